From an optimization exercise on the open Yosys and OpenROAD flow, aimed at small area; shortcuts taken in it are not production practice.
Where RTL was checked, it was by simulation tests only, not by an equivalence proof against the original.
Order is by start time. A run may have started before the one above it ended, and the first run may already hold edits.
Some runs may be left out. An edit can pass the tests and still lose a function that they never use.
Only the layout flow was run in run 1; the RTL was not checked for function there.
Power and IR drop assume default switching activity.

## config.mk

```make
export PLATFORM = sky130hd
export DESIGN_NAME = System
export DESIGN_NICKNAME = System
export VERILOG_FILES = /design/flow/design.v
export SDC_FILE = /design/flow/constraint.sdc
export NUM_CORES = 4
export LEC_CHECK = 0
export CAP_MARGIN = 20
export CORE_MARGIN = 2
export CORE_UTILIZATION = 40
export SLEW_MARGIN = 20
```

## constraint.sdc

```tcl
create_clock -name core_clock -period 20.0 [get_ports {clk}]
set_input_delay 4.0000 -clock core_clock [delete_from_list [all_inputs] [get_ports {clk}]]
set_output_delay 4.0000 -clock core_clock [all_outputs]
set_load 0.01 [all_outputs]
```

## design.v

```verilog
module Decoder
#(
    parameter nOuts = 12'h200  
)
(
    input logic[$clog2(nOuts) - 1:0] In,
    output logic[nOuts - 1:0] Out
);
always_comb begin
    for(int i = 0; i < nOuts; i++) begin
        Out[i] = In == i; 
    end
end
endmodule
module Cell
#(
    parameter logic[31:0] default_val = 0,
    parameter WORD_SIZE = 8
)
(
    input logic clk, rst,
    input logic Addr, WE,
    input logic[WORD_SIZE - 1:0] DataIn,
    output logic[WORD_SIZE - 1:0] DataOut
);
logic[WORD_SIZE - 1:0] ff;
always_ff @(posedge clk) begin
    if(rst)
        ff <= default_val;
    else if(Addr & WE)
        ff <= DataIn;
end
assign DataOut = Addr ? ff : 0;
endmodule
module MemoryCore
#(
    parameter nCells = 8,
    parameter WORD_SIZE = 8
)
(
    input logic clk, rst,
    input logic WE,
    input logic[nCells - 1:0] PTR,
    input logic[$clog2(nCells) - 1:0] ADDR,
    input logic[WORD_SIZE - 1:0] DataIn,
    output logic[WORD_SIZE - 1:0] DataOut
);
logic[nCells - 1:0][WORD_SIZE - 1:0] cell_out;
Cell #(.WORD_SIZE(WORD_SIZE), .default_val(32'h0_0000_F00)) c0(.clk(clk), .rst(rst), .WE(WE), .Addr(PTR[0]), .DataIn(DataIn), .DataOut(cell_out[0]));        
Cell #(.WORD_SIZE(WORD_SIZE), .default_val(32'h1_0000_000)) c1(.clk(clk), .rst(rst), .WE(WE), .Addr(PTR[1]), .DataIn(DataIn), .DataOut(cell_out[1]));        
Cell #(.WORD_SIZE(WORD_SIZE), .default_val(32'h3_0000_0F0)) c2(.clk(clk), .rst(rst), .WE(WE), .Addr(PTR[2]), .DataIn(DataIn), .DataOut(cell_out[2]));        
Cell #(.WORD_SIZE(WORD_SIZE), .default_val(32'h2_0000_00F)) c3(.clk(clk), .rst(rst), .WE(WE), .Addr(PTR[3]), .DataIn(DataIn), .DataOut(cell_out[3]));        
Cell #(.WORD_SIZE(WORD_SIZE), .default_val(32'h4_0000_F0F)) c4(.clk(clk), .rst(rst), .WE(WE), .Addr(PTR[4]), .DataIn(DataIn), .DataOut(cell_out[4]));        
Cell #(.WORD_SIZE(WORD_SIZE), .default_val(32'h5_0000_F00)) c5(.clk(clk), .rst(rst), .WE(WE), .Addr(PTR[5]), .DataIn(DataIn), .DataOut(cell_out[5]));        
Cell #(.WORD_SIZE(WORD_SIZE), .default_val(32'h6_3030_000)) c6(.clk(clk), .rst(rst), .WE(WE), .Addr(PTR[6]), .DataIn(DataIn), .DataOut(cell_out[6]));        
Cell #(.WORD_SIZE(WORD_SIZE), .default_val(32'h7_0000_000)) c7(.clk(clk), .rst(rst), .WE(WE), .Addr(PTR[7]), .DataIn(DataIn), .DataOut(cell_out[7]));        
assign DataOut = cell_out[ADDR];
endmodule
module MemoryChip
#(
    parameter nCells = 8,
    parameter WORD_SIZE = 8
)
(
    input logic clk, rst,
    input logic WE_bar, CS_bar,
    input logic[$clog2(nCells) - 1:0] Address,
    input logic[WORD_SIZE - 1:0] DataIn, 
    output logic[WORD_SIZE - 1:0] DataOut 
);
logic WE;
assign WE = ~(WE_bar | CS_bar);
logic[nCells - 1:0] PTR;
Decoder #(.nOuts(nCells)) pnt2row(.In(Address), .Out(PTR));
defparam mem_core.nCells = nCells;
defparam mem_core.WORD_SIZE = WORD_SIZE;
MemoryCore mem_core(.clk(clk), .rst(rst), .WE(WE), .PTR(PTR), .ADDR(Address), .DataIn(DataIn), .DataOut(DataOut));
endmodule
module Memory
(
    input logic clk, rst,
    input logic WE_bar, CS_bar,
    input logic[2:0] Address,
    input logic[11:0][7:0] DataIn, 
    output logic[11:0][7:0] DataOut
);
generate;
    genvar i;
    for(i = 0; i < 12; i++) begin : genMemChips
        MemoryChip mem_chp(.clk(clk), .rst(rst), .WE_bar(WE_bar), .CS_bar(CS_bar), .Address(Address), .DataIn(DataIn[i]), .DataOut(DataOut[i]));
    end
endgenerate
endmodule
module PosEdge
(
    input logic clk, rst,
    input logic signal,
    output logic pedge
);
logic[1:0] ff;
always_ff @(posedge clk) begin
    if(rst)
        ff <= 2'd0;
    else begin
        ff[0] <= signal;
        ff[1] <= ff[0];
    end
end
assign pedge = ~ff[1] & ff[0];
endmodule
module Timer
#(
    parameter N = 4
)
(
    input logic clk, rst, start,
    input logic[N-1:0] ceil,
    output logic status
);
enum logic[1:0] {SLEEP, INCR, STOP} state;
logic pStrt;
PosEdge pStart(.clk(clk), .rst(rst), .signal(start), .pedge(pStrt));
logic[N-1:0] ctr;
always_ff @(posedge clk) begin
    if(rst) begin
        ctr <= 0;
        status <= 1'b0;
        state <= SLEEP;
    end else begin
        case(state)
            SLEEP: begin
                status <= 1'b0;
                if(pStrt) state <= INCR;
            end  
            INCR: begin
                if(ctr == ceil - 3) begin 
                    status <= 1'b1;
                    ctr <= 0;
                    state <= SLEEP;
                end else
                    ctr <= ctr + 1;
            end
            default: state <= SLEEP;
        endcase
    end
end
endmodule
module Pedge
(
    input logic clk, rst,
    input logic signal,
    output logic pedge
);
logic start_1s, passed_1s;
Timer #(.N(14)) _2s(.clk(clk), .rst(rst), .start(start_1s), .ceil(14'd9_999), .status(passed_1s));
enum logic[1:0] {S0, S1, S2} state;
always_ff @(posedge clk) begin
    if(rst) begin
        pedge <= 1'b0;
        start_1s <= 1'b0;
        state <= S0;
    end else begin
        case(state)
            S0: begin
                if(signal) begin
                    pedge <= 1'b1;
                    state <= S1; 
                end
            end
            S1: begin
                pedge <= 1'b0;
                start_1s <= 1'b1;
                state <= S2;
            end
            S2: begin 
                start_1s <= 1'b0;
                if(passed_1s) state <= S0;
            end    
            default: state <= S0;
        endcase
    end
end
endmodule
module PWM
(
    input logic clk, rst,
    input logic[15:0] T_LOW, T_HIGH,
    output logic pulse
);
logic[15:0] t_low, t_high;
always_ff @(posedge clk) begin
    if(rst) begin
        pulse <= 1'b1;
        t_low <= 0;
        t_high <= 0;
    end else begin 
        if(t_low == T_LOW - 1) begin
            t_low <= 0;
            pulse <= ~pulse;
        end else if(t_high == T_HIGH - 1) begin
            t_high <= 0;
            pulse <= ~pulse;
        end else begin
            if(pulse)
                t_high <= t_high + 1;
            else
                t_low <= t_low + 1;
        end
    end
end
endmodule
module Usample
(
    input logic[3:0] In,
    output logic[7:0] Out
);
localparam int base4 = 4'hF;
localparam int base8 = 8'hFF;
always_comb begin
    Out = base8 * In / base4;
end
endmodule
module UsampleChip
(
    input logic[2:0][3:0] In,
    output logic[2:0][7:0] Out
);
generate;
    genvar i;
    for(i = 0; i < 3; i++) begin : genUpSampling
        Usample mdl_(.In(In[i]), .Out(Out[i]));
    end
endgenerate
endmodule
module SPI
#(
    parameter T = 80
)
(
    input logic clk, rst,
    input logic start, stop,
    input logic write,
    input logic[7:0] data,
    output logic done,
    output logic sclk, mosi, cs
);
logic pStart, pStop, pWrite;
PosEdge peStart(.clk(clk), .rst(rst), .signal(start), .pedge(pStart));
PosEdge peStop(.clk(clk), .rst(rst), .signal(stop), .pedge(pStop));
PosEdge peWrite(.clk(clk), .rst(rst), .signal(write), .pedge(pWrite));
logic[1:0] sel_sclk;
always_comb begin
    case(sel_sclk)
        2'd0: sclk = 1'b0;
        2'd1: sclk = 1'b1;
        2'd2: sclk = pulse;
        default: sclk = 1'b1;
    endcase
end
localparam T_div_2 = (T / 10) - 1;
logic[$clog2(T_div_2) - 1:0] ctr;
logic pulse;
always_ff @(posedge clk) begin : wav_gen
    if(rst) begin
        ctr <= 3'b0;
        pulse <= 1'b0;
    end
    else if(sel_sclk == 2'd2) begin
        if(ctr == T_div_2) begin
            pulse <= ~pulse;
            ctr <= 3'b0;
        end else
            ctr <= ctr + 1'b1;
    end else begin
        pulse <= 1'b0;
        ctr <= 1'b0;
    end
end
logic[3:0] i;
always_ff @(posedge clk) begin
    if(rst) begin
        i <= 0;
    end else if(sel_sclk == 2'd2) begin
        if(sclk == 1'b1 && ctr == 1'b0) 
            if(i < 8) i <= i + 1;
            else i <= 0;
    end else
        i <= 1'b0;
end
logic _80ns_passed, start_80ns;
Timer #(.N(3)) _80ns(.clk(clk), .rst(rst), .start(start_80ns), .ceil(3'd7), .status(_80ns_passed));
enum {IDLE, S0, S1, S2, S3, S4, DONE} state;
always_ff @(posedge clk) begin
    if(rst) begin
        sel_sclk <= 1'b1;
        cs <= 1'b1;
        mosi <= 1'b0;
        done <= 1'b0;
        start_80ns <= 1'b0;
        state <= IDLE;
    end else begin
        case(state)
            IDLE: begin
                if(pStart) begin
                    start_80ns <= 1'b1;
                    cs <= 1'b0;
                    state <= S0;
                end
            end
            S0: begin
                if(_80ns_passed) begin
                    start_80ns <= 1'b0;
                    sel_sclk <= 2'd0;
                    done <= 1'b1;
                    state <= S1;
                end
            end
            S1: begin
                if(pWrite) begin 
                    sel_sclk <= 2'd2;
                    done <= 1'b0;
                    state <= S2;
                end
                else if(pStop) begin
                    start_80ns <= 1'b1;
                    sel_sclk <= 1'b1;
                    done <= 1'b0;
                    state <= DONE;
                end 
            end
            S2: begin
                if(i < 8 && ctr == 2) begin
                    mosi <= data[7 - i];
                end else if(i == 8 && ctr == 7 && !sclk) begin
                    sel_sclk <= 1'b0;
                    mosi <= 1'b0;
                    done <= 1'b1;
                    state <= S1;
                end
            end
            DONE: begin
                if(_80ns_passed) begin
                    start_80ns <= 1'b0;
                    cs <= 1'b1;
                    state <= IDLE;
                end
            end
            default: state <= IDLE;
        endcase
    end
end
endmodule
module I2C
#(
    parameter T_LOW = 50,  
    parameter T_HIGH = 50,  
    parameter T_SAMPLE = 25  
)
(
    input logic clk, rst, 
    input logic S, P,
    input logic write, read,
    input logic[7:0] wData,
    input logic sda_in,
    output logic sda_out, sda_oe,
    output logic sclk,
    output logic[7:0] rData,
    output logic rdy,
    output logic ack
);
enum logic[2:0] {S_IDLE, S_WAIT, WRITE0, WRITE1, READ0, READ1, P_WAIT, BUS_FREE} state;
logic[2:0] sel_sclk;
always_comb begin
    case(sel_sclk)
        3'b001: sclk = pulse;
        3'b010: sclk = 1'b0;
        3'b100: sclk = 1'b1;
        default: sclk = 1'b0;
    endcase
end
logic[$clog2(T_LOW) - 1:0] t_low;
logic[$clog2(T_HIGH) - 1:0] t_high;
logic pulse;
always_ff @(posedge clk) begin : gen_wav
    if(rst) begin
        pulse <= 1'b0;
        t_low <= 0;
        t_high <= 0;
    end else if(sel_sclk == 1) begin
        if(t_low == T_LOW - 1) begin
            t_low <= 0;
            pulse <= ~pulse;
        end else if(t_high == T_HIGH - 1) begin
            t_high <= 0;
            pulse <= ~pulse;
        end else begin
            if(pulse)
                t_high <= t_high + 1;
            else
                t_low <= t_low + 1;
        end
    end else begin
        t_low <= 0;
        t_high <= 0;
    end
end
logic pWrite;
PosEdge posedge_write(.clk(clk), .rst(rst), .signal(write), .pedge(pWrite));
logic pRead;
PosEdge posedge_read(.clk(clk), .rst(rst), .signal(read), .pedge(pRead));
logic is_out;
logic sda;
assign sda_oe = is_out;
assign sda = is_out ? sda_out : sda_in;
logic hello;
PosEdge pHello(.clk(clk), .rst(rst), .signal(S), .pedge(hello));
logic goodbye;
PosEdge pGoodbye(.clk(clk), .rst(rst), .signal(P), .pedge(goodbye));
logic start_790ns, passed_790ns;
Timer #(.N(7)) _790ns(.clk(clk), .rst(rst), .start(start_790ns), .ceil(7'd79), .status(passed_790ns));
logic start_1p3us, passed_1p3us;
Timer #(.N(8)) _1300ns(.clk(clk), .rst(rst), .start(start_1p3us), .ceil(8'd130), .status(passed_1p3us));
logic rw;
logic[3:0] nPulse;
always_ff @(posedge clk) begin
    if(rst) begin
        sda_out <= 1'b1;
        sel_sclk <= 3'd4;  
        is_out <= 1'b1;
        nPulse <= 1'b0;
        rdy <= 1'b0;
        rw <= 1'b0;
        {ack, start_790ns, start_1p3us} <= 3'b0;
        rData <= 8'h00;
        state <= S_IDLE;
    end else begin
        case(state)
            S_IDLE: begin
                if(hello) begin
                    sda_out <= 1'b0;
                    start_790ns <= 1'b1;
                    rdy <= 1'b0;
                    state <= S_WAIT;
                end
            end
            S_WAIT: begin
                if(passed_790ns) begin
                    start_790ns <= 1'b0;
                    sel_sclk <= 3'd2;
                    rdy <= 1'b1;
                    state <= WRITE0; 
                end
            end
            WRITE0: begin
                if(pWrite) begin
                    sel_sclk <= 3'd1;
                    rdy <= 1'b0;
                    ack <= 1'b0;
                    state <= WRITE1;
                end else if(goodbye) begin
                    rw <= 1'b0;
                    sel_sclk <= 3'd4;
                    start_790ns <= 1'b1;
                    rdy <= 1'b0;
                    state <= P_WAIT;
                end
            end
            WRITE1: begin
                if(nPulse < 10) begin
                    if(t_low == T_SAMPLE) begin
                        if(nPulse < 8)
                            sda_out <= wData[7 - nPulse];
                        if(nPulse == 8)
                            is_out <= 1'b0;
                        nPulse <= nPulse + 1'b1;
                    end
                    if(nPulse == 9 && t_high == 80) begin
                        if(~sda) 
                            ack <= 1'b1;
                        else
                            ack <= 1'b0;
                    end
                end else begin
                    sda_out <= 1'b0;
                    sel_sclk <= 3'd2;
                    is_out <= 1'b1;
                    nPulse <= 0;
                    rdy <= 1'b1;
                    if(!rw) begin
                        rw <= 1'b1;
                        if(wData[0])
                            state <= READ0;
                        else
                            state <= WRITE0;
                    end else 
                        state <= WRITE0;
                end
            end
            READ0: begin
                if(pRead) begin
                    sel_sclk <= 3'd1;
                    is_out <= 1'b0;
                    rdy <= 1'b0;
                    state <= READ1;
                end else if(goodbye) begin
                    rw <= 1'b0;
                    sel_sclk <= 3'd4;
                    start_790ns <= 1'b1;
                    rdy <= 1'b0;
                    state <= P_WAIT;
                end
            end
            READ1: begin
                if(nPulse < 10) begin
                    if(t_low == T_SAMPLE) begin
                        if(nPulse < 8)
                            rData[7 - nPulse] <= sda;
                        if(nPulse == 8) begin
                            sda_out <= 1'b0;
                            is_out <= 1'b1;
                        end
                        nPulse <= nPulse + 1'b1;
                    end
                end else begin
                    sel_sclk <= 3'd2;
                    is_out <= 1'b1;
                    nPulse <= 0;
                    rdy <= 1'b1;
                    state <= READ0;
                end
            end
            P_WAIT: begin
                if(passed_790ns) begin
                    sda_out <= 1'b1;
                    start_790ns <= 1'b0;
                    start_1p3us <= 1'b1;
                    state <= BUS_FREE; 
                end
            end
            BUS_FREE: begin
                if(passed_1p3us) begin
                    start_1p3us <= 1'b0;
                    rdy <= 1'b1;
                    state <= S_IDLE;
                end
            end
            default: state <= S_IDLE;
        endcase
    end   
end
endmodule
module IColor
(
    input logic clk, rst,
    input logic detect,
    input logic led_in,
    input logic sda_in,
    output logic sda_out, sda_oe,
    output logic sclk, led_en,
    output logic R, G, B,
    output logic[7:0] r, g, b
);
enum {IDLE, START0, START1, START2, START3, S0, S1, S2, S3, S4, S5, S6, S7, S8, S9, S10, G0, G1, G2, G3, G4, G5, G6, G7, G8, G9, G10, G11, STOP0, STOP1, STOP2, STOP3} state;
assign led_en = led_in;
logic[7:0] wData, rData;
logic rdy, rcvd_ack;
logic S, P, write, read;
defparam prtcl.T_LOW = 200;
defparam prtcl.T_HIGH = 100;
defparam prtcl.T_SAMPLE = 80;
I2C prtcl(.clk(clk), .rst(rst), .S(S), .write(write), .read(read), .wData(wData), .rData(rData), .P(P), .sclk(sclk), .sda_in(sda_in), .sda_out(sda_out), .sda_oe(sda_oe), .rdy(rdy), .ack(rcvd_ack));
logic start_10ms, passed_10ms;
Timer #(.N(10)) _10ms(.clk(clk), .rst(rst), .start(start_10ms), .ceil(10'd1000), .status(passed_10ms));
logic pDetect;
Pedge peDetect(.clk(clk), .rst(rst), .signal(detect), .pedge(pDetect));
logic[16:0] red, green, blue;
always_comb begin
    red = {buffer[3], buffer[2]};
    green = {buffer[5], buffer[4]};
    blue = {buffer[7], buffer[6]};
end
always_comb begin
    if(red > blue && red > green) begin 
        R = pulse;
        r = 8'hFF;
    end else begin
        R = 1'b0;
        r = 0;
    end 
    if(green > blue && green > red) begin 
        G = pulse;
        g = 8'hFF;
    end else begin
        G = 1'b0;
        g = 0;
    end 
    if(blue > red && blue > green)  begin 
        B = pulse;
        b = 8'hFF;
    end else begin
        B = 1'b0;
        b = 0;
    end 
end
logic pulse;
PWM wav_gen(.clk(clk), .rst(rst), .T_LOW(16'hFFFF), .T_HIGH(16'h0FFF), .pulse(pulse));
logic err;
logic[1:0] flag; 
logic[3:0] j;
logic[2:0] i;
logic[7:0][7:0] buffer;
function automatic logic[7:0] send_data(input logic[2:0] idx);
    case(idx)
        3'd0: send_data = 8'h52;
        3'd1: send_data = 8'hA0;
        3'd2: send_data = 8'h03;
        3'd3: send_data = 8'h52;
        3'd4: send_data = 8'hB4;
        3'd5: send_data = 8'h53;
        default: send_data = 8'h00;
    endcase
endfunction
always_ff @(posedge clk) begin
    if(rst) begin
        i <= 3'd0;
        j <= 3'b0;
        err <= 1'b0;
        flag <= 2'b0;
        {S, P, write, read, start_10ms} <= 5'b0;
        wData <= 8'h00;
        buffer <= 64'h0;
        state <= IDLE;
    end else begin
        case(state)
            IDLE: begin
                if(pDetect) state <= START0; 
            end
            START0: begin
                S <= 1'b1;
                state <= START1;
            end
            START1: begin
                state <= START2;
            end
            START2: begin
                state <= START3;
            end
            START3: begin
                if(rdy) begin
                    S <= 1'b0;
                    case(flag)
                        2'd0:
                            state <= S0;
                        2'd1:
                            state <= S4;
                        2'd2:
                            state <= S8;
                        default:
                            state <= S0;
                    endcase
                end
            end
            S0: begin
                if(i < 3) begin
                    wData <= send_data(i);
                    write <= 1'b1;
                    state <= G0;
                end else begin
                    write <= 1'b0;
                    state <= S2;
                end
            end
            G0: begin
               state <= G1;
            end
            G1: begin
                state <= G2;
            end
            G2: begin
                if(rdy) begin 
                    write <= 1'b0;
                    state <= S1;
                end
            end
            S1: begin
                if(rcvd_ack) begin
                    i <= i + 1;
                    state <= S0;
                end else begin
                    err <= 1'b1;
                    i <= 1'b0;
                    flag <= 2'd0;
                    state <= STOP0;
                end
            end
            S2: begin
                start_10ms <= 1'b1;
                state <= S3;
            end
            S3: begin
                if(passed_10ms) begin
                    start_10ms <= 1'b0;
                    flag <= 2'd1;
                    state <= STOP0;
                end 
            end
            S4: begin
                if(i < 5) begin
                    wData <= send_data(i);
                    write <= 1'b1;
                    state <= G3;
                end else begin
                    write <= 1'b0;
                    state <= S6;
                end
            end
            G3: begin
                state <= G4;
            end
            G4: begin
                state <= G5;
            end
            G5: begin
                if(rdy) begin 
                    write <= 1'b0;
                    state <= S5;
                end
            end
            S5: begin
                if(rcvd_ack) begin
                    i <= i + 1;
                    state <= S4;
                end else begin
                    err <= 1'b1;
                    i <= 3'd0;
                    flag <= 2'd0;
                    state <= STOP0;
                end
            end
            S6: begin
                start_10ms <= 1'b1;
                state <= S7;
            end
            S7: begin
                if(passed_10ms) begin
                    start_10ms <= 1'b0;
                    flag <= 2'd2;
                    state <= STOP0;
                end 
            end
            S8: begin
                flag <= 2'd0;
                wData <= send_data(i);
                write <= 1'b1;
                state <= G6;
            end
            G6: begin
                state <= G7;
            end
            G7: begin
                state <= G8;
            end
            G8: begin
                if(rdy) begin 
                    write <= 1'b0;
                    state <= S9;
                end
            end
            S9: begin
                if(rcvd_ack) begin
                    i <= 3'b0;
                    state <= S10;
                end else begin
                    err <= 1'b1;
                    i <= 3'd0;
                    flag <= 2'd0;
                    state <= STOP0;
                end
            end
            S10: begin
                 if(j < 8) begin
                    read <= 1'b1;
                    state <= G9;
                end else begin
                    j <= 1'b0;
                    state <= STOP0;
                end
            end
            G9: begin
                state <= G10;
            end
            G10: begin
                state <= G11;
            end
            G11: begin
                if(rdy) begin
                    buffer[j] <= rData;
                    read <= 1'b0;
                    j <= j + 1;
                    state <= S10;
                end
            end
            STOP0: begin
                P <= 1'b1;
                state <= STOP1;
            end
            STOP1: begin
                state <= STOP2;
            end
            STOP2: begin
               state <= STOP3;
            end
            STOP3: begin
                if(rdy) begin
                    P <= 1'b0;
                    if(err || |flag) begin
                        err <= 1'b0;
                        state <= START0;
                    end else
                        state <= IDLE;
                end
            end
            default: state <= IDLE;
        endcase
    end
end
endmodule
module IDisplay
(
    input logic clk, rst,
    input logic on_off, exec,
    input logic[3:0] cmd,
    input logic[10:0][7:0] IR,
    output logic rdy,
    output logic sclk, mosi, cs, 
    output logic vcc_en, pmod_en, dc, res
);
enum logic[4:0] {IDLE, ON0, ON1, ON2, ON3, ON4, ON5, ON6, ON7, ON8, ON9, GFX0, GFX1, GFX2, DELAY0, DELAY1, DELAY2, DELAY3, DELAY4, DELAY5, OFF0, OFF1, OFF2} state;
logic[5:0] i;
function automatic logic[7:0] data_to_send(input logic[5:0] idx);
    case(idx)
        6'd0: data_to_send = 8'hFD;
        6'd1: data_to_send = 8'h12;
        6'd2: data_to_send = 8'hAE;
        6'd3: data_to_send = 8'hA0;
        6'd4: data_to_send = 8'h72;
        6'd5: data_to_send = 8'hA1;
        6'd6: data_to_send = 8'h00;
        6'd7: data_to_send = 8'hA2;
        6'd8: data_to_send = 8'h00;
        6'd9: data_to_send = 8'hA4;
        6'd10: data_to_send = 8'hA8;
        6'd11: data_to_send = 8'h3F;
        6'd12: data_to_send = 8'hAD;
        6'd13: data_to_send = 8'h8E;
        6'd14: data_to_send = 8'hB0;
        6'd15: data_to_send = 8'h0B;
        6'd16: data_to_send = 8'hB1;
        6'd17: data_to_send = 8'h31;
        6'd18: data_to_send = 8'hB3;
        6'd19: data_to_send = 8'hF0;
        6'd20: data_to_send = 8'h8A;
        6'd21: data_to_send = 8'h64;
        6'd22: data_to_send = 8'h8B;
        6'd23: data_to_send = 8'h78;
        6'd24: data_to_send = 8'h8C;
        6'd25: data_to_send = 8'h64;
        6'd26: data_to_send = 8'hBB;
        6'd27: data_to_send = 8'h3A;
        6'd28: data_to_send = 8'hBE;
        6'd29: data_to_send = 8'h3E;
        6'd30: data_to_send = 8'h87;
        6'd31: data_to_send = 8'h06;
        6'd32: data_to_send = 8'h81;
        6'd33: data_to_send = 8'h91;
        6'd34: data_to_send = 8'h82;
        6'd35: data_to_send = 8'h50;
        6'd36: data_to_send = 8'h83;
        6'd37: data_to_send = 8'h7D;
        6'd38: data_to_send = 8'h2E;
        6'd39: data_to_send = 8'h25;
        6'd40: data_to_send = 8'h0;
        6'd41: data_to_send = 8'h0;
        6'd42: data_to_send = 8'h3F;
        6'd43: data_to_send = 8'h1F;
        6'd44: data_to_send = 8'hAF;
        default: data_to_send = 8'h00;
    endcase
endfunction
logic start, stop, write, done;
logic[7:0] data;
SPI protocol(.clk(clk), .rst(rst), .sclk(sclk), .mosi(mosi), .cs(cs), .start(start), .stop(stop), .write(write), .data(data), .done(done));
logic passed_25ms, strt_25ms;
Timer #(.N(12)) _25ms(.clk(clk), .rst(rst), .start(strt_25ms), .ceil(12'd2499), .status(passed_25ms));
logic strt_4us, passed_4us;
Timer #(.N(9)) _4us(.clk(clk), .rst(rst), .start(strt_4us), .ceil(9'd399), .status(passed_4us));
logic passed_100ms, strt_100ms;
Timer #(.N(14)) _100ms(.clk(clk), .rst(rst), .start(strt_100ms), .ceil(14'd9999), .status(passed_100ms));
logic strt_400ms, rst_400ms, passed_400ms;
Timer #(.N(16)) _400ms(.clk(clk), .rst(rst), .start(strt_400ms), .ceil(16'd39999), .status(passed_400ms));
logic[3:0] j;  
logic[3:0] nBytes;  
always_ff @(posedge clk) begin
    if(rst) begin
        {i, j} <= 2'b0;
        nBytes <= 2'd2;
        rdy <= 1'b0;
        {dc, res, vcc_en, pmod_en} <= 4'b0;
        {strt_25ms, strt_4us, strt_100ms, strt_400ms} <= 4'b0;
        {start, stop, write} <= 3'b0;
        data <= 8'h00;
        state <= IDLE;
    end else begin
        case(state)
            IDLE: begin
                if(on_off) begin
                    state <= ON0;
                end    
            end
            ON0: begin
                {dc, res, vcc_en, pmod_en} <= 4'b0101;
                strt_25ms <= 1'b1;
                state <= ON1;
            end
            ON1: begin
                if(passed_25ms) begin
                    res <= 1'b0;
                    strt_25ms <= 1'b0; 
                    strt_4us <= 1'b1;
                    state <= ON2;     
                end
            end
            ON2: begin
                if(passed_4us) begin
                    strt_4us <= 1'b0;
                    start <= 1'b1;
                    res <= 1'b1;
                    state <= ON3;     
                end
            end
            ON3: begin
                if(done) begin
                    start <= 1'b0;
                    state <= ON4;
                end    
            end
            ON4: begin
                if(i < 44) begin
                    write <= 1'b1;
                    data <= data_to_send(i);
                    state <= DELAY0;
                end else
                    state <= ON6;
            end
            DELAY0: state <= DELAY1;
            DELAY1: state <= ON5;
            ON5: begin
                write <= 1'b0;
                if(done) begin
                    i <= i + 1;
                    state <= ON4;                    
                end
            end
            ON6: begin
                vcc_en <= 1'b1;
                strt_25ms <= 1'b1;
                write <= 1'b0;
                state <= ON7;
            end
            ON7: begin
                if(passed_25ms) begin
                    strt_25ms <= 1'b0;
                    write <= 1'b1;
                    data <= data_to_send(i);
                    state <= DELAY2;
                end
            end
            DELAY2: state <= DELAY3;
            DELAY3: state <= ON8;    
            ON8: begin
                if(done) begin
                    strt_100ms <= 1'b1;
                    i <= 1'b0;
                    write <= 1'b0;
                    state <= ON9;
                end
            end
            ON9: begin
                if(passed_100ms) begin
                    strt_100ms <= 1'b0;
                    state <= GFX0;                    
                end
            end
            GFX0: begin
                rdy <= 1'b1;
                if(!on_off) begin
                    rdy <= 1'b0;
                    state <= OFF0;
                end
                if(exec) begin
                    rdy <= 1'b0;
                    case(cmd)
                        3'd0: nBytes <= 2'd2;
                        3'd1: nBytes <= 3'd5;
                        3'd2: nBytes <= 3'd7;
                        3'd3: nBytes <= 4'd8;
                        3'd4: nBytes <= 4'd11;
                        default: nBytes <= 2'd2;
                    endcase
                    state <= GFX1;
                end
            end
            GFX1: begin
                if(j < nBytes) begin
                    write <= 1'b1;
                    data <= IR[10 - j];
                    state <= DELAY4;
                end else begin
                    j <= 0;
                    state <= GFX0; 
                end
            end
            DELAY4: state <= DELAY5;
            DELAY5: state <= GFX2;
            GFX2: begin
                write <= 1'b0;
                if(done) begin
                    j <= j + 1;
                    state <= GFX1;
                end
            end
            OFF0: begin
                write <= 1'b1;
                data <= 8'hAE;
                if(done) begin
                    stop <= 1'b1; 
                    state <= OFF1;
                end
            end
            OFF1: begin
                {vcc_en, stop} <= 2'b0;
                strt_400ms <= 1'b1;
                state <= OFF2; 
            end
            OFF2: begin
                if(passed_400ms) begin
                    strt_400ms <= 1'b0;
                    pmod_en <= 1'b0;
                    state <= IDLE;
                end
            end
            default: state <= IDLE;
        endcase
    end
end
endmodule
module IKeyboard
(
    input logic clk, rst,
    input logic[3:0] row,
    output logic[3:0] col, key,
    output logic key_was_pressed
);
logic[15:0] kwp;
logic[1:0][15:0] ff;
assign key_was_pressed = ~(|ff[1]) & |ff[0];
always_ff @(posedge clk) begin
    if(rst)
        ff <= {16'h0, 16'h0};
    else begin
        ff[0] <= kwp;
        ff[1] <= ff[0];
    end
end
logic[$clog2(408) - 1:0] ctr;
always_ff @(posedge clk) begin
    if(rst) begin
        ctr <= 9'd0;
        kwp <= 4'b0;
        col <= 4'b0;
        key <= 4'b0;
    end
    else begin
        if(ctr == 9'd100) begin
            col <= 4'b0111;
            ctr <= ctr + 1'b1;
        end
        else if(ctr == 9'd108) begin
            case(row)
                4'b0111: begin
                    key <= 4'd1;
                    kwp[0] <= 1'b1;
                    kwp[3:1] <= 3'b0;
                end
                4'b1011: begin
                    key <= 4'd4;
                    kwp[1] <= 1'b1;
                    kwp[3:2] <= 2'b0;
                    kwp[0] <= 1'b0;
                end
                4'b1101: begin
                    key <= 4'd7;
                    kwp[2] <= 1'b1;
                    kwp[1:0] <= 2'b0;
                    kwp[3] <= 1'b0;
                end
                4'b1110: begin
                    key <= 4'd0;
                    kwp[3] <= 1'b1;
                    kwp[2:0] <= 3'b0;
                end
                default:
                    kwp[3:0] <= 4'b0;
            endcase
            ctr <= ctr + 1'b1;
        end
        else if(ctr == 9'd200) begin
            col <= 4'b1011;
            ctr <= ctr + 1'b1;
        end
        else if(ctr == 9'd208) begin
            case(row)
                4'b0111: begin
                    key <= 4'd2;
                    kwp[4] <= 1'b1;
                    kwp[7:5] <= 3'b0;
                end
                4'b1011: begin
                    key <= 4'd5;
                    kwp[5] <= 1'b1;
                    kwp[7:6] <= 2'b0;
                    kwp[4] <= 1'b0;
                end
                4'b1101: begin
                    key <= 4'd8;
                    kwp[6] <= 1'b1;
                    kwp[5:4] <= 2'b0;
                    kwp[7] <= 1'b0;
                end
                4'b1110: begin
                    key <= 4'hF;
                    kwp[7] <= 1'b1;
                    kwp[6:4] <= 3'b0;
                end
                default:
                    kwp[7:4] <= 4'b0;
            endcase
            ctr <= ctr + 1'b1;
        end
        else if(ctr == 9'd300) begin
            col <= 4'b1101;
            ctr <= ctr +1'b1;
        end
        else if(ctr == 9'd308) begin
            case(row)
                4'b0111: begin
                    key <= 4'd3;
                    kwp[8] <= 1'b1;
                    kwp[11:9] <= 3'b0;
                end
                4'b1011: begin
                    key <= 4'd6;
                    kwp[9] <= 1'b1;
                    kwp[11:10] <= 2'b0;
                    kwp[8] <= 1'b0;
                end
                4'b1101: begin
                    key <= 4'd9;
                    kwp[10] <= 1'b1;
                    kwp[9:8] <= 2'b0;
                    kwp[11] <= 1'b0;
                end
                4'b1110: begin
                    key <= 4'hE;
                    kwp[11] <= 1'b1;
                    kwp[10:8] <= 3'b0;
                end
                default:
                    kwp[11:8] <= 4'b0;
            endcase
            ctr <= ctr + 1'b1;
        end
        else if(ctr == 9'd400) begin
            col <= 4'b1110;
            ctr <= ctr + 1'b1;
        end
        else if(ctr == 9'd408) begin
            case(row)
               4'b0111: begin
                    key <= 4'hA;
                    kwp[12] <= 1'b1;
                    kwp[15:13] <= 3'b0;
                end
                4'b1011: begin
                    key <= 4'hB;
                    kwp[13] <= 1'b1;
                    kwp[15:14] <= 2'b0;
                    kwp[12] <= 1'b0;
                end
                4'b1101: begin
                    key <= 4'hC;
                    kwp[14] <= 1'b1;
                    kwp[13:12] <= 2'b0;
                    kwp[15] <= 1'b0;
                end
                4'b1110: begin
                    key <= 4'hD;
                    kwp[15] <= 1'b1;
                    kwp[14:12] <= 3'b0;
                end
                default:
                    kwp[15:12] <= 4'b0;
            endcase
            ctr <= 0;
        end
        else begin
            ctr <= ctr + 1'b1;
        end
    end 
end
endmodule
module IEncoder
(
    input logic clk, rst,
    input logic A, B,
    output logic add, sub 
);
enum logic[3:0] {IDLE, A0, A1, A2, B0, B1, B2, SUB, ADD} state;
always_ff @(posedge clk) begin
    if(rst) begin
        add <= 1'b0;
        sub <= 1'b0;
        state <= IDLE;
    end else
        case(state)
            IDLE: begin
                add <= 1'b0;
                sub <= 1'b0;
                if(~A)
                    state <= A0;
                else if(~B)
                    state <= B0;    
            end
            A0: begin
                if(A)
                    state <= IDLE;
                else if(~B)
                    state <= A1;
            end
            A1: begin
                if(B)
                    state <= A0;
                else if(A)
                    state <= A2;
            end
            A2: begin
                if(~A)
                    state <= A1;
                else if(B)
                    state <= SUB;
            end
            SUB: begin
                sub <= 1'b1;
                state <= IDLE;
            end 
            B0: begin
                if(B)
                    state <= IDLE;
                else if(~A)
                    state <= B1;
            end
            B1: begin
                if(A)
                    state <= B0;
                else if(B)
                    state <= B2;
            end
            B2: begin
                if(~B)
                    state <= B1;
                else if(A)
                    state <= ADD;
            end
            ADD: begin
                add <= 1'b1;
                state <= IDLE;
            end
            default:
                state <= IDLE;
        endcase
end
endmodule
module SegmentRefresh
#(
    parameter nSeg = 8
)
(
    input logic clk, rst,
    output logic[7:0] AN
);
logic[7:0] an;
assign AN = an;
logic[6:0] ctr;
always_ff @(posedge clk) begin
    if(rst) begin
        ctr <= 7'd0;
        an <= 8'b11111110;
    end else
        if(ctr == 7'd100) begin
            an <= roll_shift(an);
            ctr <= 7'd0;
        end else
            ctr <= ctr + 1'b1;
end
function automatic logic[7:0] roll_shift(input logic[7:0] bits);
    logic[7:0] ret;
    logic last_bit;
    last_bit = bits[nSeg - 1];
    ret = bits << 1;
    ret[0] = last_bit;
    if(nSeg < 8)
        for (int i = nSeg; i < 8; i++)
            ret[i] = 1'b1;
    roll_shift = ret;
endfunction
endmodule
module ISegmentDisplay
#(
    parameter nSeg = 8
)
(
    input logic[3:0] val,
    output logic[7:0] C
);
always_comb begin
    case(val)
        4'd0:
            C = 8'b00000011;
        4'd1:
            C = 8'b10011111;
        4'd2:
            C = 8'b00100101;
        4'd3:
            C = 8'b00001101;
        4'd4:
            C = 8'b10011001;
        4'd5:
            C = 8'b01001001;
        4'd6:
            C = 8'b01000001;
        4'd7:
            C = 8'b00011111;
        4'd8:
            C = 8'b00000001;
        4'd9:
            C = 8'b00001001;
        4'hA:
            C = 8'b00010001;
        4'hB:
            C = 8'b11000001;
        4'hC:
            C = 8'b01100011;
        4'hD:
            C = 8'b10000101;
        4'hE:
            C = 8'b01100001;
        4'hF:
            C = 8'b01110001;
        default:
            C = 8'b11111111;
    endcase
end
endmodule
module Programmer
(
    input logic clk, rst,
    input logic mode,  
    input logic[1:0] stage,
    input logic[3:0] row,
    output logic[3:0] col,
    input logic A, B,
    input logic btn, swt,
    output logic[7:0] AN, C,
    output logic[2:0] Addr,
    input logic[7:0][3:0] RF_Data,
    output logic WE_bar,
    output logic[31:0] entrdCommand
);
logic kwp;
logic[3:0] key;
IKeyboard PmodKYPD(.clk(clk), .rst(rst), .row(row), .col(col), .key(key), .key_was_pressed(kwp));
logic[2:0] i;
logic[7:0][3:0] kypd_buffer;
assign entrdCommand = kypd_buffer;
always_ff @(posedge clk) begin : writer_kypd_buffer
    if(rst) begin
        kypd_buffer <= 0;
        i <= 0;
    end else if(kwp & !mode & !swt) begin
        kypd_buffer[i] <= key;
        i <= i + 1; 
    end else if(add & !mode & swt) i <= i + 1;
    else if(sub & !mode & swt) i <= i - 1;
end
logic add, sub;
IEncoder PmodENC(.clk(clk), .rst(rst), .A(A), .B(B), .add(add), .sub(sub));
logic[7:0] an;
assign AN = an;
SegmentRefresh arbiter(.clk(clk), .rst(rst), .AN(an));
logic[2:0] k;
always_comb begin : InvEncoder
    k[0] = ~(an[1] & an[3] & an[5] & an[7]);
    k[1] = ~(an[2] & an[3] & an[6] & an[7]);
    k[2] = ~(an[4] & an[5] & an[6] & an[7]);
end
logic pBTN;
Pedge pedge_btn(.clk(clk), .rst(rst), .signal(btn), .pedge(pBTN));
enum logic {IDLE, WRITE_AND_INC} state;
always_ff @(posedge clk) begin
    if(rst) begin
        WE_bar <= 1'b1;
        Addr <= 0;
        state <= IDLE;
    end else begin
        case(state)
            IDLE: begin
                if(add & mode & (stage == 0)) Addr <= Addr + 1;
                else if(sub & mode & (stage == 0)) Addr <= Addr - 1;
                if(pBTN & (stage == 0)) begin
                    WE_bar <= 1'b0;
                    state <= WRITE_AND_INC;
                end
            end
            WRITE_AND_INC: begin
                WE_bar <= 1'b1;
                Addr <= Addr + 1'b1;
                state <= IDLE;
            end
            default: state <= IDLE;
        endcase
    end
end
logic[3:0] val;
assign val = mode ? RF_Data[k] : kypd_buffer[k];
logic[7:0] c;
ISegmentDisplay display(.val(val), .C(c));
always_comb begin : Light_up_dot
    if(!mode) begin
        if(k == i) C = {c[7:1], 1'b0};
        else C = c;
    end else begin
        C = c;
    end
end
endmodule
module Compiler
(
    input logic clk, rst,
    input logic compile,
    input logic[31:0] DataIn,
    input logic[2:0][7:0] color,
    output logic WE_bar, done,
    output logic[2:0] Addr,
    output logic[95:0] DataOut
);
logic pCompile;
Pedge peCompile(.clk(clk), .rst(rst), .signal(compile), .pedge(pCompile));
logic sel_IR;
logic[31:0] IR;
always_ff @(posedge clk) begin : DataInREG
    if(rst) begin
        IR <= 0;
    end else begin
        if(sel_IR)
            IR <= DataIn;
    end
end
logic sel_Addr;
always_ff @(posedge clk) begin : AddrOutREG
    if(rst) begin
        Addr <= 0;
    end else begin
        if(sel_Addr)
            Addr <= Addr + 1;
    end
end
logic sel_cmd, sel_colr, sel_offset, sel_opcode;
logic[1:0][4:0] cmd;
logic[11:0] InColor;
logic[2:0][7:0] OutColor;
logic[1:0][15:0] offset;
logic[1:0][7:0] opcode;
always_ff @(posedge clk) begin : CmdREG
    if(rst) begin
        {cmd, InColor, OutColor, offset} <= 0;
        opcode <= 0;
    end else begin
        if(sel_cmd)
            cmd[0] <= IR[31:28];
        else
            cmd[1] <= cl_cmd;
        if(sel_offset)
            offset[0] <= IR[27:12];
        else
            offset[1] <= offset[0];
        if(sel_colr)
            InColor <= IR[11:0];
        else
            OutColor <= cl_colr;
        if(sel_opcode)
            opcode[0] <= 0;
        else
            opcode[1] <= cl_opcode;
    end
end
logic sel_DataOut;
always_ff @(posedge clk) begin
    if(rst)
        DataOut[95:0] <= 96'h00_00_10_10_40_30_00_00_00_00_00_00;
    else begin
        if(sel_DataOut) begin
            DataOut[92] <= cl_fill;
            DataOut[91:88] <= cmd[1];
            DataOut[87:80] <= opcode[1];
            DataOut[47:0] <= cl_LSBs;
            if(opcode[1] == 8'h25)
                DataOut[79:48] <= 32'h00_00_5F_3F;
            else
                DataOut[79:48] <= 32'h10_10_40_20;
        end
    end
end
logic cl_fill;
logic[3:0] cl_cmd;
logic[7:0] cl_opcode;
always_comb begin : CL_cmd_opcode
    case(cmd[0])
        4'd0: begin
            cl_cmd = 4'd3;
            cl_opcode = 8'h21;
            cl_fill = 1'b0;
        end 
        4'd1: begin
            cl_cmd = 4'd3;
            cl_opcode = 8'h21;
            cl_fill = 1'b0;
        end 
        4'd2: begin
            cl_cmd = 4'd4;
            cl_opcode = 8'h22;
            cl_fill = 1'b0;
        end 
        4'd3: begin
            cl_cmd = 4'd4;
            cl_opcode = 8'h22;
            cl_fill = 1'b1;
        end 
        4'd4: begin
            cl_cmd = 4'd4;
            cl_opcode = 8'h22;
            cl_fill = 1'b0;
        end 
        4'd5: begin
            cl_cmd = 4'd4;
            cl_opcode = 8'h22;
            cl_fill = 1'b1;
        end 
        4'd6: begin
            cl_cmd = 4'd2;
            cl_opcode = 8'h23;
            cl_fill = 1'b0;
        end 
        4'd7: begin
            cl_cmd = 4'd1;
            cl_opcode = 8'h25;
            cl_fill = 1'b0;
        end 
        default: begin
            cl_cmd = 4'd1;
            cl_opcode = 8'h25;
            cl_fill = 1'b0;
        end 
    endcase
end
logic[2:0][7:0] cl_colr;
UsampleChip CL_colr(.In(InColor), .Out(cl_colr));
logic[47:0] cl_LSBs;
always_comb begin
    if(opcode[1] == 8'h23) begin
        cl_LSBs = {offset[1], 32'h0};
    end else begin
        if(cmd[0] == 1 || cmd[0] == 4 || cmd[0] == 5)
            cl_LSBs = {color[2], color[1], color[0], color[2], color[1], color[0]};
        else
            cl_LSBs = {OutColor[2], OutColor[1], OutColor[0], OutColor[2], OutColor[1], OutColor[0]};
    end 
end
enum {S0, S1, S2, S3, S4, S5, S6, S7, S8, S9, IDLE} state;
logic[3:0] i;
always_ff @(posedge clk) begin
    if(rst) begin
        {sel_opcode, sel_cmd, sel_colr, sel_offset} <= 0;
        {sel_IR, sel_DataOut, sel_Addr} <= 0;
        WE_bar <= 1'b1;
        done <= 1'b0;
        i <= 0;
        state <= IDLE;
    end else begin
        case(state)
            IDLE: begin 
                done <= 1'b1;
                if(pCompile) begin
                    done <= 1'b0; 
                    state <= S0;
                end
            end
            S0: begin
                if(i < 8) begin
                    WE_bar <= 1'b1;
                    i <= i + 1;
                    sel_IR <= 1'b1;
                    sel_colr <= 1'b1;
                    state <= S1;
                end else begin
                    {sel_opcode, sel_cmd, sel_colr, sel_offset} <= 0;
                    {sel_IR, sel_DataOut, sel_Addr} <= 0;
                    WE_bar <= 1'b1;
                    i <= 0;
                    state <= IDLE;
                end   
            end
            S1: begin
                {sel_IR, sel_colr} <= 0;
                {sel_opcode, sel_cmd, sel_colr, sel_offset} <= 4'hF;
                sel_Addr <= 1'b1;
                state <= S2;
            end
            S2: begin
                {sel_opcode, sel_cmd, sel_colr, sel_offset} <= 0;
                sel_Addr <= 1'b0;
                state <= S3;
            end
            S3: begin
                sel_DataOut <= 1'b1;
                state <= S4;
            end
            S4: begin
                sel_DataOut <= 1'b0;
                WE_bar <= 1'b0;
                state <= S0;
            end
            default: state <= IDLE;
        endcase
    end   
end
endmodule
module ExecModule
(
    input logic clk, rst,
    input logic rdy_oled, rdy_compiler, run,
    input logic[95:0] DataIn,
    output logic draw,
    output logic[2:0] Addr,
    output logic[3:0] cmd,
    output logic[87:0] oled_IR
);
assign cmd = IR[91:88];
logic pRun;
Pedge peRun(.clk(clk), .rst(rst), .signal(run), .pedge(pRun));
logic sel_IR;
logic[95:0] IR;
always_ff @(posedge clk) begin
    if(rst) begin
        IR <= 0;
    end else if(sel_IR)
        IR <= DataIn;
end
logic sel_Addr;
always_ff @(posedge clk) begin
    if(rst)
        Addr <= 0;
    else if(sel_Addr)
        Addr <= Addr + 1; 
end
logic sel_oIR;
always_ff @(posedge clk) begin
    if(rst)
        oled_IR <= 0;
    else if(sel_oIR)
        oled_IR <= IR[87:0];
    else 
        oled_IR <= cl_command;
end
logic[87:0] cl_command;
always_comb begin : next_oled_instr
    if(IR[92])
        cl_command = 88'h26_01_00_00_00_00_00_00_00_00_00;
    else 
        cl_command = 88'h26_00_00_00_00_00_00_00_00_00_00;
end
enum logic[2:0] {IDLE, S0, S1, S2, S3, S4} state;
always_ff @(posedge clk) begin
    if(rst) begin
        {sel_IR, sel_Addr, sel_oIR} <= 0;
        draw <= 0;
        state <= IDLE;
    end else begin
        case(state)
            IDLE: begin
                if(rdy_compiler & rdy_oled & pRun) state <= S0;    
            end
            S0: begin
                {sel_IR, sel_Addr, sel_oIR} <= 3'b110;
                state <= S1;
            end
            S1: begin
                {sel_IR, sel_Addr, sel_oIR} <= 3'b000;
                draw <= 1'b1;
                state <= S2;
            end
            S2: begin
                {sel_IR, sel_Addr, sel_oIR} <= 3'b000;
                draw <= 1'b0;
                state <= S3;
            end
            S3: begin
                if(rdy_oled) begin
                    {sel_IR, sel_Addr, sel_oIR} <= 3'b001;
                    draw <= 1'b1;
                    state <= S4;
                end
            end
            S4: begin
                {sel_IR, sel_Addr, sel_oIR} <= 3'b001;
                draw <= 1'b0;
                state <= IDLE;
            end
            default: state <= IDLE;
        endcase
    end
end
endmodule
module System
(
    input logic clk, rst,
    input logic mode,  
    input logic[1:0] stage,  
    input logic on_off,  
    input logic detect,  
    input logic compile,  
    input logic run,  
    input logic[3:0] row,
    output logic[3:0] col,
    input logic A_ENC, B_ENC,
    input logic btn, swt,
    input logic led_in,
    input logic sda_in,  
    output logic sda_out, sda_oe,  
    output logic sclk_c, led_en,
    output logic sclk_o, mosi, cs, 
    output logic vcc_en, pmod_en, dc, res,
    output logic R, G, B,
    output logic[7:0] AN, C,
    output logic[2:0] mem_addr
);
logic WE_bar_0;
logic[2:0] RF_Addr;
logic[31:0] entrdCommand;
logic[31:0] DataOut;
logic[2:0] Addr_RF;
logic rdy;
logic[7:0] r, g, b;
logic WE_bar_1, cmpl_done, compl;
logic[2:0] IS_RF_Addr;
logic[95:0] cmpldCommand;
logic[95:0] exeCommand;
logic[2:0] Addr_IS;
logic oled_draw, oled_rdy;
logic[3:0] oled_cmd;
logic[87:0] oled_IR;
logic exe;
logic[2:0] IS_Addr;
assign mem_addr = (stage == 0 || stage == 1) ? Addr_RF : Addr_IS;
assign Addr_RF = (stage == 0) ? RF_Addr : (stage == 1) ? IS_RF_Addr : 0;
assign Addr_IS = (stage == 1) ? IS_RF_Addr : (stage == 2) ? IS_Addr : 0;
assign compl = (stage == 1) ? compile : 1'b0;
assign exe = (stage == 2) ? run : 1'b0;
IColor PmodCOLOR(.clk(clk), .rst(~rst), .detect(detect), .led_in(led_in), .sda_in(sda_in), .sda_out(sda_out), .sda_oe(sda_oe), .sclk(sclk_c), .led_en(led_en), .R(R), .G(G), .B(B), 
                 .r(r), .g(g), .b(b));
Programmer code_writer(.clk(clk), .rst(~rst), .mode(mode), .stage(stage), .row(row), .col(col), .A(A_ENC), .B(B_ENC), .btn(btn), .swt(swt), 
                       .AN(AN), .C(C), .WE_bar(WE_bar_0), .Addr(RF_Addr), .entrdCommand(entrdCommand), .RF_Data(DataOut));
defparam reg_file.WORD_SIZE = 32;  
MemoryChip reg_file(.clk(clk), .rst(~rst), .WE_bar(WE_bar_0), .CS_bar(1'b0), .Address(Addr_RF), .DataIn(entrdCommand), .DataOut(DataOut));
Compiler to_executable(.clk(clk), .rst(~rst), .compile(compl), .DataIn(DataOut), .color({r, g, b}), .WE_bar(WE_bar_1), .done(cmpl_done), 
                       .Addr(IS_RF_Addr), .DataOut(cmpldCommand));
Memory dot_exe(.clk(clk), .rst(~rst), .WE_bar(WE_bar_1), .CS_bar(1'b0), .Address(Addr_IS), .DataIn(cmpldCommand), .DataOut(exeCommand));
ExecModule driver(.clk(clk), .rst(~rst), .rdy_oled(oled_rdy), .rdy_compiler(cmpl_done), .run(exe), .DataIn(exeCommand), .Addr(IS_Addr),
                  .draw(oled_draw), .cmd(oled_cmd), .oled_IR(oled_IR));
IDisplay PmodOLED(.clk(clk), .rst(~rst), .on_off(on_off), .exec(oled_draw), .cmd(oled_cmd), .IR(oled_IR), .rdy(oled_rdy), 
                  .sclk(sclk_o), .mosi(mosi), .vcc_en(vcc_en), .pmod_en(pmod_en), .cs(cs), .dc(dc), .res(res));
endmodule
```

## run.sh

```bash
#!/bin/bash
# synth_recipe.tcl (not shown) runs the flow's synth.tcl, then flattens the netlist and writes it again
# the make line also repeats each setting of config.mk as NAME=value (left out here)
make -C /OpenROAD-flow-scripts/flow DESIGN_CONFIG=/design/flow/config.mk WORK_HOME=/design/flow/orfs CLKGATE_MAP_FILE= SYNTH_SCRIPT=/design/flow/synth_recipe.tcl finish
```

==> results of run 1 <==
-- routing by layer --
metal / vias to the layer above / GRT usage (%) / wire length [um]
li1: 29800 / - / -
met3: 358 / 3.05 / 11800
met2: 1735 / 35.8 / 93100
met4: 4 / 7.80 / 6200
met1: 29000 / 28.9 / 90400
met5: - / 0 / 28
-- path summary, 6_finish.rpt --
path,startpoint,to
max,stage[0],C[4]
min,PmodCOLOR.prtcl.pHello.ff[0],PmodCOLOR.prtcl.pHello.ff[1]
max reg2reg,to_executable.InColor[2],to_executable.OutColor[0]
min reg2reg,PmodCOLOR.prtcl.pHello.ff[0],PmodCOLOR.prtcl.pHello.ff[1]
-- tightest hold or removal path: cells and delay by family (launching register included) --
kind | cells | cell delay, ns
AND/OR/NAND/NOR | 1 | 0.04
buffers and inverters | 1 | 0.06
flip-flops | 1 | 0.29
-- cell type report --
class / instances / area share, %
Antenna cell: 1 / 0.00318
Clock buffer: 241 / 6.19
Clock inverter: 58 / 0.790
Inverter: 222 / 1.07
Multi-Input combinational cell: 6506 / 47.7
Sequential cell: 1529 / 38.9
Tap cell: 2340 / 3.72
Timing Repair Buffer: 147 / 1.62
-- cells in the mapped netlist, types with 30 or more instances --
cell      count  area (um2)
nand4_1      99         619
a31oi_1      94         588
o21a_1       30         225
mux2i_1     176        1760
xor2_1      131        1150
nand2b_1    100         626
clkbuf_1    614        2300
nand2_1    2090        7850
a311oi_1     64         561
o21ai_0     202        1010
and3_1       97         607
a22oi_1      77         578
a211oi_1    137        1030
nor2_1      772        2900
inv_1       219         822
a221oi_1     55         482
ha_1        212        2650
nand3_1     340        1700
buf_1        31         116
nor4_1       51         319
mux2_2       32         360
dfxtp_1    1529       30600
a21oi_1     908        4540
or3_1        32         200
nor3_1      103         515
and2_1       99         619
nor2b_1      68         425
xnor2_1      89         780
mux4_2       83        1870
-- power by group through the flow --
| stage | registers, mW | clock network [mW] | logic (mW) |
|---|---|---|---|
| 3_3_place_gp | 3.20 | 0 | 0.343 |
| 3_5_place_dp | 3.21 | 0 | 0.348 |
| 6_report | 3.14 | 3.09 | 0.354 |
| 5_1_grt | 3.14 | 3.29 | 0.396 |
| 2_1_floorplan | 3.17 | 0 | 0.284 |
| 4_1_cts | 3.14 | 3.16 | 0.350 |
-- sequential cells by signal, indices dropped and copies added (netlist names), 48 cells and up, named ones only --
name	count
dot_exe.genMemChips.mem_chp.mem_core.c3.ff	54
PmodCOLOR.buffer	48
dot_exe.genMemChips.mem_chp.mem_core.c1.ff	52
dot_exe.genMemChips.mem_chp.mem_core.c0.ff	52
driver.oled_IR	52
dot_exe.genMemChips.mem_chp.mem_core.c2.ff	53
to_executable.DataOut	51
driver.IR	55
dot_exe.genMemChips.mem_chp.mem_core.c5.ff	52
dot_exe.genMemChips.mem_chp.mem_core.c7.ff	52
dot_exe.genMemChips.mem_chp.mem_core.c6.ff	52
dot_exe.genMemChips.mem_chp.mem_core.c4.ff	54
-- cell families (layout without fill, tap and decap cells) --
family,count (synthesis),after routing
simple gates,3954,3954
compound gates,1801,1801
flops,1529,1529
buf+inv,877,668
mux,294,294
fa+ha+maj,233,233
xor+xnor,223,223
other cells,1,2
-- stage by stage --
| step | hold slack, ns | setup slack [ns] |
|---|---|---|
| 2_1_floorplan | 0.405 | 7.14 |
| 3_3_place_gp | 0.417 | 6.44 |
| 3_5_place_dp | 0.421 | 6.38 |
| 4_1_cts | 0.429 | 6.36 |
| 5_1_grt | 0.460 | 6.04 |
| 6_report | 0.429 | 6.47 |
==> run summary, run 1 <==
status finished clean; critical path's slowest cell buf_4; 1st-pass router iterations 8; leading cell type in the layout, fill and taps excluded nand2_1; CP most frequent cell mux2i_1; PD cells 83.6 mW/mm2; sequence of cells on the critical path clkdlybuf4s50_1 -> mux2i_1 -> or2_4 -> buf_4 -> mux4_2 -> mux2i_1 -> mux2i_1 -> mux4_2 -> mux2i_1 -> ha_1 -> and2_1 -> o31ai_1 -> clkdlybuf4s50_1; chip height 426 um; Final Power roughly 6.6 mW; CTS tree built; Clock Power Share 47.0%; initial antenna violation count 4; share of power burned in registers 47.7%; initial core utilization just over 40%; crit-path max FO 41; area of the core approximately 0.18 mm2; cell internal pwr 5.01 mW; Cell Count, Final, Fillers Out about 11000; total track usage between 20% and 30%; worst reg-to-reg setup slack roughly 11 ns; CTS Hold Bufs 0; type of the worst setup path in2out; CTS Sinks 1529; fin crit period 13.53 ns; Sw Ratio between 20% and 30%; Async SR Flop Fraction 0%; Finished Cell Area 0.0787 mm2; crit-path leading delay family multiplexers; Clock Latency Late Sink 0.83 ns; Vias 60900; PortBufs 52; H-tree depth 4; # fillers 17400; Routed WL per cell 18.2 um; Placed Instances roughly 11000; Die Footprint 0.182 mm2; sw power 1.57 mW; largest net degree at the start of global routing 202; final hold vios 0; final core occ 44.6%; Register Area between 0.03 and 0.04 mm2; initial DRC count 5332; startpoint class of the critical path input pin; simple-gate portion of the synthesized area 24.1%; Area Overhead vs Synth 10.4%; CTS Buf Count 165; IR drop worst, VDD 0.0000946 V; final worst-path cycle share 67.7%; dpl cell area between 0.07 and 0.08 mm2; worst reg2reg path depth 29; CP bufs+invs 3; Syn Std Cell Area 0.0713 mm2; I/O pin total 56; #FFs+latches synth 1529; Max Freq 73.9 MHz; Top FF cell, synth dfxtp_1; CTS resizes 0; fin. max-slew vios 0; instance count on the critical path 13; worst min path class reg2reg; XOR/XNOR Fraction of Synth Area between 2 and 3%; CTS clock-pin slew for the worst setup and hold paths 0.06 ns; clk_skew between 0.03 and 0.04 ns; syn avg cell area 8.00 um2; drt total wl roughly 200000 um; Seq/Total Area, Yosys 42.9%; # rows 154; Layout Nets 8820; Die Wd 426 um; Mapped Nets approximately 9000; GR Overflow Total 0; DRC viols 0; Vias/cell 5.51; root buffer cell clkbuf_16; post-synth cell types 106; main combinational cell family by area after synthesis simple AND/OR/NAND/NOR gates; Crit path largest cell delay 0.75 ns; RSZ-0062 raised after global routing no; Max clock buf depth 3; Setup Buffers After CTS 0; Worst-Margin Slew 1.30 ns; critical path arrival between 9 and 10 ns; Antenna Nets Post-Route 0; hold depth 2; first-pass GRT wire length 321000 um; slew margin rel. 13.6%; Adder-Cell Fraction of Synth Area around 4.3%; Yosys warning total 40; Multi-input gate area 0.0376 mm2; DP HPWL 123000 um; Post-synth EDFFs 0; Worst Path Required 16.00 ns; final setup vio count 0; Static Leak roughly 29 nW; most frequent cells in the layout 2086 x nand2_1, 1524 x dfxtp_1, 908 x a21oi_1; layout cell share with drive strength beyond 1 under 10%; max-cap viol count 0; CP Capture Type output pin; routability cong. around 0.86; Gate power share 5.4%; post-synthesis compound-gate area fraction 15.5%; vias in the first global route 57800; Final TNS setup 0 ns; post-synthesis mux area share 5.67%; Cells after Synth 8912
==> run 2, diff against run 1 <==
==> design.v (replaced) <==
module MemoryChip
(
    input logic clk, rst,
    input logic WE_bar,
    input logic[2:0] Address,
    input logic[31:0] DataIn,
    output logic[31:0] DataOut
);
function automatic logic[31:0] default_val(input logic[2:0] a);
    case(a)
        3'd0: default_val = 32'h0_0000_F00;
        3'd1: default_val = 32'h1_0000_000;
        3'd2: default_val = 32'h3_0000_0F0;
        3'd3: default_val = 32'h2_0000_00F;
        3'd4: default_val = 32'h4_0000_F0F;
        3'd5: default_val = 32'h5_0000_F00;
        3'd6: default_val = 32'h6_3030_000;
        default: default_val = 32'h7_0000_000;
    endcase
endfunction
logic[7:0][31:0] mem;
always_ff @(posedge clk) begin
    for(int a = 0; a < 8; a++) begin
        if(rst)
            mem[a] <= default_val(a[2:0]);
        else if(!WE_bar && Address == a[2:0])
            mem[a] <= DataIn;
    end
end
assign DataOut = mem[Address];
endmodule
module Memory
(
    input logic clk, rst,
    input logic WE_bar,
    input logic[2:0] Address,
    input logic[18:0] DataIn,
    output logic[18:0] DataOut
);
function automatic logic[7:0] reset_byte(input logic[2:0] a);
    case(a)
        3'd2: reset_byte = 8'hF0;
        3'd3: reset_byte = 8'h0F;
        3'd4: reset_byte = 8'h0F;
        default: reset_byte = 8'h00;
    endcase
endfunction
logic[7:0][18:0] mem;
always_ff @(posedge clk) begin
    for(int a = 0; a < 8; a++) begin
        if(rst)
            mem[a] <= {3'b100, 8'h00, reset_byte(a[2:0])};
        else if(!WE_bar && Address == a[2:0])
            mem[a] <= DataIn;
    end
end
assign DataOut = mem[Address];
endmodule
module PosEdge
(
    input logic clk, rst,
    input logic signal,
    output logic pedge
);
logic[1:0] ff;
always_ff @(posedge clk) begin
    if(rst)
        ff <= 2'd0;
    else begin
        ff[0] <= signal;
        ff[1] <= ff[0];
    end
end
assign pedge = ~ff[1] & ff[0];
endmodule
module Pedge
(
    input logic clk, rst,
    input logic signal,
    output logic pedge
);
logic busy;
logic[13:0] ctr;
always_ff @(posedge clk) begin
    if(rst) begin
        pedge <= 1'b0;
        busy <= 1'b0;
        ctr <= 14'd0;
    end else if(pedge) begin
        pedge <= 1'b0;
        busy <= 1'b1;
    end else if(busy) begin
        if(ctr == 14'd9999) begin
            busy <= 1'b0;
            ctr <= 14'd0;
        end else
            ctr <= ctr + 1'b1;
    end else if(signal)
        pedge <= 1'b1;
end
endmodule
module PWM
(
    input logic clk, rst,
    output logic pulse
);
logic[15:0] ctr;
always_ff @(posedge clk) begin
    if(rst) begin
        pulse <= 1'b1;
        ctr <= 16'd0;
    end else if(pulse ? (ctr == 16'h0FFE) : (ctr == 16'hFFFE)) begin
        pulse <= ~pulse;
        ctr <= 16'd0;
    end else
        ctr <= ctr + 1'b1;
end
endmodule
module SPI
(
    input logic clk, rst,
    input logic start, stop,
    input logic write,
    input logic[7:0] data,
    output logic done,
    output logic sclk, mosi, cs
);
logic pStart, pStop, pWrite;
PosEdge peStart(.clk(clk), .rst(rst), .signal(start), .pedge(pStart));
PosEdge peStop(.clk(clk), .rst(rst), .signal(stop), .pedge(pStop));
PosEdge peWrite(.clk(clk), .rst(rst), .signal(write), .pedge(pWrite));
typedef enum logic[2:0] {IDLE, S0, S1, S2, DONE} state_t;
state_t state;
logic[1:0] sel_sclk;
logic pulse;
always_comb begin
    case(sel_sclk)
        2'd0: sclk = 1'b0;
        2'd2: sclk = pulse;
        default: sclk = 1'b1;
    endcase
end
logic[2:0] ctr;
logic wait_st;
assign wait_st = (state == S0) || (state == DONE);
always_ff @(posedge clk) begin : wav_gen
    if(rst) begin
        ctr <= 3'b0;
        pulse <= 1'b0;
    end else if(sel_sclk == 2'd2) begin
        if(ctr == 3'd7)
            pulse <= ~pulse;
        ctr <= ctr + 1'b1;
    end else begin
        pulse <= 1'b0;
        ctr <= wait_st ? ctr + 1'b1 : 3'd0;
    end
end
logic[3:0] i;
always_ff @(posedge clk) begin
    if(rst) begin
        i <= 0;
    end else if(sel_sclk == 2'd2) begin
        if(sclk == 1'b1 && ctr == 3'd0)
            if(i < 8) i <= i + 1;
            else i <= 0;
    end else
        i <= 1'b0;
end
logic passed;
assign passed = (ctr == 3'd7);
always_ff @(posedge clk) begin
    if(rst) begin
        sel_sclk <= 2'd1;
        cs <= 1'b1;
        mosi <= 1'b0;
        done <= 1'b0;
        state <= IDLE;
    end else begin
        case(state)
            IDLE: begin
                if(pStart) begin
                    cs <= 1'b0;
                    state <= S0;
                end
            end
            S0: begin
                if(passed) begin
                    sel_sclk <= 2'd0;
                    done <= 1'b1;
                    state <= S1;
                end
            end
            S1: begin
                if(pWrite) begin
                    sel_sclk <= 2'd2;
                    done <= 1'b0;
                    state <= S2;
                end
                else if(pStop) begin
                    sel_sclk <= 2'd1;
                    done <= 1'b0;
                    state <= DONE;
                end
            end
            S2: begin
                if(i < 8 && ctr == 3'd2) begin
                    mosi <= data[7 - i];
                end else if(i == 8 && ctr == 3'd7 && !sclk) begin
                    sel_sclk <= 2'd0;
                    mosi <= 1'b0;
                    done <= 1'b1;
                    state <= S1;
                end
            end
            DONE: begin
                if(passed) begin
                    cs <= 1'b1;
                    state <= IDLE;
                end
            end
            default: state <= IDLE;
        endcase
    end
end
endmodule
module I2C
(
    input logic clk, rst,
    input logic S, P,
    input logic write, read,
    input logic[7:0] wData,
    input logic sda_in,
    output logic sda_out, sda_oe,
    output logic sclk,
    output logic[7:0] rData,
    output logic rdy,
    output logic ack
);
localparam T_LOW = 200, T_HIGH = 100, T_SAMPLE = 80;
typedef enum logic[2:0] {S_IDLE, S_WAIT, WRITE0, WRITE1, READ0, READ1, P_WAIT, BUS_FREE} state_t;
state_t state;
logic[1:0] sel_sclk;
logic pulse;
always_comb begin
    case(sel_sclk)
        2'd1: sclk = pulse;
        2'd2: sclk = 1'b0;
        default: sclk = 1'b1;
    endcase
end
logic[7:0] ctr;
logic passed;
always_comb begin
    case(state)
        S_WAIT, P_WAIT: passed = (ctr == 8'd79);
        BUS_FREE: passed = (ctr == 8'd130);
        default: passed = 1'b0;
    endcase
end
logic t_low_sample, t_high_sample;
assign t_low_sample = !pulse && ctr == T_SAMPLE;
assign t_high_sample = pulse && ctr == 8'd80;
always_ff @(posedge clk) begin : gen_wav
    if(rst) begin
        pulse <= 1'b0;
        ctr <= 0;
    end else if(sel_sclk == 2'd1) begin
        if(pulse ? (ctr == T_HIGH - 1) : (ctr == T_LOW - 1)) begin
            ctr <= 0;
            pulse <= ~pulse;
        end else
            ctr <= ctr + 1'b1;
    end else if((state == S_WAIT || state == P_WAIT || state == BUS_FREE) && !passed)
        ctr <= ctr + 1'b1;
    else
        ctr <= 0;
end
logic pWrite;
PosEdge posedge_write(.clk(clk), .rst(rst), .signal(write), .pedge(pWrite));
logic pRead;
PosEdge posedge_read(.clk(clk), .rst(rst), .signal(read), .pedge(pRead));
logic is_out;
logic sda;
assign sda_oe = is_out;
assign sda = is_out ? sda_out : sda_in;
logic hello;
PosEdge pHello(.clk(clk), .rst(rst), .signal(S), .pedge(hello));
logic goodbye;
PosEdge pGoodbye(.clk(clk), .rst(rst), .signal(P), .pedge(goodbye));
logic rw;
logic[3:0] nPulse;
always_ff @(posedge clk) begin
    if(rst) begin
        sda_out <= 1'b1;
        sel_sclk <= 2'd0;
        is_out <= 1'b1;
        nPulse <= 1'b0;
        rdy <= 1'b0;
        rw <= 1'b0;
        ack <= 1'b0;
        rData <= 8'h00;
        state <= S_IDLE;
    end else begin
        case(state)
            S_IDLE: begin
                if(hello) begin
                    sda_out <= 1'b0;
                    rdy <= 1'b0;
                    state <= S_WAIT;
                end
            end
            S_WAIT: begin
                if(passed) begin
                    sel_sclk <= 2'd2;
                    rdy <= 1'b1;
                    state <= WRITE0;
                end
            end
            WRITE0: begin
                if(pWrite) begin
                    sel_sclk <= 2'd1;
                    rdy <= 1'b0;
                    ack <= 1'b0;
                    state <= WRITE1;
                end else if(goodbye) begin
                    rw <= 1'b0;
                    sel_sclk <= 2'd0;
                    rdy <= 1'b0;
                    state <= P_WAIT;
                end
            end
            WRITE1: begin
                if(nPulse < 10) begin
                    if(t_low_sample) begin
                        if(nPulse < 8)
                            sda_out <= wData[7 - nPulse];
                        if(nPulse == 8)
                            is_out <= 1'b0;
                        nPulse <= nPulse + 1'b1;
                    end
                    if(nPulse == 9 && t_high_sample)
                        ack <= ~sda;
                end else begin
                    sda_out <= 1'b0;
                    sel_sclk <= 2'd2;
                    is_out <= 1'b1;
                    nPulse <= 0;
                    rdy <= 1'b1;
                    if(!rw) begin
                        rw <= 1'b1;
                        if(wData[0])
                            state <= READ0;
                        else
                            state <= WRITE0;
                    end else
                        state <= WRITE0;
                end
            end
            READ0: begin
                if(pRead) begin
                    sel_sclk <= 2'd1;
                    is_out <= 1'b0;
                    rdy <= 1'b0;
                    state <= READ1;
                end else if(goodbye) begin
                    rw <= 1'b0;
                    sel_sclk <= 2'd0;
                    rdy <= 1'b0;
                    state <= P_WAIT;
                end
            end
            READ1: begin
                if(nPulse < 10) begin
                    if(t_low_sample) begin
                        if(nPulse < 8)
                            rData[7 - nPulse] <= sda;
                        if(nPulse == 8) begin
                            sda_out <= 1'b0;
                            is_out <= 1'b1;
                        end
                        nPulse <= nPulse + 1'b1;
                    end
                end else begin
                    sel_sclk <= 2'd2;
                    is_out <= 1'b1;
                    nPulse <= 0;
                    rdy <= 1'b1;
                    state <= READ0;
                end
            end
            P_WAIT: begin
                if(passed) begin
                    sda_out <= 1'b1;
                    state <= BUS_FREE;
                end
            end
            BUS_FREE: begin
                if(passed) begin
                    rdy <= 1'b1;
                    state <= S_IDLE;
                end
            end
            default: state <= S_IDLE;
        endcase
    end
end
endmodule
module IColor
(
    input logic clk, rst,
    input logic detect,
    input logic led_in,
    input logic sda_in,
    output logic sda_out, sda_oe,
    output logic sclk, led_en,
    output logic R, G, B,
    output logic[2:0] rgb
);
typedef enum logic[4:0] {IDLE, START0, START1, START2, START3, S0, S1, S2, S3, S4, S5, S6, S7, S8, S9, S10, G0, G1, G2, G3, G4, G5, G6, G7, G8, G9, G10, G11, STOP0, STOP1, STOP2, STOP3} state_t;
state_t state;
assign led_en = led_in;
function automatic logic[7:0] send_data(input logic[2:0] idx);
    case(idx)
        3'd0: send_data = 8'h52;
        3'd1: send_data = 8'hA0;
        3'd2: send_data = 8'h03;
        3'd3: send_data = 8'h52;
        3'd4: send_data = 8'hB4;
        3'd5: send_data = 8'h53;
        default: send_data = 8'h00;
    endcase
endfunction
logic[7:0] rData;
logic rdy, rcvd_ack;
logic S, P, write, read;
logic[2:0] widx;  
I2C prtcl(.clk(clk), .rst(rst), .S(S), .write(write), .read(read), .wData(send_data(widx)), .rData(rData), .P(P), .sclk(sclk), .sda_in(sda_in), .sda_out(sda_out), .sda_oe(sda_oe), .rdy(rdy), .ack(rcvd_ack));
logic[9:0] tctr;
logic passed_10ms;
assign passed_10ms = (tctr == 10'd1000);
always_ff @(posedge clk) begin
    if(rst)
        tctr <= 10'd0;
    else if((state == S3 || state == S7) && !passed_10ms)
        tctr <= tctr + 1'b1;
    else
        tctr <= 10'd0;
end
logic pDetect;
Pedge peDetect(.clk(clk), .rst(rst), .signal(detect), .pedge(pDetect));
logic[7:2][7:0] buffer;
logic[15:0] red, green, blue;
assign red = {buffer[3], buffer[2]};
assign green = {buffer[5], buffer[4]};
assign blue = {buffer[7], buffer[6]};
assign rgb[2] = red > blue && red > green;
assign rgb[1] = green > blue && green > red;
assign rgb[0] = blue > red && blue > green;
logic pulse;
PWM wav_gen(.clk(clk), .rst(rst), .pulse(pulse));
assign R = rgb[2] & pulse;
assign G = rgb[1] & pulse;
assign B = rgb[0] & pulse;
logic err;
logic[1:0] flag;
logic[3:0] j;
logic[2:0] i;
always_ff @(posedge clk) begin
    if(rst) begin
        i <= 3'd0;
        j <= 4'd0;
        err <= 1'b0;
        flag <= 2'b0;
        {S, P, write, read} <= 4'b0;
        widx <= 3'd7;
        buffer <= 48'h0;
        state <= IDLE;
    end else begin
        case(state)
            IDLE: begin
                if(pDetect) state <= START0;
            end
            START0: begin
                S <= 1'b1;
                state <= START1;
            end
            START1: state <= START2;
            START2: state <= START3;
            START3: begin
                if(rdy) begin
                    S <= 1'b0;
                    case(flag)
                        2'd1: state <= S4;
                        2'd2: state <= S8;
                        default: state <= S0;
                    endcase
                end
            end
            S0: begin
                if(i < 3) begin
                    widx <= i;
                    write <= 1'b1;
                    state <= G0;
                end else begin
                    write <= 1'b0;
                    state <= S2;
                end
            end
            G0: state <= G1;
            G1: state <= G2;
            G2: begin
                if(rdy) begin
                    write <= 1'b0;
                    state <= S1;
                end
            end
            S1: begin
                if(rcvd_ack) begin
                    i <= i + 1;
                    state <= S0;
                end else begin
                    err <= 1'b1;
                    i <= 1'b0;
                    flag <= 2'd0;
                    state <= STOP0;
                end
            end
            S2: state <= S3;
            S3: begin
                if(passed_10ms) begin
                    flag <= 2'd1;
                    state <= STOP0;
                end
            end
            S4: begin
                if(i < 5) begin
                    widx <= i;
                    write <= 1'b1;
                    state <= G3;
                end else begin
                    write <= 1'b0;
                    state <= S6;
                end
            end
            G3: state <= G4;
            G4: state <= G5;
            G5: begin
                if(rdy) begin
                    write <= 1'b0;
                    state <= S5;
                end
            end
            S5: begin
                if(rcvd_ack) begin
                    i <= i + 1;
                    state <= S4;
                end else begin
                    err <= 1'b1;
                    i <= 3'd0;
                    flag <= 2'd0;
                    state <= STOP0;
                end
            end
            S6: state <= S7;
            S7: begin
                if(passed_10ms) begin
                    flag <= 2'd2;
                    state <= STOP0;
                end
            end
            S8: begin
                flag <= 2'd0;
                widx <= i;
                write <= 1'b1;
                state <= G6;
            end
            G6: state <= G7;
            G7: state <= G8;
            G8: begin
                if(rdy) begin
                    write <= 1'b0;
                    state <= S9;
                end
            end
            S9: begin
                if(rcvd_ack) begin
                    i <= 3'b0;
                    state <= S10;
                end else begin
                    err <= 1'b1;
                    i <= 3'd0;
                    flag <= 2'd0;
                    state <= STOP0;
                end
            end
            S10: begin
                if(j < 8) begin
                    read <= 1'b1;
                    state <= G9;
                end else begin
                    j <= 1'b0;
                    state <= STOP0;
                end
            end
            G9: state <= G10;
            G10: state <= G11;
            G11: begin
                if(rdy) begin
                    case(j)
                        4'd2: buffer[2] <= rData;
                        4'd3: buffer[3] <= rData;
                        4'd4: buffer[4] <= rData;
                        4'd5: buffer[5] <= rData;
                        4'd6: buffer[6] <= rData;
                        4'd7: buffer[7] <= rData;
                        default: ;
                    endcase
                    read <= 1'b0;
                    j <= j + 1;
                    state <= S10;
                end
            end
            STOP0: begin
                P <= 1'b1;
                state <= STOP1;
            end
            STOP1: state <= STOP2;
            STOP2: state <= STOP3;
            STOP3: begin
                if(rdy) begin
                    P <= 1'b0;
                    if(err || |flag) begin
                        err <= 1'b0;
                        state <= START0;
                    end else
                        state <= IDLE;
                end
            end
            default: state <= IDLE;
        endcase
    end
end
endmodule
module IDisplay
(
    input logic clk, rst,
    input logic on_off, exec,
    input logic[18:0] IR,  
    input logic osel,      
    output logic rdy,
    output logic sclk, mosi, cs,
    output logic vcc_en, pmod_en, dc, res
);
typedef enum logic[4:0] {IDLE, ON0, ON1, ON2, ON3, ON4, ON5, ON6, ON7, ON8, ON9, GFX0, GFX1, GFX2, DELAY0, DELAY1, DELAY2, DELAY3, DELAY4, DELAY5, OFF0, OFF1, OFF2} state_t;
state_t state;
logic[5:0] i;
function automatic logic[7:0] data_to_send(input logic[5:0] idx);
    case(idx)
        6'd0: data_to_send = 8'hFD;
        6'd1: data_to_send = 8'h12;
        6'd2: data_to_send = 8'hAE;
        6'd3: data_to_send = 8'hA0;
        6'd4: data_to_send = 8'h72;
        6'd5: data_to_send = 8'hA1;
        6'd6: data_to_send = 8'h00;
        6'd7: data_to_send = 8'hA2;
        6'd8: data_to_send = 8'h00;
        6'd9: data_to_send = 8'hA4;
        6'd10: data_to_send = 8'hA8;
        6'd11: data_to_send = 8'h3F;
        6'd12: data_to_send = 8'hAD;
        6'd13: data_to_send = 8'h8E;
        6'd14: data_to_send = 8'hB0;
        6'd15: data_to_send = 8'h0B;
        6'd16: data_to_send = 8'hB1;
        6'd17: data_to_send = 8'h31;
        6'd18: data_to_send = 8'hB3;
        6'd19: data_to_send = 8'hF0;
        6'd20: data_to_send = 8'h8A;
        6'd21: data_to_send = 8'h64;
        6'd22: data_to_send = 8'h8B;
        6'd23: data_to_send = 8'h78;
        6'd24: data_to_send = 8'h8C;
        6'd25: data_to_send = 8'h64;
        6'd26: data_to_send = 8'hBB;
        6'd27: data_to_send = 8'h3A;
        6'd28: data_to_send = 8'hBE;
        6'd29: data_to_send = 8'h3E;
        6'd30: data_to_send = 8'h87;
        6'd31: data_to_send = 8'h06;
        6'd32: data_to_send = 8'h81;
        6'd33: data_to_send = 8'h91;
        6'd34: data_to_send = 8'h82;
        6'd35: data_to_send = 8'h50;
        6'd36: data_to_send = 8'h83;
        6'd37: data_to_send = 8'h7D;
        6'd38: data_to_send = 8'h2E;
        6'd39: data_to_send = 8'h25;
        6'd40: data_to_send = 8'h0;
        6'd41: data_to_send = 8'h0;
        6'd42: data_to_send = 8'h3F;
        6'd43: data_to_send = 8'h1F;
        6'd44: data_to_send = 8'hAF;
        default: data_to_send = 8'h00;
    endcase
endfunction
logic[2:0] cls;
logic[15:0] d;
assign cls = IR[18:16];
assign d = IR[15:0];
logic[3:0] nBytes;
always_comb begin
    case(cls)
        3'b000: nBytes = 4'd8;
        3'b001: nBytes = 4'd7;
        3'b101: nBytes = 4'd5;
        3'b100: nBytes = 4'd2;
        default: nBytes = 4'd11;
    endcase
end
logic[3:0] j;  
logic[7:0] cmd_byte;
always_comb begin
    if(!osel) begin
        if(j == 0) cmd_byte = 8'h26;
        else if(j == 1) cmd_byte = {7'b0, cls == 3'b011 || (cls == 3'b100 && d[4])};
        else cmd_byte = 8'h00;
    end else if(cls == 3'b100) begin
        cmd_byte = d[7:0];
    end else begin
        case(j)
            4'd0: case(cls)
                      3'b000: cmd_byte = 8'h21;
                      3'b001: cmd_byte = 8'h23;
                      3'b101: cmd_byte = 8'h25;
                      default: cmd_byte = 8'h22;
                  endcase
            4'd1, 4'd2: cmd_byte = (cls == 3'b101) ? 8'h00 : 8'h10;
            4'd3: cmd_byte = (cls == 3'b101) ? 8'h5F : 8'h40;
            4'd4: cmd_byte = (cls == 3'b101) ? 8'h3F : 8'h20;
            4'd5: cmd_byte = (cls == 3'b001) ? d[15:8] : {2{d[11:8]}};
            4'd6: cmd_byte = (cls == 3'b001) ? d[7:0] : {2{d[7:4]}};
            4'd7, 4'd10: cmd_byte = {2{d[3:0]}};
            4'd8: cmd_byte = {2{d[11:8]}};
            default: cmd_byte = {2{d[7:4]}};
        endcase
    end
end
logic start, stop, write, done;
logic[7:0] data;
SPI protocol(.clk(clk), .rst(rst), .sclk(sclk), .mosi(mosi), .cs(cs), .start(start), .stop(stop), .write(write), .data(data), .done(done));
logic[15:0] tctr;
logic passed;
always_comb begin
    case(state)
        ON1, ON7: passed = (tctr == 16'd2499);
        ON2: passed = (tctr == 16'd399);
        ON9: passed = (tctr == 16'd9999);
        OFF2: passed = (tctr == 16'd39999);
        default: passed = 1'b0;
    endcase
end
always_ff @(posedge clk) begin
    if(rst)
        tctr <= 16'd0;
    else if((state == ON1 || state == ON2 || state == ON7 || state == ON9 || state == OFF2) && !passed)
        tctr <= tctr + 1'b1;
    else
        tctr <= 16'd0;
end
assign dc = 1'b0;
always_ff @(posedge clk) begin
    if(rst) begin
        {i, j} <= 2'b0;
        rdy <= 1'b0;
        {res, vcc_en, pmod_en} <= 3'b0;
        {start, stop, write} <= 3'b0;
        data <= 8'h00;
        state <= IDLE;
    end else begin
        case(state)
            IDLE: begin
                if(on_off) begin
                    state <= ON0;
                end
            end
            ON0: begin
                {res, vcc_en, pmod_en} <= 3'b101;
                state <= ON1;
            end
            ON1: begin
                if(passed) begin
                    res <= 1'b0;
                    state <= ON2;
                end
            end
            ON2: begin
                if(passed) begin
                    start <= 1'b1;
                    res <= 1'b1;
                    state <= ON3;
                end
            end
            ON3: begin
                if(done) begin
                    start <= 1'b0;
                    state <= ON4;
                end
            end
            ON4: begin
                if(i < 44) begin
                    write <= 1'b1;
                    data <= data_to_send(i);
                    state <= DELAY0;
                end else
                    state <= ON6;
            end
            DELAY0: state <= DELAY1;
            DELAY1: state <= ON5;
            ON5: begin
                write <= 1'b0;
                if(done) begin
                    i <= i + 1;
                    state <= ON4;
                end
            end
            ON6: begin
                vcc_en <= 1'b1;
                write <= 1'b0;
                state <= ON7;
            end
            ON7: begin
                if(passed) begin
                    write <= 1'b1;
                    data <= data_to_send(i);
                    state <= DELAY2;
                end
            end
            DELAY2: state <= DELAY3;
            DELAY3: state <= ON8;
            ON8: begin
                if(done) begin
                    i <= 1'b0;
                    write <= 1'b0;
                    state <= ON9;
                end
            end
            ON9: begin
                if(passed) state <= GFX0;
            end
            GFX0: begin
                rdy <= 1'b1;
                if(!on_off) begin
                    rdy <= 1'b0;
                    state <= OFF0;
                end
                if(exec) begin
                    rdy <= 1'b0;
                    state <= GFX1;
                end
            end
            GFX1: begin
                if(j < nBytes) begin
                    write <= 1'b1;
                    data <= cmd_byte;
                    state <= DELAY4;
                end else begin
                    j <= 0;
                    state <= GFX0;
                end
            end
            DELAY4: state <= DELAY5;
            DELAY5: state <= GFX2;
            GFX2: begin
                write <= 1'b0;
                if(done) begin
                    j <= j + 1;
                    state <= GFX1;
                end
            end
            OFF0: begin
                write <= 1'b1;
                data <= 8'hAE;
                if(done) begin
                    stop <= 1'b1;
                    state <= OFF1;
                end
            end
            OFF1: begin
                {vcc_en, stop} <= 2'b0;
                state <= OFF2;
            end
            OFF2: begin
                if(passed) begin
                    pmod_en <= 1'b0;
                    state <= IDLE;
                end
            end
            default: state <= IDLE;
        endcase
    end
end
endmodule
module IKeyboard
(
    input logic clk, rst,
    input logic[3:0] row,
    output logic[3:0] col, key,
    output logic key_was_pressed
);
logic[3:0] grp;
logic[1:0] ff;
assign key_was_pressed = ~ff[1] & ff[0];
logic[8:0] ctr;
logic[1:0] r;
logic hit;
always_comb begin
    hit = 1'b1;
    r = 2'd0;
    case(row)
        4'b0111: r = 2'd0;
        4'b1011: r = 2'd1;
        4'b1101: r = 2'd2;
        4'b1110: r = 2'd3;
        default: hit = 1'b0;
    endcase
end
function automatic logic[3:0] keymap(input logic[1:0] c, input logic[1:0] r);
    case({c, r})
        4'h0: keymap = 4'h1;
        4'h1: keymap = 4'h4;
        4'h2: keymap = 4'h7;
        4'h3: keymap = 4'h0;
        4'h4: keymap = 4'h2;
        4'h5: keymap = 4'h5;
        4'h6: keymap = 4'h8;
        4'h7: keymap = 4'hF;
        4'h8: keymap = 4'h3;
        4'h9: keymap = 4'h6;
        4'hA: keymap = 4'h9;
        4'hB: keymap = 4'hE;
        4'hC: keymap = 4'hA;
        4'hD: keymap = 4'hB;
        4'hE: keymap = 4'hC;
        default: keymap = 4'hD;
    endcase
endfunction
logic scan;
logic[1:0] c;
always_comb begin
    scan = 1'b1;
    c = 2'd0;
    case(ctr)
        9'd108: c = 2'd0;
        9'd208: c = 2'd1;
        9'd308: c = 2'd2;
        9'd408: c = 2'd3;
        default: scan = 1'b0;
    endcase
end
always_ff @(posedge clk) begin
    if(rst) begin
        ctr <= 9'd0;
        grp <= 4'b0;
        col <= 4'b0;
        key <= 4'b0;
        ff <= 2'b0;
    end else begin
        ff[0] <= |grp;
        ff[1] <= ff[0];
        ctr <= (ctr == 9'd408) ? 9'd0 : ctr + 1'b1;
        case(ctr)
            9'd100: col <= 4'b0111;
            9'd200: col <= 4'b1011;
            9'd300: col <= 4'b1101;
            9'd400: col <= 4'b1110;
            default: ;
        endcase
        if(scan) begin
            grp[c] <= hit;
            if(hit) key <= keymap(c, r);
        end
    end
end
endmodule
module IEncoder
(
    input logic clk, rst,
    input logic A, B,
    output logic add, sub
);
typedef enum logic[3:0] {IDLE, A0, A1, A2, B0, B1, B2, SUB, ADD, IDLE_ADD, IDLE_SUB} state_t;
state_t state;
assign add = (state == IDLE_ADD);
assign sub = (state == IDLE_SUB);
always_ff @(posedge clk) begin
    if(rst)
        state <= IDLE;
    else
        case(state)
            IDLE, IDLE_ADD, IDLE_SUB: begin
                if(~A)
                    state <= A0;
                else if(~B)
                    state <= B0;
                else
                    state <= IDLE;
            end
            A0: begin
                if(A)
                    state <= IDLE;
                else if(~B)
                    state <= A1;
            end
            A1: begin
                if(B)
                    state <= A0;
                else if(A)
                    state <= A2;
            end
            A2: begin
                if(~A)
                    state <= A1;
                else if(B)
                    state <= SUB;
            end
            SUB: state <= IDLE_SUB;
            B0: begin
                if(B)
                    state <= IDLE;
                else if(~A)
                    state <= B1;
            end
            B1: begin
                if(A)
                    state <= B0;
                else if(B)
                    state <= B2;
            end
            B2: begin
                if(~B)
                    state <= B1;
                else if(A)
                    state <= ADD;
            end
            ADD: state <= IDLE_ADD;
            default:
                state <= IDLE;
        endcase
end
endmodule
module SegmentRefresh
(
    input logic clk, rst,
    output logic[2:0] idx
);
logic[6:0] ctr;
always_ff @(posedge clk) begin
    if(rst) begin
        ctr <= 7'd0;
        idx <= 3'd0;
    end else if(ctr == 7'd100) begin
        idx <= idx + 1'b1;
        ctr <= 7'd0;
    end else
        ctr <= ctr + 1'b1;
end
endmodule
module ISegmentDisplay
(
    input logic[3:0] val,
    output logic[7:0] C
);
always_comb begin
    case(val)
        4'd0: C = 8'b00000011;
        4'd1: C = 8'b10011111;
        4'd2: C = 8'b00100101;
        4'd3: C = 8'b00001101;
        4'd4: C = 8'b10011001;
        4'd5: C = 8'b01001001;
        4'd6: C = 8'b01000001;
        4'd7: C = 8'b00011111;
        4'd8: C = 8'b00000001;
        4'd9: C = 8'b00001001;
        4'hA: C = 8'b00010001;
        4'hB: C = 8'b11000001;
        4'hC: C = 8'b01100011;
        4'hD: C = 8'b10000101;
        4'hE: C = 8'b01100001;
        default: C = 8'b01110001;
    endcase
end
endmodule
module Programmer
(
    input logic clk, rst,
    input logic mode,  
    input logic[1:0] stage,
    input logic[3:0] row,
    output logic[3:0] col,
    input logic A, B,
    input logic btn, swt,
    output logic[7:0] AN, C,
    output logic[2:0] Addr,
    input logic[7:0][3:0] RF_Data,
    output logic WE_bar,
    output logic[31:0] entrdCommand
);
logic kwp;
logic[3:0] key;
IKeyboard PmodKYPD(.clk(clk), .rst(rst), .row(row), .col(col), .key(key), .key_was_pressed(kwp));
logic add, sub;
IEncoder PmodENC(.clk(clk), .rst(rst), .A(A), .B(B), .add(add), .sub(sub));
logic[2:0] i;
logic[7:0][3:0] kypd_buffer;
assign entrdCommand = kypd_buffer;
always_ff @(posedge clk) begin : writer_kypd_buffer
    if(rst) begin
        kypd_buffer <= 0;
        i <= 0;
    end else if(kwp & !mode & !swt) begin
        kypd_buffer[i] <= key;
        i <= i + 1;
    end else if(add & !mode & swt) i <= i + 1;
    else if(sub & !mode & swt) i <= i - 1;
end
logic[2:0] k;
SegmentRefresh arbiter(.clk(clk), .rst(rst), .idx(k));
assign AN = ~(8'b1 << k);
logic pBTN;
Pedge pedge_btn(.clk(clk), .rst(rst), .signal(btn), .pedge(pBTN));
always_ff @(posedge clk) begin
    if(rst) begin
        WE_bar <= 1'b1;
        Addr <= 0;
    end else if(WE_bar) begin
        if(add & mode & (stage == 0)) Addr <= Addr + 1;
        else if(sub & mode & (stage == 0)) Addr <= Addr - 1;
        if(pBTN & (stage == 0)) WE_bar <= 1'b0;
    end else begin
        WE_bar <= 1'b1;
        Addr <= Addr + 1'b1;
    end
end
logic[3:0] val;
assign val = mode ? RF_Data[k] : kypd_buffer[k];
logic[7:0] c;
ISegmentDisplay display(.val(val), .C(c));
assign C = {c[7:1], c[0] & ~(!mode && k == i)};
endmodule
module Compiler
(
    input logic clk, rst,
    input logic compile,
    input logic[31:0] DataIn,
    input logic[2:0] color,  
    output logic WE_bar, done,
    output logic[2:0] Addr,
    output logic[18:0] DataOut
);
logic pCompile;
Pedge peCompile(.clk(clk), .rst(rst), .signal(compile), .pedge(pCompile));
logic[2:0] cls_in;
always_comb begin
    case(DataIn[31:28])
        4'd0: cls_in = 3'b000;
        4'd1: cls_in = 3'b100;
        4'd2: cls_in = 3'b010;
        4'd3: cls_in = 3'b011;
        4'd4: cls_in = 3'b110;
        4'd5: cls_in = 3'b111;
        4'd6: cls_in = 3'b001;
        default: cls_in = 3'b101;
    endcase
end
typedef enum logic[2:0] {IDLE, S0, S1, S2, S3, S4} state_t;
state_t state;
logic[3:0] i;
always_ff @(posedge clk) begin
    if(rst)
        DataOut <= {3'b100, 16'h0};
    else if(state == S1)
        DataOut <= {cls_in, DataIn[27:24], (cls_in == 3'b001) ? DataIn[23:12] : DataIn[11:0]};
    else if(state == S4 && DataOut[18] && (DataOut[17] || !DataOut[16]))
        DataOut <= {1'b0, DataOut[17:12], {4{color[2]}}, {4{color[1]}}, {4{color[0]}}};
end
always_ff @(posedge clk) begin
    if(rst) begin
        Addr <= 0;
        WE_bar <= 1'b1;
        done <= 1'b0;
        i <= 0;
        state <= IDLE;
    end else begin
        case(state)
            IDLE: begin
                done <= 1'b1;
                if(pCompile) begin
                    done <= 1'b0;
                    state <= S0;
                end
            end
            S0: begin
                WE_bar <= 1'b1;
                if(i < 8) begin
                    i <= i + 1;
                    state <= S1;
                end else begin
                    i <= 0;
                    state <= IDLE;
                end
            end
            S1: state <= S2;
            S2: begin
                Addr <= Addr + 1;
                state <= S3;
            end
            S3: state <= S4;
            S4: begin
                WE_bar <= 1'b0;
                state <= S0;
            end
            default: state <= IDLE;
        endcase
    end
end
endmodule
module ExecModule
(
    input logic clk, rst,
    input logic rdy_oled, rdy_compiler, run,
    input logic[18:0] DataIn,
    output logic draw,
    output logic[2:0] Addr,
    output logic[18:0] IR,
    output logic osel
);
logic pRun;
Pedge peRun(.clk(clk), .rst(rst), .signal(run), .pedge(pRun));
typedef enum logic[2:0] {IDLE, S0, S1, S2, S3, S4} state_t;
state_t state;
logic sel_oIR;
always_ff @(posedge clk) begin
    if(rst) begin
        IR <= {3'b100, 16'h0};
        Addr <= 0;
        sel_oIR <= 1'b0;
        osel <= 1'b0;
        draw <= 1'b0;
        state <= IDLE;
    end else begin
        osel <= sel_oIR;
        if(state == S1) begin
            IR <= DataIn;
            Addr <= Addr + 1;
        end
        case(state)
            IDLE: begin
                if(rdy_compiler & rdy_oled & pRun) state <= S0;
            end
            S0: begin
                sel_oIR <= 1'b0;
                state <= S1;
            end
            S1: begin
                draw <= 1'b1;
                state <= S2;
            end
            S2: begin
                draw <= 1'b0;
                state <= S3;
            end
            S3: begin
                if(rdy_oled) begin
                    sel_oIR <= 1'b1;
                    draw <= 1'b1;
                    state <= S4;
                end
            end
            S4: begin
                sel_oIR <= 1'b1;
                draw <= 1'b0;
                state <= IDLE;
            end
            default: state <= IDLE;
        endcase
    end
end
endmodule
module System
(
    input logic clk, rst,
    input logic mode,  
    input logic[1:0] stage,  
    input logic on_off,  
    input logic detect,  
    input logic compile,  
    input logic run,  
    input logic[3:0] row,
    output logic[3:0] col,
    input logic A_ENC, B_ENC,
    input logic btn, swt,
    input logic led_in,
    input logic sda_in,  
    output logic sda_out, sda_oe,  
    output logic sclk_c, led_en,
    output logic sclk_o, mosi, cs,
    output logic vcc_en, pmod_en, dc, res,
    output logic R, G, B,
    output logic[7:0] AN, C,
    output logic[2:0] mem_addr
);
logic WE_bar_0;
logic[2:0] RF_Addr;
logic[31:0] entrdCommand;
logic[31:0] DataOut;
logic[2:0] Addr_RF;
logic[2:0] rgb;
logic WE_bar_1, cmpl_done, compl;
logic[2:0] IS_RF_Addr;
logic[18:0] cmpldCommand;
logic[18:0] exeCommand;
logic[2:0] Addr_IS;
logic oled_draw, oled_rdy, oled_sel;
logic[18:0] oled_IR;
logic exe;
logic[2:0] IS_Addr;
assign mem_addr = (stage == 0 || stage == 1) ? Addr_RF : Addr_IS;
assign Addr_RF = (stage == 0) ? RF_Addr : (stage == 1) ? IS_RF_Addr : 3'd0;
assign Addr_IS = (stage == 1) ? IS_RF_Addr : (stage == 2) ? IS_Addr : 3'd0;
assign compl = (stage == 1) ? compile : 1'b0;
assign exe = (stage == 2) ? run : 1'b0;
IColor PmodCOLOR(.clk(clk), .rst(~rst), .detect(detect), .led_in(led_in), .sda_in(sda_in), .sda_out(sda_out), .sda_oe(sda_oe), .sclk(sclk_c), .led_en(led_en), .R(R), .G(G), .B(B),
                 .rgb(rgb));
Programmer code_writer(.clk(clk), .rst(~rst), .mode(mode), .stage(stage), .row(row), .col(col), .A(A_ENC), .B(B_ENC), .btn(btn), .swt(swt),
                       .AN(AN), .C(C), .WE_bar(WE_bar_0), .Addr(RF_Addr), .entrdCommand(entrdCommand), .RF_Data(DataOut));
MemoryChip reg_file(.clk(clk), .rst(~rst), .WE_bar(WE_bar_0), .Address(Addr_RF), .DataIn(entrdCommand), .DataOut(DataOut));
Compiler to_executable(.clk(clk), .rst(~rst), .compile(compl), .DataIn(DataOut), .color(rgb), .WE_bar(WE_bar_1), .done(cmpl_done),
                       .Addr(IS_RF_Addr), .DataOut(cmpldCommand));
Memory dot_exe(.clk(clk), .rst(~rst), .WE_bar(WE_bar_1), .Address(Addr_IS), .DataIn(cmpldCommand), .DataOut(exeCommand));
ExecModule driver(.clk(clk), .rst(~rst), .rdy_oled(oled_rdy), .rdy_compiler(cmpl_done), .run(exe), .DataIn(exeCommand), .Addr(IS_Addr),
                  .draw(oled_draw), .IR(oled_IR), .osel(oled_sel));
IDisplay PmodOLED(.clk(clk), .rst(~rst), .on_off(on_off), .exec(oled_draw), .IR(oled_IR), .osel(oled_sel), .rdy(oled_rdy),
                  .sclk(sclk_o), .mosi(mosi), .vcc_en(vcc_en), .pmod_en(pmod_en), .cs(cs), .dc(dc), .res(res));
endmodule
==> run 2 against run 1 <==
Still clean on timing, DRC and antenna. Clock-buffer cell count down 116. Worst hold slack worse by 0.0095 ns. Highest routed layer unchanged. Largest cell class unchanged. Final cell count fell by 41%. Critical path type unchanged.
==> run summary, run 2 <==
total track usage 23.7%; initial antenna violation count 4; post-synth cell types approximately 110; Setup Buffers After CTS 0; startpoint class of the critical path input pin; first-pass GRT wire length 197000 um; max-cap viol count 0; Final TNS setup 0 ns; share of power burned in registers 46.1%; worst setup margin 6.33 ns; DRC viols 0; Biggest register reg_file.mem; Vias 37200; type of the worst setup path in2out; fin. max-slew vios 0; Die Footprint 0.104 mm2; final setup vio count 0; clk_skew 0.0350 ns; Area Overhead vs Synth 10.6%; layout cell share with drive strength beyond 1 5.75%; Syn Std Cell Area 0.0404 mm2; final worst-path cycle share 68.3%; leading cell type in the layout, fill and taps excluded nand2_1; routability cong. 0.962; Max Freq 73.2 MHz; Post-synth top cells 1292 x nand2_1, 819 x dfxtp_1, 585 x a21oi_1; CTS tree built; 1st-pass router iterations 8; IR drop worst, VDD 0.0000670 V; CTS resizes 0; post-synth top area cell dfxtp_1; max FFs per register 256; CTS Buf Count 89; initial DRC count 3465; Cells after Synth 5329; dpl cell area 0.0417 mm2; diodes inserted 0; Seq/Total Area, Yosys 40.6%; Async SR Flop Fraction 0%; root buffer cell clkbuf_16; Final Power 3.72 mW; Max clock buf depth 3; cell with the most instances after synthesis nand2_1; Sw Ratio 26.2%; Post-synth EDFFs 0; Die Wd 322 um; area of the core 0.100 mm2; Yosys warning total 16; CP Capture Type output pin; PD cells 83.3 mW/mm2; Vias/cell 5.69; slew margin rel. 19.6%; Routed WL per cell 19.2 um; PortBufs 52; Clock Power Share 45.0%; Antenna Nets Post-Route 0; # rows 116; drt total wl 125000 um; DP Worst Slack 6.40 ns; Finished Cell Area 0.0447 mm2; Clock Latency Late Sink 0.68 ns; fin crit period 13.67 ns; initial core utilization roughly two fifths; largest net degree at the start of global routing 150; biggest regs reg_file.mem x256, dot_exe.mem x152, PmodCOLOR.buffer x48; Top FF cell, synth dfxtp_1; RSZ-0062 raised after global routing no; sw power 974 uW; chip height around 320 um; worst min path class reg2reg; CTS clock-pin slew for the worst setup and hold paths about 0.06 ns; crit-path max FO 27; CTS Sinks 819; cell internal pwr 2.75 mW; status finished clean; Gate power share 8.8%; vias in the first global route ~34000; DP HPWL 82600 um; top cells by area, synth dfxtp_1 41%, nand2_1 12%, a21oi_1 7.2%; Hold Worst Slack 0.419 ns; final hold vios 0; #FFs+latches synth 819; most frequent cells in the layout 1291 x nand2_1, 819 x dfxtp_1, 585 x a21oi_1; I/O pin total 56; CTS Hold Bufs 0; Static Leak approximately 16 nW; critical path arrival 9.67 ns; H-tree depth 3; post-synth top area share approximately two fifths; Mapped Nets 5480; Layout Nets 5314; syn avg cell area 7.58 um2; Worst-Margin Slew 1.20 ns; Worst Path Required 16.00 ns; GR Overflow Total 0
[run 2: changes by cell type after synthesis, moves of 70 or more]
cell / before / now
a211oi_1: 137 / 48
nor2_1: 772 / 450
clkbuf_1: 614 / 320
dfxtp_1: 1529 / 819
mux4_2: 83 / 4
inv_1: 219 / 138
nand2b_1: 100 / 30
nand3_1: 340 / 210
mux2i_1: 176 / 61
ha_1: 212 / 132
nand2_1: 2090 / 1292
a21oi_1: 908 / 585
[run 2: final timing paths]
check                                from                           end  slack [ns]  cells after the start
max reg2reg         to_executable.Addr[0]      to_executable.DataOut[3]       15.12                     10
min reg2reg  PmodCOLOR.prtcl.pHello.ff[0]  PmodCOLOR.prtcl.pHello.ff[1]        0.42                      2
min          PmodCOLOR.prtcl.pHello.ff[0]  PmodCOLOR.prtcl.pHello.ff[1]        0.42                      2
max                              stage[0]                          C[1]        6.33                     14
[run 2: metrics by stage]
stage / cells / utilization, %
2_1_floorplan: 5329 / -
3_3_place_gp: 6369 / 41.6
3_5_place_dp: 6369 / 41.6
4_1_cts: 6533 / 44.6
5_1_grt: 6534 / 44.6
6_report: 6534 / 44.6
[run 2: routing by layer]
metal | wire [um] | part of all wire [%] | GRT usage (%)
met5 | 139 | 0.11 | 0
met4 | 5000 | 4.0 | 9.28
met3 | 9000 | 7.2 | 4.63
met2 | 55200 | 44 | 36.8
met1 | 55900 | 45 | 32.2
[run 2: critical path: stages]
cell	delay (ns)
clkdlybuf4s50_1	0.89
and4b_1	0.92
or2_1	0.82
buf_4	0.39
a221o_1	0.21
o22ai_1	0.10
o22a_2	0.30
a2111oi_0	0.44
a31o_2	0.29
inv_1	0.12
ha_1	0.22
mux2_2	0.26
a22o_1	0.18
clkdlybuf4s50_1	0.48
[run 2: cell type report]
cell class | count | area, um2
multi-input cells | 3984 | 22100
clock buffers | 125 | 2520
flip-flops and latches | 819 | 16400
fillers | 10000 | 55400
inverters | 144 | 548
repair buffers | 125 | 1070
well taps | 1298 | 1620
clock inverters | 39 | 483
[run 2: power groups by stage]
stage          clock network (mW)  registers [mW]  logic, mW
5_1_grt                      1.78            1.72      0.365
2_1_floorplan                   0            1.72      0.267
3_5_place_dp                    0            1.75      0.321
6_report                     1.68            1.72      0.329
4_1_cts                      1.71            1.72      0.323
3_3_place_gp                    0            1.75      0.320
[run 2: cell families after synthesis]
| kind of cell | after synthesis | share of synthesized area [%] |
|---|---|---|
| AOI/OAI and AO/OA | 1266 | 19.2 |
| xor gates and xnor gates | 139 | 3.01 |
| buffers and inverters | 526 | 5.24 |
| other | 1 | 0.00928 |
| adders and majority gates | 134 | 4.14 |
| and+or+nand+nor | 2367 | 25.7 |
| DFF | 819 | 40.6 |
| muxes | 77 | 2.08 |
==> run 3, diff against run 2 <==
--- a/design.v
+++ b/design.v
@@ -36,4 +36,4 @@
     input logic[2:0] Address,
-    input logic[18:0] DataIn,
-    output logic[18:0] DataOut
+    input logic[16:0] DataIn,
+    output logic[16:0] DataOut
 );
@@ -47,3 +47,3 @@
 endfunction
-logic[7:0][18:0] mem;
+logic[7:0][16:0] mem;
 always_ff @(posedge clk) begin
@@ -51,3 +51,3 @@
         if(rst)
-            mem[a] <= {3'b100, 8'h00, reset_byte(a[2:0])};
+            mem[a] <= {2'b00, 3'b100, 4'h0, reset_byte(a[2:0])};
         else if(!WE_bar && Address == a[2:0])
@@ -81,4 +81,11 @@
 );
-logic busy;
+logic busy, term;
 logic[13:0] ctr;
+assign term = (ctr == 14'h1E4A);
+always_ff @(posedge clk) begin
+    if(rst || !busy || term)
+        ctr <= 14'h3FFF;
+    else
+        ctr <= {ctr[12:0], ^(ctr & 14'h3802)};
+end
 always_ff @(posedge clk) begin
@@ -87,3 +94,2 @@
         busy <= 1'b0;
-        ctr <= 14'd0;
     end else if(pedge) begin
@@ -92,7 +98,4 @@
     end else if(busy) begin
-        if(ctr == 14'd9999) begin
+        if(term)
             busy <= 1'b0;
-            ctr <= 14'd0;
-        end else
-            ctr <= ctr + 1'b1;
     end else if(signal)
@@ -107,2 +110,4 @@
 logic[15:0] ctr;
+logic end_high;
+assign end_high = pulse && ctr == 16'hC261;
 always_ff @(posedge clk) begin
@@ -110,8 +115,8 @@
         pulse <= 1'b1;
-        ctr <= 16'd0;
-    end else if(pulse ? (ctr == 16'h0FFE) : (ctr == 16'hFFFE)) begin
-        pulse <= ~pulse;
-        ctr <= 16'd0;
-    end else
-        ctr <= ctr + 1'b1;
+        ctr <= 16'hFFFF;
+    end else begin
+        if(end_high || (!pulse && ctr == 16'h7FFF))
+            pulse <= ~pulse;
+        ctr <= end_high ? 16'hFFFF : {ctr[14:0], ^(ctr & 16'hD008)};
+    end
 end
@@ -239,3 +244,2 @@
 );
-localparam T_LOW = 200, T_HIGH = 100, T_SAMPLE = 80;
 typedef enum logic[2:0] {S_IDLE, S_WAIT, WRITE0, WRITE1, READ0, READ1, P_WAIT, BUS_FREE} state_t;
@@ -255,4 +259,4 @@
     case(state)
-        S_WAIT, P_WAIT: passed = (ctr == 8'd79);
-        BUS_FREE: passed = (ctr == 8'd130);
+        S_WAIT, P_WAIT: passed = (ctr == 8'h56);
+        BUS_FREE: passed = (ctr == 8'h1B);
         default: passed = 1'b0;
@@ -260,19 +264,17 @@
 end
-logic t_low_sample, t_high_sample;
-assign t_low_sample = !pulse && ctr == T_SAMPLE;
-assign t_high_sample = pulse && ctr == 8'd80;
+logic t_low_sample, t_high_sample, half_end;
+assign t_low_sample = !pulse && ctr == 8'hAD;
+assign t_high_sample = pulse && ctr == 8'hAD;
+assign half_end = pulse ? (ctr == 8'h87) : (ctr == 8'hFA);
 always_ff @(posedge clk) begin : gen_wav
-    if(rst) begin
+    if(rst)
         pulse <= 1'b0;
-        ctr <= 0;
-    end else if(sel_sclk == 2'd1) begin
-        if(pulse ? (ctr == T_HIGH - 1) : (ctr == T_LOW - 1)) begin
-            ctr <= 0;
-            pulse <= ~pulse;
-        end else
-            ctr <= ctr + 1'b1;
-    end else if((state == S_WAIT || state == P_WAIT || state == BUS_FREE) && !passed)
-        ctr <= ctr + 1'b1;
+    else if(sel_sclk == 2'd1 && half_end)
+        pulse <= ~pulse;
+end
+always_ff @(posedge clk) begin
+    if(rst || (sel_sclk == 2'd1 ? half_end : !((state == S_WAIT || state == P_WAIT || state == BUS_FREE) && !passed)))
+        ctr <= 8'hFF;
     else
-        ctr <= 0;
+        ctr <= {ctr[6:0], ^(ctr & 8'hB8)};
 end
@@ -440,10 +442,8 @@
 logic passed_10ms;
-assign passed_10ms = (tctr == 10'd1000);
+assign passed_10ms = (tctr == 10'h29B);
 always_ff @(posedge clk) begin
-    if(rst)
-        tctr <= 10'd0;
-    else if((state == S3 || state == S7) && !passed_10ms)
-        tctr <= tctr + 1'b1;
+    if(!rst && (state == S3 || state == S7) && !passed_10ms)
+        tctr <= {tctr[8:0], ^(tctr & 10'h240)};
     else
-        tctr <= 10'd0;
+        tctr <= 10'h3FF;
 end
@@ -456,5 +456,12 @@
 assign blue = {buffer[7], buffer[6]};
-assign rgb[2] = red > blue && red > green;
-assign rgb[1] = green > blue && green > red;
-assign rgb[0] = blue > red && blue > green;
+logic rg, rb, gb, erg, erb, egb;
+assign rg = red > green;
+assign rb = red > blue;
+assign gb = green > blue;
+assign erg = red == green;
+assign erb = red == blue;
+assign egb = green == blue;
+assign rgb[2] = rb && rg;
+assign rgb[1] = gb && !rg && !erg;
+assign rgb[0] = !rb && !erb && !gb && !egb;
 logic pulse;
@@ -648,3 +655,3 @@
     input logic on_off, exec,
-    input logic[18:0] IR,  
+    input logic[16:0] IR,  
     input logic osel,      
@@ -709,3 +716,3 @@
 logic[15:0] d;
-assign cls = IR[18:16];
+assign cls = IR[16] ? 3'b001 : IR[14:12];
 assign d = IR[15:0];
@@ -756,6 +763,6 @@
     case(state)
-        ON1, ON7: passed = (tctr == 16'd2499);
-        ON2: passed = (tctr == 16'd399);
-        ON9: passed = (tctr == 16'd9999);
-        OFF2: passed = (tctr == 16'd39999);
+        ON1, ON7: passed = (tctr == 16'hD578);  
+        ON2: passed = (tctr == 16'h8F64);       
+        ON9: passed = (tctr == 16'h87B1);       
+        OFF2: passed = (tctr == 16'h5448);      
         default: passed = 1'b0;
@@ -764,8 +771,6 @@
 always_ff @(posedge clk) begin
-    if(rst)
-        tctr <= 16'd0;
-    else if((state == ON1 || state == ON2 || state == ON7 || state == ON9 || state == OFF2) && !passed)
-        tctr <= tctr + 1'b1;
+    if(!rst && (state == ON1 || state == ON2 || state == ON7 || state == ON9 || state == OFF2) && !passed)
+        tctr <= {tctr[14:0], ^(tctr & 16'hD008)};
     else
-        tctr <= 16'd0;
+        tctr <= 16'hFFFF;
 end
@@ -954,6 +959,6 @@
     case(ctr)
-        9'd108: c = 2'd0;
-        9'd208: c = 2'd1;
-        9'd308: c = 2'd2;
-        9'd408: c = 2'd3;
+        9'h0B8: c = 2'd0;  
+        9'h14F: c = 2'd1;  
+        9'h0EB: c = 2'd2;  
+        9'h12E: c = 2'd3;  
         default: scan = 1'b0;
@@ -963,3 +968,3 @@
     if(rst) begin
-        ctr <= 9'd0;
+        ctr <= 9'h1FF;
         grp <= 4'b0;
@@ -971,8 +976,8 @@
         ff[1] <= ff[0];
-        ctr <= (ctr == 9'd408) ? 9'd0 : ctr + 1'b1;
+        ctr <= (ctr == 9'h12E) ? 9'h1FF : {ctr[7:0], ^(ctr & 9'h110)};
         case(ctr)
-            9'd100: col <= 4'b0111;
-            9'd200: col <= 4'b1011;
-            9'd300: col <= 4'b1101;
-            9'd400: col <= 4'b1110;
+            9'h0DA: col <= 4'b0111;  
+            9'h02B: col <= 4'b1011;  
+            9'h058: col <= 4'b1101;  
+            9'h0AF: col <= 4'b1110;  
             default: ;
@@ -1060,9 +1065,9 @@
     if(rst) begin
-        ctr <= 7'd0;
+        ctr <= 7'h7F;
         idx <= 3'd0;
-    end else if(ctr == 7'd100) begin
+    end else if(ctr == 7'h69) begin
         idx <= idx + 1'b1;
-        ctr <= 7'd0;
+        ctr <= 7'h7F;
     end else
-        ctr <= ctr + 1'b1;
+        ctr <= {ctr[5:0], ^(ctr & 7'h60)};
 end
@@ -1160,3 +1165,3 @@
     output logic[2:0] Addr,
-    output logic[18:0] DataOut
+    output logic[16:0] DataOut
 );
@@ -1173,3 +1178,3 @@
         4'd5: cls_in = 3'b111;
-        4'd6: cls_in = 3'b001;
+        4'd6: cls_in = 3'b001;  
         default: cls_in = 3'b101;
@@ -1182,7 +1187,10 @@
     if(rst)
-        DataOut <= {3'b100, 16'h0};
-    else if(state == S1)
-        DataOut <= {cls_in, DataIn[27:24], (cls_in == 3'b001) ? DataIn[23:12] : DataIn[11:0]};
-    else if(state == S4 && DataOut[18] && (DataOut[17] || !DataOut[16]))
-        DataOut <= {1'b0, DataOut[17:12], {4{color[2]}}, {4{color[1]}}, {4{color[0]}}};
+        DataOut <= {1'b0, 1'b0, 3'b100, 12'h0};
+    else if(state == S1) begin
+        if(DataIn[31:28] == 4'd6)
+            DataOut <= {1'b1, DataIn[27:12]};
+        else
+            DataOut <= {1'b0, DataIn[27], cls_in, DataIn[11:0]};
+    end else if(state == S4 && !DataOut[16] && DataOut[14] && (DataOut[13] || !DataOut[12]))
+        DataOut <= {DataOut[16:15], 1'b0, DataOut[13:12], {4{color[2]}}, {4{color[1]}}, {4{color[0]}}};
 end
@@ -1233,6 +1241,6 @@
     input logic rdy_oled, rdy_compiler, run,
-    input logic[18:0] DataIn,
+    input logic[16:0] DataIn,
     output logic draw,
     output logic[2:0] Addr,
-    output logic[18:0] IR,
+    output logic[16:0] IR,
     output logic osel
@@ -1246,3 +1254,3 @@
     if(rst) begin
-        IR <= {3'b100, 16'h0};
+        IR <= {2'b00, 3'b100, 12'h0};
         Addr <= 0;
@@ -1322,7 +1330,7 @@
 logic[2:0] IS_RF_Addr;
-logic[18:0] cmpldCommand;
-logic[18:0] exeCommand;
+logic[16:0] cmpldCommand;
+logic[16:0] exeCommand;
 logic[2:0] Addr_IS;
 logic oled_draw, oled_rdy, oled_sel;
-logic[18:0] oled_IR;
+logic[16:0] oled_IR;
 logic exe;
==> run 3 against run 2 <==
Sequential power decreased by 3%. Total power increased by 0.79%. Non-clock buffer count decreased by 8. Final cell count decreased by 5.9%. Worst setup slack improved by 0.22 ns. Clock-buffer cell count decreased by 6. Synthesized cell count decreased by 6.6%. Maximum frequency increased by 1.6%. Clock skew decreased by 0.012 ns. Register-to-register slack improved by 0.58 ns. Via count decreased by 6.0%. Largest cell class unchanged. Largest power group is now clock.
==> run summary, run 3 <==
status finished clean; PortBufs 52; Yosys warning total 16; DP HPWL 79300 um; post-synth top area share 41.8%; type of the worst setup path in2out; Worst Path Required 16.00 ns; cell with the most instances after synthesis nand2_1; crit-path max FO 39; slew margin rel. 24.0%; RSZ-0062 raised after global routing no; startpoint class of the critical path input pin; critical path's slowest cell clkdlybuf4s50_1; Setup Buffers After CTS 0; vias in the first global route 32100; I/O pin total 56; CTS Sinks 799; DRC viols 0; instance count on the critical path 14; final setup vio count 0; cell internal pwr roughly 2.8 mW; largest net degree at the start of global routing between 200 and 250; Routed WL per cell 19.5 um; crit-path leading delay family buffers and inverters; Multi-input gate area 0.0205 mm2; fin. max-slew vios 0; Biggest register reg_file.mem; Die Footprint around 0.098 mm2; sw power 952 uW; Crit path largest cell delay 0.94 ns; clk_skew 0.0226 ns; post-synth top area cell dfxtp_1; H-tree depth 3; Gate power share around 8.6%; Static Leak 15.2 nW; Area Overhead vs Synth 11.8%; Syn Std Cell Area 0.0383 mm2; GR Overflow Total 0; Vias between 30000 and 40000; Register Area around 0.016 mm2; max FFs per register 256; post-synthesis mux area share 2.91%; PD cells 87.7 mW/mm2; Critical path origin stage[1]; Antenna Nets Post-Route 0; Placed Instances 5989; Die Wd between 300 and 400 um; crit path to C[7]; XOR/XNOR Fraction of Synth Area 1.14%; share of power burned in registers 44.6%; Vias/cell 5.68; sequence of cells on the critical path clkdlybuf4s50_1 -> or2_1 -> o22a_2 -> a22oi_1 -> nand3_1 -> nand2_1 -> mux4_2 -> and2_1 -> o31ai_1 -> buf_4 -> ha_1 -> nor3b_1 -> a211oi_1 -> clkdlybuf4s50_1; Final Power ~3.8 mW; Clock Power Share 46.8%; # rows 113; Mapped Nets between 5000 and 6000; area of the core 0.0949 mm2; layout cell share with drive strength beyond 1 around 7.2%; initial core utilization 40.3%; chip height ~310 um; final worst-path cycle share 67.2%; max-cap viol count 0; initial antenna violation count 1; drt total wl 120000 um; Adder-Cell Fraction of Synth Area 4.14%; syn avg cell area around 7.7 um2; simple-gate portion of the synthesized area 25.8%; CTS clock-pin slew for the worst setup and hold paths ~0.060 ns; root buffer cell clkbuf_16; CTS Hold Bufs 0; #FFs+latches synth 799; Post-synth top cells 1204 x nand2_1, 799 x dfxtp_1, 524 x a21oi_1; Final TNS setup 0 ns; post-synth cell types 92; FF-to-FF Start to_executable.Addr[1]; Cells after Synth 4978; Layout Nets about 5000; main combinational cell family by area after synthesis simple AND/OR/NAND/NOR gates; initial DRC count 3601; Top FF cell, synth dfxtp_1; Sw Ratio 25.4%; Clock Latency Late Sink 0.67 ns; CTS Buf Count 88; Worst-Margin Slew 1.14 ns; CP bufs+invs 3; worst min path class reg2reg; Max Freq 74.4 MHz; CP Capture Type output pin; # fillers 9386; hold path startpoint PmodCOLOR.peDetect.busy; 1st-pass router iterations 7; first-pass GRT wire length 188000 um; final hold vios 0; post-synthesis compound-gate area fraction between 10% and 20%; Cell Count, Final, Fillers Out 6149; CP most frequent cell clkdlybuf4s50_1; total track usage 23.7%; top cells by area, synth dfxtp_1 42%, nand2_1 12%, a21oi_1 6.9%; most frequent cells in the layout 1204 x nand2_1, 799 x dfxtp_1, 524 x a21oi_1; leading cell type in the layout, fill and taps excluded nand2_1; CTS resizes 0; Max clock buf depth 3; critical path arrival 9.45 ns; Post-synth EDFFs 0; worst reg-to-reg setup slack 15.70 ns; biggest regs reg_file.mem x256, dot_exe.mem x136, PmodCOLOR.buffer x48; fin crit period 13.45 ns; worst reg2reg path depth 10; CTS tree built; Async SR Flop Fraction 0%; routability cong. approximately 0.96; diodes inserted 0; IR drop worst, VDD 0.0000638 V; FF-to-FF End to_executable.DataOut[4]; Seq/Total Area, Yosys 41.8%
-- run 3: cell count changes after synthesis, moves of 20 or more --
cell | previous run | this run
buf_2 | 33 | 10
nand2_1 | 1292 | 1204
or2_2 | 14 | 62
xor2_1 | 85 | 13
nand2b_1 | 30 | 78
nor2_1 | 450 | 304
dfxtp_1 | 819 | 799
a21oi_1 | 585 | 524
-- run 3: worst min path at each step --
stage               slack, ns                        to  cells past startpoint
floorplan                0.40  PmodCOLOR.peDetect.pedge                      1
global placement         0.40  PmodCOLOR.peDetect.pedge                      1
detailed placement       0.41  PmodCOLOR.peDetect.pedge                      1
CTS                      0.42  PmodCOLOR.peDetect.pedge                      1
global route             0.44  PmodCOLOR.peDetect.pedge                      1
finish                   0.42  PmodCOLOR.peDetect.pedge                      1
-- run 3: area by class of cell --
type	instances	share of cell area [%]
clock buffer	119	5.92
clock inverter	41	1.43
inverter	144	1.28
multi-input combinational	3664	47.9
sequential	799	37.4
tap	1265	3.70
timing repair buffer	117	2.39
-- run 3: per-stage QoR --
| step | area, um2 | util, % | hold slack (ns) | setup WS [ns] |
|---|---|---|---|---|
| final | 42800 | 45.1 | 0.417 | 6.55 |
| after global routing | 42800 | 45.1 | 0.438 | 6.20 |
| after CTS | 42700 | 45.1 | 0.422 | 6.59 |
| after detailed placement | 39600 | 41.7 | 0.414 | 6.61 |
| after global placement | 39600 | 41.7 | 0.405 | 6.66 |
| after floorplan | 38300 | - | 0.398 | 8.67 |
-- run 3: power groups by stage --
stage	registers, mW	logic (mW)	clock network, mW
6_report	1.67	0.321	1.76
5_1_grt	1.68	0.359	1.85
4_1_cts	1.67	0.317	1.78
3_5_place_dp	1.71	0.315	0
3_3_place_gp	1.71	0.314	0
2_1_floorplan	1.68	0.263	0
-- run 3: cells by family after synthesis --
logic type / after synthesis
compound gates: 1179
xor+xnor: 50
fa+ha+maj: 127
buf+inv: 515
flops: 799
mux: 101
other cells: 1
simple gates: 2206
-- run 3: metal layers --
layer	vias to the layer above	track usage, %	wire (um)
li1	16900	-	-
met1	16500	33.8	54700
met2	1262	36.3	52400
met3	247	4.20	9030
met4	2	7.42	3750
met5	-	0	11
==> run 4, diff against run 3 <==
--- a/design.v
+++ b/design.v
@@ -21,9 +21,13 @@
 logic[7:0][31:0] mem;
-always_ff @(posedge clk) begin
-    for(int a = 0; a < 8; a++) begin
-        if(rst)
-            mem[a] <= default_val(a[2:0]);
-        else if(!WE_bar && Address == a[2:0])
-            mem[a] <= DataIn;
-    end
+logic[31:0] din0, din1;
+assign din0 = DataIn & {32{~rst}};
+assign din1 = DataIn | {32{rst}};
+logic[7:0][31:0] nxt;
+always_comb
+    for(int a = 0; a < 8; a++)
+        nxt[a] = (din1 & default_val(a[2:0])) | (din0 & ~default_val(a[2:0]));
+always_ff @(posedge clk) begin
+    for(int a = 0; a < 8; a++)
+        if(rst || (!WE_bar && Address == a[2:0]))
+            mem[a] <= nxt[a];
 end
@@ -48,9 +52,15 @@
 logic[7:0][16:0] mem;
-always_ff @(posedge clk) begin
+logic[16:0] din0, din1;
+assign din0 = DataIn & {17{~rst}};
+assign din1 = DataIn | {17{rst}};
+logic[7:0][16:0] rv, nxt;
+always_comb
     for(int a = 0; a < 8; a++) begin
-        if(rst)
-            mem[a] <= {2'b00, 3'b100, 4'h0, reset_byte(a[2:0])};
-        else if(!WE_bar && Address == a[2:0])
-            mem[a] <= DataIn;
+        rv[a] = {2'b00, 3'b100, 4'h0, reset_byte(a[2:0])};
+        nxt[a] = (din1 & rv[a]) | (din0 & ~rv[a]);
     end
+always_ff @(posedge clk) begin
+    for(int a = 0; a < 8; a++)
+        if(rst || (!WE_bar && Address == a[2:0]))
+            mem[a] <= nxt[a];
 end
@@ -473,8 +483,6 @@
 logic[1:0] flag;
-logic[3:0] j;
-logic[2:0] i;
+logic[3:0] i;
 always_ff @(posedge clk) begin
     if(rst) begin
-        i <= 3'd0;
-        j <= 4'd0;
+        i <= 4'd0;
         err <= 1'b0;
@@ -508,3 +516,3 @@
                 if(i < 3) begin
-                    widx <= i;
+                    widx <= i[2:0];
                     write <= 1'b1;
@@ -544,3 +552,3 @@
                 if(i < 5) begin
-                    widx <= i;
+                    widx <= i[2:0];
                     write <= 1'b1;
@@ -580,3 +588,3 @@
                 flag <= 2'd0;
-                widx <= i;
+                widx <= i[2:0];
                 write <= 1'b1;
@@ -604,3 +612,3 @@
             S10: begin
-                if(j < 8) begin
+                if(i < 8) begin
                     read <= 1'b1;
@@ -608,3 +616,3 @@
                 end else begin
-                    j <= 1'b0;
+                    i <= 4'd0;
                     state <= STOP0;
@@ -616,3 +624,3 @@
                 if(rdy) begin
-                    case(j)
+                    case(i)
                         4'd2: buffer[2] <= rData;
@@ -626,3 +634,3 @@
                     read <= 1'b0;
-                    j <= j + 1;
+                    i <= i + 1;
                     state <= S10;
@@ -728,3 +736,4 @@
 end
-logic[3:0] j;  
+logic[3:0] j;
+assign j = i[3:0];
 logic[7:0] cmd_byte;
@@ -779,3 +788,3 @@
     if(rst) begin
-        {i, j} <= 2'b0;
+        i <= 6'd0;
         rdy <= 1'b0;
@@ -868,3 +877,3 @@
             GFX1: begin
-                if(j < nBytes) begin
+                if(i < nBytes) begin
                     write <= 1'b1;
@@ -873,3 +882,3 @@
                 end else begin
-                    j <= 0;
+                    i <= 0;
                     state <= GFX0;
@@ -882,3 +891,3 @@
                 if(done) begin
-                    j <= j + 1;
+                    i <= i + 1;
                     state <= GFX1;
@@ -1182,3 +1191,3 @@
 end
-typedef enum logic[2:0] {IDLE, S0, S1, S2, S3, S4} state_t;
+typedef enum logic[2:0] {IDLE, S0, S1, S2, S3, S4, S0W} state_t;
 state_t state;
@@ -1196,2 +1205,3 @@
 end
+assign WE_bar = (state != S0W);
 always_ff @(posedge clk) begin
@@ -1199,3 +1209,2 @@
         Addr <= 0;
-        WE_bar <= 1'b1;
         done <= 1'b0;
@@ -1212,4 +1221,3 @@
             end
-            S0: begin
-                WE_bar <= 1'b1;
+            S0, S0W: begin
                 if(i < 8) begin
@@ -1228,6 +1236,3 @@
             S3: state <= S4;
-            S4: begin
-                WE_bar <= 1'b0;
-                state <= S0;
-            end
+            S4: state <= S0W;
             default: state <= IDLE;
@@ -1252,2 +1257,3 @@
 logic sel_oIR;
+assign draw = (state == S2) || (state == S4);
 always_ff @(posedge clk) begin
@@ -1258,3 +1264,2 @@
         osel <= 1'b0;
-        draw <= 1'b0;
         state <= IDLE;
@@ -1274,10 +1279,4 @@
             end
-            S1: begin
-                draw <= 1'b1;
-                state <= S2;
-            end
-            S2: begin
-                draw <= 1'b0;
-                state <= S3;
-            end
+            S1: state <= S2;
+            S2: state <= S3;
             S3: begin
@@ -1285,3 +1284,2 @@
                     sel_oIR <= 1'b1;
-                    draw <= 1'b1;
                     state <= S4;
@@ -1291,3 +1289,2 @@
                 sel_oIR <= 1'b1;
-                draw <= 1'b0;
                 state <= IDLE;
==> run 4 against run 3 <==
Via count is 20% lower. Critical endpoint unchanged. Worst hold slack better by 0.012 ns. Largest cell class is now sequential cells. Combinational power rose by 21%. Non-clock buffer count is 13 lower.
==> run summary, run 4 <==
status finished clean; worst min path class reg2reg; initial core utilization 40.2%; routability cong. 0.870; #FFs+latches synth 790; root buffer cell clkbuf_16; # rows 111; Vias between 20000 and 30000; crit path to C[7]; initial antenna violation count 0; CP Capture Type output pin; Antenna Nets Post-Route 0; total track usage roughly a fifth; Max clock buf depth 3; CTS Buf Count 82; CP most frequent cell clkdlybuf4s50_1; final worst-path cycle share about two thirds; vias in the first global route 26200; chip height between 300 and 400 um; post-synth top area cell edfxtp_1; I/O pin total between 50 and 60; CP bufs+invs 2; syn avg cell area 10.0 um2; Die Wd 307 um; CTS tree built; Mapped Nets 3797; largest net degree at the start of global routing 137; H-tree depth 3; Crit path largest cell delay 0.85 ns; Max Freq around 73 MHz; Multi-input gate area between 0.015 and 0.02 mm2; most frequent cells in the layout 405 x nand2_1, 398 x dfxtp_1, 392 x edfxtp_1; top cells by area, synth edfxtp_1 32%, dfxtp_1 22%, nand2_1 4.1%; critical path arrival 9.65 ns; leading cell type in the layout, fill and taps excluded nand2_1; drt total wl ~100000 um; Biggest register reg_file.mem; FF-to-FF Start driver.IR[12]; hold depth 2; diodes inserted 0; CTS resizes 0; Routed WL per cell ~20 um; fin. max-slew vios 0; area of the core 0.0914 mm2; GR Overflow Total 0; Post-synth EDFFs 392; Vias/cell 5.71; CTS Sinks 790; # fillers 8600; crit-path leading delay family compound AO/OA/AOI/OAI gates; CTS Hold Bufs 0; Worst-Margin Slew 1.03 ns; PortBufs between 50 and 60; Clock Latency Late Sink 0.65 ns; sequence of cells on the critical path clkdlybuf4s50_1 -> or4b_1 -> nand2_2 -> a221o_1 -> o22ai_1 -> mux4_2 -> a2111oi_0 -> a41o_1 -> ha_1 -> nor3b_1 -> a211oi_1 -> clkdlybuf4s50_1; 1st-pass router iterations 10; critical path's slowest cell clkdlybuf4s50_1; Post-synth top cells 405 x nand2_1, 398 x dfxtp_1, 392 x edfxtp_1; Async SR Flop Fraction 0%; Cells after Synth ~3700; layout cell share with drive strength beyond 1 8.40%; instance count on the critical path 12; slew margin rel. around 31%; RSZ-0062 raised after global routing no; Die Footprint 0.0943 mm2; Setup Buffers After CTS 0; initial DRC count approximately 2600; clk_skew 0.0326 ns; Layout Nets about 3800; Static Leak 14.7 nW; Yosys warning total 16; fin crit period 13.65 ns; type of the worst setup path in2out; Syn Std Cell Area 0.0367 mm2; cell with the most instances after synthesis nand2_1; max-cap viol count 0; worst reg-to-reg setup slack 15.02 ns; post-synth cell types 110; crit-path max FO 29; Worst Path Required 16.00 ns; Final TNS setup 0 ns; PD cells 92.4 mW/mm2; Hold Worst Slack 0.429 ns; Critical path origin stage[1]; Register Area 0.0197 mm2; post-synth top area share 32.0%; CTS clock-pin slew for the worst setup and hold paths 0.06 ns; startpoint class of the critical path input pin; final hold vios 0; Area Overhead vs Synth 12.5%; DP HPWL 63000 um; IR drop worst, VDD 0.0000912 V; final setup vio count 0; first-pass GRT wire length 152000 um; max FFs per register around 260; worst reg2reg path depth 13; Top FF cell, synth dfxtp_1; DRC viols 0; Seq/Total Area, Yosys 53.7%; biggest regs reg_file.mem x256, dot_exe.mem x136, PmodCOLOR.buffer x48
==> run 4: cell count changes after synthesis, sizes merged, moves of 42 or more <==
cell / previous run / this run
a21oi: 524 / 234
a22oi: 83 / 39
and2: 26 / 68
clkbuf: 331 / 153
dfxtp: 799 / 398
edfxtp: 0 / 392
nand2: 1204 / 408
nand2b: 78 / 130
nand3: 202 / 159
==> run 4: logic make-up after synthesis <==
family	count (synthesis)	synth area share [%]
buffers and inverters	351	3.90
DFF	790	53.7
other	1	0.0102
and+or+nand+nor	1402	19.2
adders and majority gates	122	4.15
AOI/OAI and AO/OA	889	16.2
muxes	56	1.75
xor gates and xnor gates	46	1.10
==> run 4: report_power, final <==
group | switching (mW) | internal [mW] | total, mW
logic | 0.243 | 0.145 | 0.388
clock network | 0.649 | 0.940 | 1.59
registers | 0.0722 | 1.77 | 1.84
total | 0.964 | 2.85 | 3.82
==> run 4: worst reg2reg max path: cells and delay by family (launching register included) <==
kind                       cells  cell delay, ns
adders and majority gates      2            0.67
and+or+nand+nor                3            0.54
DFF                            1            0.50
buffers and inverters          1            0.29
muxes                          1            0.80
AOI/OAI and AO/OA              6            2.05
==> run 4: stage by stage <==
stage                     instance area [um2]  power (mW)  util (%)  setup WS (ns)  std cells
after floorplan                         36700        2.14         -           8.89       3657
after global placement                  38500        2.26      42.1           6.21       4732
after detailed placement                38500        2.26      42.1           6.09       4732
after CTS                               41300        3.85      45.2           6.07       4885
after global routing                    41300        3.97      45.2           6.21       4887
final                                   41300        3.82      45.2           6.35       4887
==> run 4: how the worst min path moves through the flow <==
stage,to,startpoint,slack [ns]
final,PmodCOLOR.prtcl.pHello.ff[1],PmodCOLOR.prtcl.pHello.ff[0],0.43
after global routing,code_writer.arbiter.ctr[4],code_writer.arbiter.ctr[3],0.45
after CTS,PmodCOLOR.peDetect.pedge,PmodCOLOR.peDetect.busy,0.43
after detailed placement,driver.peRun.ctr[4],driver.peRun.ctr[3],0.42
after global placement,to_executable.peCompile.ctr[3],to_executable.peCompile.ctr[2],0.41
after floorplan,to_executable.peCompile.pedge,to_executable.peCompile.busy,0.40
==> run 4: final cells by class <==
class	instances	area share, %
Clock buffer	110	5.54
Clock inverter	43	1.27
Inverter	138	1.27
Multi-Input combinational cell	2516	38.3
Sequential cell	790	47.7
Tap cell	1186	3.59
Timing Repair Buffer	104	2.26
==> run 4: routing by layer <==
metal,global-route usage [%],wire [um],vias up
met3,2.49,5230,170
met2,33.2,45200,877
met1,28.1,44400,13500
li1,-,-,13400
met5,0,0,-
met4,5.48,2390,0
==> run 5, diff against run 4 <==
--- a/design.v
+++ b/design.v
@@ -431,3 +431,12 @@
 );
-typedef enum logic[4:0] {IDLE, START0, START1, START2, START3, S0, S1, S2, S3, S4, S5, S6, S7, S8, S9, S10, G0, G1, G2, G3, G4, G5, G6, G7, G8, G9, G10, G11, STOP0, STOP1, STOP2, STOP3} state_t;
+typedef enum logic[4:0] {
+    START0 = 5'b000_00, START1 = 5'b000_01, START2 = 5'b000_10, START3 = 5'b000_11,
+    S0     = 5'b001_00, G0     = 5'b001_01, G1     = 5'b001_10, G2     = 5'b001_11,
+    S4     = 5'b010_00, G3     = 5'b010_01, G4     = 5'b010_10, G5     = 5'b010_11,
+    S8     = 5'b011_00, G6     = 5'b011_01, G7     = 5'b011_10, G8     = 5'b011_11,
+    S10    = 5'b100_00, G9     = 5'b100_01, G10    = 5'b100_10, G11    = 5'b100_11,
+    STOP0  = 5'b101_00, STOP1  = 5'b101_01, STOP2  = 5'b101_10, STOP3  = 5'b101_11,
+    IDLE   = 5'b110_00, S1     = 5'b110_01, S2     = 5'b110_10, S3     = 5'b110_11,
+    S9     = 5'b111_00, S5     = 5'b111_01, S6     = 5'b111_10, S7     = 5'b111_11
+} state_t;
 state_t state;
@@ -476,2 +485,9 @@
 assign rgb[0] = !rb && !erb && !gb && !egb;
+logic[7:0] rData_in;
+assign rData_in = rData & {8{~rst}};
+always_ff @(posedge clk) begin
+    for(int n = 2; n < 8; n++)
+        if(rst || (state == G11 && rdy && i == n))
+            buffer[n] <= rData_in;
+end
 logic pulse;
@@ -491,3 +507,2 @@
         widx <= 3'd7;
-        buffer <= 48'h0;
         state <= IDLE;
@@ -624,11 +639,2 @@
                 if(rdy) begin
-                    case(i)
-                        4'd2: buffer[2] <= rData;
-                        4'd3: buffer[3] <= rData;
-                        4'd4: buffer[4] <= rData;
-                        4'd5: buffer[5] <= rData;
-                        4'd6: buffer[6] <= rData;
-                        4'd7: buffer[7] <= rData;
-                        default: ;
-                    endcase
                     read <= 1'b0;
@@ -1006,59 +1012,38 @@
 );
-typedef enum logic[3:0] {IDLE, A0, A1, A2, B0, B1, B2, SUB, ADD, IDLE_ADD, IDLE_SUB} state_t;
-state_t state;
-assign add = (state == IDLE_ADD);
-assign sub = (state == IDLE_SUB);
+logic dir;
+logic[2:0] lvl;
+assign add = (lvl == 3'd5) & dir;
+assign sub = (lvl == 3'd5) & ~dir;
+logic P, Q;
+assign P = dir ? B : A;
+assign Q = dir ? A : B;
 always_ff @(posedge clk) begin
-    if(rst)
-        state <= IDLE;
-    else
-        case(state)
-            IDLE, IDLE_ADD, IDLE_SUB: begin
-                if(~A)
-                    state <= A0;
-                else if(~B)
-                    state <= B0;
-                else
-                    state <= IDLE;
-            end
-            A0: begin
-                if(A)
-                    state <= IDLE;
-                else if(~B)
-                    state <= A1;
-            end
-            A1: begin
-                if(B)
-                    state <= A0;
-                else if(A)
-                    state <= A2;
-            end
-            A2: begin
-                if(~A)
-                    state <= A1;
-                else if(B)
-                    state <= SUB;
-            end
-            SUB: state <= IDLE_SUB;
-            B0: begin
-                if(B)
-                    state <= IDLE;
-                else if(~A)
-                    state <= B1;
+    if(rst) begin
+        dir <= 1'b0;
+        lvl <= 3'd0;
+    end else
+        case(lvl)
+            3'd1: begin
+                if(P) lvl <= 3'd0;
+                else if(~Q) lvl <= 3'd2;
+            end
+            3'd2: begin
+                if(Q) lvl <= 3'd1;
+                else if(P) lvl <= 3'd3;
+            end
+            3'd3: begin
+                if(~P) lvl <= 3'd2;
+                else if(Q) lvl <= 3'd4;
+            end
+            3'd4: lvl <= 3'd5;
+            default: begin
+                if(~A) begin
+                    dir <= 1'b0;
+                    lvl <= 3'd1;
+                end else if(~B) begin
+                    dir <= 1'b1;
+                    lvl <= 3'd1;
+                end else
+                    lvl <= 3'd0;
             end
-            B1: begin
-                if(A)
-                    state <= B0;
-                else if(B)
-                    state <= B2;
-            end
-            B2: begin
-                if(~B)
-                    state <= B1;
-                else if(A)
-                    state <= ADD;
-            end
-            ADD: state <= IDLE_ADD;
-            default:
-                state <= IDLE;
         endcase
@@ -1132,12 +1117,17 @@
 assign entrdCommand = kypd_buffer;
-always_ff @(posedge clk) begin : writer_kypd_buffer
-    if(rst) begin
-        kypd_buffer <= 0;
+always_ff @(posedge clk) begin : writer_i
+    if(rst)
         i <= 0;
-    end else if(kwp & !mode & !swt) begin
-        kypd_buffer[i] <= key;
+    else if(kwp & !mode & !swt)
         i <= i + 1;
-    end else if(add & !mode & swt) i <= i + 1;
+    else if(add & !mode & swt) i <= i + 1;
     else if(sub & !mode & swt) i <= i - 1;
 end
+logic[3:0] key_in;
+assign key_in = key & {4{~rst}};
+always_ff @(posedge clk) begin : writer_kypd_buffer
+    for(int n = 0; n < 8; n++)
+        if(rst || (kwp & !mode & !swt & i == n[2:0]))
+            kypd_buffer[n] <= key_in;
+end
 logic[2:0] k;
==> flow/run.sh (new file) <==
#!/bin/bash
# The standard layout (standard.sh, standard synthesis unchanged) with
# two changes:
#  - before the placement's repair_design, flow/downsize.tcl gives the
#    combinational cells their smallest size and the port buffers buf_1;
#    repair_design then fixes slew and capacitance as usual;
#  - clock tree synthesis adds no dummy loads and builds the tree from
#    clkbuf_4 cells driving clusters of up to 8 flip-flops.
# Every tool's output goes to standard_flow.log here, and ORFS's own logs
# stay under orfs/logs.
set -euo pipefail
cd "$(dirname "$0")/.."
CTS="-sink_clustering_enable -repair_clock_nets -dont_use_dummy_load"
CTS="$CTS -buf_list sky130_fd_sc_hd__clkbuf_4 -sink_clustering_size 8 -sink_clustering_max_diameter 40"
bash standard.sh "CTS_ARGS=$CTS" "PRE_RESIZE_TCL=$PWD/flow/downsize.tcl" finish > standard_flow.log 2>&1
test -f out/final.def
==> flow/downsize.tcl (new file) <==
# Before the placement's repair_design: give every combinational cell the
# smallest drive strength of its kind, and make the port buffers buf_1.
# repair_design, which runs next, then fixes any slew, capacitance or fanout
# limit this breaks. Registers keep their cell type and size.
set dont_use {}
if { [info exists ::env(DONT_USE_CELLS)] } { set dont_use $::env(DONT_USE_CELLS) }
proc is_dont_use { name dont_use } {
  foreach pat $dont_use { if { [string match $pat $name] } { return 1 } }
  return 0
}
set n 0
set saved 0.0
foreach inst [get_cells *] {
  set master [get_property $inst ref_name]
  if { $master eq "sky130_fd_sc_hd__clkdlybuf4s50_1" } {
    set saved [expr { $saved + [get_property [get_lib_cells $master] area] - [get_property [get_lib_cells sky130_fd_sc_hd__buf_1] area] }]
    replace_cell $inst sky130_fd_sc_hd__buf_1
    incr n
    continue
  }
  if { ![regexp {^sky130_fd_sc_hd__([a-z0-9]+)_([0-9]+)$} $master -> base size] } { continue }
  if { [regexp {^(s?dfx|edf|dfr|dfs|dfb|sdf|dl|tap|fill|decap|conb|clk|lpflow|probe|diode)} $base] } { continue }
  set best $master
  set best_area [get_property [get_lib_cells $master] area]
  foreach lc [get_lib_cells sky130_fd_sc_hd__${base}_*] {
    set name [get_name $lc]
    if { ![regexp "^sky130_fd_sc_hd__${base}_\[0-9\]+\$" $name] } { continue }
    if { [is_dont_use $name $dont_use] } { continue }
    set a [get_property $lc area]
    if { $a < $best_area - 1e-6 } { set best $name; set best_area $a }
  }
  if { $best ne $master } {
    set saved [expr { $saved + [get_property [get_lib_cells $master] area] - $best_area }]
    replace_cell $inst $best
    incr n
  }
}
puts "downsize: $n cells resized, [format %.1f $saved] um2 less"
==> standard.sh (new file) <==
#!/bin/bash
# synth_recipe.tcl (not shown) runs the flow's synth.tcl, then flattens the netlist and writes it again
# the make line also repeats each setting of config.mk as NAME=value (left out here)
make -C /OpenROAD-flow-scripts/flow DESIGN_CONFIG=/design/flow/config.mk WORK_HOME=/design/flow/orfs CLKGATE_MAP_FILE= SYNTH_SCRIPT=/design/flow/synth_recipe.tcl "${@:-finish}"
removed: run.sh
==> run 5 against run 4 <==
Sequential power is essentially flat. Design area shrank 5.3%. Largest cell class unchanged. Wire length shrank 4.1%. Maximum frequency grew 6.8%. Die area shrank 1.0%. Area after synthesis shrank 1.1%.
==> run summary, run 5 <==
Cells after Synth 3423; XOR/XNOR Fraction of Synth Area 1.37%; syn avg cell area ~11 um2; Async SR Flop Fraction 0%; Die Footprint between 0.09 and 0.1 mm2; max-cap viol count 0; CP Capture Type output pin; type of the worst setup path in2out; dpl cell area 0.0381 mm2; Clock Latency Late Sink 1.02 ns; chip height 305 um; leading cell type in the layout, fill and taps excluded edfxtp_1; largest net degree at the start of global routing 47; Post-synth top cells 472 x edfxtp_1, 332 x nand2_1, 318 x dfxtp_1; Setup Buffers After CTS 0; vias in the first global route 25300; CTS tree built; fin crit period 12.78 ns; Routed WL per cell 20.0 um; CTS clock-pin slew for the worst setup and hold paths 0.07 ns; final worst-path cycle share 63.9%; Biggest register reg_file.mem; status finished clean; initial core utilization 40.4%; startpoint class of the critical path input pin; Max Freq 78.2 MHz; initial antenna violation count 3; Area Overhead vs Synth 7.74%; main combinational cell family by area after synthesis simple AND/OR/NAND/NOR gates; CTS resizes 0; layout cell share with drive strength beyond 1 between 8 and 9%; PD cells 78.0 mW/mm2; final setup vio count 0; simple-gate portion of the synthesized area 17.7%; 1st-pass router iterations 7; routability cong. 0.878; Vias/cell between 5 and 6; Layout Nets 3624; DP HPWL 62100 um; max FFs per register 256; DRC viols 0; post-synth cell types between 80 and 90; critical path arrival 8.78 ns; I/O pin total 56; fin. max-slew vios 0; cell with the most instances after synthesis edfxtp_1; post-synth top area cell edfxtp_1; root buffer cell clkbuf_4; # rows 110; Adder-Cell Fraction of Synth Area under 10%; #FFs+latches synth 790; clk_skew 0.135 ns; post-synthesis compound-gate area fraction 14.7%; Finished Cell Area about 0.039 mm2; Final TNS setup 0 ns; RSZ-0062 raised after global routing no; total track usage 19.7%; area of the core between 0.09 and 0.1 mm2; Hold Worst Slack 0.400 ns; Yosys warning total 16; Mapped Nets 3564; H-tree depth 4; drt total wl about 93000 um; crit-path max FO 24; Worst-Margin Slew about 1.1 ns; Syn Std Cell Area 0.0363 mm2; Post-synth EDFFs ~470; first-pass GRT wire length 145000 um; Die Wd 305 um; biggest regs reg_file.mem x256, dot_exe.mem x136, PmodCOLOR.buffer x48; post-synthesis mux area share 1.64%; Vias 26400; Worst Path Required 16.00 ns; top cells by area, synth edfxtp_1 39%, dfxtp_1 18%, ha_1 4.2%; IR drop worst, VDD 0.0000499 V; final hold vios 0; Seq/Total Area, Yosys between 50% and 60%; Antenna Nets Post-Route 0; worst min path class reg2reg; post-synth top area share 39.0%; initial DRC count 2421; Top FF cell, synth edfxtp_1; slew margin rel. 29.3%; GR Overflow Total 0; CTS Sinks 790; Max clock buf depth 3; CTS Buf Count 140; most frequent cells in the layout 472 x edfxtp_1, 332 x nand2_1, 318 x dfxtp_1; CTS Hold Bufs 0; PortBufs 52; Static Leak 14.2 nW
run 5: changes by cell type in the layout (fill, tap and decap cells not counted), moves of 42 or more:
cell,before,now
buf_1,0,66
a21oi_1,232,171
clkbuf_4,0,140
a22oi_1,36,78
edfxtp_1,392,472
clkbuf_16,84,0
o22ai_1,69,23
nand2_1,405,332
nand3_1,159,114
o21ai_0,151,193
buf_4,49,2
clkdlybuf4s50_1,50,0
nor2_1,276,200
dfxtp_1,398,318
run 5: final timing paths:
check | slack (ns) | end | depth (start not counted) | start
hold reg to reg | 0.40 | PmodCOLOR.tctr[6] | 1 | PmodCOLOR.tctr[5]
setup reg to reg | 14.80 | flip-flop | 13 | driver.IR[12]
hold / removal | 0.40 | PmodCOLOR.tctr[6] | 1 | PmodCOLOR.tctr[5]
setup / recovery | 7.22 | C[4] | 18 | stage[0]
run 5: power by group:
| part | internal [mW] | total (mW) | switching (mW) |
|---|---|---|---|
| logic | 0.124 | 0.341 | 0.217 |
| registers | 1.80 | 1.86 | 0.0650 |
| clock network | 0.320 | 0.852 | 0.532 |
| total | 2.24 | 3.06 | 0.813 |
run 5: layout make-up:
cell class	instances	area [um2]
Multi-Input combinational cell	2288	14500
Inverter	132	495
Fill cell	8644	50800
Timing Repair Buffer	131	1090
Antenna cell	4	10.0
Sequential cell	790	20500
Tap cell	1176	1470
Clock buffer	140	1050
run 5: cell families (layout without fill, tap and decap cells):
logic type / count (synthesis) / count (layout)
compound gates: 818 / 818
xor+xnor: 57 / 57
fa+ha+maj: 124 / 124
buf+inv: 345 / 403
flops: 790 / 790
mux: 53 / 53
other cells: 1 / 5
simple gates: 1235 / 1235
run 5: per-layer routing:
layer,GRT usage (%),wire length (um),vias to the layer above
li1,-,-,12700
met3,3.31,5650,165
met1,26.5,41500,12700
met4,6.94,2060,2
met2,32.1,44000,919
met5,0,13,-
run 5: metrics by stage:
stage                     util, %  worst slack, ns  power (mW)  instances
after floorplan                 -             8.91        2.14       3423
after CTS                    43.5             7.22        3.09       4657
final                        43.5             7.22        3.06       4661
after detailed placement     42.3             7.22        2.24       4517
after global placement       42.3             6.84        2.24       4483
after global routing         43.5             6.81        3.21       4660
run 5: worst max-delay path, cell delays in order:
cell and delay, ns:
buf_1 0.37, nor4bb_1 0.33, buf_1 0.72, or2_1 0.18
buf_2 0.50, buf_16 0.24, a22oi_1 0.08, and3_1 0.18
a31oi_1 0.20, mux2_2 0.19, o21ai_0 0.11, o22ai_1 0.65
inv_1 0.18, ha_1 0.31, inv_1 0.07, mux2i_1 0.06
mux2i_1 0.19, buf_1 0.19
==> run 6, diff against run 5 <==
--- a/flow/run.sh
+++ b/flow/run.sh
@@ -1,4 +1,7 @@
 #!/bin/bash
-# The standard layout (standard.sh, standard synthesis unchanged) with
-# two changes:
+# The standard layout (standard.sh) with three changes:
+#  - after the standard synthesis, flow/resyn.sh re-synthesises its
+#    combinational logic for area with ABC (flow/abc_area.script), keeping
+#    every register cell and name, and proves the result equal to the
+#    standard netlist; if anything fails the standard netlist is kept;
 #  - before the placement's repair_design, flow/downsize.tcl gives the
@@ -8,6 +11,16 @@
 #    clkbuf_4 cells driving clusters of up to 8 flip-flops.
-# Every tool's output goes to standard_flow.log here, and ORFS's own logs
-# stay under orfs/logs.
+# Each tool's output goes to a log file here: std_synth.log, resyn_yosys.log,
+# equiv_yosys.log and standard_flow.log (ORFS's own logs stay in orfs/logs).
 set -euo pipefail
 cd "$(dirname "$0")/.."
+bash standard.sh synth > std_synth.log 2>&1
+R=orfs/results/sky130hd/System/base
+cp $R/1_2_yosys.v std_1_2_yosys.v
+if bash flow/resyn.sh "$PWD/std_1_2_yosys.v" "$PWD/resyn.v" > resyn.log 2>&1; then
+  cp resyn.v $R/1_2_yosys.v
+  rm -f $R/1_synth.odb
+  echo "resynthesised netlist in use" >> resyn.log
+else
+  echo "resynthesis failed: standard netlist in use" >> resyn.log
+fi
 CTS="-sink_clustering_enable -repair_clock_nets -dont_use_dummy_load"
==> flow/abc_area.script (new file) <==
strash
&get -n
&st
&dch -f
&nf -p
&put
mfs2
strash
dch -f
amap
mfs2
strash
dch -f
amap
topo
==> flow/dontuse.txt (new file) <==
-dont_use sky130_fd_sc_hd__probe_p_8 -dont_use sky130_fd_sc_hd__probec_p_8 -dont_use sky130_fd_sc_hd__lpflow_bleeder_1 -dont_use sky130_fd_sc_hd__lpflow_clkbufkapwr_1 -dont_use sky130_fd_sc_hd__lpflow_clkbufkapwr_16 -dont_use sky130_fd_sc_hd__lpflow_clkbufkapwr_2 -dont_use sky130_fd_sc_hd__lpflow_clkbufkapwr_4 -dont_use sky130_fd_sc_hd__lpflow_clkbufkapwr_8 -dont_use sky130_fd_sc_hd__lpflow_clkinvkapwr_1 -dont_use sky130_fd_sc_hd__lpflow_clkinvkapwr_16 -dont_use sky130_fd_sc_hd__lpflow_clkinvkapwr_2 -dont_use sky130_fd_sc_hd__lpflow_clkinvkapwr_4 -dont_use sky130_fd_sc_hd__lpflow_clkinvkapwr_8 -dont_use sky130_fd_sc_hd__lpflow_decapkapwr_12 -dont_use sky130_fd_sc_hd__lpflow_decapkapwr_3 -dont_use sky130_fd_sc_hd__lpflow_decapkapwr_4 -dont_use sky130_fd_sc_hd__lpflow_decapkapwr_6 -dont_use sky130_fd_sc_hd__lpflow_decapkapwr_8 -dont_use sky130_fd_sc_hd__lpflow_inputiso0n_1 -dont_use sky130_fd_sc_hd__lpflow_inputiso0p_1 -dont_use sky130_fd_sc_hd__lpflow_inputiso1n_1 -dont_use sky130_fd_sc_hd__lpflow_inputiso1p_1 -dont_use sky130_fd_sc_hd__lpflow_inputisolatch_1 -dont_use sky130_fd_sc_hd__lpflow_isobufsrc_1 -dont_use sky130_fd_sc_hd__lpflow_isobufsrc_16 -dont_use sky130_fd_sc_hd__lpflow_isobufsrc_2 -dont_use sky130_fd_sc_hd__lpflow_isobufsrc_4 -dont_use sky130_fd_sc_hd__lpflow_isobufsrc_8 -dont_use sky130_fd_sc_hd__lpflow_isobufsrckapwr_16 -dont_use sky130_fd_sc_hd__lpflow_lsbuf_lh_hl_isowell_tap_1 -dont_use sky130_fd_sc_hd__lpflow_lsbuf_lh_hl_isowell_tap_2 -dont_use sky130_fd_sc_hd__lpflow_lsbuf_lh_hl_isowell_tap_4 -dont_use sky130_fd_sc_hd__lpflow_lsbuf_lh_isowell_4 -dont_use sky130_fd_sc_hd__lpflow_lsbuf_lh_isowell_tap_1 -dont_use sky130_fd_sc_hd__lpflow_lsbuf_lh_isowell_tap_2 -dont_use sky130_fd_sc_hd__lpflow_lsbuf_lh_isowell_tap_4 -dont_use sky130_fd_sc_hd__fill_1 -dont_use sky130_fd_sc_hd__fill_2 -dont_use sky130_fd_sc_hd__fill_4 -dont_use sky130_fd_sc_hd__fill_8 
==> flow/equiv.ys.in (new file) <==
# Proves the re-synthesised netlist equal to the standard one, register by
# register (the registers are matched by name).
read_liberty -ignore_miss_func @LIB@
read_verilog @NET@
rename System gold
read_verilog @OUT@
rename System gate
flatten
opt_clean
async2sync
equiv_make gold gate equiv
hierarchy -top equiv
equiv_simple -seq 1
equiv_status -assert
==> flow/resyn.sh (new file) <==
#!/bin/bash
# usage: resyn.sh NETLIST OUT  (run from the flow folder)
set -euo pipefail
HERE=$(cd "$(dirname "$0")" && pwd)
NET=$1; OUT=$2
LIB=${FLOW_HOME:-/OpenROAD-flow-scripts/flow}/platforms/sky130hd/lib/sky130_fd_sc_hd__tt_025C_1v80.lib
YOSYS=${YOSYS_EXE:-$(command -v yosys || echo ${FLOW_HOME:-/OpenROAD-flow-scripts/flow}/../tools/install/yosys/bin/yosys)}
KEEP=$(grep -o 'sky130_fd_sc_hd__[a-z0-9_]*' "$NET" | sort -u | grep -E '__(dfxtp|edfxtp|dfrtp|dfstp|dfxbp|sdfxtp|dlxtp|conb)_' | tr '\n' ' ')
sed -e "s|@LIB@|$LIB|g" -e "s|@NET@|$NET|g" -e "s|@OUT@|$OUT|g" -e "s|@SCRIPT@|$HERE/abc_area.script|g" \
    -e "s|@DONTUSE@|$(cat $HERE/dontuse.txt)|g" -e "s|@KEEP@|$KEEP|g" $HERE/resyn.ys.in > resyn.ys
"$YOSYS" -s resyn.ys > resyn_yosys.log 2>&1
sed -e "s|@LIB@|$LIB|g" -e "s|@NET@|$NET|g" -e "s|@OUT@|$OUT|g" $HERE/equiv.ys.in > equiv.ys
"$YOSYS" -s equiv.ys > equiv_yosys.log 2>&1
==> flow/resyn.ys.in (new file) <==
# Re-synthesises the combinational logic of the standard synthesis netlist for
# area. Registers (and the tie cell) are kept as they are: same cells, same
# instance names. @LIB@, @NET@, @OUT@, @SCRIPT@, @DONTUSE@ and @KEEP@ are
# filled in by run.sh.
read_liberty -ignore_miss_func @LIB@
read_verilog @NET@
hierarchy -top System
setattr -mod -set keep_hierarchy 1 @KEEP@
flatten
delete t:$scopeinfo
opt_clean
select System
abc -liberty @LIB@ @DONTUSE@ -script @SCRIPT@
opt_clean -purge
select -clear
hilomap -singleton -hicell sky130_fd_sc_hd__conb_1 HI -locell sky130_fd_sc_hd__conb_1 LO
splitnets
opt_clean -purge
insbuf -buf sky130_fd_sc_hd__buf_4 A X
delete @KEEP@
tee -o @OUT@.stat stat -liberty @LIB@
write_verilog -noattr -nohex -nodec @OUT@
==> run 6 against run 5 <==
Clock power shrank 4.7%. Largest power group unchanged. Still clean. Global-route usage grew 0.40 points. Sequential power is essentially flat. Highest routed layer is now met4.
==> run summary, run 6 <==
slew margin rel. 21.2%; Max clock buf depth 3; type of the worst setup path in2out; hold depth 1; CTS Buf Count ~130; clk_skew ~0.10 ns; IR drop worst, VDD 0.0000277 V; fin crit period 13.04 ns; Max Freq 76.7 MHz; CTS resizes 0; final worst-path cycle share roughly 65%; RSZ-0062 raised after global routing no; PD cells between 80 and 90 mW/mm2; final hold vios 0; # rows 104; Worst Path Required 16.00 ns; I/O pin total 56; met1 GRT Util a little over a quarter; biggest regs reg_file.mem x256, dot_exe.mem x136, PmodCOLOR.buffer x48; Final TNS setup 0 ns; Setup Buffers After CTS 0; Placed Instances 4200; final setup vio count 0; Cell Count, Final, Fillers Out 4333; status finished clean; CTS Sinks 790; initial core utilization approximately 40%; max FFs per register approximately 260; Area Overhead vs Synth 9.88%; root buffer cell clkbuf_4; initial antenna violation count 1; crit-path max FO 28; Biggest register reg_file.mem; max-cap viol count 0; routability cong. roughly 0.90; GR Overflow Total 0; worst reg2reg path depth 17; CTS Hold Bufs 0; Cells after Synth 3028; Register Area 0.0205 mm2; Die Wd 289 um; Syn Std Cell Area between 0.03 and 0.04 mm2; area of the core 0.0804 mm2; total track usage 20.1%; fin. max-slew vios 0; layout cell share with drive strength beyond 1 5.62%; Die Footprint 0.0834 mm2; first-pass GRT wire length ~130000 um; Routed WL per cell 19.4 um; Yosys warning total 16; H-tree depth 4; Static Leak between 10 and 15 nW; vias in the first global route 23400; DP HPWL just under 60000 um; PortBufs 52; drt total wl about 84000 um; # fillers around 7600; largest net degree at the start of global routing 43; CTS tree built; Mapped Nets 3047; 1st-pass router iterations 7; Vias ~25000; gr busiest metal met2; CTS clock-pin slew for the worst setup and hold paths 0.08 ns; most frequent cells in the layout 499 x nor2_1, 472 x edfxtp_1, 318 x dfxtp_1; Antenna Nets Post-Route 0; leading cell type in the layout, fill and taps excluded nor2_1; worst min path class reg2reg; critical path arrival 9.04 ns; Clock Latency Late Sink 0.98 ns; met2 usage 32.5%; Multi-input gate area 0.0108 mm2; CP Capture Type output pin; chip height 289 um; Worst-Margin Slew 1.18 ns; DRC viols 0; met3 GRT Util 3.62%; Layout Nets 3293; Vias/cell 5.66; startpoint class of the critical path input pin; initial DRC count 2250; syn avg cell area 10.7 um2
-- run 6: cell type report --
| cell class | instances | share of cell area [%] |
|---|---|---|
| Sequential cell | 790 | 57.6 |
| Inverter | 298 | 3.14 |
| Timing Repair Buffer | 117 | 2.59 |
| Multi-Input combinational cell | 1935 | 30.2 |
| Clock buffer | 132 | 2.78 |
| Antenna cell | 1 | 0.00702 |
| Tap cell | 1060 | 3.72 |
-- run 6: final timing paths --
path / from / end / slack [ns]
worst min-delay path: PmodOLED.tctr[1] / PmodOLED.tctr[2] / 0.36
worst min register to register: PmodOLED.tctr[1] / PmodOLED.tctr[2] / 0.36
worst max register to register: PmodOLED.state[1] / flip-flop / 14.65
worst max-delay path: mode / C[4] / 6.96
-- run 6: worst max-delay path, stage by stage --
cell and delay (ns):
buf_1 0.53, clkinv_1 0.87, nor2_1 0.36, clkinv_1 0.60, o22ai_1 0.39, nor3_1 0.11
nor4_1 0.52, nand2_1 0.11, o32ai_1 0.52, clkinv_1 0.37, nor2_1 0.22, nor2_1 0.08
o21ai_0 0.15, buf_1 0.17
-- run 6: report_power, final --
group,internal (mW),total [mW],switching [mW]
combinational,0.110,0.342,0.232
sequential,1.80,1.86,0.0555
clock,0.303,0.812,0.509
-- run 6: metrics by stage --
stage	util [%]	worst slack, ns	hold WS [ns]	instance area (um2)	power, mW
final	44.3	6.96	0.362	35700	3.01
after global routing	44.3	6.55	0.378	35700	3.16
after CTS	44.3	7.10	0.371	35700	3.04
after detailed placement	43.1	7.14	0.402	34700	2.23
after global placement	43.2	6.24	0.402	34800	2.24
after floorplan	-	5.43	0.388	32500	2.11
-- run 6: layer usage --
metal / part of all wire [%] / wire [um]
met1: 45 / 37600
met2: 47 / 39200
met3: 6.5 / 5430
met4: 2.2 / 1880
met5: 0 / 0
==> run 7, diff against run 6 <==
--- a/design.v
+++ b/design.v
@@ -1246,3 +1246,3 @@
 state_t state;
-logic sel_oIR;
+assign osel = (state != S3);
 assign draw = (state == S2) || (state == S4);
@@ -1252,7 +1252,4 @@
         Addr <= 0;
-        sel_oIR <= 1'b0;
-        osel <= 1'b0;
         state <= IDLE;
     end else begin
-        osel <= sel_oIR;
         if(state == S1) begin
@@ -1265,6 +1262,3 @@
             end
-            S0: begin
-                sel_oIR <= 1'b0;
-                state <= S1;
-            end
+            S0: state <= S1;
             S1: state <= S2;
@@ -1272,11 +1266,5 @@
             S3: begin
-                if(rdy_oled) begin
-                    sel_oIR <= 1'b1;
-                    state <= S4;
-                end
-            end
-            S4: begin
-                sel_oIR <= 1'b1;
-                state <= IDLE;
+                if(rdy_oled) state <= S4;
             end
+            S4: state <= IDLE;
             default: state <= IDLE;
==> flow/abc_area.script (replaced) <==
strash
dc2
&get -n
&st
&dch -f
&nf -p
&put
mfs2
strash
dch -f
amap
mfs2
strash
dc2
dch -f
amap
mfs2
strash
dch -f
amap
topo
==> run 7 against run 6 <==
Synthesized cell count decreased by 1.0%. Final cell count shrank 0.51%. Critical path depth grew 6.
==> run summary, run 7 <==
status finished clean; critical path arrival roughly 9.1 ns; max-cap viol count 0; Syn Std Cell Area 0.0322 mm2; critical path's slowest cell a2111oi_0; syn avg cell area 10.8 um2; Mapped Nets between 3000 and 4000; GR Overflow Total 0; clk_skew roughly 0.11 ns; Max clock buf depth 3; I/O pin total 56; Antenna Nets Post-Route 0; CP Capture Type output pin; Final TNS setup 0 ns; CTS tree built; CTS resizes 0; CP most frequent cell nor2_1; Layout Nets 3270; DP Worst Slack roughly 7.1 ns; initial DRC count 1991; Vias/cell 5.65; chip height 288 um; CP bufs+invs 8; biggest regs reg_file.mem x256, dot_exe.mem x136, PmodCOLOR.buffer x48; startpoint class of the critical path input pin; final worst-path cycle share 65.6%; hold depth 2; PD cells 88.2 mW/mm2; # rows around 100; root buffer cell clkbuf_4; Die Wd 288 um; routability cong. 0.904; fin crit period 13.11 ns; layout cell share with drive strength beyond 1 5.97%; area of the core 0.0802 mm2; 1st-pass router iterations 6; worst min path class reg2reg; RSZ-0062 raised after global routing no; Die Footprint 0.0829 mm2; CTS Sinks 788; CTS clock-pin slew for the worst setup and hold paths 0.08 ns; fin. max-slew vios 0; initial core utilization 40.2%; Biggest register reg_file.mem; PortBufs 52; worst reg-to-reg setup slack about 15 ns; sequence of cells on the critical path buf_1 -> nor2_1 -> clkinv_1 -> o211ai_1 -> inv_2 -> buf_2 -> buf_16 -> buf_16 -> a22o_1 -> a221oi_1 -> nor2_1 -> a2111oi_0 -> a2111oi_0 -> o22ai_1 -> clkinv_1 -> nor2_1 -> nor2_1 -> a21oi_1 -> a21oi_1 -> buf_1; Vias 24400; total track usage 20.5%; sw power roughly 860 uW; vias in the first global route about 23000; Routed WL per cell between 15 and 20 um; Setup Buffers After CTS 0; IR drop worst, VDD 0.0000469 V; Area Overhead vs Synth 10.1%; final setup vio count 0; crit-path max FO 25; cell internal pwr 2.26 mW; max FFs per register 256; Max Freq 76.3 MHz; initial antenna violation count 3; CTS Hold Bufs 0; worst reg2reg path depth 16; Clock Power Share 26.7%; first-pass GRT wire length roughly 130000 um; Worst-Margin Slew 1.09 ns; H-tree depth 4; Yosys warning total 16; DRC viols 0; leading cell type in the layout, fill and taps excluded nor2_1; instance count on the critical path 20; most frequent cells in the layout 487 x nor2_1, 472 x edfxtp_1, 316 x dfxtp_1; Sw Ratio 27.6%; Static Leak 11.8 nW; slew margin rel. around 27%; drt total wl 84800 um; Worst Path Required between 15 and 20 ns; crit-path leading delay family compound AO/OA/AOI/OAI gates; share of power burned in registers between 60 and 70%; worst setup margin 6.89 ns; DP HPWL ~57000 um; Cells after Synth approximately 3000; Clock Latency Late Sink 0.97 ns; CTS Buf Count 135; largest net degree at the start of global routing 72; Gate power share about an eighth; final hold vios 0; type of the worst setup path in2out; Crit path largest cell delay 0.84 ns
[run 7: final cells by class]
cell class                      count  area, um2
Timing Repair Buffer              122        928
Sequential cell                   788      20500
Fill cell                        7711      44700
Tap cell                         1060       1330
Multi-Input combinational cell   1887      10500
Antenna cell                        2       5.00
Inverter                          317       1190
Clock buffer                      135       1010
[run 7: layer usage]
| layer | vias up | track usage, % | part of all wire, % |
|---|---|---|---|
| li1 | 11700 | - | - |
| met1 | 11600 | 27.5 | 43 |
| met2 | 882 | 33.0 | 47 |
| met3 | 154 | 4.01 | 7.3 |
| met4 | 2 | 7.22 | 2.6 |
| met5 | - | 0 | 0.015 |
[run 7: final timing paths]
check | from | endpoint
worst min-delay path | PmodCOLOR.prtcl.pGoodbye.ff[0] | PmodCOLOR.prtcl.pGoodbye.ff[1]
worst min register to register | PmodCOLOR.prtcl.pGoodbye.ff[0] | PmodCOLOR.prtcl.pGoodbye.ff[1]
worst max-delay path | stage[0] | C[4]
worst max register to register | code_writer.Addr[0] | to_executable.DataOut[6]
[run 7: metrics by stage]
stage | utilization [%] | instance area [um2] | power [mW] | std cells | hold WS [ns]
2_1_floorplan | - | 32200 | 2.19 | 2997 | 0.394
3_5_place_dp | 43.0 | 34500 | 2.33 | 4174 | 0.407
5_1_grt | 44.3 | 35500 | 3.29 | 4311 | 0.320
4_1_cts | 44.3 | 35500 | 3.16 | 4309 | 0.317
3_3_place_gp | 43.1 | 34600 | 2.34 | 4150 | 0.409
6_report | 44.3 | 35500 | 3.13 | 4311 | 0.323
[run 7: worst reg2reg max path: stages (launching register included)]
cell      delay [ns]
dfxtp_1         0.40
clkinv_1        0.13
nor2_1          0.17
clkinv_1        0.10
o22ai_1         0.15
buf_2           0.55
buf_12          0.31
a21oi_1         0.11
a32oi_1         0.47
nand2_1         0.17
nor3_1          0.20
buf_2           0.53
clkinv_1        0.89
o22ai_1         0.34
a32oi_1         0.22
o21ai_0         0.42
o21a_1          0.18
[run 7: power groups by stage]
stage	registers (mW)	logic [mW]	clock network [mW]
detailed placement	1.92	0.403	0
global route	1.90	0.454	0.931
floorplan	1.91	0.280	0
finish	1.89	0.406	0.834
CTS	1.89	0.404	0.869
global placement	1.93	0.412	0
==> run 8, diff against run 7 <==
--- a/config.mk
+++ b/config.mk
@@ -7,5 +7,6 @@
 export LEC_CHECK = 0
-export CAP_MARGIN = 20
+export CAP_MARGIN = 10
 export CORE_MARGIN = 2
 export CORE_UTILIZATION = 40
-export SLEW_MARGIN = 20
+export GPL_TIMING_DRIVEN = 0
+export SLEW_MARGIN = 10
==> run 8 against run 7 <==
Global-route usage down 0.37 points. Core utilization up 0.28 points. First-iteration DRC count down 2.9%. Area after synthesis unchanged. Clock power down 5.5%. Clock skew up 0.099 ns. Worst hold slack better by 0.042 ns. Final cell count down 0.84%. Critical path type unchanged. Critical endpoint is now C[1]. Largest cell class unchanged.
==> run summary, run 8 <==
status finished clean; Routed WL per cell 19.5 um; fin. max-slew vios 0; CTS Buf Count 121; total track usage 20.1%; slew margin rel. between 10% and 20%; Hold Worst Slack 0.365 ns; routability cong. 0.905; Syn Std Cell Area 0.0322 mm2; Biggest register reg_file.mem; fin crit period 13.73 ns; RSZ-0062 raised after global routing no; share of power burned in registers 61.1%; CTS resizes 0; drt total wl 83500 um; Die Wd around 290 um; Vias between 20000 and 25000; hold path startpoint to_executable.peCompile.busy; most frequent cells in the layout 487 x nor2_1, 472 x edfxtp_1, 316 x dfxtp_1; Worst-Margin Slew 1.24 ns; final core occ 44.6%; first-pass GRT wire length 131000 um; chip height 288 um; DP HPWL 56300 um; layout cell share with drive strength beyond 1 under 10%; FF-to-FF Start to_executable.Addr[0]; CTS clock-pin slew for the worst setup and hold paths 0.09 ns; worst min path class reg2reg; critical path arrival 9.73 ns; Sw Ratio approximately 28%; final hold vios 0; sw power 851 uW; Static Leak 11.8 nW; Mapped Nets 3016; initial core utilization 40.2%; Crit path largest cell delay 0.79 ns; Max Freq approximately 73 MHz; Hold Path Sink to_executable.peCompile.pedge; cell internal pwr 2.23 mW; Final Power 3.08 mW; worst reg2reg path depth 15; Finished Cell Area 0.0357 mm2; final worst-path cycle share 68.6%; sequence of cells on the critical path buf_1 -> nor2_1 -> clkinv_1 -> o211ai_1 -> clkinv_2 -> buf_12 -> a222oi_1 -> a32oi_1 -> a221oi_1 -> a2111oi_0 -> o22ai_1 -> clkinv_1 -> nor2_1 -> clkinv_1 -> a221oi_1 -> buf_1; DP Worst Slack 6.47 ns; worst reg-to-reg setup slack 13.70 ns; dpl cell area 0.0348 mm2; type of the worst setup path in2out; max-cap viol count 0; max FFs per register between 200 and 300; # rows roughly 100; clk_skew 0.211 ns; largest net degree at the start of global routing around 110; CP Capture Type output pin; Antenna Nets Post-Route 0; Max clock buf depth 3; Worst Path Required roughly 16 ns; Vias/cell 5.67; CTS Sinks slightly below 800; IR drop worst, VDD approximately 0.000042 V; PortBufs 53; Gate power share 13.3%; hold depth 1; syn avg cell area 10.8 um2; I/O pin total 56; vias in the first global route 23500; CP most frequent cell clkinv_1; area of the core around 0.080 mm2; Clock Latency Late Sink 0.98 ns; root buffer cell clkbuf_4; worst setup margin 6.27 ns; initial antenna violation count 3; H-tree depth 3; critical path's slowest cell o211ai_1; Layout Nets 3235; crit-path max FO 41; biggest regs reg_file.mem x256, dot_exe.mem x136, PmodCOLOR.buffer x48; Clock Power Share 25.5%; CTS tree built; startpoint class of the critical path input pin; DRC viols 0; Area Overhead vs Synth 10.8%; 1st-pass router iterations 6; FF-to-FF End to_executable.DataOut[3]; final setup vio count 0; Setup Buffers After CTS 0; PD cells 86.4 mW/mm2; Cells after Synth 2997; CTS Hold Bufs 0; Die Footprint between 0.08 and 0.09 mm2; initial DRC count 1933; leading cell type in the layout, fill and taps excluded nor2_1; GR Overflow Total 0; Yosys warning total 16
run 8: worst max-delay path by stage:
stage                         from    to  slack, ns
after CTS                 stage[0]  C[1]       6.47
after global placement    stage[1]  C[4]      -1.27
after global routing      stage[0]  C[5]       6.07
after detailed placement  stage[0]  C[1]       6.47
final                     stage[0]  C[1]       6.27
after floorplan           stage[0]  C[3]       5.40
run 8: worst max-delay path: cells and delay by family:
family	cells	cell delay [ns]
buffers and inverters	7	2.07
AO/OA/AOI/OAI	7	2.92
AND/OR/NAND/NOR	2	0.68
run 8: power groups by stage:
stage               Sequential [mW]  Combinational (mW)  Clock, mW
floorplan                      1.91               0.280          0
global placement               1.93               0.401          0
detailed placement             1.92               0.405          0
CTS                            1.88               0.407      0.816
global route                   1.90               0.460      0.883
finish                         1.89               0.411      0.788
run 8: area by class of cell:
type | instances | area [um2]
flip-flops and latches | 788 | 20500
clock buffers | 121 | 908
well taps | 1060 | 1330
inverters | 317 | 1200
fillers | 7642 | 44400
multi-input cells | 1887 | 10700
repair buffers | 96 | 1050
plain buffers | 5 | 18.8
diodes | 1 | 2.50
run 8: layer usage:
metal,track usage [%],vias up,routed length (um),share of wire [%]
met5,0,-,29,0.035
met4,6.85,4,2250,2.7
met3,3.77,166,5700,6.8
met2,32.3,821,38500,46
met1,27.3,11600,37000,44
li1,-,11600,-,-
run 8: through the flow:
step | cells | TNS, ns
2_1_floorplan | 2997 | 0
3_3_place_gp | 4110 | -8.83
3_5_place_dp | 4152 | 0
4_1_cts | 4273 | 0
5_1_grt | 4275 | 0
6_report | 4275 | 0
==> run 9, diff against run 8 <==
--- a/flow/run.sh
+++ b/flow/run.sh
@@ -8,3 +8,4 @@
 #    combinational cells their smallest size and the port buffers buf_1;
-#    repair_design then fixes slew and capacitance as usual;
+#    repair_design then fixes slew and capacitance as usual, with buffers
+#    no larger than buf_2;
 #  - clock tree synthesis adds no dummy loads and builds the tree from
--- a/flow/downsize.tcl
+++ b/flow/downsize.tcl
@@ -3,3 +3,5 @@
 # repair_design, which runs next, then fixes any slew, capacitance or fanout
-# limit this breaks. Registers keep their cell type and size.
+# limit this breaks, with buffers no larger than buf_2 (the large buffers are
+# set dont_use for the rest of this step only). Registers keep their cell
+# type and size.
 set dont_use {}
@@ -10,2 +12,3 @@
 }
+set_dont_use {sky130_fd_sc_hd__buf_4 sky130_fd_sc_hd__buf_6 sky130_fd_sc_hd__buf_8 sky130_fd_sc_hd__buf_12 sky130_fd_sc_hd__buf_16 sky130_fd_sc_hd__bufbuf_8 sky130_fd_sc_hd__bufbuf_16 sky130_fd_sc_hd__clkbuf_8 sky130_fd_sc_hd__clkbuf_16 sky130_fd_sc_hd__bufinv_8 sky130_fd_sc_hd__bufinv_16}
 set n 0
--- a/config.mk
+++ b/config.mk
@@ -7,6 +7,5 @@
 export LEC_CHECK = 0
-export CAP_MARGIN = 10
+export CAP_MARGIN = 20
 export CORE_MARGIN = 2
-export CORE_UTILIZATION = 40
-export GPL_TIMING_DRIVEN = 0
-export SLEW_MARGIN = 10
+export CORE_UTILIZATION = 55
+export SLEW_MARGIN = 20
==> run 9 against run 8 <==
Die area down 27%. Combinational power down 3%. Critical path depth up 4. Non-clock buffer count up 15. First-iteration DRC count up 35%. Still clean. Design area down 2.9%. Wire length up 1.5%. Via count up 2.7%. Worst setup slack better by 0.58 ns.
==> run summary, run 9 <==
leading cell type in the layout, fill and taps excluded nor2_1; Max Freq 76.1 MHz; 1st-pass router iterations 10; initial core utilization a little under three fifths; PortBufs 52; Routed WL per cell 21.1 um; total track usage 28.1%; DRC viols 0; fin. max-slew vios 0; CTS clock-pin slew for the worst setup and hold paths 0.09 ns; type of the worst setup path in2out; Vias/cell 6.21; cell internal pwr 2.25 mW; PD cells 89.5 mW/mm2; critical path arrival ~9.2 ns; final worst-path cycle share 65.7%; Worst Path Required between 15 and 20 ns; Clock Power Share 26.3%; Setup Buffers After CTS 0; Die Footprint ~0.061 mm2; final setup vio count 0; Worst-Margin Slew between 1 and 1.5 ns; wl on met1 36200 um; max-cap viol count 0; CTS resizes 0; DP HPWL 57500 um; worst min path class reg2reg; area of the core between 0.05 and 0.06 mm2; CP Capture Type output pin; Antenna Nets Post-Route 0; Static Leak roughly 12 nW; root buffer cell clkbuf_4; layout cell share with drive strength beyond 1 5.71%; routability cong. 0.912; hold depth 2; syn avg cell area between 10 and 15 um2; Placed Instances 3873; FF-to-FF Start PmodOLED.state[2]; worst reg2reg path depth 20; Layout Nets 3260; Syn Std Cell Area 0.0322 mm2; Max clock buf depth 3; # rows between 80 and 90; RSZ-0062 raised after global routing no; I/O pin total 56; Met2 Routed Length 39300 um; Mapped Nets 3016; Die Wd 246 um; Hold Path Sink PmodCOLOR.prtcl.pHello.ff[1]; Clock Latency Late Sink approximately 0.96 ns; CTS Hold Bufs 0; initial DRC count about 2600; Hold Worst Slack 0.395 ns; initial antenna violation count 3; Cell Count, Final, Fillers Out 4012; final hold vios 0; Yosys warning total 16; hold path startpoint PmodCOLOR.prtcl.pHello.ff[0]; share of power burned in registers 60.8%; CTS Buf Count 131; GR Overflow Total 0; H-tree depth 4; worst setup margin 6.85 ns; Cells after Synth 2997; clk_skew 0.0880 ns; slew margin rel. roughly 17%; DP Worst Slack 7.09 ns; Area Overhead vs Synth 7.53%; chip height 246 um; max FFs per register between 200 and 300; sw power 852 uW; largest net degree at the start of global routing 42; met3 wire len 6760 um; drt total wl 84700 um; Sw Ratio 27.5%; Vias 24900; startpoint class of the critical path input pin; most frequent cells in the layout 487 x nor2_1, 472 x edfxtp_1, 316 x dfxtp_1; Final TNS setup 0 ns; worst reg-to-reg setup slack 14.97 ns; status finished clean; crit-path max FO 34; fin crit period 13.15 ns; IR drop worst, VDD 0.0000499 V; first-pass GRT wire length 132000 um; CTS tree built; Critical path origin stage[0]; Biggest register reg_file.mem; CTS Sinks 788; final core occ 60.0%; biggest regs reg_file.mem x256, dot_exe.mem x136, PmodCOLOR.buffer x48; vias in the first global route around 24000; Max Used Layer met4; Gate power share between 10% and 20%
[run 9: area by class of cell]
type                    instances  area [um2]
fillers                      4915       23100
flip-flops and latches        788       20500
multi-input cells            1887       10500
inverters                     317        1190
clock buffers                 131         983
well taps                     765         957
repair buffers                116         493
diodes                          8        20.0
[run 9: routing by layer]
| layer | vias to the layer above | global-route usage [%] |
|---|---|---|
| met5 | - | 0 |
| met3 | 187 | 5.78 |
| met1 | 11900 | 38.3 |
| met2 | 1129 | 44.5 |
| li1 | 11700 | - |
| met4 | 0 | 10.4 |
[run 9: worst max path at each step]
stage | slack, ns | depth (start not counted) | end
after global placement | 6.54 | 18 | C[4]
final | 6.85 | 20 | C[1]
after global routing | 6.62 | 20 | C[1]
after CTS | 7.08 | 20 | C[1]
after floorplan | 5.40 | 13 | C[3]
after detailed placement | 7.09 | 20 | C[1]
[run 9: per-stage QoR]
step | power [mW] | instance area (um2)
after floorplan | 2.19 | 32200
after global placement | 2.32 | 34100
after detailed placement | 2.32 | 33700
after CTS | 3.12 | 34600
after global routing | 3.25 | 34700
final | 3.10 | 34700
[run 9: power groups by stage]
stage / sequential [mW] / clock [mW] / combinational [mW]
6_report: 1.89 / 0.816 / 0.399
3_5_place_dp: 1.92 / 0 / 0.391
3_3_place_gp: 1.92 / 0 / 0.401
2_1_floorplan: 1.91 / 0 / 0.280
5_1_grt: 1.90 / 0.904 / 0.447
4_1_cts: 1.89 / 0.836 / 0.393
[run 9: critical path, cell delays in order]
cell and delay [ns]:
buf_1 0.11, nor2_1 0.33, clkinv_1 0.22, nor2_1 0.19, a22oi_1 0.14, inv_2 0.06
buf_2 0.61, buf_2 0.68, a22o_1 0.22, a221oi_1 0.06, nor2_1 0.14, a21oi_1 0.07
o311a_1 0.16, or4_1 0.51, o32ai_1 0.47, clkinv_1 0.27, nor2_1 0.23, nor2_1 0.09
a221oi_1 0.37, buf_1 0.19
==> run 10, diff against run 9 <==
--- a/design.v
+++ b/design.v
@@ -149,2 +149,11 @@
 logic[1:0] sel_sclk;
+always_comb begin
+    case(state)
+        S1: sel_sclk = 2'd0;
+        S2: sel_sclk = 2'd2;
+        default: sel_sclk = 2'd1;
+    endcase
+end
+assign done = (state == S1);
+assign cs = (state == IDLE);
 logic pulse;
@@ -188,6 +197,3 @@
     if(rst) begin
-        sel_sclk <= 2'd1;
-        cs <= 1'b1;
         mosi <= 1'b0;
-        done <= 1'b0;
         state <= IDLE;
@@ -197,3 +203,2 @@
                 if(pStart) begin
-                    cs <= 1'b0;
                     state <= S0;
@@ -203,4 +208,2 @@
                 if(passed) begin
-                    sel_sclk <= 2'd0;
-                    done <= 1'b1;
                     state <= S1;
@@ -210,4 +213,2 @@
                 if(pWrite) begin
-                    sel_sclk <= 2'd2;
-                    done <= 1'b0;
                     state <= S2;
@@ -215,4 +216,2 @@
                 else if(pStop) begin
-                    sel_sclk <= 2'd1;
-                    done <= 1'b0;
                     state <= DONE;
@@ -224,5 +223,3 @@
                 end else if(i == 8 && ctr == 3'd7 && !sclk) begin
-                    sel_sclk <= 2'd0;
                     mosi <= 1'b0;
-                    done <= 1'b1;
                     state <= S1;
@@ -232,3 +229,2 @@
                 if(passed) begin
-                    cs <= 1'b1;
                     state <= IDLE;
@@ -244,4 +240,4 @@
     input logic clk, rst,
-    input logic S, P,
-    input logic write, read,
+    input logic hello, goodbye,
+    input logic pWrite, pRead,
     input logic[7:0] wData,
@@ -257,2 +253,9 @@
 logic[1:0] sel_sclk;
+always_comb begin
+    case(state)
+        WRITE0, READ0: sel_sclk = 2'd2;
+        WRITE1, READ1: sel_sclk = 2'd1;
+        default: sel_sclk = 2'd0;
+    endcase
+end
 logic pulse;
@@ -290,6 +293,2 @@
 end
-logic pWrite;
-PosEdge posedge_write(.clk(clk), .rst(rst), .signal(write), .pedge(pWrite));
-logic pRead;
-PosEdge posedge_read(.clk(clk), .rst(rst), .signal(read), .pedge(pRead));
 logic is_out;
@@ -298,6 +297,2 @@
 assign sda = is_out ? sda_out : sda_in;
-logic hello;
-PosEdge pHello(.clk(clk), .rst(rst), .signal(S), .pedge(hello));
-logic goodbye;
-PosEdge pGoodbye(.clk(clk), .rst(rst), .signal(P), .pedge(goodbye));
 logic rw;
@@ -307,3 +302,2 @@
         sda_out <= 1'b1;
-        sel_sclk <= 2'd0;
         is_out <= 1'b1;
@@ -326,3 +320,2 @@
                 if(passed) begin
-                    sel_sclk <= 2'd2;
                     rdy <= 1'b1;
@@ -333,3 +326,2 @@
                 if(pWrite) begin
-                    sel_sclk <= 2'd1;
                     rdy <= 1'b0;
@@ -339,3 +331,2 @@
                     rw <= 1'b0;
-                    sel_sclk <= 2'd0;
                     rdy <= 1'b0;
@@ -357,3 +348,2 @@
                     sda_out <= 1'b0;
-                    sel_sclk <= 2'd2;
                     is_out <= 1'b1;
@@ -373,3 +363,2 @@
                 if(pRead) begin
-                    sel_sclk <= 2'd1;
                     is_out <= 1'b0;
@@ -379,3 +368,2 @@
                     rw <= 1'b0;
-                    sel_sclk <= 2'd0;
                     rdy <= 1'b0;
@@ -396,3 +384,2 @@
                 end else begin
-                    sel_sclk <= 2'd2;
                     is_out <= 1'b1;
@@ -456,5 +443,9 @@
 logic rdy, rcvd_ack;
-logic S, P, write, read;
-logic[2:0] widx;  
-I2C prtcl(.clk(clk), .rst(rst), .S(S), .write(write), .read(read), .wData(send_data(widx)), .rData(rData), .P(P), .sclk(sclk), .sda_in(sda_in), .sda_out(sda_out), .sda_oe(sda_oe), .rdy(rdy), .ack(rcvd_ack));
+logic hello, goodbye, pWrite, pRead;
+assign hello = (state == START2);
+assign goodbye = (state == STOP2);
+assign pWrite = (state == G1) || (state == G4) || (state == G7);
+assign pRead = (state == G10);
+logic[3:0] i;
+I2C prtcl(.clk(clk), .rst(rst), .hello(hello), .goodbye(goodbye), .pWrite(pWrite), .pRead(pRead), .wData(send_data(i[2:0])), .rData(rData), .sclk(sclk), .sda_in(sda_in), .sda_out(sda_out), .sda_oe(sda_oe), .rdy(rdy), .ack(rcvd_ack));
 logic[9:0] tctr;
@@ -499,3 +490,2 @@
 logic[1:0] flag;
-logic[3:0] i;
 always_ff @(posedge clk) begin
@@ -505,4 +495,2 @@
         flag <= 2'b0;
-        {S, P, write, read} <= 4'b0;
-        widx <= 3'd7;
         state <= IDLE;
@@ -514,3 +502,2 @@
             START0: begin
-                S <= 1'b1;
                 state <= START1;
@@ -521,3 +508,2 @@
                 if(rdy) begin
-                    S <= 1'b0;
                     case(flag)
@@ -531,7 +517,4 @@
                 if(i < 3) begin
-                    widx <= i[2:0];
-                    write <= 1'b1;
                     state <= G0;
                 end else begin
-                    write <= 1'b0;
                     state <= S2;
@@ -543,3 +526,2 @@
                 if(rdy) begin
-                    write <= 1'b0;
                     state <= S1;
@@ -567,7 +549,4 @@
                 if(i < 5) begin
-                    widx <= i[2:0];
-                    write <= 1'b1;
                     state <= G3;
                 end else begin
-                    write <= 1'b0;
                     state <= S6;
@@ -579,3 +558,2 @@
                 if(rdy) begin
-                    write <= 1'b0;
                     state <= S5;
@@ -603,4 +581,2 @@
                 flag <= 2'd0;
-                widx <= i[2:0];
-                write <= 1'b1;
                 state <= G6;
@@ -611,3 +587,2 @@
                 if(rdy) begin
-                    write <= 1'b0;
                     state <= S9;
@@ -628,3 +603,2 @@
                 if(i < 8) begin
-                    read <= 1'b1;
                     state <= G9;
@@ -639,3 +613,2 @@
                 if(rdy) begin
-                    read <= 1'b0;
                     i <= i + 1;
@@ -645,3 +618,2 @@
             STOP0: begin
-                P <= 1'b1;
                 state <= STOP1;
@@ -652,3 +624,2 @@
                 if(rdy) begin
-                    P <= 1'b0;
                     if(err || |flag) begin
@@ -678,52 +649,12 @@
 logic[5:0] i;
-function automatic logic[7:0] data_to_send(input logic[5:0] idx);
-    case(idx)
-        6'd0: data_to_send = 8'hFD;
-        6'd1: data_to_send = 8'h12;
-        6'd2: data_to_send = 8'hAE;
-        6'd3: data_to_send = 8'hA0;
-        6'd4: data_to_send = 8'h72;
-        6'd5: data_to_send = 8'hA1;
-        6'd6: data_to_send = 8'h00;
-        6'd7: data_to_send = 8'hA2;
-        6'd8: data_to_send = 8'h00;
-        6'd9: data_to_send = 8'hA4;
-        6'd10: data_to_send = 8'hA8;
-        6'd11: data_to_send = 8'h3F;
-        6'd12: data_to_send = 8'hAD;
-        6'd13: data_to_send = 8'h8E;
-        6'd14: data_to_send = 8'hB0;
-        6'd15: data_to_send = 8'h0B;
-        6'd16: data_to_send = 8'hB1;
-        6'd17: data_to_send = 8'h31;
-        6'd18: data_to_send = 8'hB3;
-        6'd19: data_to_send = 8'hF0;
-        6'd20: data_to_send = 8'h8A;
-        6'd21: data_to_send = 8'h64;
-        6'd22: data_to_send = 8'h8B;
-        6'd23: data_to_send = 8'h78;
-        6'd24: data_to_send = 8'h8C;
-        6'd25: data_to_send = 8'h64;
-        6'd26: data_to_send = 8'hBB;
-        6'd27: data_to_send = 8'h3A;
-        6'd28: data_to_send = 8'hBE;
-        6'd29: data_to_send = 8'h3E;
-        6'd30: data_to_send = 8'h87;
-        6'd31: data_to_send = 8'h06;
-        6'd32: data_to_send = 8'h81;
-        6'd33: data_to_send = 8'h91;
-        6'd34: data_to_send = 8'h82;
-        6'd35: data_to_send = 8'h50;
-        6'd36: data_to_send = 8'h83;
-        6'd37: data_to_send = 8'h7D;
-        6'd38: data_to_send = 8'h2E;
-        6'd39: data_to_send = 8'h25;
-        6'd40: data_to_send = 8'h0;
-        6'd41: data_to_send = 8'h0;
-        6'd42: data_to_send = 8'h3F;
-        6'd43: data_to_send = 8'h1F;
-        6'd44: data_to_send = 8'hAF;
-        default: data_to_send = 8'h00;
-    endcase
-endfunction
+localparam logic[359:0] INIT_BYTES = {
+    8'hFD, 8'h12, 8'hAE, 8'hA0, 8'h72, 8'hA1, 8'h00, 8'hA2,
+    8'h00, 8'hA4, 8'hA8, 8'h3F, 8'hAD, 8'h8E, 8'hB0, 8'h0B,
+    8'hB1, 8'h31, 8'hB3, 8'hF0, 8'h8A, 8'h64, 8'h8B, 8'h78,
+    8'h8C, 8'h64, 8'hBB, 8'h3A, 8'hBE, 8'h3E, 8'h87, 8'h06,
+    8'h81, 8'h91, 8'h82, 8'h50, 8'h83, 8'h7D, 8'h2E, 8'h25,
+    8'h00, 8'h00, 8'h3F, 8'h1F, 8'hAF
+};
+logic[7:0] init_byte;
+assign init_byte = INIT_BYTES[9'd352 - {i, 3'b000} +: 8];
 logic[2:0] cls;
@@ -772,3 +703,7 @@
 logic start, stop, write, done;
+assign start = (state == ON3);
+assign stop = (state == OFF1);
+logic[1:0] src;  
 logic[7:0] data;
+assign data = (src == 2'd2) ? 8'hAE : (src == 2'd1) ? cmd_byte : init_byte;
 SPI protocol(.clk(clk), .rst(rst), .sclk(sclk), .mosi(mosi), .cs(cs), .start(start), .stop(stop), .write(write), .data(data), .done(done));
@@ -792,2 +727,9 @@
 assign dc = 1'b0;
+assign pmod_en = (state != IDLE) && (state != ON0);
+always_comb begin
+    case(state)
+        ON7, DELAY2, DELAY3, ON8, ON9, GFX0, GFX1, DELAY4, DELAY5, GFX2, OFF0, OFF1: vcc_en = 1'b1;
+        default: vcc_en = 1'b0;
+    endcase
+end
 always_ff @(posedge clk) begin
@@ -796,5 +738,5 @@
         rdy <= 1'b0;
-        {res, vcc_en, pmod_en} <= 3'b0;
-        {start, stop, write} <= 3'b0;
-        data <= 8'h00;
+        res <= 1'b0;
+        write <= 1'b0;
+        src <= 2'd0;
         state <= IDLE;
@@ -808,3 +750,3 @@
             ON0: begin
-                {res, vcc_en, pmod_en} <= 3'b101;
+                res <= 1'b1;
                 state <= ON1;
@@ -819,3 +761,2 @@
                 if(passed) begin
-                    start <= 1'b1;
                     res <= 1'b1;
@@ -826,3 +767,2 @@
                 if(done) begin
-                    start <= 1'b0;
                     state <= ON4;
@@ -833,3 +773,3 @@
                     write <= 1'b1;
-                    data <= data_to_send(i);
+                    src <= 2'd0;
                     state <= DELAY0;
@@ -848,3 +788,2 @@
             ON6: begin
-                vcc_en <= 1'b1;
                 write <= 1'b0;
@@ -855,3 +794,3 @@
                     write <= 1'b1;
-                    data <= data_to_send(i);
+                    src <= 2'd0;
                     state <= DELAY2;
@@ -885,3 +824,3 @@
                     write <= 1'b1;
-                    data <= cmd_byte;
+                    src <= 2'd1;
                     state <= DELAY4;
@@ -903,10 +842,6 @@
                 write <= 1'b1;
-                data <= 8'hAE;
-                if(done) begin
-                    stop <= 1'b1;
-                    state <= OFF1;
-                end
+                src <= 2'd2;
+                if(done) state <= OFF1;
             end
             OFF1: begin
-                {vcc_en, stop} <= 2'b0;
                 state <= OFF2;
@@ -915,3 +850,2 @@
                 if(passed) begin
-                    pmod_en <= 1'b0;
                     state <= IDLE;
@@ -1183,3 +1117,3 @@
 state_t state;
-logic[3:0] i;
+logic[2:0] i;
 always_ff @(posedge clk) begin
@@ -1212,9 +1146,7 @@
             S0, S0W: begin
-                if(i < 8) begin
+                if(state == S0 || i != 3'd0) begin
                     i <= i + 1;
                     state <= S1;
-                end else begin
-                    i <= 0;
+                end else
                     state <= IDLE;
-                end
             end
==> run 10 against run 9 <==
Still clean on timing, DRC and antenna. Wire length is 2.8% lower. First-iteration DRC count down 9.4%. Sequential share of layout area grew 0.75 points. Die area decreased by 4.7%. Flip-flop and latch count fell by 39. Clock skew about the same. Maximum frequency shrank 1.0%. Total power shrank 9.2%. Critical path depth fell by 1. Largest cell class unchanged. Largest power group unchanged.
==> run summary, run 10 <==
status finished clean; GR Overflow Total 0; worst reg-to-reg setup slack 14.60 ns; chip height 240 um; crit path to C[6]; total track usage 28.8%; fin. max-slew vios 0; critical path arrival 9.28 ns; Setup Buffers After CTS 0; Layout Nets 3014; slew margin rel. 20.7%; final worst-path cycle share about two thirds; first-pass GRT wire length between 100000 and 150000 um; Syn Std Cell Area 0.0307 mm2; DP HPWL 56300 um; Antenna Nets Post-Route 0; most frequent cells in the layout 472 x edfxtp_1, 387 x nor2_1, 280 x clkinv_1; Cells after Synth 2775; Mapped Nets ~2800; 1st-pass router iterations 6; Crit path largest cell delay 0.70 ns; type of the worst setup path in2out; Routed WL per cell 22.0 um; IR drop worst, VDD approximately 0.000045 V; cell internal pwr 2.07 mW; Clock Latency Late Sink 0.89 ns; drt total wl 82300 um; vias in the first global route roughly 23000; max FFs per register between 200 and 300; share of power burned in registers 62.6%; Clock Power Share 26.1%; Static Leak approximately 11 nW; Die Footprint 0.0577 mm2; crit-path max FO 33; max-cap viol count 0; Biggest register reg_file.mem; initial core utilization 55.7%; Worst-Margin Slew ~1.2 ns; root buffer cell clkbuf_4; worst min path class reg2reg; DRC viols 0; PortBufs 52; largest net degree at the start of global routing 45; clk_skew 0.0880 ns; Yosys warning total 16; final setup vio count 0; CP Capture Type output pin; Hold Worst Slack 0.408 ns; startpoint class of the critical path input pin; # rows 86; CTS Hold Bufs 0; biggest regs reg_file.mem x256, dot_exe.mem x136, PmodCOLOR.buffer x48; CTS tree built; Gate power share 11.3%; Max Freq 75.3 MHz; area of the core 0.0551 mm2; CP most frequent cell clkinv_1; sw power 752 uW; initial antenna violation count 3; Max clock buf depth 3; sequence of cells on the critical path buf_1 -> clkinv_1 -> or2_0 -> nor2b_1 -> clkinv_1 -> o22ai_1 -> buf_2 -> buf_2 -> a222oi_1 -> a32oi_1 -> a221oi_1 -> a2111oi_0 -> a31oi_1 -> o22ai_1 -> clkinv_1 -> nor2_1 -> nor2_1 -> a221oi_1 -> buf_1; Final TNS setup 0 ns; Vias 23500; Sw Ratio around a quarter; hold depth 1; CTS Buf Count roughly 110; Area Overhead vs Synth 7.31%; PD cells around 86 mW/mm2; Critical path origin stage[0]; H-tree depth 3; fin crit period 13.28 ns; Worst Path Required 16.00 ns; I/O pin total 56; FF-to-FF End vcc_en; final hold vios 0; Vias/cell 6.28; Die Wd about 240 um; worst reg2reg path depth 14; syn avg cell area 11.1 um2; CTS resizes 0; initial DRC count 2362; CTS clock-pin slew for the worst setup and hold paths 0.08 ns; FF-to-FF Start PmodOLED.state[1]; routability cong. 0.938; leading cell type in the layout, fill and taps excluded edfxtp_1; critical path's slowest cell buf_2; layout cell share with drive strength beyond 1 5.51%; RSZ-0062 raised after global routing no; CTS Sinks 749
==> run 10: worst min-delay path by stage <==
stage / endpoint / slack [ns] / from
2_1_floorplan: PmodCOLOR.peDetect.ctr[0] / 0.39 / PmodCOLOR.peDetect.busy
5_1_grt: PmodCOLOR.wav_gen.ctr[10] / 0.43 / PmodCOLOR.wav_gen.ctr[9]
6_report: PmodCOLOR.peDetect.ctr[0] / 0.41 / PmodCOLOR.peDetect.busy
3_3_place_gp: PmodOLED.protocol.peStop.ff[1] / 0.40 / PmodOLED.protocol.peStop.ff[0]
4_1_cts: PmodCOLOR.peDetect.ctr[0] / 0.42 / PmodCOLOR.peDetect.busy
3_5_place_dp: PmodOLED.protocol.peStop.ff[1] / 0.41 / PmodOLED.protocol.peStop.ff[0]
==> run 10: stage by stage <==
stage	instances	setup WS (ns)	power (mW)	cell area, um2	util [%]
after floorplan	2775	5.55	2.00	30700	-
after global placement	3609	6.74	2.12	32600	59.1
after detailed placement	3628	6.77	2.11	32100	58.2
after CTS	3741	6.77	2.83	32900	59.7
after global routing	3742	6.32	2.94	32900	59.8
final	3743	6.72	2.82	32900	59.8
==> run 10: final cells by class <==
| type | instances | area [um2] |
|---|---|---|
| repair buffers | 110 | 468 |
| inverters | 282 | 1060 |
| well taps | 748 | 936 |
| clock buffers | 113 | 848 |
| flip-flops and latches | 749 | 19700 |
| multi-input cells | 1739 | 9890 |
| diodes | 2 | 5.00 |
| fillers | 4647 | 22200 |
==> run 10: power groups by stage <==
stage	sequential, mW	combinational (mW)	clock, mW
after CTS	1.76	0.314	0.753
after floorplan	1.78	0.217	0
final	1.76	0.319	0.735
after detailed placement	1.80	0.313	0
after global placement	1.80	0.324	0
after global routing	1.77	0.354	0.810
==> run 10: critical path, delay by kind of cell <==
kind | cells | cell delay (ns)
AOI/OAI and AO/OA | 8 | 2.25
buffers and inverters | 7 | 2.16
and+or+nand+nor | 4 | 0.86
==> run 10: per-layer routing <==
layer / GRT usage, % / up-vias / wire length [um]
met5: 0 / - / 37
met4: 11.0 / 4 / 2630
met3: 5.42 / 186 / 6720
met2: 47.2 / 1056 / 39000
met1: 38.2 / 11200 / 34000
li1: - / 11000 / -
==> run 11, diff against run 10 <==
--- a/flow/run.sh
+++ b/flow/run.sh
@@ -3,3 +3,4 @@
 #  - after the standard synthesis, flow/resyn.sh re-synthesises its
-#    combinational logic for area with ABC (flow/abc_area.script), keeping
+#    combinational logic for area with ABC (the smallest result of the
+#    scripts flow/abc_area*.script), keeping
 #    every register cell and name, and proves the result equal to the
@@ -12,4 +13,4 @@
 #    clkbuf_4 cells driving clusters of up to 8 flip-flops.
-# Each tool's output goes to a log file here: std_synth.log, resyn_yosys.log,
-# equiv_yosys.log and standard_flow.log (ORFS's own logs stay in orfs/logs).
+# Each tool's output goes to a log file here: std_synth.log, resyn_yosys_*.log,
+# equiv_yosys_*.log and standard_flow.log (ORFS's own logs stay in orfs/logs).
 set -euo pipefail
==> flow/abc_area1.script (new file) <==
strash
dc2
&get -n
&st
&dch -f
&nf -p
&put
mfs2
strash
dch -f
amap
mfs2
strash
dc2
dch -f
amap
mfs2
strash
dch -f
amap
topo
==> flow/abc_area2.script (new file) <==
strash
dc2
&get -n
&st
&dch -f
&nf -p
&put
mfs2
strash
dch -f
amap
mfs2
strash
dc2
dch -f
amap
mfs2
strash
dc2
dch -f
amap
mfs2
strash
dch -f
amap
topo
==> flow/abc_area3.script (new file) <==
strash
dc2
resub -K 8 -N 2
dc2
&get -n
&st
&dch -f
&nf -p
&put
mfs2
strash
dch -f
amap
mfs2
strash
dc2
dch -f
amap
mfs2
strash
dch -f
amap
topo
==> flow/abc_area4.script (new file) <==
strash
&get -n
&st
&dch -f
&nf -p
&put
mfs2
strash
dch -f
amap
mfs2
strash
dch -f
amap
topo
==> flow/resyn.sh (replaced) <==
#!/bin/bash
# usage: resyn.sh NETLIST OUT  (run from the flow's work folder)
# Re-synthesises NETLIST's combinational logic with each ABC script
# flow/abc_area*.script, keeps the smallest result that is proven equal to
# NETLIST, and writes it to OUT. Fails if none is.
set -euo pipefail
HERE=$(cd "$(dirname "$0")" && pwd)
NET=$1; OUT=$2
LIB=${FLOW_HOME:-/OpenROAD-flow-scripts/flow}/platforms/sky130hd/lib/sky130_fd_sc_hd__tt_025C_1v80.lib
YOSYS=${YOSYS_EXE:-$(command -v yosys || echo ${FLOW_HOME:-/OpenROAD-flow-scripts/flow}/../tools/install/yosys/bin/yosys)}
KEEP=$(grep -o 'sky130_fd_sc_hd__[a-z0-9_]*' "$NET" | sort -u | grep -E '__(dfxtp|edfxtp|dfrtp|dfstp|dfxbp|sdfxtp|dlxtp|conb)_' | tr '\n' ' ')
: > resyn_areas.txt
for S in "$HERE"/abc_area*.script; do
  n=$(basename "$S" .script)
  sed -e "s|@LIB@|$LIB|g" -e "s|@NET@|$NET|g" -e "s|@OUT@|$OUT.$n|g" -e "s|@SCRIPT@|$S|g" \
      -e "s|@DONTUSE@|$(cat $HERE/dontuse.txt)|g" -e "s|@KEEP@|$KEEP|g" $HERE/resyn.ys.in > resyn_$n.ys
  if "$YOSYS" -s resyn_$n.ys > resyn_yosys_$n.log 2>&1; then
    a=$(grep "Chip area" "$OUT.$n.stat" | awk '{print $NF}')
    echo "$a $n" >> resyn_areas.txt
  fi
done
sort -g resyn_areas.txt > resyn_order.txt
while read -r a n; do
  sed -e "s|@LIB@|$LIB|g" -e "s|@NET@|$NET|g" -e "s|@OUT@|$OUT.$n|g" $HERE/equiv.ys.in > equiv_$n.ys
  if "$YOSYS" -s equiv_$n.ys > equiv_yosys_$n.log 2>&1; then
    cp "$OUT.$n" "$OUT"
    echo "chosen $n ($a um2)"
    exit 0
  fi
done < resyn_order.txt
exit 1
removed: flow/abc_area.script
==> run 11 against run 10 <==
Register-to-register slack got worse by 0.29 ns. Clock-buffer cell count increased by 4. Clock power grew 1%. Final cell count increased by 0.59%. Via count down 0.36%. Total power is 8.3% higher. Design area rose by 0.18%. First-iteration DRC count rose by 8.3%. Non-clock buffer count rose by 12. Area after synthesis is 0.14% lower. Wire length down 4.3%. Critical endpoint is now C[7]. Largest power group unchanged.
==> run summary, run 11 <==
status finished clean; final core occ 59.9%; Sw Ratio between 20% and 30%; Worst-Margin Slew roughly 1.1 ns; largest net degree at the start of global routing 40; Syn Std Cell Area 0.0306 mm2; biggest regs reg_file.mem x256, dot_exe.mem x136, PmodCOLOR.buffer x48; CP Capture Type output pin; crit-path max FO 36; CTS resizes 0; first-pass GRT wire length 123000 um; CTS Hold Bufs 0; DP HPWL 54600 um; Cells after Synth 2779; slew margin rel. 24.6%; area of the core 0.0551 mm2; Setup Buffers After CTS 0; share of power burned in registers 60.4%; Max clock buf depth 3; Area Overhead vs Synth 7.65%; Layout Nets 3034; critical path arrival 9.03 ns; Die Wd around 240 um; met1 GRT Util 37.2%; critical path's slowest cell buf_2; cell internal pwr 2.19 mW; GR Overflow Total 0; RSZ-0062 raised after global routing no; final setup vio count 0; max-cap viol count 0; IR drop worst, VDD 0.0000711 V; type of the worst setup path in2out; H-tree depth 3; startpoint class of the critical path input pin; final worst-path cycle share 65.2%; total track usage 27.5%; crit-path leading delay family buffers and inverters; layout cell share with drive strength beyond 1 just under 6%; Vias 23400; Clock Power Share between 20% and 30%; # rows 86; drt total wl approximately 79000 um; max FFs per register around 260; Routed WL per cell 20.9 um; Gate power share about 15%; Yosys warning total 16; final hold vios 0; Final TNS setup 0 ns; DRC viols 0; most frequent cells in the layout 472 x edfxtp_1, 395 x nor2_1, 279 x clkinv_1; fin crit period ~13 ns; initial core utilization around 56%; met3 GRT Util ~5%; 1st-pass router iterations 12; sequence of cells on the critical path buf_1 -> nor2_1 -> clkinv_1 -> o21ai_0 -> o211ai_1 -> clkinv_1 -> buf_2 -> buf_2 -> a222oi_1 -> a32oi_1 -> o22ai_1 -> or4_1 -> o41ai_1 -> buf_1 -> clkinv_1 -> a21oi_1 -> nand2_1 -> o22ai_1 -> buf_1; PortBufs 52; Crit path largest cell delay 0.62 ns; Hold Worst Slack 0.387 ns; CTS tree built; Clock Latency Late Sink 0.94 ns; initial DRC count 2559; CTS Sinks 749; root buffer cell clkbuf_4; fin. max-slew vios 0; I/O pin total 56; initial antenna violation count 3; sw power between 800 and 900 uW; CTS clock-pin slew for the worst setup and hold paths 0.08 ns; chip height ~240 um; CTS Buf Count 117; met2 usage 45.0%; Biggest register reg_file.mem; Vias/cell about 6.2; Static Leak 11.0 nW; routability cong. roughly 0.96; leading cell type in the layout, fill and taps excluded edfxtp_1; Final Power 3.05 mW; Max Freq around 77 MHz; Antenna Nets Post-Route 0; worst min path class reg2reg; clk_skew around 0.15 ns; PD cells just over 90 mW/mm2; Mapped Nets between 2000 and 3000; syn avg cell area ~11 um2; Die Footprint 0.0576 mm2; Worst Path Required 16.00 ns; CP bufs+invs 8; vias in the first global route 22500; gr busiest metal met2
-- run 11: power by group through the flow --
stage	combinational (mW)	sequential [mW]	clock [mW]
3_3_place_gp	0.471	1.88	0
4_1_cts	0.459	1.84	0.764
6_report	0.465	1.85	0.742
3_5_place_dp	0.457	1.88	0
2_1_floorplan	0.321	1.86	0
5_1_grt	0.517	1.86	0.825
-- run 11: final timing paths --
path | slack, ns | cells after the start | startpoint | end
worst min register to register | 0.39 | 1 | driver.peRun.busy | driver.peRun.pedge
worst min-delay path | 0.39 | 1 | driver.peRun.busy | driver.peRun.pedge
worst max-delay path | 6.97 | 19 | stage[0] | C[7]
worst max register to register | 14.31 | 15 | code_writer.Addr[0] | to_executable.DataOut[11]
-- run 11: layout make-up --
| type | count | area, um2 |
|---|---|---|
| fillers | 4676 | 22100 |
| flip-flops and latches | 749 | 19700 |
| multi-input cells | 1745 | 9880 |
| inverters | 280 | 1050 |
| well taps | 748 | 936 |
| clock buffers | 117 | 878 |
| repair buffers | 122 | 518 |
| diodes | 4 | 10.0 |
-- run 11: per-layer routing --
layer	part of all wire, %	up-vias	wire length [um]
met2	47	1039	37100
met5	0	-	0
met4	2.9	0	2290
li1	-	11000	-
met3	8.4	168	6620
met1	42	11200	32900
-- run 11: worst reg2reg max path: cells and delay by family (launching register included) --
family,cells,cell delay (ns)
buf+inv,7,3.00
compound gates,6,2.01
flops,1,0.33
simple gates,2,0.33
-- run 11: through the flow --
step                      worst slack [ns]  cells  cell area, um2
final                                 6.97   3765           33000
after global routing                  6.67   3764           33000
after CTS                             7.10   3761           33000
after detailed placement              7.11   3644           32100
after global placement                6.81   3620           32500
after floorplan                       5.86   2779           30600

==> separate check: timing with driven ports <==
How much do the figures lean on ideal ports? The routed layouts below were timed once more, with nothing changed but the port constraints. Step 1 sets driving cells, clkbuf_16 on the clock port and buf_2 on the other inputs (assumed; they add their load-dependent delay and slew). Step 2, shift: input delay + t, output delay - t, t = (earliest + latest rising clock arrival at the registers) / 2. This alone moves slack from input paths to output paths. Slacks: no drivers / after step 1 / after step 2; pairs: no drivers / after step 1.
run | t (ns) | setup WS [ns] | hold WS [ns]
run 1 | 0.901 | 6.468 / 6.256 / 6.256 | 0.429 / 0.429 / 0.429
run 2 | 0.730 | 6.332 / 6.272 / 6.272 | 0.419 / 0.419 / 0.419
run 3 | 0.728 | 6.553 / 6.513 / 6.513 | 0.417 / 0.417 / 0.417
run 4 | 0.700 | 6.346 / 6.296 / 6.296 | 0.429 / 0.429 / 0.429
run 5 | 1.026 | 7.219 / 7.192 / 7.192 | 0.400 / 0.400 / 0.400
run 6 | 1.005 | 6.960 / 6.929 / 6.929 | 0.362 / 0.362 / 0.362
run 7 | 0.994 | 6.889 / 6.813 / 6.813 | 0.323 / 0.323 / 0.323
run 8 | 0.946 | 6.274 / 6.232 / 6.232 | 0.365 / 0.365 / 0.365
run 9 | 0.994 | 6.855 / 6.790 / 6.790 | 0.395 / 0.395 / 0.395
run 10 | 0.909 | 6.720 / 6.638 / 6.638 | 0.408 / 0.408 / 0.408
run 11 | 0.922 | 6.968 / 6.935 / 6.935 | 0.387 / 0.387 / 0.387
After both steps every run listed still meets setup and hold. The setup slack of run 1, which loses most, moves by -0.212 ns with the drivers and by -0.212 ns with both steps.
